Source: an optimization exercise on an open RTL-to-GDS flow (aim: small area). Production flows keep margins and buffers that such runs may drop.
Where RTL was checked, it was by simulation tests only, not by an equivalence proof against the original.
Runs are listed by start time; runs that overlapped did not see each other's results, and the first one shown may already differ from the original design.
The series may have gaps, and a smaller design here may also do less where the tests do not look.
No functional check of the RTL was part of runs 6 and 7.

==> flow/design.v <==
module clk_div_4 (
  input     wire clk,
  input     wire rst,
  output    wire clk_div_4,    
  output    wire rise_ce,      
  output    wire fall_ce       
);
  reg [1:0] div;
  always @(posedge clk) begin
    if (rst)
      div <= 2'd0;
    else
      div <= div + 2'd1;
  end
  assign clk_div_4 = div[1];
  assign rise_ce   = (div == 2'd1);
  assign fall_ce   = (div == 2'd3);
endmodule
module word_clk #(
  parameter DIVCLK = 256
) (
  input         clk,
  input         rst,
  input         mclk_rise,
  output reg    word_clk,
  output wire   word_rise
);
  localparam bit_width = $clog2(DIVCLK);
  reg [bit_width :0] word_count;
  assign word_rise = mclk_rise && (word_count == DIVCLK/2-1);
  always @(posedge clk) begin
    if (rst) begin
      word_count <= 0;
      word_clk   <= 1'b0;
    end else if (mclk_rise) begin
      word_count <= word_count + 16'b1;
      if (word_count == DIVCLK-1) begin
        word_count <= 16'b0;
        word_clk <= 1'b0;
      end else if (word_count == DIVCLK/2-1) begin
        word_clk <= 1'b1;
      end
    end
  end
endmodule
module data_adc (
  input     wire     clk,
  input     wire     mclk_rise,
  input     wire     data_in_i,
  input     wire     data_in_u,
  output    reg      mdat_i,
  output    reg      mdat_u
);
  always @(posedge clk) begin
    if (mclk_rise) begin
      mdat_i <= data_in_i;
      mdat_u <= data_in_u;
    end
  end
endmodule
module filter_sinc3 #(
  parameter WIDTH = 16,
  parameter REG_BIT_WIDTH = 37      
) (
  input                       clk,
  input                       rst,
  input                       mclk_fall,              
  input                       mdata1,                 
  input                       word_rise,              
  output reg [WIDTH - 1: 0]   DATA                    
);
   reg [REG_BIT_WIDTH - 1:0] ip_data1;
   reg [REG_BIT_WIDTH - 1:0] acc1;
   reg [REG_BIT_WIDTH - 1:0] acc2;
   reg [REG_BIT_WIDTH - 1:0] acc3;
   reg [REG_BIT_WIDTH - 1:0] acc3_d2;
   reg [REG_BIT_WIDTH - 1:0] diff1;
   reg [REG_BIT_WIDTH - 1:0] diff2;
   reg [REG_BIT_WIDTH - 1:0] diff3;
   reg [REG_BIT_WIDTH - 1:0] diff1_d;
   reg [REG_BIT_WIDTH - 1:0] diff2_d;
  always @(*) begin
    if (mdata1 == 0) begin
      ip_data1 = 37'd0;
    end else begin
      ip_data1 = 37'd1;
    end
  end
  always @(posedge clk) begin
    if (rst) begin
      acc1 <= 0;
      acc2 <= 0;
      acc3 <= 0;
    end else if (mclk_fall) begin
      acc1 <= acc1 + ip_data1;
      acc2 <= acc2 + acc1;
      acc3 <= acc3 + acc2;
    end
  end
  always @(posedge clk) begin
    if (rst) begin
      diff1   <= 0;
      diff2   <= 0;
      diff3   <= 0;
      acc3_d2 <= 0;
      diff1_d <= 0;
      diff2_d <= 0;
    end else if (word_rise) begin
      diff1   <= acc3 - acc3_d2;
      diff2   <= diff1 - diff1_d;
      diff3   <= diff2 - diff2_d;
      acc3_d2 <= acc3;
      diff1_d <= diff1;
      diff2_d <= diff2;
    end
  end
  always @(posedge clk) begin
    if (rst)
      DATA <= 0;
    else if (word_rise)
      DATA <= (diff3[24:8] == 17'h10000) ? 16'hFFFF : diff3[23:8];   
  end
endmodule
module uart_tx #(
  parameter DATA_BITS = 8,
  parameter STOP_BITS = 1,
  parameter FIRST_BIT = "lsb",
  parameter PARITY_TYPE = "none",
  parameter BAUDRATE = 115200,
  parameter CLK_FREQ = 75_000_000
) (
  input wire clk,
  input wire rst,
  output reg tx,
  output reg busy,
  input wire tx_valid,
  input wire [DATA_BITS - 1 : 0] tx_data
);
parameter IDLE_S       = 2'b01;
parameter TRANSMIT_S   = 2'b10;
localparam FULLBAUD = CLK_FREQ / BAUDRATE;
localparam SR_LEN = DATA_BITS +
                   ((PARITY_TYPE != "none") ? 1 : 0) +
                   STOP_BITS;
reg [2:0] state;
reg [SR_LEN-1:0] tx_shiftreg;
reg [31:0] clk_counter;
reg [31:0] baud_counter;
function [DATA_BITS - 1 : 0] reverse_slv;
  input [DATA_BITS - 1: 0] data;
  integer i;
  begin
    reverse_slv = 0;
    for (i = 0; i < DATA_BITS; i = i + 1)
      reverse_slv[i] = data[DATA_BITS - 1 - i];
  end
endfunction
always @(posedge clk) begin
  if (rst) begin
    state <= IDLE_S;
    tx <= 1'b1;
    busy <= 1'b0;
    clk_counter <= 0;
    baud_counter <= 0;
  end else begin
    case (state)
        IDLE_S: begin
          busy <= 1'b0;
          if (tx_valid == 1'b1) begin
            state <= TRANSMIT_S;
            tx <= 1'b0;
          if (FIRST_BIT == "msb") begin
            tx_shiftreg[SR_LEN-1 -: DATA_BITS] <= tx_data;
          end else begin  
            tx_shiftreg[SR_LEN-1 -: DATA_BITS] <= reverse_slv(tx_data);
          end
            tx_shiftreg[STOP_BITS-1:0] <= {STOP_BITS{1'b1}};
          end
          end
        TRANSMIT_S: begin
          clk_counter <= clk_counter + 1;
          busy <= 1'b1;
              if (clk_counter == FULLBAUD-1) begin
                tx <= tx_shiftreg[SR_LEN-1];
                tx_shiftreg <= {tx_shiftreg[SR_LEN-2:0], 1'b1};
                baud_counter <= baud_counter + 1;
                clk_counter <= 0;
              end
              if (baud_counter == SR_LEN && clk_counter == FULLBAUD-1) begin
                state <= IDLE_S;
                tx <= 1'b1;
                clk_counter <= 0;
                baud_counter <= 0;
              end
            end
            default: begin
                state <= IDLE_S;
                tx <= 1'b1;
                tx_shiftreg <= {SR_LEN{1'b1}};
                clk_counter <= 0;
                baud_counter <= 0;
            end
        endcase
    end
end
endmodule
module top #(
  parameter WIDTH = 16
  ) (
    input                 clk,               
    input                 rst,               
    input                 data_in_i,         
    input                 data_in_u,         
    output                mclkin,            
    output                word_clk,          
    output [WIDTH - 1 :0] data_i,            
    output [WIDTH - 1 :0] data_u,            
    output                data_tx            
);
  wire      mdat_i;
  wire      mdat_u;
  wire      mclk_rise;
  wire      mclk_fall;
  wire      word_rise;
  wire  [WIDTH - 1 :0]  FILTERED_DATA_I;
  wire  [WIDTH - 1 :0]  FILTERED_DATA_U;
  clk_div_4 gen_mclkin (
    .clk(clk),
    .rst(rst),
    .clk_div_4(mclkin),
    .rise_ce(mclk_rise),
    .fall_ce(mclk_fall)
  );
  word_clk gen_word_clk (
    .clk(clk),
    .rst(rst),
    .mclk_rise(mclk_rise),
    .word_clk(word_clk),
    .word_rise(word_rise)
  );
  data_adc SIGMA_DELTA_DATA (
    .clk(clk),
    .mclk_rise(mclk_rise),
    .data_in_i(data_in_i),
    .data_in_u(data_in_u),
    .mdat_i(mdat_i),
    .mdat_u(mdat_u)
  );
  filter_sinc3 data_filter_I (
    .clk(clk),
    .rst(rst),
    .mclk_fall(mclk_fall),
    .mdata1(mdat_i),
    .word_rise(word_rise),
    .DATA(FILTERED_DATA_I)
  );
  filter_sinc3 data_filter_U (
    .clk(clk),
    .rst(rst),
    .mclk_fall(mclk_fall),
    .mdata1(mdat_u),
    .word_rise(word_rise),
    .DATA(FILTERED_DATA_U)
  );
  assign data_i = FILTERED_DATA_I;
  assign data_u = FILTERED_DATA_U;
  uart_tx #(
    .DATA_BITS(8),
    .STOP_BITS(1),
    .FIRST_BIT("msb"),
    .BAUDRATE(115200),
    .CLK_FREQ(18_750_000)
  ) send_data (
    .clk(clk),
    .rst(rst),
    .tx(data_tx),
    .busy(),
    .tx_valid(word_clk),
    .tx_data(FILTERED_DATA_I[7:0])
  );
endmodule
==> flow/run.sh <==
#!/bin/bash
# synth_recipe.tcl (not shown) runs the flow's synth.tcl, then flattens the netlist and writes it again
# the make line also repeats each setting of config.mk as NAME=value (left out here)
make -C /OpenROAD-flow-scripts/flow DESIGN_CONFIG=/design/flow/config.mk WORK_HOME=/design/flow/orfs CLKGATE_MAP_FILE= SYNTH_SCRIPT=/design/flow/synth_recipe.tcl finish
==> flow/config.mk <==
export PLATFORM = sky130hd
export DESIGN_NAME = top
export DESIGN_NICKNAME = top
export VERILOG_FILES = /design/flow/design.v
export SDC_FILE = /design/flow/constraint.sdc
export NUM_CORES = 4
export LEC_CHECK = 0
export CAP_MARGIN = 20
export CORE_MARGIN = 2
export CORE_UTILIZATION = 40
export SLEW_MARGIN = 20
==> flow/constraint.sdc <==
create_clock -name core_clock -period 10.0 [get_ports {clk}]
set_input_delay 2.0000 -clock core_clock [delete_from_list [all_inputs] [get_ports {clk}]]
set_output_delay 2.0000 -clock core_clock [all_outputs]
set_load 0.01 [all_outputs]
==> results of run 1 <==
-- worst min-delay path, cell delays in order (launching register included) --
cell and delay, ns:
dfxtp_1 0.30, nand2_1 0.05, a21oi_1 0.05
-- cell usage in the layout (no fill, tap or decap), drive strengths merged, types with 33 or more instances in the layout --
cell	n
xor2	149
a21oi	438
a211oi	40
nand4	43
o21ai	157
xnor2	137
a21o	121
clkdlybuf4s50	37
mux2i	74
clkbuf	85
nand3	78
inv	202
nand2	627
nor2	323
and3	43
nand2b	33
ha	251
dfxtp	545
nor2b	34
-- logic make-up after synthesis --
family	Yosys count	share of synthesized area
and+or+nand+nor	1309	0.1882
AOI/OAI and AO/OA	957	0.1916
DFF	555	0.3636
muxes	76	0.02475
xor gates and xnor gates	286	0.08124
buffers and inverters	355	0.04358
adders and majority gates	259	0.1071
-- per-stage QoR --
step / utilization / cell area (um2) / std cells
6_report: 0.4490 / 34160 / 4837
5_1_grt: 0.4490 / 34160 / 4837
4_1_cts: 0.4488 / 34140 / 4836
3_5_place_dp: 0.4219 / 32100 / 4726
3_3_place_gp: 0.4219 / 32100 / 4726
2_1_floorplan: - / 30830 / 3797
-- cells in the mapped netlist (32+ instances only) --
master	instances
clkbuf_1	145
ha_1	251
and3_1	43
nand2_1	626
a211oi_1	40
mux2i_1	74
nand3_1	77
nor2_1	323
o221a_2	32
xnor2_1	137
nand4_1	43
a21oi_1	438
xor2_1	149
dfxtp_1	545
o21ai_0	153
nor2b_1	34
nand2b_1	33
inv_1	198
a21o_1	121
-- layer usage --
| metal | up-vias | global-route usage | wire length (um) |
|---|---|---|---|
| met2 | 218 | 0.2516 | 26790 |
| met5 | - | 0 | 11 |
| met3 | 72 | 0.02627 | 2083 |
| met1 | 10880 | 0.2200 | 32960 |
| li1 | 13110 | - | - |
| met4 | 2 | 0.03028 | 859 |
-- area by class of cell --
class / instances / area, um2
multi-input cells: 2887 / 18330
clock buffers: 85 / 1727
well taps: 1030 / 1289
inverters: 199 / 747.0
repair buffers: 56 / 540.5
flip-flops and latches: 555 / 11210
fillers: 7540 / 41920
clock inverters: 25 / 314.1
-- worst paths after layout --
check | end | slack (ns) | cells after the start
setup reg to reg | data_filter_U.diff2[18] | 5.85 | 9
setup / recovery | data_filter_U.diff2[18] | 5.85 | 9
hold / removal | data_filter_I.diff2_d[4] | 0.45 | 2
hold reg to reg | data_filter_I.diff2_d[4] | 0.45 | 2
==> metrics.md, run 1 <==
| Metric | Value |
|---|---|
| RSZ-0062 raised after global routing | no |
| Post-CTS Resized | 0 |
| Worst min path class | register to register |
| Post-Synthesis Cells | 3797 |
| Async S/R FF share, synth | 0 |
| Main synth FF type | dfxtp_1 |
| CTS buffer count | 60 |
| CP required | between 10 and 15 ns |
| WS Path Type | register to register |
| Slew margin rel. | 0.3084 |
| Crit path max fanout | around 90 |
| RePlAce Congestion | 0.8476 |
| Crit end category | register |
| DRT Wirelength | 62.70 mm |
| R2R Path Start | gen_mclkin.div[1] |
| # rows | 101 |
| MaxCap Viol Count | 0 |
| Total number of vias | 24280 |
| Hold Buf Count CTS | 0 |
| # nets final | a little over 4000 |
| Clk slew on worst S/H paths | 0.06 ns |
| Actual slew at the worst max-slew pin | 1.037 ns |
| Final WS setup | 5.849 ns |
| Cell taking the most area after synthesis | dfxtp_1 |
| Fin crit share | 0.4151 |
| Clock Skew | 0.02431 ns |
| Hold Violations, Final | 0 |
| Number of DRC markers in iteration 0 | 1163 |
| Ys Warns | 5 |
| Yosys reg bits | 555 |
| Io pins | 39 |
| Largest net degree at the start of global routing | between 200 and 250 |
| Total congestion overflow | 0 |
| Status | finished clean |
| Post-synth EDFFs | 10 |
| DPL Wire Length | 42.38 mm |
| Synth-to-Final Area Change | 10.79% |
| CTS Sinks | 555 |
| Mapped cell area | 0.03083 mm2 |
| First-pass DRT Iterations | 5 |
| I/O Buffers | 38 |
| Setup tns final | 0 ns |
| WP buf/inv | 3 |
| Vias in the first global route | 22270 |
| F_max | between 200 and 250 MHz |
| First-pass GRT wire length | 107.1 mm |
| Diodes inserted | 0 |
| H-tree depth | 2 |
| Post-synthesis sequential area ratio | 0.3636 |
| Setup Viol. Count Final | 0 |
| Avg Cell Area, Syn | between 8 and 9 um2 |
| Post-CTS Setup Inserts | 0 |
| Routed Antenna Nets | 0 |
| Slowest stage delay, CP | 0.86 ns |
| Post-synth top area share | 0.3539 |
| Hold_ws | 0.4480 ns |
| CTS tree | yes |
| Max-slew violation count | 0 |
| Total Routing Usage GR | 0.1562 |
| Root Driver | clkbuf_16 |
| Pre-CTS setup slack | 5.455 ns |
| Crit path launch | gen_mclkin.div[1] |
| Initial Util | 0.4053 |
| Startpoint types | register |
| Share of layout cells above drive strength 1 | 0.04807 |
| Hold path start | data_filter_I.diff2_d[4] |
| Vias per cell | roughly 5 |
| Top delay family on crit path | buffers and inverters |
| Synth top area cells | dfxtp_1, ha_1, nand2_1, a21oi_1, xor2_1 |
| Critical path, cell by cell | inv_1, ha_1, nand4_1, or4_4, buf_4, buf_4, nor2_1, a21oi_1, nor2_1 |
| Core Area | 0.07608 mm2 |
| DRC | 0 |
| Crit path DAT | 4.63 ns |
| Yosys cell types | 80 |
| Largest regs | send_data.baud_counter: 32 flops, send_data.clk_counter: 32 flops |
| Crit-path slowest cell | buf_4 |
| Tmin final | ~4.2 ns |
| Die X | 281.6 um |
| Worst-case clock buffer depth | 3 |
| Die height | between 200 and 300 um |
| Full die area | 0.07932 mm2 |
| Clock latency (worst-skew pair) | about 0.63 ns |
| Avg WL per Cell | 12.96 um |
| Antenna violations before repair | 1 |
Power of run 1 is not shown: the default activity estimate is doubtful for this run.
==> run 2: changes to the inputs <==
==> flow/design.v (replaced) <==
module clk_div_4 (
  input  wire       clk,
  input  wire       rst,
  output reg  [9:0] c
);
  always @(posedge clk) begin
    if (rst)
      c <= 10'd2;
    else
      c <= c + 10'd1;
  end
endmodule
module word_clk (
  input  wire        clk,
  input  wire        rst,
  input  wire        step,      
  input  wire [7:0]  p,         
  output reg  [15:0] w0,
  output wire [15:0] w1,
  output wire [15:0] w2
);
  always @(posedge clk) begin
    if (rst)
      w0 <= 16'd8515;                        
    else if (step)
      w0 <= (p == 8'd255) ? 16'd1 : w0 + {8'd0, p} + 16'd2;
  end
  assign w2 = w0 + 16'd32384 - {p, 8'd0};
  assign w1 = 16'd33152 + {p, 8'd0} - {w0[14:0], 1'b0};
endmodule
module data_adc (
  input     wire     clk,
  input     wire     mclk_rise,
  input     wire     data_in_i,
  input     wire     data_in_u,
  output    reg      mdat_i,
  output    reg      mdat_u
);
  always @(posedge clk) begin
    if (mclk_rise) begin
      mdat_i <= data_in_i;
      mdat_u <= data_in_u;
    end
  end
endmodule
module filter_sinc3 (
  input             clk,
  input             rst,
  input             acc_en,                 
  input             mdata1,                 
  input             word_rise,              
  input      [15:0] w0,
  input      [15:0] w1,
  input      [15:0] w2,
  output reg [15:0] DATA                    
);
  reg [21:0] a_new;
  reg [23:0] a_mid;
  reg [24:0] a_old;
  reg [15:0] q0, q1, q2;
  wire add = acc_en & mdata1;
  always @(posedge clk) begin
    if (rst) begin
      a_new <= 0;
      a_mid <= 0;
      a_old <= 0;
    end else if (word_rise) begin
      a_new <= 0;
      a_mid <= {2'b0, a_new};
      a_old <= {1'b0, a_mid};
    end else if (add) begin
      a_new <= a_new + w0;
      a_mid <= a_mid + w1;
      a_old <= a_old + w2;
    end
  end
  always @(posedge clk) begin
    if (rst) begin
      q0   <= 0;
      q1   <= 0;
      q2   <= 0;
      DATA <= 0;
    end else if (word_rise) begin
      DATA <= q0;
      q0   <= q1;
      q1   <= q2;
      q2   <= a_old[24] ? 16'hFFFF : a_old[23:8];
    end
  end
endmodule
module uart_tx (
  input  wire       clk,
  input  wire       rst,
  output wire       tx,
  input  wire       tx_valid,
  input  wire [7:0] tx_data
);
  reg [9:0] sr;
  reg [7:0] cnt;
  wire idle    = (sr == 10'd0);
  wire bit_end = (cnt == 8'd161);
  always @(posedge clk) begin
    if (rst) begin
      sr  <= 10'd0;
      cnt <= 8'd0;
    end else if (idle) begin
      if (tx_valid)
        sr <= {1'b0, tx_data, 1'b1};
    end else if (bit_end) begin
      sr  <= {sr[8:0], 1'b0};
      cnt <= 8'd0;
    end else begin
      cnt <= cnt + 8'd1;
    end
  end
  assign tx = idle | sr[9];
endmodule
module top #(
  parameter WIDTH = 16
  ) (
    input                 clk,               
    input                 rst,               
    input                 data_in_i,         
    input                 data_in_u,         
    output                mclkin,            
    output                word_clk,          
    output [WIDTH - 1 :0] data_i,            
    output [WIDTH - 1 :0] data_u,            
    output                data_tx            
);
  wire [9:0]  c;
  wire        mdat_i, mdat_u;
  wire [15:0] w0, w1, w2;
  clk_div_4 gen_timing (.clk(clk), .rst(rst), .c(c));
  assign mclkin   = ~c[1];
  assign word_clk = c[9];
  wire mclk_rise = (c[1:0] == 2'd3);           
  wire acc_en    = (c[1:0] == 2'd0);           
  wire w_step    = (c[1:0] == 2'd1);           
  wire word_rise = (c == 10'd511);             
  wire [7:0] p   = {~c[9], c[8:2]};            
  word_clk gen_weights (
    .clk(clk), .rst(rst), .step(w_step), .p(p), .w0(w0), .w1(w1), .w2(w2)
  );
  data_adc SIGMA_DELTA_DATA (
    .clk(clk),
    .mclk_rise(mclk_rise),
    .data_in_i(data_in_i),
    .data_in_u(data_in_u),
    .mdat_i(mdat_i),
    .mdat_u(mdat_u)
  );
  filter_sinc3 data_filter_I (
    .clk(clk), .rst(rst), .acc_en(acc_en), .mdata1(mdat_i), .word_rise(word_rise),
    .w0(w0), .w1(w1), .w2(w2), .DATA(data_i)
  );
  filter_sinc3 data_filter_U (
    .clk(clk), .rst(rst), .acc_en(acc_en), .mdata1(mdat_u), .word_rise(word_rise),
    .w0(w0), .w1(w1), .w2(w2), .DATA(data_u)
  );
  uart_tx send_data (
    .clk(clk),
    .rst(rst),
    .tx(data_tx),
    .tx_valid(word_clk),
    .tx_data(data_i[7:0])
  );
endmodule
==> run 2 against run 1 <==
Still clean on timing, DRC and antenna. Final area is 41% lower. Flip-flop and latch count is 239 lower. Clock skew is 0.0059 ns lower. Synthesized area is 41% lower. Worst hold slack worse by 0.00085 ns. Critical path depth is 9 higher. Synthesized cell count is 39% lower. Routed wire length is 24% lower. Critical endpoint is now data_filter_U.a_old[18]. Largest cell class unchanged.
==> metrics.md, run 2 <==
| Metric | Value |
|---|---|
| Status | finished clean |
| Worst Hold Path Cells | 2 (unchanged) |
| Share of layout cells above drive strength 1 | 0.04502 (-0.003048) |
| Largest regs | data_filter_I.a_old: 25 flops, data_filter_U.a_old: 25 flops |
| Crit path to | data_filter_U.a_old[18] |
| Hold Violations, Final | 0 (unchanged) |
| Clock latency (worst-skew pair) | 0.56 ns (-0.07 ns) |
| Async S/R FF share, synth | 0 (unchanged) |
| Die X | 217.3 um (-23%) |
| Synth-to-Final Area Change | 11.64% |
| Die height | 217.3 um (-23%) |
| Ys Warns | 5 (unchanged) |
| Largest net degree at the start of global routing | 235 (+13%) |
| FF-to-FF End | data_filter_U.a_old[18] |
| Yosys cell types | 77 (-3.8%) |
| Vias per cell | 5.488 (+9.3%) |
| Main synth FF type | dfxtp_1 |
| Post-CTS Setup Inserts | 0 (unchanged) |
| DPL Wire Length | 32.25 mm (-24%) |
| Synth top area cells | dfxtp_1, ha_1, nand2_1, a21oi_1, nor2_1 |
| Post-Synthesis Cells | 2309 (-39%) |
| Worst min path class | register to register |
| Initial Util | 0.4027 (-0.002558) |
| Count leader, synth | nand2_1 |
| Cell taking the most area after synthesis | dfxtp_1 |
| Post-synth EDFFs | 2 (-8) |
| Mapped cell area | 0.01820 mm2 (-41%) |
| Full die area | 0.04721 mm2 (-40%) |
| DRC | 0 (unchanged) |
| Most common cell after layout, fill and taps aside | nand2_1 |
| MaxCap Viol Count | 0 (unchanged) |
| Avg WL per Cell | 16.44 um (+27%) |
| Vias in the first global route | 15090 (-32%) |
| CTS tree | yes |
| Routed Antenna Nets | 0 (unchanged) |
| Core Area | 0.04519 mm2 (-41%) |
| Post-synth top area share | 0.3454 (-0.008433) |
| Avg Cell Area, Syn | 7.881 um2 (-2.9%) |
| CP required | 10.47 ns (about the same) |
| Hold Buf Count CTS | 0 (unchanged) |
| Setup Viol. Count Final | 0 (unchanged) |
| Io pins | 39 (unchanged) |
| Root Driver | clkbuf_16 |
| Post-synthesis sequential area ratio | 0.3487 (-0.01487) |
| First-pass GRT wire length | 78.18 mm (-27%) |
| RSZ-0062 raised after global routing | no |
| R2R Path Start | gen_weights.w0[1] |
| Crit path launch | gen_weights.w0[1] |
| Total number of vias | 15970 (-34%) |
| # rows | 78 (-23%) |
| Yosys reg bits | 316 (-43%) |
| Worst R2R Path Depth | 18 (+9) |
| Flop-to-flop setup slack | 4.96 ns (-0.89 ns) |
| WS Path Type | register to register |
| Worst-case clock buffer depth | 3 (unchanged) |
| Max-slew violation count | 0 (unchanged) |
| CTS buffer count | 38 (-37%) |
| First-pass DRT Iterations | 5 (unchanged) |
| Startpoint types | register |
| # nets final | 2450 (-39%) |
| Slew margin rel. | 0.1615 (-0.1469) |
| Fin crit share | 0.5043 (+0.08925) |
| Total congestion overflow | 0 (unchanged) |
| Diodes inserted | 0 (unchanged) |
| Most frequent cells in the layout | nand2_1, dfxtp_1, nor2_1, a21oi_1, ha_1 |
| Clock Skew | 0.01843 ns (-0.005887 ns) |
| Crit path DAT | 5.51 ns (+0.88 ns) |
| F_max | 198.3 MHz (-18%) |
| Tmin final | 5.043 ns (+0.8925 ns) |
| DRT Wirelength | 47.85 mm (-24%) |
| Crit path max fanout | 9 (-90%) |
| H-tree depth | 2 (unchanged) |
| I/O Buffers | 38 (unchanged) |
| Clk slew on worst S/H paths | 0.06 ns (about the same) |
| Crit end category | register |
| RePlAce Congestion | 0.9023 (+6.5%) |
| Setup tns final | 0 ns (unchanged) |
| CTS Sinks | 316 (-43%) |
| Total Routing Usage GR | 0.2019 (+0.04570) |
| Actual slew at the worst max-slew pin | 1.258 ns (+0.2204 ns) |
| Most frequent cells after synthesis | nand2_1, dfxtp_1, nor2_1, a21oi_1, ha_1 |
| Post-CTS Resized | 0 (unchanged) |
| Antenna violations before repair | 0 (-1) |
| Number of DRC markers in iteration 0 | 1183 (+1.7%) |
==> run 2: cell count changes after synthesis, moves of 77 or more <==
cell and delta:
nor3_1 +77, a21oi_1 -195, inv_1 -122, o21ai_0 -81, nand2_1 -253, ha_1 -93, dfxtp_1 -231, xor2_1 -109
a21o_1 -78
==> run 2: final cells by class <==
| class | instances | area [um2] |
|---|---|---|
| sequential | 316 | 6346 |
| multi-input combinational | 1800 | 11120 |
| tap | 600 | 750.7 |
| clock buffer | 55 | 1147 |
| fill | 4531 | 24870 |
| clock inverter | 14 | 173.9 |
| inverter | 77 | 289.0 |
| timing repair buffer | 48 | 484.2 |
==> run 2: critical path, stage by stage (launching register included) <==
cell	delay, ns
dfxtp_1	0.53
inv_1	0.30
ha_1	0.40
o21bai_1	0.07
a21oi_1	0.23
o21bai_1	0.09
a21o_1	0.22
a21oi_1	0.31
o21ai_0	0.21
a21oi_1	0.21
xnor2_1	0.21
ha_1	0.35
a21oi_1	0.15
o21ai_0	0.12
a221o_1	0.37
o31ai_1	0.63
nor3_1	0.15
xnor2_1	0.17
a211oi_1	0.22
==> run 2: worst min path at each step <==
stage	slack [ns]	start	to
floorplan	0.43	data_filter_I.q1[0]	data_filter_I.q0[0]
global placement	0.44	data_filter_U.q2[1]	data_filter_U.q1[1]
detailed placement	0.44	data_filter_I.q0[6]	data_filter_I.DATA[6]
CTS	0.45	data_filter_I.q1[14]	data_filter_I.q0[14]
global route	0.47	data_filter_I.q1[10]	data_filter_I.q0[10]
finish	0.45	data_filter_I.q1[14]	data_filter_I.q0[14]
==> run 2: metal layers <==
layer / track usage / share of wire / up-vias
met1: 0.2691 / 0.48 / 7492
met2: 0.3319 / 0.45 / 327
met4: 0.07671 / 0.031 / 0
met5: 0 / 0 / -
li1: - / - / 8069
met3: 0.02683 / 0.039 / 83
==> run 2: cell families (layout without fill, tap and decap cells) <==
group | count (synthesis) | after routing | share of synthesized area
flops | 316 | 316 | 0.3487
buf+inv | 193 | 194 | 0.04118
xor+xnor | 131 | 131 | 0.06305
fa+ha+maj | 165 | 165 | 0.1163
mux | 9 | 9 | 0.004951
compound gates | 580 | 580 | 0.2043
simple gates | 915 | 915 | 0.2215
==> run 2: through the flow <==
stage	hold WS, ns	util	setup WS [ns]	cells	area (um2)
after global routing	0.4657	0.4496	4.570	2910	20320
after global placement	0.4375	0.4204	5.108	2841	18990
after CTS	0.4494	0.4496	5.022	2910	20320
after detailed placement	0.4428	0.4204	5.112	2841	18990
after floorplan	0.4321	-	5.937	2309	18200
final	0.4471	0.4496	4.957	2910	20320
Power of run 2 is not shown: the default activity estimate is doubtful for this run.
==> run 3: changes to the inputs <==
--- a/flow/design.v
+++ b/flow/design.v
@@ -15,18 +15,32 @@
   input  wire        rst,
   input  wire        step,      
   input  wire [7:0]  p,         
-  output reg  [15:0] w0,
-  output wire [15:0] w1,
-  output wire [15:0] w2
+  input  wire [1:0]  ph,        
+  output wire [6:0]  d0,
+  output wire [6:0]  d1,
+  output wire [6:0]  d2
 );
+  reg  [15:0] w0;
+  wire [15:0] w1, w2;
   always @(posedge clk) begin
     if (rst)
-      w0 <= 16'd8515;                        
+      w0 <= 16'd8385;                        
     else if (step)
       w0 <= (p == 8'd255) ? 16'd1 : w0 + {8'd0, p} + 16'd2;
   end
   assign w2 = w0 + 16'd32384 - {p, 8'd0};
   assign w1 = 16'd33152 + {p, 8'd0} - {w0[14:0], 1'b0};
+  function [6:0] digit(input [15:0] w, input [1:0] k);
+    case (k)
+      2'd0:    digit = w[6:0];
+      2'd1:    digit = w[13:7];
+      2'd2:    digit = {5'd0, w[15:14]};
+      default: digit = 7'd0;
+    endcase
+  endfunction
+  assign d0 = digit(w0, ph);
+  assign d1 = digit(w1, ph);
+  assign d2 = digit(w2, ph);
 endmodule
 module data_adc (
   input     wire     clk,
@@ -46,46 +60,43 @@
 module filter_sinc3 (
   input             clk,
   input             rst,
-  input             acc_en,                 
+  input             fresh,                  
+  input             pass,                   
+  input             first,                  
   input             mdata1,                 
   input             word_rise,              
-  input      [15:0] w0,
-  input      [15:0] w1,
-  input      [15:0] w2,
+  input             valid,                  
+  input      [6:0]  d0,
+  input      [6:0]  d1,
+  input      [6:0]  d2,
   output reg [15:0] DATA                    
 );
-  reg [21:0] a_new;
-  reg [23:0] a_mid;
-  reg [24:0] a_old;
-  reg [15:0] q0, q1, q2;
-  wire add = acc_en & mdata1;
+  reg [6:0] n0, n1, n2, n3;                 
+  reg [6:0] m0, m1, m2, m3;                 
+  reg [6:0] o0, o1, o2, o3;                 
+  reg       cn, cm, co;                     
+  reg [47:0] q;
+  wire [6:0] n_in = (fresh | pass) ? 7'd0 : n0;
+  wire [6:0] m_in = fresh ? 7'd0 : pass ? n0 : m0;
+  wire [6:0] o_in = fresh ? 7'd0 : pass ? m0 : o0;
+  wire [7:0] n_sum = n_in + (mdata1 ? d0 : 7'd0) + (cn & ~first);
+  wire [7:0] m_sum = m_in + (mdata1 ? d1 : 7'd0) + (cm & ~first);
+  wire [7:0] o_sum = o_in + (mdata1 ? d2 : 7'd0) + (co & ~first);
   always @(posedge clk) begin
-    if (rst) begin
-      a_new <= 0;
-      a_mid <= 0;
-      a_old <= 0;
-    end else if (word_rise) begin
-      a_new <= 0;
-      a_mid <= {2'b0, a_new};
-      a_old <= {1'b0, a_mid};
-    end else if (add) begin
-      a_new <= a_new + w0;
-      a_mid <= a_mid + w1;
-      a_old <= a_old + w2;
-    end
+    n0 <= n1; n1 <= n2; n2 <= n3; n3 <= n_sum[6:0]; cn <= n_sum[7];
+    m0 <= m1; m1 <= m2; m2 <= m3; m3 <= m_sum[6:0]; cm <= m_sum[7];
+    o0 <= o1; o1 <= o2; o2 <= o3; o3 <= o_sum[6:0]; co <= o_sum[7];
+  end
+  wire [15:0] word = o0[3] ? 16'hFFFF : {o0[2:0], o3, o2[6:1]};
+  always @(posedge clk) begin
+    q[47:16] <= {q[0], q[47:17]};
+    q[15:0]  <= word_rise ? word : q[16:1];
   end
   always @(posedge clk) begin
-    if (rst) begin
-      q0   <= 0;
-      q1   <= 0;
-      q2   <= 0;
+    if (rst)
       DATA <= 0;
-    end else if (word_rise) begin
-      DATA <= q0;
-      q0   <= q1;
-      q1   <= q2;
-      q2   <= a_old[24] ? 16'hFFFF : a_old[23:8];
-    end
+    else if (word_rise)
+      DATA <= valid ? q[16:1] : 16'd0;
   end
 endmodule
 module uart_tx (
@@ -130,17 +141,33 @@
 );
   wire [9:0]  c;
   wire        mdat_i, mdat_u;
-  wire [15:0] w0, w1, w2;
+  wire [6:0]  d0, d1, d2;
+  reg         fresh;
+  reg  [1:0]  words;
   clk_div_4 gen_timing (.clk(clk), .rst(rst), .c(c));
   assign mclkin   = ~c[1];
   assign word_clk = c[9];
   wire mclk_rise = (c[1:0] == 2'd3);           
-  wire acc_en    = (c[1:0] == 2'd0);           
-  wire w_step    = (c[1:0] == 2'd1);           
+  wire first     = (c[1:0] == 2'd0);           
   wire word_rise = (c == 10'd511);             
+  wire pass      = (c[9:2] == 8'd128);         
   wire [7:0] p   = {~c[9], c[8:2]};            
+  wire valid     = (words == 2'd3);
+  always @(posedge clk) begin
+    if (rst)
+      fresh <= 1'b1;
+    else if (c[2:0] == 3'd7)
+      fresh <= 1'b0;
+  end
+  always @(posedge clk) begin
+    if (rst)
+      words <= 2'd0;
+    else if (word_rise && !valid)
+      words <= words + 2'd1;
+  end
   word_clk gen_weights (
-    .clk(clk), .rst(rst), .step(w_step), .p(p), .w0(w0), .w1(w1), .w2(w2)
+    .clk(clk), .rst(rst), .step(mclk_rise), .p(p), .ph(c[1:0]),
+    .d0(d0), .d1(d1), .d2(d2)
   );
   data_adc SIGMA_DELTA_DATA (
     .clk(clk),
@@ -151,12 +178,12 @@
     .mdat_u(mdat_u)
   );
   filter_sinc3 data_filter_I (
-    .clk(clk), .rst(rst), .acc_en(acc_en), .mdata1(mdat_i), .word_rise(word_rise),
-    .w0(w0), .w1(w1), .w2(w2), .DATA(data_i)
+    .clk(clk), .rst(rst), .fresh(fresh), .pass(pass), .first(first), .mdata1(mdat_i),
+    .word_rise(word_rise), .valid(valid), .d0(d0), .d1(d1), .d2(d2), .DATA(data_i)
   );
   filter_sinc3 data_filter_U (
-    .clk(clk), .rst(rst), .acc_en(acc_en), .mdata1(mdat_u), .word_rise(word_rise),
-    .w0(w0), .w1(w1), .w2(w2), .DATA(data_u)
+    .clk(clk), .rst(rst), .fresh(fresh), .pass(pass), .first(first), .mdata1(mdat_u),
+    .word_rise(word_rise), .valid(valid), .d0(d0), .d1(d1), .d2(d2), .DATA(data_u)
   );
   uart_tx send_data (
     .clk(clk),
==> run 3 against run 2 <==
Worst setup slack improved by 0.80 ns. Final area decreased by 23%. Sequential share of layout area grew 14 points. Clock skew about the same. Flip-flop and latch count grew 35. Non-clock buffer count down 1. Synthesized area down 26%. Cell count decreased by 36%. Die area is 26% lower. Worst hold slack lost 0.14 ns. Maximum frequency up 19%. Core utilization rose by 1.9 points. Largest cell class is now flip-flops and latches.
==> metrics.md, run 3 <==
| Metric | Value |
|---|---|
| Status | finished clean |
| Synth-to-Final Area Change | 16.08% |
| Most frequent cells after synthesis | dfxtp_1, nor2_1, ha_1, a21oi_1, nand2_1 |
| Startpoint types | register |
| Hold Buf Count CTS | 0 (unchanged) |
| Total Routing Usage GR | 0.1670 (-0.03490) |
| Avg Cell Area, Syn | 10.05 um2 (+28%) |
| Setup Viol. Count Final | 0 (unchanged) |
| Post-CTS Setup Inserts | 0 (unchanged) |
| WS Path Type | register to primary output |
| Full die area | 0.03505 mm2 (-26%) |
| Largest net degree at the start of global routing | 36 (-85%) |
| Antenna violations before repair | 0 (unchanged) |
| Cell taking the most area after synthesis | dfxtp_1 |
| Total congestion overflow | 0 (unchanged) |
| # rows | 67 (-14%) |
| Crit path DAT | 2.24 ns (-3.27 ns) |
| CP required | 8.00 ns (-2.47 ns) |
| Slew margin rel. | 0.3603 (+0.1988) |
| Most common cell after layout, fill and taps aside | dfxtp_1 |
| DRC | 0 (unchanged) |
| Count leader, synth | dfxtp_1 |
| Clk slew on worst S/H paths | 0.06 ns (about the same) |
| Diodes inserted | 0 (unchanged) |
| Routed Antenna Nets | 0 (unchanged) |
| Main synth FF type | dfxtp_1 |
| Share of layout cells above drive strength 1 | 0.06914 (+0.02412) |
| Clock latency (worst-skew pair) | 0.53 ns (-0.03 ns) |
| Setup tns final | 0 ns (unchanged) |
| CTS Sinks | 351 (+11%) |
| Post-CTS Resized | 0 (unchanged) |
| Largest regs | data_filter_I.q: 48 flops, data_filter_U.q: 48 flops |
| Clock Skew | 0.01857 ns (+0.0001413 ns) |
| DPL Wire Length | 20.21 mm (-37%) |
| Post-synth EDFFs | 2 (unchanged) |
| RePlAce Congestion | 0.8593 (-4.8%) |
| Core Area | 0.03328 mm2 (-26%) |
| Vias per cell | 4.949 (-9.8%) |
| Number of DRC markers in iteration 0 | 429 (-64%) |
| Hold Violations, Final | 0 (unchanged) |
| Mapped cell area | 0.01343 mm2 (-26%) |
| RSZ-0062 raised after global routing | no |
| Die height | 187.2 um (-14%) |
| Total number of vias | 9160 (-43%) |
| Synth top area cells | dfxtp_1, ha_1, nor2_1, xnor2_1, a21oi_1 |
| Fin crit share | 0.4241 (-0.08021) |
| Async S/R FF share, synth | 0 (unchanged) |
| Tmin final | 4.241 ns (-0.8021 ns) |
| Vias in the first global route | 9077 (-40%) |
| Root Driver | clkbuf_16 |
| DRT Wirelength | 28.70 mm (-40%) |
| Worst min path class | register to register |
| Max-slew violation count | 0 (unchanged) |
| Filler instances | 3149 (-31%) |
| First-pass DRT Iterations | 4 (-1) |
| CTS tree | yes |
| I/O Buffers | 38 (unchanged) |
| GRT Max-Usage Layer | met2 |
| Yosys reg bits | 351 (+11%) |
| CTS buffer count | 38 (unchanged) |
| Actual slew at the worst max-slew pin | 0.9596 ns (-0.2982 ns) |
| Ys Warns | 6 (+1) |
| Die X | 187.2 um (-14%) |
| First-pass GRT wire length | 47.33 mm (-39%) |
| Avg WL per Cell | 15.51 um (-5.7%) |
| Post-synth top area share | 0.5204 (+0.1749) |
| Met2 usage | 0.2642 (-0.06772) |
| Hold_ws | 0.3083 ns (-0.1388 ns) |
| Initial Util | 0.4034 (+0.0007115) |
| Io pins | 39 (unchanged) |
| Yosys cell types | 70 (-9.1%) |
| Worst-case clock buffer depth | 3 (unchanged) |
| MaxCap Viol Count | 0 (unchanged) |
| F_max | 235.8 MHz (+19%) |
| # nets final | 1492 (-39%) |
| Post-synthesis sequential area ratio | 0.5248 (+0.1761) |
| Most frequent cells in the layout | dfxtp_1, nor2_1, ha_1, a21oi_1, nand2_1 |
| Crit end category | primary output |
| Met3 GRT Util | 0.02833 (+0.001496) |
| H-tree depth | 2 (unchanged) |
| Met1 GRT Util | 0.2280 (-0.04114) |
| Post-Synthesis Cells | 1336 (-42%) |
| Crit path max fanout | 9 (unchanged) |
==> run 3: cell count changes after synthesis, moves of 41 or more <==
cell	delta
a21oi_1	-154
nor3_1	-64
nand2_1	-287
a211oi_1	-51
nor2_1	-83
clkbuf_1	-64
o21ai_0	-41
ha_1	-57
==> run 3: worst max-delay path: stages (launching register included) <==
cell	delay (ns)
dfxtp_1	0.33
nor4_2	0.41
nand4_4	0.24
or2b_2	0.22
clkdlybuf4s50_1	0.53
==> run 3: routing by layer <==
layer,vias up,wire (um)
met5,-,0
met4,0,912
met3,67,1267
met2,186,12480
met1,4294,14040
li1,4613,-
==> run 3: cell type report <==
| type | count | area, um2 | area share |
|---|---|---|---|
| sequential | 351 | 7047 | 0.4521 |
| clock buffer | 48 | 1039 | 0.06663 |
| timing repair buffer | 47 | 447.9 | 0.02874 |
| clock inverter | 21 | 332.8 | 0.02135 |
| tap | 448 | 560.5 | 0.03596 |
| inverter | 73 | 274.0 | 0.01758 |
| multi-input combinational | 863 | 5886 | 0.3776 |
==> run 3: logic make-up (layout without fill, tap and decap cells) <==
group | after synthesis | in the layout | share of synthesized area
XOR/XNOR | 72 | 72 | 0.04697
buffers and inverters | 122 | 189 | 0.03709
AO/OA/AOI/OAI | 240 | 240 | 0.1190
flip-flops | 351 | 351 | 0.5248
AND/OR/NAND/NOR | 426 | 426 | 0.1495
multiplexers | 11 | 11 | 0.009133
adder cells (fa/ha/maj) | 114 | 114 | 0.1135
==> run 3: per-stage QoR <==
| step | setup slack, ns | utilization | area (um2) | std cells |
|---|---|---|---|---|
| after detailed placement | 5.954 | 0.4271 | 14210 | 1782 |
| after global placement | 5.974 | 0.4271 | 14210 | 1782 |
| after global routing | 5.544 | 0.4683 | 15590 | 1851 |
| after floorplan | 6.468 | - | 13430 | 1336 |
| final | 5.759 | 0.4683 | 15590 | 1851 |
| after CTS | 5.713 | 0.4683 | 15580 | 1851 |
==> run 3: final timing paths <==
kind,startpoint,end,slack [ns],depth (start not counted)
worst max-delay path,send_data.sr[9],data_tx,5.76,4
worst min-delay path,data_filter_I.q[39],data_filter_I.q[38],0.31,0
worst max register to register,gen_weights.w0[11],data_filter_U.o3[6],5.93,19
worst min register to register,data_filter_I.q[39],data_filter_I.q[38],0.31,0
Power of run 3 is not shown: the default activity estimate is doubtful for this run.
==> run 4: changes to the inputs <==
==> flow/design.v (replaced) <==
module clk_div_4 (
  input  wire       clk,
  input  wire       rst,
  output reg  [9:0] c
);
  wire [9:0] c_inc;
  inc #(.W(10)) c_step (.a(c), .ci(1'b1), .s(c_inc), .co());
  always @(posedge clk) begin
    if (rst)
      c <= 10'd2;
    else
      c <= c_inc;
  end
endmodule
module inc #(
  parameter W = 8
) (
  input  wire [W-1:0] a,
  input  wire         ci,
  output wire [W-1:0] s,
  output wire         co
);
  wire [W:0] cy;
  assign cy[0] = ci;
  genvar i;
  generate
    for (i = 0; i < W; i = i + 1) begin : bit_
      assign s[i]    = a[i] ^ cy[i];
      assign cy[i+1] = a[i] & cy[i];
    end
  endgenerate
  assign co = cy[W];
endmodule
module rca #(
  parameter W = 4
) (
  input  wire [W-1:0] a,
  input  wire [W-1:0] b,
  input  wire         ci,
  output wire [W-1:0] s,
  output wire         co
);
  wire [W:0] cy;
  assign cy[0] = ci;
  genvar i;
  generate
    for (i = 0; i < W; i = i + 1) begin : bit_
      assign s[i]    = a[i] ^ b[i] ^ cy[i];
      assign cy[i+1] = (a[i] & b[i]) | (cy[i] & (a[i] ^ b[i]));
    end
  endgenerate
  assign co = cy[W];
endmodule
module word_clk (
  input  wire        clk,
  input  wire        fresh,     
  input  wire        wrap,      
  input  wire [1:0]  ph,
  input  wire [7:0]  p,         
  output wire [3:0]  w0d,       
  output wire [3:0]  w1d,
  output wire [3:0]  w2d
);
  reg  [3:0] r0, r1, r2, r3;    
  reg  [3:0] s0, s1, s2, s3;    
  reg        ca, cb, cc;
  wire       ph0 = (ph == 2'd0);
  wire [8:0] dl;
  assign dl[0] = p[0];
  inc #(.W(7)) dl_inc (.a(p[7:1]), .ci(1'b1), .s(dl[7:1]), .co(dl[8]));
  reg [3:0] da, db, ka, kb, kw;
  always @(*) begin
    case (ph)
      2'd0: begin da = dl[3:0];        db = dl[3:0];    ka = 4'h2; kb = 4'h3; kw = 4'h1; end
      2'd1: begin da = dl[7:4];        db = dl[7:4];    ka = 4'h4; kb = 4'hC; kw = 4'h8; end
      2'd2: begin da = {3'd0, dl[8]};  db = {4{~dl[8]}}; ka = 4'h1; kb = 4'hE; kw = 4'hE; end
      default: begin da = 4'd0;        db = {4{~dl[8]}}; ka = 4'h2; kb = 4'h1; kw = 4'h7; end
    endcase
  end
  wire [3:0] a_h = fresh ? ka : r0;
  wire [3:0] b_h = fresh ? kb : s0;
  wire [3:0] a_s, b_s;
  wire       a_c, b_c, c_c;
  rca #(.W(4)) a_add (.a(a_h), .b(da), .ci(ca & ~ph0), .s(a_s), .co(a_c));
  rca #(.W(4)) b_add (.a(b_h), .b(db), .ci(cb & ~ph0), .s(b_s), .co(b_c));
  rca #(.W(4)) c_add (.a(~a_h), .b(~b_h), .ci(cc | ph0), .s(w1d), .co(c_c));
  always @(posedge clk) begin
    r0 <= r1; r1 <= r2; r2 <= r3; r3 <= wrap ? 4'd0 : a_s; ca <= a_c;
    s0 <= s1; s1 <= s2; s2 <= s3; s3 <= wrap ? kw : b_s;   cb <= b_c;
    cc <= c_c;
  end
  assign w0d = a_h;
  assign w2d = b_h;
endmodule
module data_adc (
  input     wire     clk,
  input     wire     mclk_rise,
  input     wire     data_in_i,
  input     wire     data_in_u,
  output    reg      mdat_i,
  output    reg      mdat_u
);
  always @(posedge clk) begin
    if (mclk_rise) begin
      mdat_i <= data_in_i;
      mdat_u <= data_in_u;
    end
  end
endmodule
module acc_ring (
  input  wire       clk,
  input  wire       ph0,
  input  wire [3:0] lo_in,      
  input  wire [1:0] hi_in,      
  input  wire       hi_c0,      
  input  wire [3:0] wd,         
  input  wire       ci0,        
  output reg  [3:0] l0, l1, l2, l3,
  output reg  [1:0] h0, h1, h2, h3,
  output reg        cl
);
  reg        ch;
  wire [3:0] ls;
  wire [1:0] hs;
  wire       lc, hc;
  rca #(.W(4)) lo_add (.a(lo_in), .b(wd), .ci(ph0 ? ci0 : cl), .s(ls), .co(lc));
  inc #(.W(2)) hi_add (.a(hi_in), .ci(ph0 ? hi_c0 : ch), .s(hs), .co(hc));
  always @(posedge clk) begin
    l0 <= l1; l1 <= l2; l2 <= l3; l3 <= ls; cl <= lc;
    h0 <= h1; h1 <= h2; h2 <= h3; h3 <= hs; ch <= hc;
  end
endmodule
module filter_sinc3 (
  input             clk,
  input             rst,
  input             fresh,
  input             pass,
  input             ph0,                    
  input             mdata1,                 
  input             word_rise,              
  input             valid,                  
  input      [3:0]  w0d,                    
  input      [3:0]  w1d,
  input      [3:0]  w2d,
  output reg [15:0] DATA                    
);
  wire [3:0] nl0, nl1, nl2, nl3, ml0, ml1, ml2, ml3, ol0, ol1, ol2, ol3;
  wire [1:0] nh0, nh1, nh2, nh3, mh0, mh1, mh2, mh3, oh0, oh1, oh2, oh3;
  wire       ncl, mcl, ocl;
  reg [47:0] q;
  wire x  = mdata1;
  wire zn = fresh | pass;
  acc_ring a_new (
    .clk(clk), .ph0(ph0),
    .lo_in(zn ? 4'd0 : nl0), .hi_in(zn ? 2'd0 : nh0), .hi_c0(~zn & ncl),
    .wd(x ? w0d : 4'd0), .ci0(x),
    .l0(nl0), .l1(nl1), .l2(nl2), .l3(nl3), .h0(nh0), .h1(nh1), .h2(nh2), .h3(nh3), .cl(ncl)
  );
  acc_ring a_mid (
    .clk(clk), .ph0(ph0),
    .lo_in(fresh ? 4'd0 : pass ? nl0 : ml0), .hi_in(fresh ? 2'd0 : pass ? nh0 : mh0),
    .hi_c0(~fresh & (pass ? ncl : mcl)),
    .wd(x ? w1d : 4'd0), .ci0(1'b0),
    .l0(ml0), .l1(ml1), .l2(ml2), .l3(ml3), .h0(mh0), .h1(mh1), .h2(mh2), .h3(mh3), .cl(mcl)
  );
  acc_ring a_old (
    .clk(clk), .ph0(ph0),
    .lo_in(fresh ? 4'd0 : pass ? ml0 : ol0), .hi_in(fresh ? 2'd0 : pass ? mh0 : oh0),
    .hi_c0(~fresh & (pass ? mcl : ocl)),
    .wd(x ? w2d : 4'd0), .ci0(1'b0),
    .l0(ol0), .l1(ol1), .l2(ol2), .l3(ol3), .h0(oh0), .h1(oh1), .h2(oh2), .h3(oh3), .cl(ocl)
  );
  wire [23:8] d3   = {oh0, oh3, oh2, oh1, ol0, ol3};
  wire        zero = ~|{ol0, ol1, ol2, ol3, oh0, oh1, oh2, oh3};
  wire        full = zero & mh0[1];           
  wire [15:0] word = d3 | {16{full}};
  always @(posedge clk) begin
    q[47:16] <= {q[0], q[47:17]};
    q[15:0]  <= word_rise ? word : q[16:1];
  end
  always @(posedge clk) begin
    if (rst)
      DATA <= 0;
    else if (word_rise)
      DATA <= valid ? q[16:1] : 16'd0;
  end
endmodule
module uart_tx (
  input  wire       clk,
  input  wire       rst,
  output wire       tx,
  input  wire       tx_valid,
  input  wire [7:0] tx_data
);
  reg  [9:0] sr;
  reg  [7:0] cnt;
  wire [7:0] cnt_inc;
  wire idle    = (sr == 10'd0);
  wire bit_end = (cnt == 8'd161);
  inc #(.W(8)) cnt_step (.a(cnt), .ci(1'b1), .s(cnt_inc), .co());
  always @(posedge clk) begin
    if (rst) begin
      sr  <= 10'd0;
      cnt <= 8'd0;
    end else if (idle) begin
      if (tx_valid)
        sr <= {1'b0, tx_data, 1'b1};
    end else if (bit_end) begin
      sr  <= {sr[8:0], 1'b0};
      cnt <= 8'd0;
    end else begin
      cnt <= cnt_inc;
    end
  end
  assign tx = idle | sr[9];
endmodule
module top #(
  parameter WIDTH = 16
  ) (
    input                 clk,               
    input                 rst,               
    input                 data_in_i,         
    input                 data_in_u,         
    output                mclkin,            
    output                word_clk,          
    output [WIDTH - 1 :0] data_i,            
    output [WIDTH - 1 :0] data_u,            
    output                data_tx            
);
  wire [9:0]  c;
  wire        mdat_i, mdat_u;
  wire [3:0]  w0d, w1d, w2d;
  reg         fresh;
  reg  [1:0]  words;
  clk_div_4 gen_timing (.clk(clk), .rst(rst), .c(c));
  assign mclkin   = ~c[1];
  assign word_clk = c[9];
  wire [1:0] ph  = c[1:0];
  wire mclk_rise = (ph == 2'd3);               
  wire ph0       = (ph == 2'd0);
  wire word_rise = (c == 10'd511);             
  wire [7:0] p   = {~c[9], c[8:2]};            
  wire pass      = (p == 8'd0);                
  wire wrap      = (p == 8'd255);              
  wire valid     = (words == 2'd3);
  always @(posedge clk) begin
    if (rst)
      fresh <= 1'b1;
    else if (c[2:0] == 3'd7)
      fresh <= 1'b0;
  end
  always @(posedge clk) begin
    if (rst)
      words <= 2'd0;
    else if (word_rise && !valid)
      words <= words + 2'd1;
  end
  word_clk gen_weights (
    .clk(clk), .fresh(fresh), .wrap(wrap), .ph(ph), .p(p),
    .w0d(w0d), .w1d(w1d), .w2d(w2d)
  );
  data_adc SIGMA_DELTA_DATA (
    .clk(clk),
    .mclk_rise(mclk_rise),
    .data_in_i(data_in_i),
    .data_in_u(data_in_u),
    .mdat_i(mdat_i),
    .mdat_u(mdat_u)
  );
  filter_sinc3 data_filter_I (
    .clk(clk), .rst(rst), .fresh(fresh), .pass(pass), .ph0(ph0), .mdata1(mdat_i),
    .word_rise(word_rise), .valid(valid), .w0d(w0d), .w1d(w1d), .w2d(w2d), .DATA(data_i)
  );
  filter_sinc3 data_filter_U (
    .clk(clk), .rst(rst), .fresh(fresh), .pass(pass), .ph0(ph0), .mdata1(mdat_u),
    .word_rise(word_rise), .valid(valid), .w0d(w0d), .w1d(w1d), .w2d(w2d), .DATA(data_u)
  );
  uart_tx send_data (
    .clk(clk),
    .rst(rst),
    .tx(data_tx),
    .tx_valid(word_clk),
    .tx_data(data_i[7:0])
  );
endmodule
==> run 4 against run 3 <==
Flip-flop and latch count up 1. Worst hold slack better by 0.0059 ns. Clock-buffer cell count down 2. Critical path depth unchanged. Maximum frequency down 13%. Worst setup slack worse by 0.64 ns. Die area down 17%. Routed wire length down 33%. Sequential share of layout area up 8.8 points. Core utilization up 0.52 points.
==> metrics.md, run 4 <==
| Metric | Value |
|---|---|
| Total Routing Usage GR | 0.1380 (-0.02907) |
| DRT Wirelength | 19.24 mm (-33%) |
| Post-synth EDFFs | 2 (unchanged) |
| RSZ-0062 raised after global routing | no |
| Tmin final | 4.879 ns (+0.6378 ns) |
| Slowest stage delay, CP | 0.81 ns (+0.28 ns) |
| Most common cell after layout, fill and taps aside | dfxtp_1 |
| Total congestion overflow | 0 (unchanged) |
| Diodes inserted | 0 (unchanged) |
| Hold Violations, Final | 0 (unchanged) |
| # nets final | 1094 (-27%) |
| Synth top area cells | dfxtp_1, fa_1, ha_1, a21oi_1, nor2_1 |
| RePlAce Congestion | 0.7875 (-8.4%) |
| Share of layout cells above drive strength 1 | 0.09309 (+0.02395) |
| Clock Skew | 0.02071 ns (+0.002147 ns) |
| First-pass GRT wire length | 32.43 mm (-31%) |
| Post-synth top area share | 0.6284 (+0.1080) |
| Largest net degree at the start of global routing | 68 (+89%) |
| F_max | 205.0 MHz (-13%) |
| Crit path launch | send_data.sr[3] |
| Max-slew violation count | 0 (unchanged) |
| Largest regs | data_filter_I.q: 48 flops, data_filter_U.q: 48 flops |
| Setup tns final | 0 ns (unchanged) |
| MaxCap Viol Count | 0 (unchanged) |
| CTS buffer count | 35 (-7.9%) |
| Actual slew at the worst max-slew pin | 0.9255 ns (-0.03408 ns) |
| Status | finished clean |
| Io pins | 39 (unchanged) |
| Full die area | 0.02923 mm2 (-17%) |
| DRC | 0 (unchanged) |
| Post-CTS Setup Inserts | 0 (unchanged) |
| Most frequent cells in the layout | dfxtp_1, nor2_1, nand2_1, a21oi_1, inv_1 |
| Avg Cell Area, Syn | 11.32 um2 (+13%) |
| Die height | 171.0 um (-8.7%) |
| First-pass DRT Iterations | 5 (+1) |
| Cell taking the most area after synthesis | dfxtp_1 |
| Vias in the first global route | 6394 (-30%) |
| Post-CTS Resized | 0 (unchanged) |
| Yosys cell types | 39 (-44%) |
| Post-Synthesis Cells | 985 (-26%) |
| Mapped cell area | 0.01115 mm2 (-17%) |
| Fin crit share | 0.4879 (+0.06378) |
| Initial Util | 0.4036 (about the same) |
| Clk slew on worst S/H paths | 0.06 ns (about the same) |
| Root Driver | clkbuf_16 |
| Count leader, synth | dfxtp_1 |
| Yosys reg bits | 352 (+0.28%) |
| H-tree depth | 2 (unchanged) |
| Main synth FF type | dfxtp_1 |
| Async S/R FF share, synth | 0 (unchanged) |
| Vias per cell | 4.590 (-7.2%) |
| Crit-path slowest cell | nor4_2 |
| Filler instances | 2579 (-18%) |
| Worst min path class | register to register |
| Crit path DAT | 2.88 ns (+0.64 ns) |
| Ys Warns | 7 (+1) |
| Critical path, cell by cell | nor4_2, nand3_2, nand2b_1, clkdlybuf4s50_1 |
| Setup Viol. Count Final | 0 (unchanged) |
| Crit path max fanout | 11 (+2) |
| Avg WL per Cell | 13.55 um (-13%) |
| Worst-case clock buffer depth | 3 (unchanged) |
| Post-synthesis sequential area ratio | 0.6338 (+0.1089) |
| Startpoint types | register |
| Number of DRC markers in iteration 0 | 385 (-10%) |
| Hold path start | data_filter_I.a_mid.l3[1] |
| Crit end category | primary output |
| CTS tree | yes |
| Most frequent cells after synthesis | dfxtp_1, nor2_1, nand2_1, a21oi_1, inv_1 |
| CTS Sinks | 352 (+0.28%) |
| Die X | 171.0 um (-8.7%) |
| # rows | 61 (-9.0%) |
| Slew margin rel. | 0.3779 (+0.01759) |
| R2R Path Start | fresh |
| Routed Antenna Nets | 0 (unchanged) |
| Hold Buf Count CTS | 0 (unchanged) |
| I/O Buffers | 38 (unchanged) |
| Synth-to-Final Area Change | 17.34% |
| Core Area | 0.02763 mm2 (-17%) |
| WS Path Type | register to primary output |
| DPL Wire Length | 12.65 mm (-37%) |
| Total number of vias | 6518 (-29%) |
| CP required | 8.00 ns (about the same) |
| Antenna violations before repair | 0 (unchanged) |
| Clock latency (worst-skew pair) | 0.51 ns (-0.02 ns) |
==> run 4: cell count changes after synthesis, moves of 15 or more <==
| cell | change |
|---|---|
| a22o_1 | -32 |
| a22oi_1 | -15 |
| fa_1 | +23 |
| ha_1 | -64 |
| inv_1 | -29 |
| nor2_1 | -74 |
| nor3_1 | -41 |
| o21ai_0 | -27 |
| xnor2_1 | -51 |
| xor2_1 | -18 |
==> run 4: area by class of cell <==
type / instances / area (um2) / area share
Clock buffer: 46 / 1020 / 0.07794
Clock inverter: 16 / 217.7 / 0.01664
Inverter: 43 / 161.4 / 0.01234
Multi-Input combinational cell: 541 / 3722 / 0.2845
Sequential cell: 352 / 7067 / 0.5401
Tap cell: 378 / 473.0 / 0.03615
Timing Repair Buffer: 44 / 422.9 / 0.03232
==> run 4: kinds of logic after synthesis <==
kind of cell,Yosys count,synth area share
DFF,352,0.6338
and+or+nand+nor,317,0.1354
AOI/OAI and AO/OA,119,0.06059
buffers and inverters,92,0.03321
adders and majority gates,73,0.1061
muxes,29,0.02850
xor gates and xnor gates,3,0.002357
==> run 4: critical path: cells and delay by family (launching register included) <==
kind | cells | cell delay (ns)
and+or+nand+nor | 3 | 1.49
DFF | 1 | 0.33
buffers and inverters | 1 | 0.54
==> run 4: stage by stage <==
stage	setup slack [ns]	hold slack (ns)	cell area, um2	cells	utilization
after floorplan	6.364	0.3096	11150	985	-
after global placement	5.695	0.3098	11840	1358	0.4286
after detailed placement	5.653	0.3121	11840	1358	0.4286
after CTS	5.104	0.3136	13080	1420	0.4734
after global routing	4.859	0.3175	13080	1420	0.4736
final	5.121	0.3143	13080	1420	0.4736
==> run 4: worst paths after layout <==
kind                            cells after the start  slack [ns]                        end
worst min register to register                      0        0.31  data_filter_I.a_mid.l2[1]
worst max-delay path                                4        5.12                    data_tx
worst min-delay path                                0        0.31  data_filter_I.a_mid.l2[1]
worst max register to register                     10        5.81  data_filter_I.a_mid.l3[3]
==> run 4: per-layer routing <==
metal | vias to the layer above | wire length (um) | share of wire | global-route usage
met5 | - | 0 | 0 | 0
met4 | 0 | 332 | 0.017 | 0.03906
met3 | 34 | 1071 | 0.056 | 0.03308
met2 | 127 | 8007 | 0.42 | 0.2041
met1 | 3066 | 9825 | 0.51 | 0.2007
li1 | 3291 | - | - | -
Power of run 4 is not shown: the default activity estimate is doubtful for this run.
==> run 5: changes to the inputs <==
--- a/flow/config.mk
+++ b/flow/config.mk
@@ -8,4 +8,5 @@
 export CAP_MARGIN = 20
 export CORE_MARGIN = 2
 export CORE_UTILIZATION = 40
+export CTS_BUF_LIST = sky130_fd_sc_hd__clkbuf_4
 export SLEW_MARGIN = 20
==> run 5 against run 4 <==
Critical path depth is the same. Routed wire length grew 2.5%. Clock skew grew 0.050 ns. Die area is the same. Synthesized cell count unchanged. Cell count rose by 6.6%. Worst hold slack got worse by 0.032 ns. Sequential share of layout area is 0.57 points higher. Flip-flop and latch count did not move. Maximum frequency is 4.0% lower. Register-to-register slack better by 0.04 ns. Largest cell class unchanged. Highest routed layer unchanged.
==> metrics.md, run 5 <==
| Metric | Value |
|---|---|
| Avg Cell Area, Syn | 11.32 um2 (unchanged) |
| # rows | 61 (unchanged) |
| I/O Buffers | 38 (unchanged) |
| Most common cell after layout, fill and taps aside | dfxtp_1 |
| Actual slew at the worst max-slew pin | 0.9280 ns (+0.002470 ns) |
| Mapped cell area | 0.01115 mm2 (unchanged) |
| RePlAce Congestion | 0.7875 (unchanged) |
| WL met2 | 8.396 mm (+4.9%) |
| Critical path, cell by cell | nor4_2, nand3_2, nand2b_1, clkdlybuf4s50_1 |
| WS Path Type | register to primary output |
| Count leader, synth | dfxtp_1 |
| Most frequent cells in the layout | dfxtp_1, clkbuf_4, nor2_1, nand2_1, a21oi_1 |
| Most frequent cells after synthesis | dfxtp_1, nor2_1, nand2_1, a21oi_1, inv_1 |
| Hold EP | data_filter_I.q[39] |
| Hold Buf Count CTS | 0 (unchanged) |
| DPL Wire Length | 12.65 mm (unchanged) |
| Hold_ws | 0.2823 ns (-0.03201 ns) |
| Die X | 171.0 um (unchanged) |
| RSZ-0062 raised after global routing | no |
| CTS tree | yes |
| Worst Hold Path Cells | 0 (unchanged) |
| Crit path DAT | 3.08 ns (+0.20 ns) |
| Crit end category | primary output |
| Hold Violations, Final | 0 (unchanged) |
| Avg WL per Cell | 13.02 um (-3.9%) |
| Filler instances | 2656 (+3.0%) |
| Largest net degree at the start of global routing | 68 (unchanged) |
| Worst R2R Path Depth | 10 (unchanged) |
| Async S/R FF share, synth | 0 (unchanged) |
| H-tree depth | 3 (+1) |
| Post-Synth Adder-Cell Area | 0.1061 (unchanged) |
| Mux cell area share after synthesis | 0.02850 (unchanged) |
| First-pass DRT Iterations | 5 (unchanged) |
| Synth top area cells | dfxtp_1, fa_1, ha_1, a21oi_1, nor2_1 |
| Total Routing Usage GR | 0.1426 (+0.004598) |
| Clk slew on worst S/H paths | 0.07 ns (about the same) |
| Setup Viol. Count Final | 0 (unchanged) |
| MaxCap Viol Count | 0 (unchanged) |
| Core Area | 0.02763 mm2 (unchanged) |
| Slew margin rel. | 0.3762 (-0.001660) |
| Vias per cell | 4.493 (-2.1%) |
| FF-to-FF End | data_filter_I.a_mid.l3[3] |
| Crit-path slowest cell | nor4_2 |
| Post-synthesis sequential area ratio | 0.6338 (unchanged) |
| Initial Util | 0.4036 (unchanged) |
| Full die area | 0.02923 mm2 (unchanged) |
| Post-CTS Resized | 0 (unchanged) |
| Antenna violations before repair | 1 (+1) |
| Flop-to-flop setup slack | 5.85 ns (+0.04 ns) |
| Ys Warns | 7 (unchanged) |
| Vias in the first global route | 6894 (+7.8%) |
| CP required | 8.00 ns (about the same) |
| Register area | 0.007067 mm2 (unchanged) |
| Post-Synthesis Cells | 985 (unchanged) |
| Hold path start | data_filter_I.q[40] |
| CTS buffer count | 86 (+150%) |
| Share of layout cells above drive strength 1 | 0.1507 (+0.05757) |
| Metal-1 WL | 9.837 mm (+0.12%) |
| Crit path max fanout | 11 (unchanged) |
| Status | finished clean |
| Clock latency (worst-skew pair) | 0.70 ns (+0.19 ns) |
| F_max | 196.8 MHz (-4.0%) |
| Yosys cell types | 39 (unchanged) |
| Io pins | 39 (unchanged) |
| Largest regs | data_filter_I.q: 48 flops, data_filter_U.q: 48 flops |
| Post-synth EDFFs | 2 (unchanged) |
| Post-synth top area share | 0.6284 (unchanged) |
| Met3 wire len | 1.101 mm (+2.8%) |
| Top Metal Used | met4 |
| Post-Synth Simple-Gate Area | 0.1354 (unchanged) |
| R2R Path Start | fresh |
| DRT Wirelength | 19.71 mm (+2.5%) |
| Root Driver | clkbuf_4 |
| Routed Antenna Nets | 0 (unchanged) |
| # nets final | 1145 (+4.7%) |
| Compound-Gate Fraction of Synth Area | 0.06059 (unchanged) |
| Cell taking the most area after synthesis | dfxtp_1 |
| Startpoint types | register |
| Total congestion overflow | 0 (unchanged) |
| Die height | 171.0 um (unchanged) |
| Setup tns final | 0 ns (unchanged) |
| Max-slew violation count | 0 (unchanged) |
| XOR/XNOR Fraction of Synth Area | 0.002356 (unchanged) |
| CTS Sinks | 352 (unchanged) |
| Slowest stage delay, CP | 0.82 ns (about the same) |
| Total number of vias | 6803 (+4.4%) |
| Yosys reg bits | 352 (unchanged) |
| Fin crit share | 0.5082 (+0.02027) |
| Largest family of logic cells by synthesized area | simple AND/OR/NAND/NOR gates |
| Worst min path class | register to register |
| First-pass GRT wire length | 33.34 mm (+2.8%) |
| Clock Skew | 0.07032 ns (+0.04960 ns) |
| Number of DRC markers in iteration 0 | 460 (+19%) |
| Synth-to-Final Area Change | 16.10% |
| Worst-case clock buffer depth | 3 (unchanged) |
| Post-CTS Setup Inserts | 0 (unchanged) |
| Tmin final | 5.082 ns (+0.2027 ns) |
| DRC | 0 (unchanged) |
| Main synth FF type | dfxtp_1 |
| Multi-input logic area | 0.003722 mm2 (unchanged) |
run 5: cell counts after synthesis:
No cell type changed its count.
run 5: worst max path at each step:
stage,startpoint,endpoint,slack [ns],cells after the start
final,send_data.sr[3],data_tx,4.92,4
after global routing,send_data.sr[3],data_tx,4.63,4
after CTS,send_data.sr[3],data_tx,4.86,4
after detailed placement,send_data.sr[3],data_tx,5.65,4
after global placement,send_data.sr[3],data_tx,5.70,4
after floorplan,gen_timing.c[1],data_filter_I.a_mid.l3[3],6.36,12
run 5: cell families (layout without fill, tap and decap cells):
group / after synthesis / in the layout
DFF: 352 / 352
and+or+nand+nor: 317 / 317
AOI/OAI and AO/OA: 119 / 119
buffers and inverters: 92 / 242
adders and majority gates: 73 / 73
muxes: 29 / 29
xor gates and xnor gates: 3 / 3
other: 0 / 1
run 5: metal layers:
metal  vias to the layer above  track usage
li1                       3452            -
met1                      3167       0.1962
met2                       148       0.2074
met3                        36      0.03979
met4                         0      0.06669
met5                         -            0
run 5: critical path, delay by kind of cell, from the launching register on:
kind	cells	cell delay [ns]
and+or+nand+nor	3	1.50
buffers and inverters	1	0.54
DFF	1	0.33
run 5: final cells by class:
type	count	area share
inverter	43	0.01247
multi-input combinational	541	0.2875
clock inverter	31	0.01285
timing repair buffer	44	0.03267
sequential	352	0.5459
tap	378	0.03653
clock buffer	124	0.07190
antenna	1	0.0001933
run 5: stage by stage:
stage | instance area, um2 | setup WS, ns | cells | util
2_1_floorplan | 11150 | 6.364 | 985 | -
3_3_place_gp | 11840 | 5.695 | 1358 | 0.4286
3_5_place_dp | 11840 | 5.653 | 1358 | 0.4286
4_1_cts | 12940 | 4.858 | 1513 | 0.4683
5_1_grt | 12950 | 4.626 | 1514 | 0.4686
6_report | 12950 | 4.918 | 1514 | 0.4686
Power of run 5 is not shown: the default activity estimate is doubtful for this run.
==> run 6: changes to the inputs <==
--- a/flow/design.v
+++ b/flow/design.v
@@ -57,40 +57,38 @@
   input  wire        wrap,      
   input  wire [1:0]  ph,
   input  wire [7:0]  p,         
+  input  wire [7:0]  e,         
   output wire [3:0]  w0d,       
   output wire [3:0]  w1d,
   output wire [3:0]  w2d
 );
   reg  [3:0] r0, r1, r2, r3;    
-  reg  [3:0] s0, s1, s2, s3;    
   reg        ca, cb, cc;
   wire       ph0 = (ph == 2'd0);
   wire [8:0] dl;
   assign dl[0] = p[0];
   inc #(.W(7)) dl_inc (.a(p[7:1]), .ci(1'b1), .s(dl[7:1]), .co(dl[8]));
-  reg [3:0] da, db, ka, kb, kw;
+  reg [3:0] da, ka, ke;
   always @(*) begin
     case (ph)
-      2'd0: begin da = dl[3:0];        db = dl[3:0];    ka = 4'h2; kb = 4'h3; kw = 4'h1; end
-      2'd1: begin da = dl[7:4];        db = dl[7:4];    ka = 4'h4; kb = 4'hC; kw = 4'h8; end
-      2'd2: begin da = {3'd0, dl[8]};  db = {4{~dl[8]}}; ka = 4'h1; kb = 4'hE; kw = 4'hE; end
-      default: begin da = 4'd0;        db = {4{~dl[8]}}; ka = 4'h2; kb = 4'h1; kw = 4'h7; end
+      2'd0:    begin da = dl[3:0];       ka = 4'h2; ke = 4'h1;   end
+      2'd1:    begin da = dl[7:4];       ka = 4'h4; ke = 4'h8;   end
+      2'd2:    begin da = {3'd0, dl[8]}; ka = 4'h1; ke = e[3:0]; end
+      default: begin da = 4'd0;          ka = 4'h2; ke = e[7:4]; end
     endcase
   end
   wire [3:0] a_h = fresh ? ka : r0;
-  wire [3:0] b_h = fresh ? kb : s0;
-  wire [3:0] a_s, b_s;
+  wire [3:0] a_s;
   wire       a_c, b_c, c_c;
   rca #(.W(4)) a_add (.a(a_h), .b(da), .ci(ca & ~ph0), .s(a_s), .co(a_c));
-  rca #(.W(4)) b_add (.a(b_h), .b(db), .ci(cb & ~ph0), .s(b_s), .co(b_c));
-  rca #(.W(4)) c_add (.a(~a_h), .b(~b_h), .ci(cc | ph0), .s(w1d), .co(c_c));
+  rca #(.W(4)) b_add (.a(a_h), .b(ke), .ci(cb & ~ph0), .s(w2d), .co(b_c));
+  rca #(.W(4)) c_add (.a(~a_h), .b(~w2d), .ci(cc | ph0), .s(w1d), .co(c_c));
   always @(posedge clk) begin
     r0 <= r1; r1 <= r2; r2 <= r3; r3 <= wrap ? 4'd0 : a_s; ca <= a_c;
-    s0 <= s1; s1 <= s2; s2 <= s3; s3 <= wrap ? kw : b_s;   cb <= b_c;
+    cb <= b_c;
     cc <= c_c;
   end
   assign w0d = a_h;
-  assign w2d = b_h;
 endmodule
 module data_adc (
   input     wire     clk,
@@ -243,6 +241,10 @@
   wire pass      = (p == 8'd0);                
   wire wrap      = (p == 8'd255);              
   wire valid     = (words == 2'd3);
+  wire [7:0] e;                                
+  wire [7:0] c_hi_inc;
+  inc #(.W(8)) e_inc (.a(c[9:2]), .ci(1'b1), .s(c_hi_inc), .co());
+  assign e = ~c_hi_inc;
   always @(posedge clk) begin
     if (rst)
       fresh <= 1'b1;
@@ -256,7 +258,7 @@
       words <= words + 2'd1;
   end
   word_clk gen_weights (
-    .clk(clk), .fresh(fresh), .wrap(wrap), .ph(ph), .p(p),
+    .clk(clk), .fresh(fresh), .wrap(wrap), .ph(ph), .p(p), .e(e),
     .w0d(w0d), .w1d(w1d), .w2d(w2d)
   );
   data_adc SIGMA_DELTA_DATA (
--- a/flow/config.mk
+++ b/flow/config.mk
@@ -9,4 +9,6 @@
 export CORE_MARGIN = 2
 export CORE_UTILIZATION = 40
 export CTS_BUF_LIST = sky130_fd_sc_hd__clkbuf_4
+export CTS_CLUSTER_DIAMETER = 40
+export CTS_CLUSTER_SIZE = 10
 export SLEW_MARGIN = 20
==> run 6 against run 5 <==
Still clean on timing, DRC and antenna. Register-to-register slack worse by 0.23 ns. Worst hold slack improved by 0.025 ns. Via count is 9.3% lower. Cell count shrank 13%. Clock skew decreased by 0.033 ns. Final area is 8.0% lower. Synthesized area shrank 3.3%. Largest cell class unchanged.
==> metrics.md, run 6 <==
| Metric | Value |
|---|---|
| Synth-to-Final Area Change | 10.44% |
| # rows | 60 (-1.6%) |
| RePlAce Congestion | 0.7974 (+1.3%) |
| Main synth FF type | dfxtp_1 |
| Hold EP | data_filter_U.a_mid.l0[2] |
| Worst Hold Path Cells | 0 (unchanged) |
| I/O Buffers | 38 (unchanged) |
| FF-to-FF End | data_filter_I.a_mid.l3[3] |
| Hold Violations, Final | 0 (unchanged) |
| Post-CTS Resized | 0 (unchanged) |
| Worst R2R Path Depth | 15 (+5) |
| Hold path start | data_filter_U.a_mid.l1[2] |
| Crit end category | primary output |
| Routed Antenna Nets | 0 (unchanged) |
| Largest regs | data_filter_I.q: 48 flops, data_filter_U.q: 48 flops |
| Actual slew at the worst max-slew pin | 0.8937 ns (-0.03432 ns) |
| Status | finished clean |
| Slowest stage delay, CP | 0.80 ns (-0.02 ns) |
| Vias per cell | 4.687 (+4.3%) |
| Ys Warns | 7 (unchanged) |
| Worst-case clock buffer depth | 3 (unchanged) |
| Met3 GRT Util | 0.02985 (-0.009933) |
| Post-CTS Setup Inserts | 0 (unchanged) |
| Async S/R FF share, synth | 0 (unchanged) |
| Yosys reg bits | 336 (-4.5%) |
| Crit path max fanout | 11 (unchanged) |
| Core Area | 0.02673 mm2 (-3.3%) |
| Vias in the first global route | 6098 (-12%) |
| Cell taking the most area after synthesis | dfxtp_1 |
| First-pass DRT Iterations | 6 (+1) |
| Met2 usage | 0.2061 (-0.001279) |
| Avg Cell Area, Syn | 11.83 um2 (+4.5%) |
| First-pass GRT wire length | 30.71 mm (-7.9%) |
| Clock Skew | 0.03781 ns (-0.03251 ns) |
| CTS tree | yes |
| Fin crit share | 0.5260 (+0.01779) |
| Total number of vias | 6168 (-9.3%) |
| WP buf/inv | 1 (unchanged) |
| # nets final | 1042 (-9.0%) |
| Met1 GRT Util | 0.1845 (-0.01164) |
| CP required | 8.00 ns (about the same) |
| Setup tns final | 0 ns (unchanged) |
| Post-Synthesis Cells | 912 (-7.4%) |
| Io pins | 39 (unchanged) |
| GRT Max-Usage Layer | met2 |
| Post-synth top area share | 0.6199 (-0.008485) |
| Number of DRC markers in iteration 0 | 315 (-32%) |
| Top delay family on crit path | simple AND/OR/NAND/NOR gates |
| Hold Buf Count CTS | 0 (unchanged) |
| Synth top area cells | dfxtp_1, fa_1, ha_1, nand2_1, o22a_1 |
| Critical path, cell by cell | nor4_2, nand3_1, nand2b_1, clkdlybuf4s50_1 |
| Post-synth EDFFs | 2 (unchanged) |
| RSZ-0062 raised after global routing | no |
| Flop-to-flop setup slack | 5.62 ns (-0.23 ns) |
| Die height | 168.2 um (-1.6%) |
| Crit-path slowest cell | nor4_2 |
| Most frequent cells in the layout | dfxtp_1, nand2_1, inv_1, a21oi_1, clkbuf_4 |
| Worst min path class | register to register |
| Most common cell after layout, fill and taps aside | dfxtp_1 |
| Share of layout cells above drive strength 1 | 0.08727 (-0.06339) |
| Largest net degree at the start of global routing | 68 (unchanged) |
| Total congestion overflow | 0 (unchanged) |
| F_max | 190.1 MHz (-3.4%) |
| H-tree depth | 2 (-1) |
| Clock latency (worst-skew pair) | 0.67 ns (-0.03 ns) |
| Count leader, synth | dfxtp_1 |
| DPL Wire Length | 12.24 mm (-3.2%) |
| Post-synthesis sequential area ratio | 0.6254 (-0.008303) |
| CTS buffer count | 43 (-50%) |
| Startpoint types | register |
| MaxCap Viol Count | 0 (unchanged) |
| Crit path DAT | 3.26 ns (+0.18 ns) |
| Total Routing Usage GR | 0.1335 (-0.009083) |
| Mapped cell area | 0.01079 mm2 (-3.3%) |
| CTS Sinks | 336 (-4.5%) |
| Root Driver | clkbuf_4 |
| Antenna violations before repair | 1 (unchanged) |
| Yosys cell types | 49 (+26%) |
| Most frequent cells after synthesis | dfxtp_1, nand2_1, inv_1, a21oi_1, ha_1 |
| Initial Util | 0.4036 (about the same) |
| Slew margin rel. | 0.3993 (+0.02307) |
| Setup Viol. Count Final | 0 (unchanged) |
| Clk slew on worst S/H paths | 0.09 ns (+0.02 ns) |
| Tmin final | 5.260 ns (+0.1779 ns) |
| Die X | 168.2 um (-1.6%) |
| Max-slew violation count | 0 (unchanged) |
| DRC | 0 (unchanged) |
| R2R Path Start | gen_timing.c[0] |
| WS Path Type | register to primary output |
| Avg WL per Cell | 13.88 um (+6.6%) |
| DRT Wirelength | 18.27 mm (-7.3%) |
| Full die area | 0.02830 mm2 (-3.2%) |
## run 6: cell count changes after synthesis, sizes merged, moves of 7 or more
cell    change
a21oi      -37
clkbuf      -9
dfxtp      -16
ha          +7
inv        +16
nor2       -71
o22a       +33
## run 6: worst max path at each step
stage / endpoint / cells past startpoint / from / slack, ns
final: data_tx / 4 / send_data.sr[9] / 4.74
after global routing: data_tx / 4 / send_data.sr[3] / 4.47
after CTS: data_tx / 4 / send_data.sr[3] / 4.65
after detailed placement: data_tx / 4 / send_data.sr[3] / 5.44
after global placement: data_tx / 4 / send_data.sr[3] / 5.50
after floorplan: data_filter_I.a_mid.l3[3] / 17 / gen_timing.c[1] / 5.87
## run 6: metal layers
metal | share of wire | wire (um) | up-vias
met5 | 0 | 0 | -
li1 | - | - | 3124
met4 | 0.021 | 392 | 0
met1 | 0.50 | 9079 | 2876
met3 | 0.046 | 849 | 44
met2 | 0.44 | 7948 | 124
## run 6: area by class of cell
type | instances | area [um2]
flip-flops and latches | 336 | 6746
clock inverters | 14 | 126.4
diodes | 1 | 2.502
fillers | 2533 | 14810
multi-input cells | 474 | 3613
repair buffers | 44 | 422.9
well taps | 341 | 426.7
clock buffers | 47 | 352.8
inverters | 59 | 221.5
## run 6: logic make-up after synthesis
logic type | after synthesis | share of synthesized area
buffers and inverters | 102 | 0.03990
flip-flops | 336 | 0.6254
AND/OR/NAND/NOR | 243 | 0.1107
adder cells (fa/ha/maj) | 80 | 0.1179
multiplexers | 23 | 0.02355
XOR/XNOR | 4 | 0.003248
AO/OA/AOI/OAI | 124 | 0.07934
## run 6: metrics by stage
| step | instance area (um2) | hold slack (ns) | cells | utilization | setup slack (ns) |
|---|---|---|---|---|---|
| 3_3_place_gp | 11430 | 0.3100 | 1254 | 0.4275 | 5.503 |
| 6_report | 11910 | 0.3077 | 1316 | 0.4457 | 4.740 |
| 2_1_floorplan | 10790 | 0.3096 | 912 | - | 5.870 |
| 5_1_grt | 11910 | 0.3121 | 1316 | 0.4457 | 4.470 |
| 3_5_place_dp | 11430 | 0.3121 | 1254 | 0.4275 | 5.439 |
| 4_1_cts | 11910 | 0.2996 | 1315 | 0.4455 | 4.649 |
Power of run 6 is not shown: the default activity estimate is doubtful for this run.
==> run 7: changes to the inputs <==
--- a/flow/config.mk
+++ b/flow/config.mk
@@ -8,7 +8,7 @@
 export CAP_MARGIN = 20
 export CORE_MARGIN = 2
 export CORE_UTILIZATION = 40
-export CTS_BUF_LIST = sky130_fd_sc_hd__clkbuf_4
-export CTS_CLUSTER_DIAMETER = 40
-export CTS_CLUSTER_SIZE = 10
+export CTS_BUF_LIST = sky130_fd_sc_hd__clkbuf_8
+export CTS_CLUSTER_DIAMETER = 50
+export CTS_CLUSTER_SIZE = 14
 export SLEW_MARGIN = 20
==> run 7 against run 6 <==
First-iteration DRC count is 5.4% higher. Flip-flop and latch count is the same. Sequential share of layout area shrank 0.47 points. Still clean on timing, DRC and antenna. Critical endpoint unchanged.
==> metrics.md, run 7 <==
| Metric | Value |
|---|---|
| Status | finished clean |
| Max-slew violation count | 0 (unchanged) |
| Count leader, synth | dfxtp_1 |
| Tmin final | 5.268 ns (+0.008510 ns) |
| Diodes inserted | 0 (-1) |
| Slew margin rel. | 0.3856 (-0.01365) |
| # nets final | 1030 (-1.2%) |
| Post-synthesis sequential area ratio | 0.6254 (unchanged) |
| Largest regs | data_filter_I.q: 48 flops, data_filter_U.q: 48 flops |
| First-pass GRT wire length | 30.49 mm (-0.70%) |
| Post-CTS Setup Inserts | 0 (unchanged) |
| Hold Violations, Final | 0 (unchanged) |
| Die X | 168.2 um (unchanged) |
| FF-to-FF End | data_filter_I.a_mid.l3[3] |
| Total congestion overflow | 0 (unchanged) |
| Cell taking the most area after synthesis | dfxtp_1 |
| # rows | 60 (unchanged) |
| Routed Antenna Nets | 0 (unchanged) |
| R2R Path Start | gen_timing.c[0] |
| Avg WL per Cell | 14.03 um (+1.0%) |
| Worst Hold Path Cells | 0 (unchanged) |
| Hold path start | data_filter_U.a_new.l3[2] |
| Clock Skew | 0.01502 ns (-0.02279 ns) |
| Flop-to-flop setup slack | 5.63 ns (about the same) |
| WS Path Type | register to primary output |
| Setup tns final | 0 ns (unchanged) |
| Root Driver | clkbuf_8 |
| Most frequent cells after synthesis | dfxtp_1, nand2_1, inv_1, a21oi_1, ha_1 |
| CTS buffer count | 31 (-28%) |
| Slowest stage delay, CP | 0.81 ns (about the same) |
| Startpoint types | register |
| Async S/R FF share, synth | 0 (unchanged) |
| Crit end category | primary output |
| Worst min path class | register to register |
| RSZ-0062 raised after global routing | no |
| Post-CTS Resized | 0 (unchanged) |
| MaxCap Viol Count | 0 (unchanged) |
| Mapped cell area | 0.01079 mm2 (unchanged) |
| Vias in the first global route | 5990 (-1.8%) |
| RePlAce Congestion | 0.7974 (unchanged) |
| Number of DRC markers in iteration 0 | 332 (+5.4%) |
| Ys Warns | 7 (unchanged) |
| Post-synth EDFFs | 2 (unchanged) |
| Avg Cell Area, Syn | 11.83 um2 (unchanged) |
| Share of layout cells above drive strength 1 | 0.07315 (-0.01412) |
| Worst-case clock buffer depth | 3 (unchanged) |
| Largest net degree at the start of global routing | 68 (unchanged) |
| Io pins | 39 (unchanged) |
| Fin crit share | 0.5268 (+0.0008510) |
| F_max | 189.8 MHz (-0.16%) |
| Post-synth top area share | 0.6199 (unchanged) |
| Antenna violations before repair | 0 (-1) |
| Die height | 168.2 um (unchanged) |
| Core Area | 0.02673 mm2 (unchanged) |
| Filler instances | 2518 (-0.59%) |
| CTS tree | yes |
| Actual slew at the worst max-slew pin | 0.9140 ns (+0.02030 ns) |
| DRC | 0 (unchanged) |
| CTS Sinks | 336 (unchanged) |
| Worst R2R Path Depth | 15 (unchanged) |
| Hold EP | data_filter_U.a_new.l2[2] |
| Post-Synthesis Cells | 912 (unchanged) |
| H-tree depth | 1 (-1) |
| Most frequent cells in the layout | dfxtp_1, nand2_1, inv_1, a21oi_1, ha_1 |
| DPL Wire Length | 12.24 mm (unchanged) |
| Total Routing Usage GR | 0.1313 (-0.002179) |
| DRT Wirelength | 18.21 mm (-0.33%) |
| Hold Buf Count CTS | 0 (unchanged) |
| Synth top area cells | dfxtp_1, fa_1, ha_1, nand2_1, o22a_1 |
| Crit path max fanout | 11 (unchanged) |
| Main synth FF type | dfxtp_1 |
| First-pass DRT Iterations | 5 (-1) |
| Vias per cell | 4.679 (-0.17%) |
| Yosys reg bits | 336 (unchanged) |
| Yosys cell types | 49 (unchanged) |
| Synth-to-Final Area Change | 11.37% |
| Setup Viol. Count Final | 0 (unchanged) |
| Full die area | 0.02830 mm2 (unchanged) |
| CP required | 8.00 ns (about the same) |
| Most common cell after layout, fill and taps aside | dfxtp_1 |
| I/O Buffers | 38 (unchanged) |
| Crit-path slowest cell | nor4_2 |
| Clock latency (worst-skew pair) | 0.60 ns (-0.07 ns) |
| Critical path, cell by cell | nor4_2, nand3_1, nand2b_1, clkdlybuf4s50_1 |
| Crit path DAT | 3.27 ns (about the same) |
| Total number of vias | 6073 (-1.5%) |
| Clk slew on worst S/H paths | 0.09 ns (about the same) |
| Initial Util | 0.4036 (unchanged) |
run 7: kinds of logic (layout without fill, tap and decap cells):
kind of cell,count (synthesis),in the layout,synth area share
XOR/XNOR,4,4,0.003248
AO/OA/AOI/OAI,124,124,0.07934
flip-flops,336,336,0.6254
multiplexers,23,23,0.02355
buffers and inverters,102,147,0.03990
AND/OR/NAND/NOR,243,243,0.1107
adder cells (fa/ha/maj),80,80,0.1179
run 7: per-layer routing:
layer | global-route usage | vias to the layer above | wire length (um)
met2 | 0.2065 | 86 | 7989
li1 | - | 3078 | -
met3 | 0.02562 | 31 | 730
met1 | 0.1842 | 2878 | 9115
met5 | 0 | - | 0
met4 | 0.03861 | 0 | 372
run 7: area by class of cell:
cell class | count | area (um2) | area share
clock buffer | 32 | 440.4 | 0.03666
tap | 341 | 426.7 | 0.03552
clock inverter | 12 | 141.4 | 0.01177
multi-input combinational | 474 | 3613 | 0.3008
timing repair buffer | 44 | 422.9 | 0.03520
inverter | 59 | 221.5 | 0.01844
sequential | 336 | 6746 | 0.5616
run 7: worst max path at each step:
stage / startpoint / endpoint / slack [ns]
finish: send_data.sr[3] / data_tx / 4.73
global route: send_data.sr[3] / data_tx / 4.53
CTS: send_data.sr[3] / data_tx / 4.72
detailed placement: send_data.sr[3] / data_tx / 5.44
global placement: send_data.sr[3] / data_tx / 5.50
floorplan: gen_timing.c[1] / data_filter_I.a_mid.l3[3] / 5.87
run 7: worst max-delay path: cells and delay by family, from the launching register on:
family | cells | cell delay [ns]
flops | 1 | 0.33
simple gates | 3 | 1.79
buf+inv | 1 | 0.56
run 7: through the flow:
step	utilization	setup slack, ns	hold slack [ns]	cells	cell area [um2]
finish	0.4495	4.732	0.3172	1298	12010
global route	0.4495	4.533	0.3202	1298	12010
CTS	0.4493	4.723	0.3090	1298	12010
detailed placement	0.4275	5.439	0.3121	1254	11430
global placement	0.4275	5.503	0.3100	1254	11430
floorplan	-	5.870	0.3096	912	10790
Power of run 7 is not shown: the default activity estimate is doubtful for this run.
==> run 8: changes to the inputs <==
--- a/flow/design.v
+++ b/flow/design.v
@@ -192,10 +192,9 @@
 );
   reg  [9:0] sr;
   reg  [7:0] cnt;
-  wire [7:0] cnt_inc;
+  wire [7:0] cnt_inc = {cnt[6:0], ~(cnt[7] ^ cnt[5] ^ cnt[4] ^ cnt[3])};
   wire idle    = (sr == 10'd0);
-  wire bit_end = (cnt == 8'd161);
-  inc #(.W(8)) cnt_step (.a(cnt), .ci(1'b1), .s(cnt_inc), .co());
+  wire bit_end = (cnt == 8'hB7);
   always @(posedge clk) begin
     if (rst) begin
       sr  <= 10'd0;
--- a/flow/config.mk
+++ b/flow/config.mk
@@ -8,7 +8,7 @@
 export CAP_MARGIN = 20
 export CORE_MARGIN = 2
 export CORE_UTILIZATION = 40
-export CTS_BUF_LIST = sky130_fd_sc_hd__clkbuf_8
-export CTS_CLUSTER_DIAMETER = 50
-export CTS_CLUSTER_SIZE = 14
+export CTS_BUF_LIST = sky130_fd_sc_hd__clkbuf_4
+export CTS_CLUSTER_DIAMETER = 40
+export CTS_CLUSTER_SIZE = 10
 export SLEW_MARGIN = 20
==> run 8 against run 7 <==
Largest cell class unchanged. Register-to-register slack worse by 0.03 ns. Routed wire length is 2.4% higher. Still clean. Sequential share of layout area is 0.50 points higher. Non-clock buffer count is 3 higher. Final area is 0.89% lower.
==> metrics.md, run 8 <==
| Metric | Value |
|---|---|
| Post-Synthesis Cells | 911 (-0.11%) |
| Tmin final | 4.609 ns (-0.6597 ns) |
| Post-CTS Setup Inserts | 0 (unchanged) |
| Yosys cell types | 44 (-10%) |
| Post-synth EDFFs | 2 (unchanged) |
| Hold Buf Count CTS | 0 (unchanged) |
| Fin crit share | 0.4609 (-0.06597) |
| First-pass GRT wire length | 31.73 mm (+4.1%) |
| Startpoint types | register |
| Vias in the first global route | 6293 (+5.1%) |
| Largest net degree at the start of global routing | 72 (+5.9%) |
| Hold path start | data_filter_U.a_mid.l3[3] |
| Clock Skew | 0.06251 ns (+0.04750 ns) |
| Setup tns final | 0 ns (unchanged) |
| DPL Wire Length | 12.50 mm (+2.1%) |
| Top Metal Used | met4 |
| Worst-case clock buffer depth | 3 (unchanged) |
| Crit end category | primary output |
| First-pass DRT Iterations | 4 (-1) |
| # nets final | 1040 (+0.97%) |
| Clock latency (worst-skew pair) | 0.68 ns (+0.08 ns) |
| Io pins | 39 (unchanged) |
| Slowest stage delay, CP | 0.61 ns (-0.20 ns) |
| Avg Cell Area, Syn | 11.75 um2 (-0.67%) |
| Number of DRC markers in iteration 0 | 297 (-11%) |
| Async S/R FF share, synth | 0 (unchanged) |
| I/O Buffers | 38 (unchanged) |
| RSZ-0062 raised after global routing | no |
| Most common cell after layout, fill and taps aside | dfxtp_1 |
| Synth-to-Final Area Change | 11.25% |
| Hold Violations, Final | 0 (unchanged) |
| Root Driver | clkbuf_4 |
| Crit path launch | send_data.sr[9] |
| Crit-path slowest cell | nor4_4 |
| Largest regs | data_filter_I.q: 48 flops, data_filter_U.q: 48 flops |
| Filler instances | 2465 (-2.1%) |
| Critical path, cell by cell | nor4_4, nand3_4, or2b_1, clkdlybuf4s50_1 |
| Status | finished clean |
| CTS buffer count | 43 (+39%) |
| CTS tree | yes |
| Slew margin rel. | 0.4738 (+0.08822) |
| Hold_ws | 0.2712 ns (-0.04595 ns) |
| Full die area | 0.02808 mm2 (-0.76%) |
| CTS Sinks | 336 (unchanged) |
| MaxCap Viol Count | 0 (unchanged) |
| Max-slew violation count | 0 (unchanged) |
| Actual slew at the worst max-slew pin | 0.7863 ns (-0.1276 ns) |
| Die X | 167.6 um (-0.38%) |
| Total congestion overflow | 0 (unchanged) |
| R2R Path Start | gen_timing.c[0] |
| # rows | 59 (-1.7%) |
| CP required | 8.00 ns (about the same) |
| H-tree depth | 2 (+1) |
| Total number of vias | 6209 (+2.2%) |
| Main synth FF type | dfxtp_1 |
| Cell taking the most area after synthesis | dfxtp_1 |
| WP buf/inv | 1 (unchanged) |
| Total Routing Usage GR | 0.1384 (+0.007101) |
| Top delay family on crit path | simple AND/OR/NAND/NOR gates |
| Clk slew on worst S/H paths | 0.10 ns (about the same) |
| Initial Util | 0.4096 (+0.005952) |
| Yosys reg bits | 336 (unchanged) |
| RePlAce Congestion | 0.8005 (+0.39%) |
| Vias per cell | 4.718 (+0.84%) |
| Core Area | 0.02613 mm2 (-2.2%) |
| Crit path max fanout | 10 (-1) |
| Metal-1 WL | 9.515 mm (+4.4%) |
| WL met2 | 7.914 mm (-0.94%) |
| Post-synthesis sequential area ratio | 0.6303 (+0.004899) |
| Setup Viol. Count Final | 0 (unchanged) |
| Ys Warns | 7 (unchanged) |
| Crit path DAT | 2.61 ns (-0.66 ns) |
| DRT Wirelength | 18.64 mm (+2.4%) |
| WS Path Type | register to primary output |
| Antenna violations before repair | 1 (+1) |
| Count leader, synth | dfxtp_1 |
| Post-synth top area share | 0.6247 (+0.004855) |
| DRC | 0 (unchanged) |
| F_max | 217.0 MHz (+14%) |
| Die height | 167.6 um (-0.38%) |
| Mapped cell area | 0.01070 mm2 (-0.78%) |
| Avg WL per Cell | 14.17 um (+0.99%) |
| Share of layout cells above drive strength 1 | 0.09184 (+0.01869) |
| Most frequent cells after synthesis | dfxtp_1, nand2_1, a21oi_1, inv_1, nand3_1 |
| Synth top area cells | dfxtp_1, fa_1, ha_1, nand2_1, a21oi_1 |
| Multi-input logic area | 0.003588 mm2 (-0.69%) |
| Routed Antenna Nets | 0 (unchanged) |
| Worst min path class | register to register |
| Met3 wire len | 827 um (+13%) |
| Post-CTS Resized | 0 (unchanged) |
| Register area | 0.006746 mm2 (unchanged) |
| Most frequent cells in the layout | dfxtp_1, nand2_1, a21oi_1, inv_1, clkbuf_4 |
## run 8: changes by cell type after synthesis, moves of 5 or more
cell      before  now
buf_2         14    1
nand2_1       97  107
clkbuf_1      22   31
a21oi_1       51   59
mux2_4         0    8
ha_1          44   37
buf_1          1    7
nor2_1        27   21
mux2_2         7    2
mux2i_1       13    8
## run 8: area by class of cell
class	instances	share of cell area
clock buffers	49	0.03090
clock inverters	13	0.01019
inverters	57	0.01797
multi-input cells	478	0.3014
repair buffers	47	0.03752
flip-flops and latches	336	0.5666
well taps	335	0.03520
diodes	1	0.0002102
## run 8: worst paths after layout
path	end	slack [ns]	cells after the start
hold / removal	data_filter_U.a_mid.l2[3]	0.27	0
setup / recovery	data_tx	5.39	4
hold reg to reg	data_filter_U.a_mid.l2[3]	0.27	0
setup reg to reg	data_filter_U.a_mid.l3[3]	5.60	14
## run 8: worst register-to-register path, stage by stage, from the launching register on
cell and delay (ns):
dfxtp_1 0.39, inv_1 0.08, ha_1 0.27, mux2i_1 0.53
inv_1 0.14, fa_1 0.45, fa_1 0.56, inv_1 0.08
fa_1 0.38, inv_1 0.07, fa_1 0.17, fa_1 0.44
nand2b_1 0.18, fa_1 0.51, inv_1 0.03
## run 8: through the flow
| step | setup WS (ns) | area, um2 | utilization | std cells |
|---|---|---|---|---|
| floorplan | 5.870 | 10700 | - | 911 |
| global placement | 5.676 | 11400 | 0.4362 | 1252 |
| detailed placement | 5.571 | 11410 | 0.4367 | 1253 |
| CTS | 5.325 | 11900 | 0.4554 | 1315 |
| global route | 5.238 | 11910 | 0.4556 | 1316 |
| finish | 5.391 | 11910 | 0.4556 | 1316 |
## run 8: kinds of logic after synthesis
| kind of cell | count (synthesis) | share of synthesized area |
|---|---|---|
| flip-flops | 336 | 0.6303 |
| AND/OR/NAND/NOR | 253 | 0.1189 |
| AO/OA/AOI/OAI | 129 | 0.08043 |
| buffers and inverters | 97 | 0.03484 |
| adder cells (fa/ha/maj) | 73 | 0.1106 |
| multiplexers | 18 | 0.02081 |
| XOR/XNOR | 5 | 0.004091 |
## run 8: routing by layer
metal,track usage,up-vias
li1,-,3141
met1,0.1959,2931
met2,0.2107,100
met5,0,-
met4,0.04423,0
met3,0.03143,37
Power of run 8 is not shown: the default activity estimate is doubtful for this run.
==> run 9: changes to the inputs <==
--- a/flow/config.mk
+++ b/flow/config.mk
@@ -8,7 +8,7 @@
 export CAP_MARGIN = 20
 export CORE_MARGIN = 2
 export CORE_UTILIZATION = 40
-export CTS_BUF_LIST = sky130_fd_sc_hd__clkbuf_4
-export CTS_CLUSTER_DIAMETER = 40
-export CTS_CLUSTER_SIZE = 10
+export CTS_BUF_LIST = sky130_fd_sc_hd__clkbuf_2
+export CTS_CLUSTER_DIAMETER = 30
+export CTS_CLUSTER_SIZE = 6
 export SLEW_MARGIN = 20
==> run 9 against run 8 <==
Worst setup slack got worse by 0.15 ns. Core utilization increased by 0.067 points. Maximum frequency decreased by 3.1%. Die area unchanged. First-iteration DRC count is 4.7% higher. Final area rose by 0.15%.
==> metrics.md, run 9 <==
| Metric | Value |
|---|---|
| Startpoint types | register |
| MaxCap Viol Count | 0 (unchanged) |
| Post-CTS Setup Inserts | 0 (unchanged) |
| WS Path Type | register to primary output |
| Hold Violations, Final | 0 (unchanged) |
| DRT Wirelength | 18.83 mm (+0.99%) |
| Yosys cell types | 44 (unchanged) |
| CP required | 8.00 ns (about the same) |
| Mux cell area share after synthesis | 0.02081 (unchanged) |
| Main synth FF type | dfxtp_1 |
| DPL Wire Length | 12.50 mm (unchanged) |
| Async S/R FF share, synth | 0 (unchanged) |
| Io pins | 39 (unchanged) |
| Vias per cell | 4.692 (-0.56%) |
| Cell taking the most area after synthesis | dfxtp_1 |
| Status | finished clean |
| Count leader, synth | dfxtp_1 |
| Worst min path class | register to register |
| Tmin final | 4.755 ns (+0.1463 ns) |
| RePlAce Congestion | 0.8005 (unchanged) |
| First-pass DRT Iterations | 4 (unchanged) |
| Initial Util | 0.4096 (unchanged) |
| Worst R2R Path Depth | 14 (unchanged) |
| CTS Sinks | 336 (unchanged) |
| Stages on the worst setup path | 4 (unchanged) |
| I/O Buffers | 38 (unchanged) |
| DRC | 0 (unchanged) |
| Yosys reg bits | 336 (unchanged) |
| Largest net degree at the start of global routing | 72 (unchanged) |
| Slowest stage delay, CP | 0.61 ns (about the same) |
| WP buf/inv | 1 (unchanged) |
| Share of layout cells above drive strength 1 | 0.1188 (+0.02698) |
| Crit path DAT | 2.75 ns (+0.14 ns) |
| Mapped cell area | 0.01070 mm2 (unchanged) |
| Post-Synthesis Cells | 911 (unchanged) |
| Number of DRC markers in iteration 0 | 311 (+4.7%) |
| RSZ-0062 raised after global routing | no |
| Die height | 167.6 um (unchanged) |
| Post-synthesis sequential area ratio | 0.6303 (unchanged) |
| Post-CTS Resized | 0 (unchanged) |
| # nets final | 1066 (+2.5%) |
| Routed Antenna Nets | 0 (unchanged) |
| Ys Warns | 7 (unchanged) |
| Clock latency (worst-skew pair) | 0.82 ns (+0.14 ns) |
| H-tree depth | 3 (+1) |
| # rows | 59 (unchanged) |
| Most frequent cells after synthesis | dfxtp_1, nand2_1, a21oi_1, inv_1, nand3_1 |
| Post-Synth Adder-Cell Area | 0.1106 (unchanged) |
| Worst-case clock buffer depth | 3 (unchanged) |
| Top delay family on crit path | simple AND/OR/NAND/NOR gates |
| Total congestion overflow | 0 (unchanged) |
| Setup tns final | 0 ns (unchanged) |
| Filler instances | 2489 (+0.97%) |
| Root Driver | clkbuf_2 |
| Total number of vias | 6315 (+1.7%) |
| Synth-to-Final Area Change | 11.41% |
| Actual slew at the worst max-slew pin | 0.7962 ns (+0.009879 ns) |
| Full die area | 0.02808 mm2 (unchanged) |
| F_max | 210.3 MHz (-3.1%) |
| Flop-to-flop setup slack | 5.61 ns (about the same) |
| Hold Buf Count CTS | 0 (unchanged) |
| Post-Synth Simple-Gate Area | 0.1189 (unchanged) |
| XOR/XNOR Fraction of Synth Area | 0.004092 (unchanged) |
| Crit path max fanout | 10 (unchanged) |
| Avg WL per Cell | 13.99 um (-1.3%) |
| CTS buffer count | 69 (+60%) |
| Fin crit share | 0.4755 (+0.01463) |
| Crit path launch | send_data.sr[9] |
| Synth top area cells | dfxtp_1, fa_1, ha_1, nand2_1, a21oi_1 |
| Antenna violations before repair | 1 (unchanged) |
| Vias in the first global route | 6517 (+3.6%) |
| Most frequent cells in the layout | dfxtp_1, nand2_1, clkbuf_2, a21oi_1, inv_1 |
| Largest family of logic cells by synthesized area | simple AND/OR/NAND/NOR gates |
| Avg Cell Area, Syn | 11.75 um2 (unchanged) |
| Clock Skew | 0.06802 ns (+0.005502 ns) |
| CTS tree | yes |
| First-pass GRT wire length | 32.15 mm (+1.3%) |
| Crit path to | data_tx |
| Crit-path slowest cell | nor4_4 |
| Compound-Gate Fraction of Synth Area | 0.08043 (unchanged) |
| Die X | 167.6 um (unchanged) |
| Most common cell after layout, fill and taps aside | dfxtp_1 |
| Post-synth top area share | 0.6247 (unchanged) |
| Core Area | 0.02613 mm2 (unchanged) |
| Total Routing Usage GR | 0.1412 (+0.002820) |
| Largest regs | data_filter_I.q: 48 flops, data_filter_U.q: 48 flops |
| Critical path, cell by cell | nor4_4, nand3_4, or2b_1, clkdlybuf4s50_1 |
| FF-to-FF End | data_filter_U.a_mid.l3[3] |
| Clk slew on worst S/H paths | 0.11 ns (about the same) |
| Post-synth EDFFs | 2 (unchanged) |
| Slew margin rel. | 0.4672 (-0.006610) |
| Setup Viol. Count Final | 0 (unchanged) |
| R2R Path Start | gen_timing.c[0] |
| Max-slew violation count | 0 (unchanged) |
| Crit end category | primary output |
==> run 9: cell types whose count changed in the layout (fill, tap and decap cells not counted) <==
cell / change
clkbuf_2: +83
clkbuf_4: -49
clkinv_2: -1
clkinv_4: -1
clkinvlp_4: -1
inv_6: -1
==> run 9: routing by layer <==
layer / global-route usage / vias to the layer above / wire length (um)
met5: 0 / - / 0
met4: 0.05482 / 0 / 327
met3: 0.03947 / 34 / 866
met2: 0.2114 / 121 / 8136
met1: 0.1943 / 2964 / 9498
li1: - / 3196 / -
==> run 9: cell type report <==
type,instances,area [um2],share of cell area
Inverter,57,214.0,0.01794
Antenna cell,1,2.502,0.0002099
Clock buffer,83,415.4,0.03484
Sequential cell,336,6746,0.5658
Timing Repair Buffer,47,446.7,0.03746
Clock inverter,9,91.34,0.007660
Multi-Input combinational cell,478,3588,0.3009
Tap cell,335,419.2,0.03515
==> run 9: kinds of logic after synthesis <==
| logic type | Yosys count |
|---|---|
| multiplexers | 18 |
| adder cells (fa/ha/maj) | 73 |
| XOR/XNOR | 5 |
| AND/OR/NAND/NOR | 253 |
| buffers and inverters | 97 |
| AO/OA/AOI/OAI | 129 |
| flip-flops | 336 |
==> run 9: through the flow <==
| step | cells | setup WS (ns) | hold WS, ns | area [um2] | utilization |
|---|---|---|---|---|---|
| after CTS | 1345 | 5.138 | 0.2920 | 11920 | 0.4560 |
| final | 1346 | 5.245 | 0.3009 | 11920 | 0.4563 |
| after detailed placement | 1253 | 5.571 | 0.3121 | 11410 | 0.4367 |
| after floorplan | 911 | 5.870 | 0.3096 | 10700 | - |
| after global routing | 1346 | 5.031 | 0.2746 | 11920 | 0.4563 |
| after global placement | 1252 | 5.676 | 0.3098 | 11400 | 0.4362 |
==> run 9: worst min path at each step <==
stage | start | to | slack (ns) | cells past startpoint
2_1_floorplan | data_filter_I.a_mid.h1[0] | data_filter_I.a_mid.h0[0] | 0.31 | 0
3_5_place_dp | data_filter_I.a_mid.l2[1] | data_filter_I.a_mid.l1[1] | 0.31 | 0
5_1_grt | data_filter_I.a_new.l1[1] | data_filter_I.a_new.l0[1] | 0.27 | 0
3_3_place_gp | data_filter_I.a_mid.l3[0] | data_filter_I.a_mid.l2[0] | 0.31 | 0
4_1_cts | data_filter_I.a_new.l1[1] | data_filter_I.a_new.l0[1] | 0.29 | 0
6_report | data_filter_I.a_new.l1[1] | data_filter_I.a_new.l0[1] | 0.30 | 0
Power of run 9 is not shown: the default activity estimate is doubtful for this run.
==> run 10: changes to the inputs <==
==> flow/flow/run.sh (new file) <==
#!/bin/bash
# Standard layout (standard.sh: standard synthesis, floorplan, power
# grid, placement, CTS, routing) with three settings changed:
#  - the clock tree is built from clkbuf_4 in clusters of at most 10 sinks,
#    without dummy loads;
#  - ports are buffered with buf_1 instead of the resizer's default choice;
#  - buffers inserted by ABC are removed before placement (repair_design
#    puts back what max slew/cap/fanout need).
# The full make output goes to run.log in the work folder; the ORFS logs
# of each step are under orfs/logs/.
set -euo pipefail
cd "$(dirname "$0")/.."
bash standard.sh \
  "CTS_ARGS=-sink_clustering_enable -repair_clock_nets -sink_clustering_size 10 -sink_clustering_max_diameter 40 -buf_list sky130_fd_sc_hd__clkbuf_4 -dont_use_dummy_load" \
  "BUFFER_PORTS_ARGS=-buffer_cell sky130_fd_sc_hd__buf_1" \
  "REMOVE_ABC_BUFFERS=1" \
  finish > run.log 2>&1
==> flow/standard.sh (new file) <==
#!/bin/bash
# synth_recipe.tcl (not shown) runs the flow's synth.tcl, then flattens the netlist and writes it again
# the make line also repeats each setting of config.mk as NAME=value (left out here)
make -C /OpenROAD-flow-scripts/flow DESIGN_CONFIG=/design/flow/config.mk WORK_HOME=/design/flow/orfs CLKGATE_MAP_FILE= SYNTH_SCRIPT=/design/flow/synth_recipe.tcl "${@:-finish}"
--- a/flow/config.mk
+++ b/flow/config.mk
@@ -8,7 +8,7 @@
 export CAP_MARGIN = 20
 export CORE_MARGIN = 2
 export CORE_UTILIZATION = 40
-export CTS_BUF_LIST = sky130_fd_sc_hd__clkbuf_2
-export CTS_CLUSTER_DIAMETER = 30
-export CTS_CLUSTER_SIZE = 6
+export CTS_BUF_LIST = sky130_fd_sc_hd__clkbuf_4
+export CTS_CLUSTER_DIAMETER = 40
+export CTS_CLUSTER_SIZE = 10
 export SLEW_MARGIN = 20
removed: flow/run.sh
==> run 10 against run 9 <==
Maximum frequency is 10% higher. Non-clock buffer count is 2 lower. Worst hold slack worse by 0.020 ns. Clock skew is 0.0041 ns higher. Critical path depth is 11 higher. Synthesized area stayed put. Routed wire length is 3.9% lower. Die area stayed put. Flip-flop and latch count stayed put. Via count is 3.2% lower. Critical endpoint is now data_filter_I.a_mid.l3[3].
==> metrics.md, run 10 <==
| Metric | Value |
|---|---|
| Number of DRC markers in iteration 0 | 390 (+25%) |
| Setup tns final | 0 ns (unchanged) |
| Total number of vias | 6112 (-3.2%) |
| Mapped cell area | 0.01070 mm2 (unchanged) |
| Worst Hold Path Cells | 0 (unchanged) |
| Post-Synth Adder-Cell Area | 0.1106 (unchanged) |
| Mux cell area share after synthesis | 0.02081 (unchanged) |
| Largest family of logic cells by synthesized area | simple AND/OR/NAND/NOR gates |
| Worst R2R Path Depth | 15 (+1) |
| Largest net degree at the start of global routing | 72 (unchanged) |
| Post-CTS Setup Inserts | 0 (unchanged) |
| R2R Path Start | gen_timing.c[0] |
| Post-CTS Resized | 0 (unchanged) |
| Synth-to-Final Area Change | 7.552% |
| Largest regs | data_filter_I.q: 48 flops, data_filter_U.q: 48 flops |
| Clock latency (worst-skew pair) | 0.65 ns (-0.17 ns) |
| Avg WL per Cell | 13.95 um (-0.31%) |
| Count leader, synth | dfxtp_1 |
| Setup Viol. Count Final | 0 (unchanged) |
| Total Routing Usage GR | 0.1351 (-0.006153) |
| # nets final | 1040 (-2.4%) |
| DRC | 0 (unchanged) |
| First-pass GRT wire length | 31.12 mm (-3.2%) |
| Most common cell after layout, fill and taps aside | dfxtp_1 |
| Max-slew violation count | 0 (unchanged) |
| Ys Warns | 7 (unchanged) |
| Cell taking the most area after synthesis | dfxtp_1 |
| Antenna violations before repair | 2 (+1) |
| RSZ-0062 raised after global routing | no |
| Crit path launch | gen_timing.c[0] |
| Post-Synth Simple-Gate Area | 0.1189 (unchanged) |
| Hold Buf Count CTS | 0 (unchanged) |
| Hold path start | gen_weights.r3[2] |
| CP required | 10.54 ns (+2.54 ns) |
| Compound-Gate Fraction of Synth Area | 0.08043 (unchanged) |
| Most frequent cells after synthesis | dfxtp_1, nand2_1, a21oi_1, inv_1, nand3_1 |
| Fin crit share | 0.4322 (-0.04327) |
| Full die area | 0.02808 mm2 (unchanged) |
| Crit path max fanout | 5 (-5) |
| Clk slew on worst S/H paths | 0.09 ns (-0.02 ns) |
| MaxCap Viol Count | 0 (unchanged) |
| CTS buffer count | 45 (-35%) |
| RePlAce Congestion | 0.7669 (-4.2%) |
| Main synth FF type | dfxtp_1 |
| H-tree depth | 2 (-1) |
| Status | finished clean |
| F_max | 231.4 MHz (+10%) |
| Most frequent cells in the layout | dfxtp_1, nand2_1, a21oi_1, inv_1, clkbuf_4 |
| Vias in the first global route | 6218 (-4.6%) |
| Total congestion overflow | 0 (unchanged) |
| Post-synth EDFFs | 2 (unchanged) |
| Post-synth top area share | 0.6247 (unchanged) |
| # rows | 59 (unchanged) |
| Core Area | 0.02613 mm2 (unchanged) |
| Die X | 167.6 um (unchanged) |
| Worst-case clock buffer depth | 3 (unchanged) |
| Share of layout cells above drive strength 1 | 0.08012 (-0.03869) |
| Filler instances | 2483 (-0.24%) |
| I/O Buffers | 38 (unchanged) |
| Crit path DAT | 4.86 ns (+2.11 ns) |
| Avg Cell Area, Syn | 11.75 um2 (unchanged) |
| Yosys reg bits | 336 (unchanged) |
| Slew margin rel. | 0.4881 (+0.02089) |
| Io pins | 39 (unchanged) |
| CTS Sinks | 336 (unchanged) |
| Yosys cell types | 44 (unchanged) |
| DRT Wirelength | 18.09 mm (-3.9%) |
| Vias per cell | 4.712 (+0.44%) |
| XOR/XNOR Fraction of Synth Area | 0.004092 (unchanged) |
| CTS tree | yes |
| Die height | 167.6 um (unchanged) |
| Initial Util | 0.4096 (unchanged) |
| Startpoint types | register |
| Clock Skew | 0.07208 ns (+0.004063 ns) |
| DPL Wire Length | 11.97 mm (-4.2%) |
| Post-Synthesis Cells | 911 (unchanged) |
| WS Path Type | register to register |
| Async S/R FF share, synth | 0 (unchanged) |
| Actual slew at the worst max-slew pin | 0.7650 ns (-0.03122 ns) |
| Hold Violations, Final | 0 (unchanged) |
| Post-synthesis sequential area ratio | 0.6303 (unchanged) |
| Crit end category | register |
| Routed Antenna Nets | 0 (unchanged) |
| Synth top area cells | dfxtp_1, fa_1, ha_1, nand2_1, a21oi_1 |
| First-pass DRT Iterations | 5 (+1) |
| Tmin final | 4.322 ns (-0.4327 ns) |
| Root Driver | clkbuf_4 |
| Worst min path class | register to register |
==> run 10: cell counts after synthesis <==
Identical to the previous run, type by type.
==> run 10: worst paths after layout <==
check / slack, ns / endpoint
max: 5.68 / data_filter_I.a_mid.l3[3]
min: 0.28 / gen_weights.r2[2]
max reg2reg: 5.68 / data_filter_I.a_mid.l3[3]
min reg2reg: 0.28 / gen_weights.r2[2]
==> run 10: cell families (layout without fill, tap and decap cells) <==
group / count (synthesis) / in the layout
multiplexers: 18 / 18
AND/OR/NAND/NOR: 253 / 253
flip-flops: 336 / 336
AO/OA/AOI/OAI: 129 / 129
buffers and inverters: 97 / 147
XOR/XNOR: 5 / 5
other: 0 / 1
adder cells (fa/ha/maj): 73 / 73
==> run 10: area by class of cell <==
class                   instances  area (um2)  share of cell area
diodes                          1       2.502           0.0002174
repair buffers                 45       196.4             0.01707
multi-input cells             478        3595              0.3123
clock buffers                  45       337.8             0.02935
well taps                     335       419.2             0.03641
flip-flops and latches        336        6746              0.5861
inverters                      57       214.0             0.01859
==> run 10: critical path, cell delays in order (launching register included) <==
cell and delay, ns:
dfxtp_1 0.39, inv_1 0.08, ha_1 0.27, mux2i_1 0.52, inv_1 0.14, fa_1 0.46, fa_1 0.53, inv_1 0.07
fa_1 0.38, inv_1 0.07, fa_1 0.42, nor2b_1 0.17, fa_1 0.18, inv_1 0.05, fa_1 0.47, inv_1 0.04
==> run 10: layer usage <==
layer / share of wire / global-route usage / vias to the layer above
li1: - / - / 3118
met1: 0.50 / 0.1870 / 2852
met2: 0.43 / 0.2087 / 101
met3: 0.046 / 0.03309 / 41
met4: 0.023 / 0.04310 / 0
met5: 0 / 0 / -
==> run 10: per-stage QoR <==
| stage | cells | area (um2) | setup slack [ns] | utilization | hold WS [ns] |
|---|---|---|---|---|---|
| 2_1_floorplan | 871 | 10540 | 5.679 | - | 0.3096 |
| 3_3_place_gp | 1251 | 11160 | 5.678 | 0.4271 | 0.3099 |
| 3_5_place_dp | 1251 | 11160 | 5.645 | 0.4272 | 0.3121 |
| 4_1_cts | 1296 | 11500 | 5.646 | 0.4401 | 0.2756 |
| 5_1_grt | 1297 | 11510 | 5.321 | 0.4405 | 0.2708 |
| 6_report | 1297 | 11510 | 5.678 | 0.4405 | 0.2811 |
Power of run 10 is not shown: the default activity estimate is doubtful for this run.
==> run 11: changes to the inputs <==
--- a/flow/design.v
+++ b/flow/design.v
@@ -136,7 +136,7 @@
   input             ph0,                    
   input             mdata1,                 
   input             word_rise,              
-  input             valid,                  
+  input             clr,                    
   input      [3:0]  w0d,                    
   input      [3:0]  w1d,
   input      [3:0]  w2d,
@@ -173,14 +173,14 @@
   wire        full = zero & mh0[1];           
   wire [15:0] word = d3 | {16{full}};
   always @(posedge clk) begin
-    q[47:16] <= {q[0], q[47:17]};
+    q[47:16] <= {q[0] & ~clr, q[47:17]};
     q[15:0]  <= word_rise ? word : q[16:1];
   end
   always @(posedge clk) begin
     if (rst)
       DATA <= 0;
     else if (word_rise)
-      DATA <= valid ? q[16:1] : 16'd0;
+      DATA <= q[16:1];
   end
 endmodule
 module uart_tx (
@@ -228,7 +228,7 @@
   wire        mdat_i, mdat_u;
   wire [3:0]  w0d, w1d, w2d;
   reg         fresh;
-  reg  [1:0]  words;
+  reg         clr;
   clk_div_4 gen_timing (.clk(clk), .rst(rst), .c(c));
   assign mclkin   = ~c[1];
   assign word_clk = c[9];
@@ -239,7 +239,6 @@
   wire [7:0] p   = {~c[9], c[8:2]};            
   wire pass      = (p == 8'd0);                
   wire wrap      = (p == 8'd255);              
-  wire valid     = (words == 2'd3);
   wire [7:0] e;                                
   wire [7:0] c_hi_inc;
   inc #(.W(8)) e_inc (.a(c[9:2]), .ci(1'b1), .s(c_hi_inc), .co());
@@ -252,9 +251,9 @@
   end
   always @(posedge clk) begin
     if (rst)
-      words <= 2'd0;
-    else if (word_rise && !valid)
-      words <= words + 2'd1;
+      clr <= 1'b1;
+    else if (word_rise)
+      clr <= 1'b0;
   end
   word_clk gen_weights (
     .clk(clk), .fresh(fresh), .wrap(wrap), .ph(ph), .p(p), .e(e),
@@ -270,11 +269,11 @@
   );
   filter_sinc3 data_filter_I (
     .clk(clk), .rst(rst), .fresh(fresh), .pass(pass), .ph0(ph0), .mdata1(mdat_i),
-    .word_rise(word_rise), .valid(valid), .w0d(w0d), .w1d(w1d), .w2d(w2d), .DATA(data_i)
+    .word_rise(word_rise), .clr(clr), .w0d(w0d), .w1d(w1d), .w2d(w2d), .DATA(data_i)
   );
   filter_sinc3 data_filter_U (
     .clk(clk), .rst(rst), .fresh(fresh), .pass(pass), .ph0(ph0), .mdata1(mdat_u),
-    .word_rise(word_rise), .valid(valid), .w0d(w0d), .w1d(w1d), .w2d(w2d), .DATA(data_u)
+    .word_rise(word_rise), .clr(clr), .w0d(w0d), .w1d(w1d), .w2d(w2d), .DATA(data_u)
   );
   uart_tx send_data (
     .clk(clk),
==> run 11 against run 10 <==
Non-clock buffer count is the same. Synthesized cell count shrank 0.88%. Sequential share of layout area grew 0.21 points. Die area shrank 0.81%. Synthesized area shrank 0.83%. Clock-buffer cell count is the same. Register-to-register slack lost 0.02 ns. Via count shrank 1.1%. Still clean. Clock skew grew 0.016 ns. Critical endpoint unchanged. Routed wire length shrank 3.1%.
==> metrics.md, run 11 <==
| Metric | Value |
|---|---|
| Synth top area cells | dfxtp_1, fa_1, nand2_1, ha_1, o22a_1 |
| Yosys reg bits | 335 (-0.30%) |
| Clock Skew | 0.08797 ns (+0.01589 ns) |
| Initial Util | 0.4073 (-0.002249) |
| Cell taking the most area after synthesis | dfxtp_1 |
| Vias per cell | 4.674 (-0.81%) |
| Die height | 166.9 um (-0.41%) |
| RSZ-0062 raised after global routing | no |
| Core Area | 0.02606 mm2 (-0.28%) |
| Post-CTS Setup Inserts | 0 (unchanged) |
| Hold_ws | 0.2912 ns (+0.01007 ns) |
| Share of layout cells above drive strength 1 | 0.07941 (-0.0007100) |
| Pre-CTS setup slack | 5.568 ns (-0.07658 ns) |
| Die X | 166.9 um (-0.41%) |
| Slew margin rel. | 0.4527 (-0.03539) |
| Avg Cell Area, Syn | 11.75 um2 (about the same) |
| Crit path max fanout | 5 (unchanged) |
| I/O Buffers | 38 (unchanged) |
| Post-Synthesis Cells | 903 (-0.88%) |
| Total congestion overflow | 0 (unchanged) |
| Async S/R FF share, synth | 0 (unchanged) |
| Avg WL per Cell | 13.56 um (-2.8%) |
| DRC | 0 (unchanged) |
| Crit path launch | gen_timing.c[0] |
| Status | finished clean |
| RePlAce Congestion | 0.7738 (+0.90%) |
| Max-slew violation count | 0 (unchanged) |
| Actual slew at the worst max-slew pin | 0.8179 ns (+0.05288 ns) |
| Post-CTS Resized | 0 (unchanged) |
| Top delay family on crit path | adder cells |
| F_max | 230.4 MHz (-0.44%) |
| R2R Path Start | gen_timing.c[0] |
| CP required | 10.54 ns (about the same) |
| Worst-case clock buffer depth | 3 (unchanged) |
| Io pins | 39 (unchanged) |
| CTS Sinks | 335 (-0.30%) |
| Ys Warns | 7 (unchanged) |
| Clock latency (worst-skew pair) | 0.65 ns (about the same) |
| DRT Wirelength | 17.54 mm (-3.1%) |
| DPL Wire Length | 11.56 mm (-3.5%) |
| Fin crit share | 0.4341 (+0.001890) |
| Yosys cell types | 42 (-4.5%) |
| CTS tree | yes |
| Full die area | 0.02785 mm2 (-0.81%) |
| Crit-path slowest cell | fa_1 |
| Root Driver | clkbuf_4 |
| First-pass DRT Iterations | 4 (-1) |
| H-tree depth | 2 (unchanged) |
| Antenna violations before repair | 1 (-1) |
| Filler instances | 2482 (-0.040%) |
| Crit path DAT | 4.88 ns (+0.02 ns) |
| Vias in the first global route | 6153 (-1.0%) |
| Multi-input logic area | 0.003540 mm2 (-1.5%) |
| Final WS setup | 5.659 ns (-0.01890 ns) |
| Most common cell after layout, fill and taps aside | dfxtp_1 |
| WS Path Type | register to register |
| Setup Viol. Count Final | 0 (unchanged) |
| Tmin final | 4.341 ns (+0.01890 ns) |
| Register area | 0.006726 mm2 (-0.30%) |
| First-pass GRT wire length | 30.45 mm (-2.2%) |
| WP buf/inv | 6 (unchanged) |
| Worst min path class | register to register |
| Hold Violations, Final | 0 (unchanged) |
| # nets final | 1035 (-0.48%) |
| Routed Antenna Nets | 0 (unchanged) |
| Most frequent cells after synthesis | dfxtp_1, nand2_1, a21oi_1, inv_1 |
| Total Routing Usage GR | 0.1322 (-0.002836) |
| Slowest stage delay, CP | 0.56 ns (+0.03 ns) |
| Hold Buf Count CTS | 0 (unchanged) |
| Largest net degree at the start of global routing | 71 (-1.4%) |
| Post-synthesis sequential area ratio | 0.6337 (+0.003390) |
| Number of DRC markers in iteration 0 | 365 (-6.4%) |
| Startpoint types | register |
| Total number of vias | 6044 (-1.1%) |
| Main synth FF type | dfxtp_1 |
| CTS buffer count | 45 (unchanged) |
| # rows | 59 (unchanged) |
| Mapped cell area | 0.01061 mm2 (-0.83%) |
| MaxCap Viol Count | 0 (unchanged) |
| Post-synth top area share | 0.6281 (+0.003343) |
| Setup tns final | 0 ns (unchanged) |
| Synth-to-Final Area Change | 7.745% |
| Crit end category | register |
| Most frequent cells in the layout | dfxtp_1, nand2_1, inv_1, a21oi_1, clkbuf_4 |
| Hold path start | data_filter_U.q[40] |
| Count leader, synth | dfxtp_1 |
| Clk slew on worst S/H paths | 0.10 ns (about the same) |
| Largest regs | data_filter_I.q: 48 flops, data_filter_U.q: 48 flops |
| Post-synth EDFFs | 2 (unchanged) |
| Critical path, cell by cell | inv_1, ha_1, mux2i_1, inv_1, fa_1, fa_1, inv_1, fa_1, nand2_1, fa_1, inv_1, fa_1, inv_1, fa_1, inv_1 |
run 11: worst paths after layout:
kind                                                   to  slack [ns]  depth (start not counted)
worst max-delay path            data_filter_I.a_mid.l3[3]        5.66                         15
worst min-delay path                  data_filter_U.q[39]        0.29                          0
worst max register to register  data_filter_I.a_mid.l3[3]        5.66                         15
worst min register to register        data_filter_U.q[39]        0.29                          0
run 11: cells by family after synthesis:
logic type	Yosys count	share of synthesized area
xor+xnor	5	0.004126
mux	18	0.02098
fa+ha+maj	72	0.1103
compound gates	126	0.07993
simple gates	254	0.1173
flops	335	0.6337
buf+inv	93	0.03360
run 11: area by class of cell:
type                       instances  area share
clock buffer                      45     0.02954
tap                              335     0.03665
multi-input combinational        475      0.3095
timing repair buffer              45     0.01718
antenna                            1   0.0002188
sequential                       335      0.5882
inverter                          57     0.01871
run 11: metrics by stage:
step / area (um2) / utilization / instances
4_1_cts: 11430 / 0.4385 / 1292
3_5_place_dp: 11090 / 0.4255 / 1247
2_1_floorplan: 10470 / - / 867
3_3_place_gp: 11090 / 0.4255 / 1247
5_1_grt: 11440 / 0.4389 / 1293
6_report: 11440 / 0.4389 / 1293
run 11: routing by layer:
metal  up-vias  share of wire  global-route usage
li1       3063              -                   -
met1      2846           0.50              0.1846
met2        96           0.43              0.2004
met3        39          0.044             0.03398
met5         -              0                   0
met4         0          0.021             0.04423
run 11: worst reg2reg max path, cell delays in order, from the launching register on:
cell,delay (ns)
dfxtp_1,0.37
inv_1,0.08
ha_1,0.26
mux2i_1,0.53
inv_1,0.14
fa_1,0.45
fa_1,0.56
inv_1,0.08
fa_1,0.52
nand2_1,0.08
fa_1,0.42
inv_1,0.08
fa_1,0.16
inv_1,0.05
fa_1,0.48
inv_1,0.04
Power of run 11 is not shown: the default activity estimate is doubtful for this run.
==> run 12: changes to the inputs <==
--- a/flow/design.v
+++ b/flow/design.v
@@ -137,6 +137,8 @@
   input             mdata1,                 
   input             word_rise,              
   input             clr,                    
+  input             ins,                    
+  input      [1:0]  ph,
   input      [3:0]  w0d,                    
   input      [3:0]  w1d,
   input      [3:0]  w2d,
@@ -145,7 +147,8 @@
   wire [3:0] nl0, nl1, nl2, nl3, ml0, ml1, ml2, ml3, ol0, ol1, ol2, ol3;
   wire [1:0] nh0, nh1, nh2, nh3, mh0, mh1, mh2, mh3, oh0, oh1, oh2, oh3;
   wire       ncl, mcl, ocl;
-  reg [47:0] q;
+  reg [3:0]  q0, q1, q2, q3, q4, q5, q6, q7, q8, q9, q10, q11;
+  reg        full_r;
   wire x  = mdata1;
   wire zn = fresh | pass;
   acc_ring a_new (
@@ -168,48 +171,79 @@
     .wd(x ? w2d : 4'd0), .ci0(1'b0),
     .l0(ol0), .l1(ol1), .l2(ol2), .l3(ol3), .h0(oh0), .h1(oh1), .h2(oh2), .h3(oh3), .cl(ocl)
   );
-  wire [23:8] d3   = {oh0, oh3, oh2, oh1, ol0, ol3};
-  wire        zero = ~|{ol0, ol1, ol2, ol3, oh0, oh1, oh2, oh3};
-  wire        full = zero & mh0[1];           
-  wire [15:0] word = d3 | {16{full}};
+  wire       zero = ~|{ol0, ol1, ol2, ol3, oh0, oh1, oh2, oh3};
+  wire       full = (ph == 2'd3) ? zero & mh0[1] : full_r;
   always @(posedge clk) begin
-    q[47:16] <= {q[0] & ~clr, q[47:17]};
-    q[15:0]  <= word_rise ? word : q[16:1];
+    if (word_rise)
+      full_r <= zero & mh0[1];
+  end
+  reg [3:0] wd;
+  always @(*) begin
+    case (ph)
+      2'd3:    wd = {oh2, oh1};
+      2'd0:    wd = {oh3, oh2};
+      default: wd = ol1;
+    endcase
+  end
+  always @(posedge clk) begin
+    q0 <= q1; q1 <= q2; q2 <= q3; q3 <= q4; q4 <= q5; q5 <= q6;
+    q6 <= q7; q7 <= q8; q8 <= q9; q9 <= q10; q10 <= q11;
+    q11 <= ins ? (wd | {4{full}}) : (q0 & {4{~clr}});
   end
   always @(posedge clk) begin
     if (rst)
       DATA <= 0;
     else if (word_rise)
-      DATA <= q[16:1];
+      DATA <= {q1, q0, q3, q2};
   end
 endmodule
 module uart_tx (
   input  wire       clk,
   input  wire       rst,
-  output wire       tx,
+  output reg        tx,
   input  wire       tx_valid,
   input  wire [7:0] tx_data
 );
-  reg  [9:0] sr;
+  reg  [3:0] bits;
+  reg  [2:0] low;
   reg  [7:0] cnt;
   wire [7:0] cnt_inc = {cnt[6:0], ~(cnt[7] ^ cnt[5] ^ cnt[4] ^ cnt[3])};
-  wire idle    = (sr == 10'd0);
+  wire [3:0] bits_inc;
+  wire idle    = (bits == 4'd0);
   wire bit_end = (cnt == 8'hB7);
+  inc #(.W(4)) bits_step (.a(bits), .ci(1'b1), .s(bits_inc), .co());
   always @(posedge clk) begin
     if (rst) begin
-      sr  <= 10'd0;
-      cnt <= 8'd0;
+      bits <= 4'd0;
+      cnt  <= 8'd0;
     end else if (idle) begin
       if (tx_valid)
-        sr <= {1'b0, tx_data, 1'b1};
+        bits <= 4'd1;
     end else if (bit_end) begin
-      sr  <= {sr[8:0], 1'b0};
-      cnt <= 8'd0;
+      bits <= (bits == 4'd10) ? 4'd0 : bits_inc;
+      cnt  <= 8'd0;
     end else begin
-      cnt <= cnt_inc;
+      cnt  <= cnt_inc;
     end
   end
-  assign tx = idle | sr[9];
+  always @(posedge clk) begin
+    if (idle)
+      low <= tx_data[2:0];
+  end
+  always @(*) begin
+    case (bits)
+      4'd1:    tx = 1'b0;
+      4'd2:    tx = tx_data[7];
+      4'd3:    tx = tx_data[6];
+      4'd4:    tx = tx_data[5];
+      4'd5:    tx = tx_data[4];
+      4'd6:    tx = tx_data[3];
+      4'd7:    tx = low[2];
+      4'd8:    tx = low[1];
+      4'd9:    tx = low[0];
+      default: tx = 1'b1;
+    endcase
+  end
 endmodule
 module top #(
   parameter WIDTH = 16
@@ -239,6 +273,7 @@
   wire [7:0] p   = {~c[9], c[8:2]};            
   wire pass      = (p == 8'd0);                
   wire wrap      = (p == 8'd255);              
+  wire ins       = word_rise | (pass & (ph != 2'd3));   
   wire [7:0] e;                                
   wire [7:0] c_hi_inc;
   inc #(.W(8)) e_inc (.a(c[9:2]), .ci(1'b1), .s(c_hi_inc), .co());
@@ -269,11 +304,11 @@
   );
   filter_sinc3 data_filter_I (
     .clk(clk), .rst(rst), .fresh(fresh), .pass(pass), .ph0(ph0), .mdata1(mdat_i),
-    .word_rise(word_rise), .clr(clr), .w0d(w0d), .w1d(w1d), .w2d(w2d), .DATA(data_i)
+    .word_rise(word_rise), .clr(clr), .ins(ins), .ph(ph), .w0d(w0d), .w1d(w1d), .w2d(w2d), .DATA(data_i)
   );
   filter_sinc3 data_filter_U (
     .clk(clk), .rst(rst), .fresh(fresh), .pass(pass), .ph0(ph0), .mdata1(mdat_u),
-    .word_rise(word_rise), .clr(clr), .w0d(w0d), .w1d(w1d), .w2d(w2d), .DATA(data_u)
+    .word_rise(word_rise), .clr(clr), .ins(ins), .ph(ph), .w0d(w0d), .w1d(w1d), .w2d(w2d), .DATA(data_u)
   );
   uart_tx send_data (
     .clk(clk),
==> run 12 against run 11 <==
Core utilization fell by 0.21 points. First-iteration DRC count rose by 4.1%. Non-clock buffer count rose by 1. Global-route usage rose by 0.36 points. Largest cell class unchanged. Flip-flop and latch count fell by 1. Synthesized cell count fell by 0.44%. Routed wire length rose by 4.1%. Cell count fell by 0.31%. Clock skew fell by 0.0015 ns. Clock-buffer cell count fell by 2. Still clean.
==> metrics.md, run 12 <==
| Metric | Value |
|---|---|
| Die height | 166.1 um (-0.46%) |
| Most common cell after layout, fill and taps aside | dfxtp_1 |
| Critical path, cell by cell | buf_4, mux2i_1, inv_1, fa_1, inv_1, fa_1, fa_1, nand2_1, fa_1, inv_1, fa_1, inv_1, fa_1, inv_1 |
| Clk slew on worst S/H paths | 0.10 ns (about the same) |
| Status | finished clean |
| Total congestion overflow | 0 (unchanged) |
| RePlAce Congestion | 0.8063 (+4.2%) |
| Avg WL per Cell | 14.16 um (+4.4%) |
| Post-CTS Setup Inserts | 0 (unchanged) |
| Actual slew at the worst max-slew pin | 0.7613 ns (-0.05661 ns) |
| Filler instances | 2447 (-1.4%) |
| First-pass GRT wire length | 30.51 mm (+0.20%) |
| I/O Buffers | 38 (unchanged) |
| Largest net degree at the start of global routing | 57 (-20%) |
| DRC | 0 (unchanged) |
| Full die area | 0.02760 mm2 (-0.91%) |
| Vias per cell | 4.653 (-0.45%) |
| Root Driver | clkbuf_4 |
| Mapped cell area | 0.01052 mm2 (-0.93%) |
| Most frequent cells after synthesis | dfxtp_1, nand2_1, a21oi_1, inv_1, ha_1 |
| Worst Hold Path Cells | 0 (unchanged) |
| Post-CTS Resized | 0 (unchanged) |
| Crit-path slowest cell | mux2i_1 |
| Post-synth EDFFs | 7 (+5) |
| RSZ-0062 raised after global routing | no |
| Slowest stage delay, CP | 0.68 ns (+0.12 ns) |
| H-tree depth | 2 (unchanged) |
| Top Metal Used | met4 |
| CTS tree | yes |
| Post-synthesis sequential area ratio | 0.6426 (+0.008813) |
| Ys Warns | 7 (unchanged) |
| Routed Antenna Nets | 0 (unchanged) |
| WL met2 | 8.164 mm (+8.0%) |
| First-pass DRT Iterations | 4 (unchanged) |
| Top delay family on crit path | adder cells |
| Synth-to-Final Area Change | 7.616% |
| Most common cell on crit path | fa_1 |
| Yosys reg bits | 334 (-0.30%) |
| DPL Wire Length | 12.29 mm (+6.3%) |
| Worst R2R Path Depth | 14 (-1) |
| Post-Synthesis Cells | 899 (-0.44%) |
| Clock Skew | 0.08645 ns (-0.001523 ns) |
| Die X | 166.1 um (-0.46%) |
| Worst min path class | register to register |
| Stages on the worst setup path | 14 (-1) |
| Total number of vias | 5998 (-0.76%) |
| CTS Sinks | 334 (-0.30%) |
| Yosys cell types | 51 (+21%) |
| Post-synth top area share | 0.6226 (-0.005519) |
| Async S/R FF share, synth | 0 (unchanged) |
| Clock latency (worst-skew pair) | 0.66 ns (about the same) |
| Crit end category | register |
| Startpoint types | register |
| Main synth FF type | dfxtp_1 |
| CP required | 10.54 ns (about the same) |
| CTS buffer count | 43 (-4.4%) |
| Synth top area cells | dfxtp_1, fa_1, nand2_1, ha_1, a21oi_1 |
| Metal-1 WL | 8.770 mm (-0.68%) |
| Most frequent cells in the layout | dfxtp_1, nand2_1, a21oi_1, inv_1, clkbuf_4 |
| WS Path Type | register to register |
| Share of layout cells above drive strength 1 | 0.07240 (-0.007012) |
| Antenna violations before repair | 1 (unchanged) |
| Hold Violations, Final | 0 (unchanged) |
| Fin crit share | 0.4510 (+0.01687) |
| Core Area | 0.02591 mm2 (-0.57%) |
| Slew margin rel. | 0.4906 (+0.03788) |
| Tmin final | 4.510 ns (+0.1687 ns) |
| F_max | 221.7 MHz (-3.7%) |
| # rows | 59 (unchanged) |
| Number of DRC markers in iteration 0 | 380 (+4.1%) |
| Crit path max fanout | 31 (+26) |
| Largest regs | data_filter_I.DATA: 16 flops, data_filter_U.DATA: 16 flops, gen_timing.c: 10 flops |
| WP buf/inv | 6 (unchanged) |
| Cell taking the most area after synthesis | dfxtp_1 |
| Hold Buf Count CTS | 0 (unchanged) |
| Vias in the first global route | 6038 (-1.9%) |
| Count leader, synth | dfxtp_1 |
| Initial Util | 0.4058 (-0.001494) |
| Io pins | 39 (unchanged) |
| Total Routing Usage GR | 0.1358 (+0.003601) |
| DRT Wirelength | 18.25 mm (+4.1%) |
| Setup Viol. Count Final | 0 (unchanged) |
| # nets final | 1032 (-0.29%) |
| Setup tns final | 0 ns (unchanged) |
| MaxCap Viol Count | 0 (unchanged) |
| Crit path DAT | 5.05 ns (+0.17 ns) |
| Worst-case clock buffer depth | 3 (unchanged) |
| Max-slew violation count | 0 (unchanged) |
| Avg Cell Area, Syn | 11.70 um2 (-0.49%) |
| Met3 wire len | 943 um (+22%) |
==> run 12: layout make-up <==
cell class              count  area [um2]  area share
repair buffers             46       203.9     0.01802
flip-flops and latches    334        6756      0.5971
diodes                      1       2.502   0.0002211
clock buffers              43       322.8     0.02853
well taps                 335       419.2     0.03704
multi-input cells         470        3386      0.2992
inverters                  60       225.2     0.01990
==> run 12: cell families after synthesis <==
group                      count (synthesis)  share of synthesized area
DFF                                      334                     0.6426
and+or+nand+nor                          260                     0.1208
AOI/OAI and AO/OA                        118                    0.06902
buffers and inverters                     95                    0.03605
adders and majority gates                 73                     0.1126
muxes                                     14                    0.01487
xor gates and xnor gates                   5                   0.004164
==> run 12: per-layer routing <==
metal  global-route usage  up-vias
li1                     -     3018
met1               0.1831     2812
met2               0.2167      134
met3              0.03265       34
met4              0.04348        0
met5                    0        -
==> run 12: path summary, 6_finish.rpt <==
kind | slack, ns | from | to
worst max register to register | 5.49 | fresh | data_filter_U.a_mid.l3[3]
worst min register to register | 0.28 | data_filter_U.a_mid.l3[0] | data_filter_U.a_mid.l2[0]
worst max-delay path | 5.49 | fresh | data_filter_U.a_mid.l3[3]
worst min-delay path | 0.28 | data_filter_U.a_mid.l3[0] | data_filter_U.a_mid.l2[0]
==> run 12: through the flow <==
step | instances | instance area, um2 | util | hold WS (ns) | worst slack [ns]
after floorplan | 864 | 10360 | - | 0.3096 | 5.679
after global placement | 1245 | 10990 | 0.4242 | 0.3097 | 5.637
after detailed placement | 1245 | 10990 | 0.4242 | 0.3121 | 5.483
after CTS | 1288 | 11310 | 0.4366 | 0.2734 | 5.479
after global routing | 1289 | 11320 | 0.4367 | 0.2700 | 5.181
final | 1289 | 11320 | 0.4367 | 0.2799 | 5.490
Power of run 12 is not shown: the default activity estimate is doubtful for this run.
==> run 13: changes to the inputs <==
--- a/flow/flow/run.sh
+++ b/flow/flow/run.sh
@@ -11,7 +11,7 @@
 set -euo pipefail
 cd "$(dirname "$0")/.."
 bash standard.sh \
-  "CTS_ARGS=-sink_clustering_enable -repair_clock_nets -sink_clustering_size 10 -sink_clustering_max_diameter 40 -buf_list sky130_fd_sc_hd__clkbuf_4 -dont_use_dummy_load" \
+  "CTS_ARGS=-sink_clustering_enable -repair_clock_nets -sink_clustering_size 12 -sink_clustering_max_diameter 30 -buf_list sky130_fd_sc_hd__clkbuf_4 -dont_use_dummy_load" \
   "BUFFER_PORTS_ARGS=-buffer_cell sky130_fd_sc_hd__buf_1" \
   "REMOVE_ABC_BUFFERS=1" \
   finish > run.log 2>&1
==> flow/config.mk (replaced) <==
export PLATFORM = sky130hd
export DESIGN_NAME = top
export DESIGN_NICKNAME = top
export VERILOG_FILES = /design/flow/design.v
export SDC_FILE = /design/flow/constraint.sdc
export NUM_CORES = 4
export LEC_CHECK = 0
export CAP_MARGIN = 20
export CORE_MARGIN = 2
export CORE_UTILIZATION = 60
export SLEW_MARGIN = 20
==> run 13 against run 12 <==
First-iteration DRC count fell by 36%. Maximum frequency up 2.2%. Die area fell by 33%. Via count increased by 2.0%. Worst hold slack is essentially flat. Sequential share of layout area increased by 0.61 points. Routed wire length is 0.88% lower. Synthesized cell count unchanged. Flip-flop and latch count unchanged. Clock skew shrank 0.0047 ns. Core utilization grew 21 points. Clock-buffer cell count rose by 3.
==> metrics.md, run 13 <==
| Metric | Value |
|---|---|
| Status | finished clean |
| Vias in the first global route | 6300 (+4.3%) |
| Filler instances | 1384 (-43%) |
| CP required | 10.55 ns (about the same) |
| Yosys cell types | 51 (unchanged) |
| Slew margin rel. | 0.4840 (-0.006587) |
| Critical path, cell by cell | inv_1, ha_1, mux2i_1, inv_1, fa_1, fa_1, inv_1, fa_1, inv_1, fa_1, nor2b_1, fa_1, inv_1, fa_1, inv_1 |
| Setup Viol. Count Final | 0 (unchanged) |
| Post-CTS Setup Inserts | 0 (unchanged) |
| Number of DRC markers in iteration 0 | 242 (-36%) |
| Cell taking the most area after synthesis | dfxtp_1 |
| Hold Violations, Final | 0 (unchanged) |
| Worst min path class | register to register |
| Largest regs | data_filter_I.DATA: 16 flops, data_filter_U.DATA: 16 flops, gen_timing.c: 10 flops |
| Share of layout cells above drive strength 1 | 0.07531 (+0.002911) |
| Actual slew at the worst max-slew pin | 0.7524 ns (-0.008832 ns) |
| First-pass GRT wire length | 29.86 mm (-2.1%) |
| Post-CTS Resized | 0 (unchanged) |
| Startpoint types | register |
| Mapped cell area | 0.01052 mm2 (unchanged) |
| Full die area | 0.01860 mm2 (-33%) |
| Synth top area cells | dfxtp_1, fa_1, nand2_1, ha_1, a21oi_1 |
| WS Path Type | register to register |
| Root Driver | clkbuf_4 |
| CTS tree | yes |
| Top delay family on crit path | adder cells |
| Antenna violations before repair | 1 (unchanged) |
| Most frequent cells in the layout | dfxtp_1, nand2_1, a21oi_1, inv_1, clkbuf_4 |
| DRT Wirelength | 18.09 mm (-0.88%) |
| Vias per cell | 5.178 (+11%) |
| # nets final | 1035 (+0.29%) |
| Most frequent cells after synthesis | dfxtp_1, nand2_1, a21oi_1, inv_1, ha_1 |
| Avg WL per Cell | 15.30 um (+8.1%) |
| Crit path DAT | 4.96 ns (-0.09 ns) |
| Clk slew on worst S/H paths | 0.11 ns (about the same) |
| MaxCap Viol Count | 0 (unchanged) |
| Crit-path slowest cell | fa_1 |
| I/O Buffers | 38 (unchanged) |
| Crit path max fanout | 5 (-84%) |
| F_max | 226.6 MHz (+2.2%) |
| Async S/R FF share, synth | 0 (unchanged) |
| Post-synthesis sequential area ratio | 0.6426 (unchanged) |
| Fin crit share | 0.4412 (-0.009742) |
| First-pass DRT Iterations | 4 (unchanged) |
| Ys Warns | 7 (unchanged) |
| Main synth FF type | dfxtp_1 |
| Max-slew violation count | 0 (unchanged) |
| CTS buffer count | 46 (+7.0%) |
| Routed Antenna Nets | 0 (unchanged) |
| Crit end category | register |
| Core Area | 0.01724 mm2 (-33%) |
| Avg Cell Area, Syn | 11.70 um2 (unchanged) |
| Clock latency (worst-skew pair) | 0.66 ns (about the same) |
| Synth-to-Final Area Change | 6.520% |
| Worst-case clock buffer depth | 3 (unchanged) |
| Setup tns final | 0 ns (unchanged) |
| RePlAce Congestion | 0.8570 (+6.3%) |
| H-tree depth | 2 (unchanged) |
| Die X | 136.4 um (-18%) |
| Slowest stage delay, CP | 0.54 ns (-0.14 ns) |
| Hold Buf Count CTS | 0 (unchanged) |
| Total number of vias | 6120 (+2.0%) |
| DPL Wire Length | 12.54 mm (+2.0%) |
| Total congestion overflow | 0 (unchanged) |
| Post-synth top area share | 0.6226 (unchanged) |
| DRC | 0 (unchanged) |
| Post-synth EDFFs | 7 (unchanged) |
| Tmin final | 4.412 ns (-0.09742 ns) |
| CTS Sinks | 334 (unchanged) |
| Die height | 136.4 um (-18%) |
| Largest net degree at the start of global routing | 57 (unchanged) |
| Clock Skew | 0.08170 ns (-0.004749 ns) |
| Yosys reg bits | 334 (unchanged) |
| Count leader, synth | dfxtp_1 |
| Io pins | 39 (unchanged) |
| # rows | 48 (-19%) |
| Most common cell after layout, fill and taps aside | dfxtp_1 |
| WP buf/inv | 6 (unchanged) |
| Post-Synthesis Cells | 899 (unchanged) |
| RSZ-0062 raised after global routing | no |
| Hold_ws | 0.2797 ns (-0.0001670 ns) |
| Total Routing Usage GR | 0.2044 (+0.06854) |
| Initial Util | 0.6100 (+0.2042) |
[run 13: cell counts after synthesis]
Identical to the previous run, type by type.
[run 13: worst reg2reg max path, delay by kind of cell (launching register included)]
kind	cells	cell delay [ns]
fa+ha+maj	7	2.75
buf+inv	6	0.48
flops	1	0.40
simple gates	1	0.19
mux	1	0.52
[run 13: metal layers]
metal,track usage,share of wire,up-vias
met4,0.08391,0.025,0
met3,0.04474,0.042,42
met1,0.2542,0.45,2933
met2,0.3456,0.48,114
met5,0,0,-
li1,-,-,3031
[run 13: per-stage QoR]
step                  util  cells  instance area [um2]  setup slack (ns)
floorplan                -    864                10360             5.679
detailed placement  0.6296   1135                10850             5.560
global route        0.6498   1182                11200             5.307
finish              0.6498   1182                11200             5.588
CTS                 0.6497   1181                11200             5.565
global placement    0.6296   1135                10850             5.730
[run 13: worst paths after layout]
check / start / end / slack, ns / cells after the start
setup / recovery: gen_timing.c[0] / data_filter_U.a_mid.l3[3] / 5.59 / 15
hold / removal: data_filter_I.q9[0] / data_filter_I.q8[0] / 0.28 / 0
setup reg to reg: gen_timing.c[0] / data_filter_U.a_mid.l3[3] / 5.59 / 15
hold reg to reg: data_filter_I.q9[0] / data_filter_I.q8[0] / 0.28 / 0
[run 13: cell type report]
| class | instances | area [um2] | share of cell area |
|---|---|---|---|
| inverters | 60 | 225.2 | 0.02011 |
| flip-flops and latches | 334 | 6756 | 0.6032 |
| diodes | 1 | 2.502 | 0.0002234 |
| repair buffers | 46 | 203.9 | 0.01821 |
| multi-input cells | 470 | 3386 | 0.3023 |
| clock buffers | 46 | 345.3 | 0.03083 |
| well taps | 225 | 281.5 | 0.02513 |
[run 13: kinds of logic (layout without fill, tap and decap cells)]
| family | count (synthesis) | in the layout | synth area share |
|---|---|---|---|
| other | 0 | 1 | 0 |
| XOR/XNOR | 5 | 5 | 0.004164 |
| AND/OR/NAND/NOR | 260 | 260 | 0.1208 |
| AO/OA/AOI/OAI | 118 | 118 | 0.06902 |
| flip-flops | 334 | 334 | 0.6426 |
| adder cells (fa/ha/maj) | 73 | 73 | 0.1126 |
| buffers and inverters | 95 | 152 | 0.03605 |
| multiplexers | 14 | 14 | 0.01487 |
Power of run 13 is not shown: the default activity estimate is doubtful for this run.
==> run 14: changes to the inputs <==
--- a/flow/flow/run.sh
+++ b/flow/flow/run.sh
@@ -11,7 +11,8 @@
 set -euo pipefail
 cd "$(dirname "$0")/.."
 bash standard.sh \
-  "CTS_ARGS=-sink_clustering_enable -repair_clock_nets -sink_clustering_size 12 -sink_clustering_max_diameter 30 -buf_list sky130_fd_sc_hd__clkbuf_4 -dont_use_dummy_load" \
+  "CTS_ARGS=-sink_clustering_enable -repair_clock_nets -sink_clustering_size 10 -sink_clustering_max_diameter 40 -buf_list sky130_fd_sc_hd__clkbuf_4 -dont_use_dummy_load" \
   "BUFFER_PORTS_ARGS=-buffer_cell sky130_fd_sc_hd__buf_1" \
   "REMOVE_ABC_BUFFERS=1" \
+  "RECOVER_POWER=100" \
   finish > run.log 2>&1
--- a/flow/config.mk
+++ b/flow/config.mk
@@ -7,5 +7,8 @@
 export LEC_CHECK = 0
 export CAP_MARGIN = 20
 export CORE_MARGIN = 2
-export CORE_UTILIZATION = 60
+export CORE_UTILIZATION = 40
+export CTS_BUF_LIST = sky130_fd_sc_hd__clkbuf_4
+export CTS_CLUSTER_DIAMETER = 40
+export CTS_CLUSTER_SIZE = 10
 export SLEW_MARGIN = 20
==> run 14 against run 13 <==
Now fails the layout checks on capacitance limit, slew limit. Critical path depth is 2 lower. Synthesized area stayed put. Clock skew rose by 0.010 ns. Critical path type unchanged.
==> metrics.md, run 14 <==
| Metric | Value |
|---|---|
| Yosys reg bits | 334 (unchanged) |
| Post-synth top area share | 0.6226 (unchanged) |
| Die X | 166.1 um (+22%) |
| Io pins | 39 (unchanged) |
| WS Path Type | register to register |
| CTS buffer count | 43 (-6.5%) |
| Most frequent cells after synthesis | dfxtp_1, nand2_1, a21oi_1, inv_1, ha_1 |
| F_max | 204.4 MHz (-9.8%) |
| Total congestion overflow | 0 (unchanged) |
| Fin crit share | 0.4892 (+0.04802) |
| Count leader, synth | dfxtp_1 |
| Hold Buf Count CTS | 0 (unchanged) |
| Core Area | 0.02591 mm2 (+50%) |
| CTS Sinks | 334 (unchanged) |
| Setup tns final | 0 ns (unchanged) |
| Clock Skew | 0.09207 ns (+0.01036 ns) |
| Most common cell after layout, fill and taps aside | dfxtp_1 |
| # nets final | 1032 (-0.29%) |
| CTS tree | yes |
| Flop-to-flop setup slack | 5.11 ns (-0.48 ns) |
| Clock latency (worst-skew pair) | 0.67 ns (about the same) |
| Number of DRC markers in iteration 0 | 402 (+66%) |
| Startpoint types | register |
| Post-synthesis sequential area ratio | 0.6426 (unchanged) |
| First-pass GRT wire length | 30.51 mm (+2.2%) |
| Critical path, cell by cell | inv_1, ha_1, or4b_1, nor3_4, clkbuf_1, nor2_1, and2_0, fa_1, fa_1, fa_1, inv_1, fa_1, inv_1 |
| Largest regs | data_filter_I.DATA: 16 flops, data_filter_U.DATA: 16 flops, gen_timing.c: 10 flops |
| FF-to-FF End | data_filter_I.a_new.l3[3] |
| Hold path start | data_filter_U.a_mid.l3[0] |
| Main synth FF type | dfxtp_1 |
| Total Routing Usage GR | 0.1358 (-0.06854) |
| Most common cell on crit path | fa_1 |
| Top delay family on crit path | adder cells |
| Avg Cell Area, Syn | 11.70 um2 (unchanged) |
| Async S/R FF share, synth | 0 (unchanged) |
| Post-synth EDFFs | 7 (unchanged) |
| Slowest stage delay, CP | 0.98 ns (+0.44 ns) |
| Crit-path slowest cell | clkbuf_1 |
| Crit path max fanout | 25 (+20) |
| MaxCap Viol Count | 3 (+3) |
| # rows | 59 (+23%) |
| Vias in the first global route | 6038 (-4.2%) |
| Slew margin rel. | -0.7607 (-1.245) |
| Tmin final | 4.892 ns (+0.4802 ns) |
| Mapped cell area | 0.01052 mm2 (unchanged) |
| Actual slew at the worst max-slew pin | 2.641 ns (+1.889 ns) |
| Filler instances | 2455 (+77%) |
| Largest net degree at the start of global routing | 57 (unchanged) |
| Clk slew on worst S/H paths | 0.10 ns (about the same) |
| Register area | 0.006756 mm2 (unchanged) |
| Hold EP | data_filter_U.a_mid.l2[0] |
| DRC | 0 (unchanged) |
| Total number of vias | 5977 (-2.3%) |
| Hold Violations, Final | 0 (unchanged) |
| Most frequent cells in the layout | dfxtp_1, nand2_1, a21oi_1, inv_1, clkbuf_4 |
| Cell taking the most area after synthesis | dfxtp_1 |
| Worst-case clock buffer depth | 3 (unchanged) |
| Worst Hold Path Cells | 0 (unchanged) |
| Ys Warns | 7 (unchanged) |
| Post-Synthesis Cells | 899 (unchanged) |
| Antenna violations before repair | 1 (unchanged) |
| Stages on the worst setup path | 13 (-2) |
| Status | failed layout checks |
| Yosys cell types | 51 (unchanged) |
| RSZ-0062 raised after global routing | no |
| Crit end category | register |
| First-pass DRT Iterations | 4 (unchanged) |
| WP buf/inv | 4 (-2) |
| DRT Wirelength | 18.29 mm (+1.1%) |
| Synth-to-Final Area Change | 7.258% |
| Die height | 166.1 um (+22%) |
| Worst min path class | register to register |
| RePlAce Congestion | 0.8063 (-5.9%) |
| Root Driver | clkbuf_4 |
| CP required | 10.62 ns (+0.07 ns) |
| R2R Path Start | gen_timing.c[3] |
| Routed Antenna Nets | 0 (unchanged) |
| DPL Wire Length | 12.29 mm (-2.0%) |
| Full die area | 0.02760 mm2 (+48%) |
| Initial Util | 0.4058 (-0.2042) |
| Post-CTS Resized | 0 (unchanged) |
| Worst R2R Path Depth | 13 (-2) |
| Setup Viol. Count Final | 0 (unchanged) |
| Crit path DAT | 5.51 ns (+0.55 ns) |
| Share of layout cells above drive strength 1 | 0.06296 (-0.01235) |
| Multi-input logic area | 0.003371 mm2 (-0.44%) |
| I/O Buffers | 38 (unchanged) |
| Vias per cell | 4.637 (-10%) |
| Avg WL per Cell | 14.19 um (-7.3%) |
| Fail Reasons | capacitance limit, slew limit |
| Max-slew violation count | 93 (+93) |
| Post-CTS Setup Inserts | 0 (unchanged) |
| Synth top area cells | dfxtp_1, fa_1, nand2_1, ha_1, a21oi_1 |
| H-tree depth | 2 (unchanged) |
==> run 14: changes by cell type in the layout (fill, tap and decap cells not counted) <==
cell      change
buf_4         -6
clkbuf_1      +6
and2_0        +4
and2_1        -4
clkbuf_4      -3
nor4_1        +1
nor4_2        -1
or3_1         +1
or3_4         -1
or4b_1        +1
or4b_4        -1
==> run 14: logic make-up (layout without fill, tap and decap cells) <==
logic type,Yosys count,in the layout,share of synthesized area
flops,334,334,0.6426
simple gates,260,260,0.1208
compound gates,118,118,0.06902
buf+inv,95,149,0.03605
fa+ha+maj,73,73,0.1126
mux,14,14,0.01487
xor+xnor,5,5,0.004164
other cells,0,1,0
==> run 14: how the worst max path moves through the flow <==
| stage | to | slack, ns | start |
|---|---|---|---|
| floorplan | data_filter_I.a_mid.l3[3] | 5.68 | fresh |
| global placement | data_filter_I.a_mid.l3[3] | 5.64 | fresh |
| detailed placement | data_filter_U.a_mid.l3[3] | 5.48 | fresh |
| CTS | data_filter_U.a_mid.l3[3] | 5.48 | fresh |
| global route | data_filter_I.a_new.l3[3] | 4.81 | gen_timing.c[3] |
| finish | data_filter_I.a_new.l3[3] | 5.11 | gen_timing.c[3] |
==> run 14: layer usage <==
metal	up-vias	track usage	share of wire
met5	-	0	0
met4	0	0.04348	0.022
met3	37	0.03265	0.049
met2	113	0.2167	0.45
met1	2810	0.1831	0.48
li1	3017	-	-
==> run 14: area by class of cell <==
type / count / share of cell area
Sequential cell: 334 / 0.5991
Multi-Input combinational cell: 470 / 0.2989
Tap cell: 335 / 0.03716
Clock buffer: 43 / 0.02862
Inverter: 60 / 0.01997
Timing Repair Buffer: 46 / 0.01609
Antenna cell: 1 / 0.0002219
==> run 14: through the flow <==
| step | std cells | area, um2 | hold WS (ns) | worst slack [ns] | util |
|---|---|---|---|---|---|
| final | 1289 | 11280 | 0.2800 | 5.108 | 0.4353 |
| after global routing | 1289 | 11280 | 0.2700 | 4.807 | 0.4353 |
| after CTS | 1288 | 11310 | 0.2734 | 5.479 | 0.4366 |
| after detailed placement | 1245 | 10990 | 0.3121 | 5.483 | 0.4242 |
| after global placement | 1245 | 10990 | 0.3097 | 5.637 | 0.4242 |
| after floorplan | 864 | 10360 | 0.3096 | 5.679 | - |
Power of run 14 is not shown: the default activity estimate is doubtful for this run.
==> run 15: changes to the inputs <==
--- a/flow/design.v
+++ b/flow/design.v
@@ -1,9 +1,9 @@
 module clk_div_4 (
   input  wire       clk,
   input  wire       rst,
-  output reg  [9:0] c
+  output reg  [9:0] c,
+  output wire [9:0] c_inc       
 );
-  wire [9:0] c_inc;
   inc #(.W(10)) c_step (.a(c), .ci(1'b1), .s(c_inc), .co());
   always @(posedge clk) begin
     if (rst)
@@ -259,11 +259,11 @@
     output                data_tx            
 );
   wire [9:0]  c;
+  wire [9:0]  c_inc;
   wire        mdat_i, mdat_u;
   wire [3:0]  w0d, w1d, w2d;
-  reg         fresh;
   reg         clr;
-  clk_div_4 gen_timing (.clk(clk), .rst(rst), .c(c));
+  clk_div_4 gen_timing (.clk(clk), .rst(rst), .c(c), .c_inc(c_inc));
   assign mclkin   = ~c[1];
   assign word_clk = c[9];
   wire [1:0] ph  = c[1:0];
@@ -274,22 +274,17 @@
   wire pass      = (p == 8'd0);                
   wire wrap      = (p == 8'd255);              
   wire ins       = word_rise | (pass & (ph != 2'd3));   
-  wire [7:0] e;                                
-  wire [7:0] c_hi_inc;
-  inc #(.W(8)) e_inc (.a(c[9:2]), .ci(1'b1), .s(c_hi_inc), .co());
-  assign e = ~c_hi_inc;
-  always @(posedge clk) begin
-    if (rst)
-      fresh <= 1'b1;
-    else if (c[2:0] == 3'd7)
-      fresh <= 1'b0;
-  end
+  wire [7:0] e;
+  wire [3:0] c_lo_inc;
+  inc #(.W(4)) e_inc (.a(c[5:2]), .ci(1'b1), .s(c_lo_inc), .co());
+  assign e = ~{c_inc[9:6], c_lo_inc};
   always @(posedge clk) begin
     if (rst)
       clr <= 1'b1;
     else if (word_rise)
       clr <= 1'b0;
   end
+  wire fresh = clr & (c[9:3] == 7'd0);
   word_clk gen_weights (
     .clk(clk), .fresh(fresh), .wrap(wrap), .ph(ph), .p(p), .e(e),
     .w0d(w0d), .w1d(w1d), .w2d(w2d)
--- a/flow/flow/run.sh
+++ b/flow/flow/run.sh
@@ -14,5 +14,4 @@
   "CTS_ARGS=-sink_clustering_enable -repair_clock_nets -sink_clustering_size 10 -sink_clustering_max_diameter 40 -buf_list sky130_fd_sc_hd__clkbuf_4 -dont_use_dummy_load" \
   "BUFFER_PORTS_ARGS=-buffer_cell sky130_fd_sc_hd__buf_1" \
   "REMOVE_ABC_BUFFERS=1" \
-  "RECOVER_POWER=100" \
   finish > run.log 2>&1
==> run 15 against run 14 <==
Now clean on timing, DRC and antenna. Non-clock buffer count decreased by 2. Global-route usage grew 0.19 points. Maximum frequency decreased by 2.3%.
==> metrics.md, run 15 <==
| Metric | Value |
|---|---|
| Status | finished clean |
| DRT Wirelength | 18.52 mm (+1.3%) |
| # nets final | 1031 (-0.097%) |
| Setup tns final | 0 ns (unchanged) |
| WP buf/inv | 6 (+2) |
| Hold path start | data_filter_U.a_mid.l2[0] |
| Die X | 166 um (about the same) |
| Number of DRC markers in iteration 0 | 317 (-21%) |
| Max-slew violation count | 0 (-100%) |
| Top delay family on crit path | adder cells |
| Critical path, cell by cell | or4_1, or2_1, mux2i_4, inv_1, fa_1, inv_1, fa_1, inv_1, fa_1, nand2b_1, fa_1, inv_1, fa_1, inv_1, fa_1, inv_1 |
| Most frequent cells in the layout | dfxtp_1, nand2_1, a21oi_1, inv_1, clkbuf_4 |
| Worst-case clock buffer depth | 3 (unchanged) |
| DPL Wire Length | 12.53 mm (+2.0%) |
| Count leader, synth | dfxtp_1 |
| Async S/R FF share, synth | 0 (unchanged) |
| Most frequent cells after synthesis | dfxtp_1, nand2_1, a21oi_1, inv_1, nor2b_1 |
| Crit path max fanout | 15 (-40%) |
| Post-CTS Resized | 0 (unchanged) |
| Initial Util | 0.4051 (-0.0006760) |
| Antenna violations before repair | 1 (unchanged) |
| Setup Viol. Count Final | 0 (unchanged) |
| CP required | 10.59 ns (-0.03 ns) |
| FF-to-FF End | data_filter_I.a_mid.l3[3] |
| Vias in the first global route | 5968 (-1.2%) |
| CTS buffer count | 47 (+9.3%) |
| Yosys reg bits | 333 (-0.30%) |
| Worst min path class | register to register |
| Full die area | 0.02756 mm2 (-0.16%) |
| Synth top area cells | dfxtp_1, fa_1, nand2_1, ha_1, a21oi_1 |
| MaxCap Viol Count | 0 (-3) |
| Share of layout cells above drive strength 1 | 0.08071 (+0.01775) |
| Flop-to-flop setup slack | 4.99 ns (-0.11 ns) |
| Largest net degree at the start of global routing | 56 (-1.8%) |
| Post-synthesis sequential area ratio | 0.6417 (-0.0008348) |
| Slowest stage delay, CP | 0.68 ns (-0.30 ns) |
| Main synth FF type | dfxtp_1 |
| Yosys cell types | 51 (unchanged) |
| Worst Hold Path Cells | 0 (unchanged) |
| First-pass GRT wire length | 30.87 mm (+1.2%) |
| Tmin final | 5.007 ns (+0.1149 ns) |
| Die height | 166 um (about the same) |
| Hold Violations, Final | 0 (unchanged) |
| Routed Antenna Nets | 0 (unchanged) |
| Crit-path slowest cell | or4_1 |
| Actual slew at the worst max-slew pin | 0.8578 ns (-1.783 ns) |
| Post-CTS Setup Inserts | 0 (unchanged) |
| First-pass DRT Iterations | 4 (unchanged) |
| Post-synth EDFFs | 7 (unchanged) |
| Cell taking the most area after synthesis | dfxtp_1 |
| Post-Synthesis Cells | 899 (unchanged) |
| Mapped cell area | 0.01050 mm2 (-0.17%) |
| # rows | 59 (unchanged) |
| Total congestion overflow | 0 (unchanged) |
| Largest regs | data_filter_I.DATA: 16 flops, data_filter_U.DATA: 16 flops, gen_timing.c: 10 flops |
| Vias per cell | 4.626 (-0.24%) |
| Clk slew on worst S/H paths | 0.10 ns (about the same) |
| Post-synth top area share | 0.6217 (-0.0008682) |
| Root Driver | clkbuf_4 |
| Hold_ws | 0.2300 ns (-0.04994 ns) |
| Worst R2R Path Depth | 16 (+3) |
| Fin crit share | 0.5007 (+0.01149) |
| RSZ-0062 raised after global routing | no |
| Avg Cell Area, Syn | 11.68 um2 (-0.17%) |
| Hold Buf Count CTS | 0 (unchanged) |
| Total Routing Usage GR | 0.1377 (+0.001918) |
| Synth-to-Final Area Change | 7.556% |
| Clock Skew | 0.1251 ns (+0.03308 ns) |
| I/O Buffers | 38 (unchanged) |
| Most common cell after layout, fill and taps aside | dfxtp_1 |
| Core Area | 0.02591 mm2 (unchanged) |
| Ys Warns | 7 (unchanged) |
| Total number of vias | 5972 (-0.084%) |
| Clock latency (worst-skew pair) | 0.67 ns (about the same) |
| RePlAce Congestion | 0.8160 (+1.2%) |
| Slew margin rel. | 0.4281 (+1.189) |
| CTS Sinks | 333 (-0.30%) |
| Hold EP | data_filter_U.a_mid.l1[0] |
| H-tree depth | 2 (unchanged) |
| R2R Path Start | gen_timing.c[6] |
| Avg WL per Cell | 14.34 um (+1.1%) |
| Crit path DAT | 5.59 ns (+0.08 ns) |
| Crit end category | register |
| WS Path Type | register to register |
| Startpoint types | register |
| CTS tree | yes |
| DRC | 0 (unchanged) |
| Io pins | 39 (unchanged) |
| F_max | 199.7 MHz (-2.3%) |
[run 15: cells by family (layout without fill, tap and decap cells)]
group,Yosys count,after routing,share of synthesized area
flip-flops,333,333,0.6417
AND/OR/NAND/NOR,258,258,0.1185
AO/OA/AOI/OAI,115,115,0.06413
buffers and inverters,97,152,0.03826
adder cells (fa/ha/maj),71,71,0.1104
multiplexers,20,20,0.02288
XOR/XNOR,5,5,0.004171
other,0,2,0
[run 15: area by class of cell]
class	instances	area, um2
timing repair buffer	44	188.9
clock buffer	47	352.8
tap	335	419.2
antenna	2	5.005
fill	2439	14620
sequential	333	6736
multi-input combinational	469	3359
inverter	61	229.0
[run 15: layer usage]
layer	track usage	part of all wire	wire length [um]	up-vias
met5	0	0	0	-
met1	0.1893	0.48	8975	2792
met2	0.2163	0.45	8331	113
met3	0.03146	0.047	863	35
li1	-	-	-	3032
met4	0.04499	0.019	348	0
[run 15: how the worst max path moves through the flow]
stage / startpoint / to / cells after the start
floorplan: gen_timing.c[5] / data_filter_I.a_mid.l3[3] / 16
global placement: gen_timing.c[5] / data_filter_U.a_mid.l3[3] / 16
detailed placement: gen_timing.c[5] / data_filter_I.a_mid.l3[3] / 16
CTS: gen_timing.c[0] / data_filter_I.a_mid.l3[3] / 18
global route: gen_timing.c[0] / data_filter_I.a_mid.l3[3] / 19
finish: gen_timing.c[6] / data_filter_I.a_mid.l3[3] / 16
[run 15: metrics by stage]
step / setup slack, ns / std cells / instance area (um2) / utilization
after global placement: 4.979 / 1242 / 10930 / 0.4219
after global routing: 4.674 / 1291 / 11290 / 0.4358
after floorplan: 5.281 / 863 / 10320 / -
after CTS: 4.954 / 1289 / 11290 / 0.4356
final: 4.993 / 1291 / 11290 / 0.4358
after detailed placement: 4.851 / 1242 / 10930 / 0.4219
Power of run 15 is not shown: the default activity estimate is doubtful for this run.
==> run 16: changes to the inputs <==
--- a/flow/design.v
+++ b/flow/design.v
@@ -200,49 +200,34 @@
 module uart_tx (
   input  wire       clk,
   input  wire       rst,
+  input  wire [9:0] c,
   output reg        tx,
-  input  wire       tx_valid,
   input  wire [7:0] tx_data
 );
-  reg  [3:0] bits;
+  reg        odd;
   reg  [2:0] low;
-  reg  [7:0] cnt;
-  wire [7:0] cnt_inc = {cnt[6:0], ~(cnt[7] ^ cnt[5] ^ cnt[4] ^ cnt[3])};
-  wire [3:0] bits_inc;
-  wire idle    = (bits == 4'd0);
-  wire bit_end = (cnt == 8'hB7);
-  inc #(.W(4)) bits_step (.a(bits), .ci(1'b1), .s(bits_inc), .co());
+  wire [10:0] t = {odd, c};
   always @(posedge clk) begin
-    if (rst) begin
-      bits <= 4'd0;
-      cnt  <= 8'd0;
-    end else if (idle) begin
-      if (tx_valid)
-        bits <= 4'd1;
-    end else if (bit_end) begin
-      bits <= (bits == 4'd10) ? 4'd0 : bits_inc;
-      cnt  <= 8'd0;
-    end else begin
-      cnt  <= cnt_inc;
-    end
+    if (rst)
+      odd <= 1'b0;
+    else if (c == 10'd1023)
+      odd <= ~odd;
   end
   always @(posedge clk) begin
-    if (idle)
+    if (!odd && c[9])
       low <= tx_data[2:0];
   end
   always @(*) begin
-    case (bits)
-      4'd1:    tx = 1'b0;
-      4'd2:    tx = tx_data[7];
-      4'd3:    tx = tx_data[6];
-      4'd4:    tx = tx_data[5];
-      4'd5:    tx = tx_data[4];
-      4'd6:    tx = tx_data[3];
-      4'd7:    tx = low[2];
-      4'd8:    tx = low[1];
-      4'd9:    tx = low[0];
-      default: tx = 1'b1;
-    endcase
+    if (t < 11'd513 || t >= 11'd1971) tx = 1'b1;
+    else if (t < 11'd675)  tx = 1'b0;
+    else if (t < 11'd837)  tx = tx_data[7];
+    else if (t < 11'd999)  tx = tx_data[6];
+    else if (t < 11'd1161) tx = tx_data[5];
+    else if (t < 11'd1323) tx = tx_data[4];
+    else if (t < 11'd1485) tx = tx_data[3];
+    else if (t < 11'd1647) tx = low[2];
+    else if (t < 11'd1809) tx = low[1];
+    else                   tx = low[0];
   end
 endmodule
 module top #(
@@ -308,8 +293,8 @@
   uart_tx send_data (
     .clk(clk),
     .rst(rst),
+    .c(c),
     .tx(data_tx),
-    .tx_valid(word_clk),
     .tx_data(data_i[7:0])
   );
 endmodule
==> run 16 against run 15 <==
First-iteration DRC count grew 14%. Critical endpoint unchanged. Still clean. Global-route usage grew 0.69 points. Register-to-register slack worse by 0.27 ns. Critical path type unchanged. Critical path depth is 3 higher. Synthesized area is 0.54% lower. Via count is 1.4% higher. Synthesized cell count increased by 0.22%. Cell count decreased by 1.0%. Clock-buffer cell count shrank 8. Worst setup slack lost 0.27 ns.
==> metrics.md, run 16 <==
| Metric | Value |
|---|---|
| Status | finished clean |
| DRC | 0 (unchanged) |
| RSZ-0062 raised after global routing | no |
| Share of layout cells above drive strength 1 | 0.06900 (-0.01171) |
| Yosys reg bits | 322 (-3.3%) |
| I/O Buffers | 38 (unchanged) |
| Clk slew on worst S/H paths | 0.10 ns (about the same) |
| # rows | 59 (unchanged) |
| Main synth FF type | dfxtp_1 |
| Post-route cell area | 0.01112 mm2 (-1.5%) |
| CP required | 10.57 ns (-0.02 ns) |
| First-pass DRT Iterations | 4 (unchanged) |
| Ys Warns | 7 (unchanged) |
| Tmin final | 5.273 ns (+0.2656 ns) |
| Total number of vias | 6053 (+1.4%) |
| Total congestion overflow | 0 (unchanged) |
| Routed Antenna Nets | 0 (unchanged) |
| Synth-to-Final Area Change | 6.495% |
| Post-CTS Setup Inserts | 0 (unchanged) |
| Hold Violations, Final | 0 (unchanged) |
| Post-route core utilization | 0.4304 (-0.005390) |
| Crit path DAT | 5.84 ns (+0.25 ns) |
| Hold Buf Count CTS | 0 (unchanged) |
| Die height | 165.6 um (-0.26%) |
| Yosys cell types | 59 (+16%) |
| Worst min path class | register to register |
| RePlAce Congestion | 0.8249 (+1.1%) |
| Total Routing Usage GR | 0.1446 (+0.006901) |
| Cell taking the most area after synthesis | dfxtp_1 |
| Setup Viol. Count Final | 0 (unchanged) |
| Async S/R FF share, synth | 0 (unchanged) |
| Most common cell after layout, fill and taps aside | dfxtp_1 |
| Fin crit share | 0.5273 (+0.02656) |
| Placed inst area | 0.01082 mm2 (-1.0%) |
| Root Driver | clkbuf_4 |
| CTS Sinks | 322 (-3.3%) |
| Full die area | 0.02741 mm2 (-0.52%) |
| Flop-to-flop setup slack | 4.73 ns (-0.27 ns) |
| Setup tns final | 0 ns (unchanged) |
| DPL Wire Length | 12.65 mm (+0.96%) |
| Die X | 165.6 um (-0.26%) |
| Io pins | 39 (unchanged) |
| Largest regs | data_filter_I.DATA: 16 flops, data_filter_U.DATA: 16 flops, gen_timing.c: 10 flops |
| Initial Util | 0.4041 (-0.001022) |
| Clock Skew | 0.07535 ns (-0.04980 ns) |
| Synth top area cells | dfxtp_1, fa_1, nand2_1, ha_1, a21oi_1 |
| Post-synth EDFFs | 7 (unchanged) |
| Post-Synthesis Cells | 901 (+0.22%) |
| DRT Wirelength | 18.80 mm (+1.5%) |
| Count leader, synth | dfxtp_1 |
| Vias in the first global route | 5972 (+0.067%) |
| Most frequent cells after synthesis | dfxtp_1, nand2_1, inv_1, a21oi_1, ha_1 |
| Antenna violations before repair | 2 (+1) |
| Worst R2R Path Depth | 19 (+3) |
| Worst Hold Path Cells | 0 (unchanged) |
| MaxCap Viol Count | 0 (unchanged) |
| Post-synthesis sequential area ratio | 0.6241 (-0.01763) |
| CTS buffer count | 39 (-17%) |
| Avg Cell Area, Syn | 11.59 um2 (-0.76%) |
| Avg WL per Cell | 14.71 um (+2.5%) |
| Number of DRC markers in iteration 0 | 362 (+14%) |
| Startpoint types | register |
| Crit path max fanout | 15 (unchanged) |
| Max-slew violation count | 0 (unchanged) |
| H-tree depth | 2 (unchanged) |
| Post-CTS Resized | 0 (unchanged) |
| F_max | 189.6 MHz (-5.0%) |
| Crit end category | register |
| Largest net degree at the start of global routing | 45 (-20%) |
| CTS tree | yes |
| First-pass GRT wire length | 31.17 mm (+0.98%) |
| Core Area | 0.02584 mm2 (-0.28%) |
| Mapped cell area | 0.01044 mm2 (-0.54%) |
| Actual slew at the worst max-slew pin | 0.8608 ns (+0.003032 ns) |
| WS Path Type | register to register |
| Most frequent cells in the layout | dfxtp_1, nand2_1, inv_1, a21oi_1, clkbuf_4 |
| Vias per cell | 4.736 (+2.4%) |
| # nets final | 1022 (-0.87%) |
| Worst-case clock buffer depth | 3 (unchanged) |
| Post-synth top area share | 0.6040 (-0.01774) |
| Slew margin rel. | 0.4261 (-0.002021) |
| Clock latency (worst-skew pair) | 0.62 ns (-0.05 ns) |
run 16: cell types whose count changed after synthesis, moves of 8 or more:
cell     delta
mux2i_1     +8
nand2_1    +22
nor2b_1    -14
mux2_2      -9
and3_1     +11
a21oi_1    -18
dfxtp_1    -11
run 16: path summary, 6_finish.rpt:
kind                             startpoint                         to
hold / removal    data_filter_U.a_mid.l2[0]  data_filter_U.a_mid.l1[0]
setup / recovery            gen_timing.c[1]  data_filter_I.a_mid.l3[3]
setup reg to reg            gen_timing.c[1]  data_filter_I.a_mid.l3[3]
hold reg to reg   data_filter_U.a_mid.l2[0]  data_filter_U.a_mid.l1[0]
run 16: cell families (layout without fill, tap and decap cells):
group                      count (synthesis)  after routing  synth area share
DFF                                      322            322            0.6241
muxes                                     17             17           0.01666
buffers and inverters                     99            140           0.04182
xor gates and xnor gates                   3              3          0.002517
other                                      0              1                 0
AOI/OAI and AO/OA                        117            117           0.07633
and+or+nand+nor                          269            269            0.1240
adders and majority gates                 74             74            0.1146
run 16: through the flow:
step | setup WS (ns) | hold WS (ns) | std cells
floorplan | 5.221 | 0.3096 | 860
global placement | 4.746 | 0.3098 | 1238
detailed placement | 4.682 | 0.3121 | 1238
CTS | 4.679 | 0.2777 | 1277
global route | 4.347 | 0.2924 | 1278
finish | 4.727 | 0.2835 | 1278
run 16: final cells by class:
type	instances	area, um2
flip-flops and latches	322	6516
clock buffers	39	292.8
inverters	58	219.0
repair buffers	43	181.4
multi-input cells	480	3488
diodes	1	2.502
well taps	335	419.2
fillers	2507	14720
run 16: critical path, cell delays in order (launching register included):
cell     delay, ns
dfxtp_1       0.58
ha_1          0.81
ha_1          0.28
ha_1          0.14
ha_1          0.14
ha_1          0.14
ha_1          0.24
a21oi_1       0.20
fa_1          0.48
inv_1         0.10
fa_1          0.43
and2_1        0.19
fa_1          0.38
inv_1         0.07
fa_1          0.15
inv_1         0.05
fa_1          0.34
inv_1         0.07
fa_1          0.41
inv_1         0.06
run 16: layer usage:
layer / share of wire / up-vias / wire (um) / track usage
li1: - / 3029 / - / -
met1: 0.52 / 2863 / 9729 / 0.2113
met2: 0.41 / 118 / 7735 / 0.2143
met3: 0.050 / 41 / 937 / 0.03272
met4: 0.020 / 2 / 379 / 0.04154
met5: 0.00080 / - / 15 / 0
Power of run 16 is not shown: the default activity estimate is doubtful for this run.
==> run 17: changes to the inputs <==
--- a/flow/flow/run.sh
+++ b/flow/flow/run.sh
@@ -11,7 +11,7 @@
 set -euo pipefail
 cd "$(dirname "$0")/.."
 bash standard.sh \
-  "CTS_ARGS=-sink_clustering_enable -repair_clock_nets -sink_clustering_size 10 -sink_clustering_max_diameter 40 -buf_list sky130_fd_sc_hd__clkbuf_4 -dont_use_dummy_load" \
+  "CTS_ARGS=-sink_clustering_enable -repair_clock_nets -sink_clustering_size 11 -sink_clustering_max_diameter 40 -buf_list sky130_fd_sc_hd__clkbuf_4 -dont_use_dummy_load" \
   "BUFFER_PORTS_ARGS=-buffer_cell sky130_fd_sc_hd__buf_1" \
   "REMOVE_ABC_BUFFERS=1" \
   finish > run.log 2>&1
==> run 17 against run 16 <==
Still clean. Synthesized area stayed put. Die area stayed put. Flip-flop and latch count did not move. Clock-buffer cell count fell by 2. Non-clock buffer count unchanged. Final area shrank 0.13%. Global-route usage hardly changed. First-iteration DRC count decreased by 14%. Sequential share of layout area grew 0.079 points. Maximum frequency down 0.29%. Register-to-register slack worse by 0.02 ns. Routed wire length decreased by 0.31%.
==> metrics.md, run 17 <==
| Metric | Value |
|---|---|
| Clock latency (worst-skew pair) | 0.63 ns (about the same) |
| # nets final | 1020 (-0.20%) |
| Root Driver | clkbuf_4 |
| Post-Synth Simple-Gate Area | 0.1240 (unchanged) |
| Yosys cell types | 59 (unchanged) |
| Number of DRC markers in iteration 0 | 313 (-14%) |
| Post-Synthesis Cells | 901 (unchanged) |
| Core Area | 0.02584 mm2 (unchanged) |
| Top delay family on crit path | adder cells |
| Avg Cell Area, Syn | 11.59 um2 (unchanged) |
| WP buf/inv | 5 (unchanged) |
| Most frequent cells after synthesis | dfxtp_1, nand2_1, inv_1, a21oi_1, ha_1 |
| Flop-to-flop setup slack | 4.71 ns (-0.02 ns) |
| F_max | 189.1 MHz (-0.29%) |
| Largest regs | data_filter_I.DATA: 16 flops, data_filter_U.DATA: 16 flops, gen_timing.c: 10 flops |
| CTS buffer count | 37 (-5.1%) |
| Compound-Gate Fraction of Synth Area | 0.07633 (unchanged) |
| Post-synth top area share | 0.6040 (unchanged) |
| Post-route cell area | 0.01110 mm2 (-0.13%) |
| CTS Sinks | 322 (unchanged) |
| Total Routing Usage GR | 0.1442 (-0.0004287) |
| Post-CTS Resized | 0 (unchanged) |
| Antenna violations before repair | 2 (unchanged) |
| R2R Path Start | gen_timing.c[1] |
| Stages on the worst setup path | 19 (unchanged) |
| Total number of vias | 6004 (-0.81%) |
| Routed Antenna Nets | 0 (unchanged) |
| CP required | 10.55 ns (-0.02 ns) |
| Crit path DAT | 5.83 ns (about the same) |
| XOR/XNOR Fraction of Synth Area | 0.002516 (unchanged) |
| Avg WL per Cell | 14.68 um (-0.16%) |
| Multi-input logic area | 0.003488 mm2 (unchanged) |
| Slowest stage delay, CP | 0.80 ns (about the same) |
| Post-synthesis sequential area ratio | 0.6241 (unchanged) |
| Crit-path slowest cell | ha_1 |
| Hold Buf Count CTS | 0 (unchanged) |
| Cell taking the most area after synthesis | dfxtp_1 |
| Most frequent cells in the layout | dfxtp_1, nand2_1, inv_1, a21oi_1, ha_1 |
| Clock Skew | 0.1121 ns (+0.03680 ns) |
| WS Path Type | register to register |
| Count leader, synth | dfxtp_1 |
| Die X | 165.6 um (unchanged) |
| Worst min path class | register to register |
| MaxCap Viol Count | 0 (unchanged) |
| Share of layout cells above drive strength 1 | 0.06702 (-0.001981) |
| Async S/R FF share, synth | 0 (unchanged) |
| First-pass DRT Iterations | 4 (unchanged) |
| Crit end category | register |
| DRT Wirelength | 18.74 mm (-0.31%) |
| Total congestion overflow | 0 (unchanged) |
| Max-slew violation count | 0 (unchanged) |
| Yosys reg bits | 322 (unchanged) |
| Most common cell after layout, fill and taps aside | dfxtp_1 |
| Post-synth EDFFs | 7 (unchanged) |
| Filler instances | 2496 (-0.44%) |
| Vias in the first global route | 5995 (+0.39%) |
| First-pass GRT wire length | 31.19 mm (about the same) |
| Slew margin rel. | 0.4328 (+0.006699) |
| Die height | 165.6 um (unchanged) |
| I/O Buffers | 38 (unchanged) |
| Post-CTS Setup Inserts | 0 (unchanged) |
| DRC | 0 (unchanged) |
| Crit path launch | gen_timing.c[1] |
| Fin crit share | 0.5288 (+0.001541) |
| Tmin final | 5.288 ns (+0.01541 ns) |
| Setup tns final | 0 ns (unchanged) |
| CTS tree | yes |
| Mux cell area share after synthesis | 0.01666 (unchanged) |
| Clk slew on worst S/H paths | 0.10 ns (about the same) |
| Initial Util | 0.4041 (unchanged) |
| Crit path to | data_filter_I.a_mid.l3[3] |
| Post-Synth Adder-Cell Area | 0.1146 (unchanged) |
| Vias per cell | 4.705 (-0.65%) |
| Worst-case clock buffer depth | 3 (unchanged) |
| Actual slew at the worst max-slew pin | 0.8508 ns (-0.01005 ns) |
| Hold path start | data_filter_I.a_mid.l1[3] |
| Io pins | 39 (unchanged) |
| Synth-to-Final Area Change | 6.351% |
| Largest net degree at the start of global routing | 45 (unchanged) |
| Critical path, cell by cell | ha_1, ha_1, ha_1, ha_1, ha_1, ha_1, a21oi_1, fa_1, inv_1, fa_1, and2_1, fa_1, inv_1, fa_1, inv_1, fa_1, inv_1, fa_1, inv_1 |
| FF-to-FF End | data_filter_I.a_mid.l3[3] |
| Placed inst area | 0.01082 mm2 (unchanged) |
| Startpoint types | register |
| Status | finished clean |
| H-tree depth | 2 (unchanged) |
| Setup Viol. Count Final | 0 (unchanged) |
| Largest family of logic cells by synthesized area | simple AND/OR/NAND/NOR gates |
| Crit path max fanout | 15 (unchanged) |
| Mapped cell area | 0.01044 mm2 (unchanged) |
| Register area | 0.006516 mm2 (unchanged) |
| Ys Warns | 7 (unchanged) |
| DPL Wire Length | 12.65 mm (unchanged) |
| # rows | 59 (unchanged) |
| Synth top area cells | dfxtp_1, fa_1, nand2_1, ha_1, a21oi_1 |
| Full die area | 0.02741 mm2 (unchanged) |
| RSZ-0062 raised after global routing | no |
| Main synth FF type | dfxtp_1 |
| RePlAce Congestion | 0.8249 (unchanged) |
| Hold Violations, Final | 0 (unchanged) |
| Worst R2R Path Depth | 19 (unchanged) |
run 17: cell counts after synthesis:
No cell type changed its count.
run 17: logic make-up (layout without fill, tap and decap cells):
kind of cell	Yosys count	in the layout
mux	17	17
fa+ha+maj	74	74
compound gates	117	117
buf+inv	99	138
flops	322	322
other cells	0	1
simple gates	269	269
xor+xnor	3	3
run 17: per-stage QoR:
step                  util  instances  hold slack, ns  setup WS (ns)
detailed placement  0.4189       1238          0.3121          4.682
CTS                 0.4297       1275          0.2848          4.658
global placement    0.4189       1238          0.3098          4.746
finish              0.4298       1276          0.2734          4.712
global route        0.4298       1276          0.2770          4.349
floorplan                -        860          0.3096          5.221
run 17: how the worst min path moves through the flow:
stage / endpoint / cells past startpoint
finish: data_filter_I.a_mid.l0[3] / 0
global route: data_filter_I.a_mid.l2[1] / 0
CTS: data_filter_I.a_mid.l2[1] / 0
detailed placement: data_filter_I.a_new.h1[0] / 0
global placement: data_filter_I.a_new.l0[0] / 0
floorplan: data_filter_I.a_mid.h0[0] / 0
run 17: cell type report:
type | count | area share
antenna | 1 | 0.0002254
multi-input combinational | 480 | 0.3141
timing repair buffer | 43 | 0.01634
clock buffer | 37 | 0.02501
sequential | 322 | 0.5868
inverter | 58 | 0.01972
tap | 335 | 0.03775
run 17: per-layer routing:
| layer | vias up | track usage | share of wire |
|---|---|---|---|
| met3 | 35 | 0.03422 | 0.052 |
| li1 | 3014 | - | - |
| met1 | 2845 | 0.2099 | 0.51 |
| met5 | - | 0 | 0.00069 |
| met2 | 108 | 0.2148 | 0.41 |
| met4 | 2 | 0.03840 | 0.018 |
run 17: worst reg2reg max path: cells and delay by family (launching register included):
kind            cells  cell delay [ns]
fa+ha+maj          12             3.93
buf+inv             5             0.35
compound gates      1             0.20
flops               1             0.58
simple gates        1             0.19
Power of run 17 is not shown: the default activity estimate is doubtful for this run.
==> run 18: changes to the inputs <==
--- a/flow/flow/run.sh
+++ b/flow/flow/run.sh
@@ -11,7 +11,7 @@
 set -euo pipefail
 cd "$(dirname "$0")/.."
 bash standard.sh \
-  "CTS_ARGS=-sink_clustering_enable -repair_clock_nets -sink_clustering_size 11 -sink_clustering_max_diameter 40 -buf_list sky130_fd_sc_hd__clkbuf_4 -dont_use_dummy_load" \
+  "CTS_ARGS=-sink_clustering_enable -repair_clock_nets -sink_clustering_size 10 -sink_clustering_max_diameter 40 -buf_list sky130_fd_sc_hd__clkbuf_4 -dont_use_dummy_load" \
   "BUFFER_PORTS_ARGS=-buffer_cell sky130_fd_sc_hd__buf_1" \
   "REMOVE_ABC_BUFFERS=1" \
   finish > run.log 2>&1
==> flow/config.mk (replaced) <==
export PLATFORM = sky130hd
export DESIGN_NAME = top
export DESIGN_NICKNAME = top
export VERILOG_FILES = /design/flow/design.v
export SDC_FILE = /design/flow/constraint.sdc
export NUM_CORES = 4
export LEC_CHECK = 0
export CAP_MARGIN = 20
export CORE_MARGIN = 2
export CORE_UTILIZATION = 55
export SLEW_MARGIN = 20
==> run 18 against run 17 <==
Worst hold slack gained 0.034 ns. Core utilization grew 16 points. Final area shrank 0.91%. Critical path depth shrank 3. Non-clock buffer count shrank 2. Routed wire length grew 4.2%. Register-to-register slack lost 0.31 ns. Highest routed layer is now met4. Clock skew shrank 0.034 ns. Clock-buffer cell count grew 5. Synthesized area is the same. Critical endpoint is now data_filter_U.a_mid.l3[3].
==> metrics.md, run 18 <==
| Metric | Value |
|---|---|
| Status | finished clean |
| CTS tree | yes |
| Post-Synth Adder-Cell Area | 0.1146 (unchanged) |
| Clock latency (worst-skew pair) | 0.65 ns (+0.02 ns) |
| Fin crit share | 0.5598 (+0.03093) |
| I/O Buffers | 38 (unchanged) |
| XOR/XNOR Fraction of Synth Area | 0.002516 (unchanged) |
| Crit path max fanout | 26 (+11) |
| First-pass DRT Iterations | 4 (unchanged) |
| Most frequent cells in the layout | dfxtp_1, nand2_1, inv_1, a21oi_1, clkbuf_4 |
| Vias per cell | 5.184 (+10%) |
| Hold Buf Count CTS | 0 (unchanged) |
| Yosys reg bits | 322 (unchanged) |
| Die X | 141.8 um (-14%) |
| CTS Sinks | 322 (unchanged) |
| Worst-case clock buffer depth | 3 (unchanged) |
| Crit end category | register |
| Full die area | 0.02010 mm2 (-27%) |
| H-tree depth | 2 (unchanged) |
| Avg WL per Cell | 16.55 um (+13%) |
| Hold_ws | 0.3072 ns (+0.03384 ns) |
| Largest net degree at the start of global routing | 45 (unchanged) |
| Post-Synth Simple-Gate Area | 0.1240 (unchanged) |
| Post-CTS Resized | 0 (unchanged) |
| Total Routing Usage GR | 0.2038 (+0.05962) |
| CP required | 10.49 ns (-0.06 ns) |
| Main synth FF type | dfxtp_1 |
| Routed Antenna Nets | 0 (unchanged) |
| Compound-Gate Fraction of Synth Area | 0.07633 (unchanged) |
| Hold Violations, Final | 0 (unchanged) |
| Clk slew on worst S/H paths | 0.10 ns (about the same) |
| Count leader, synth | dfxtp_1 |
| Yosys cell types | 59 (unchanged) |
| Die height | 141.8 um (-14%) |
| Most frequent cells after synthesis | dfxtp_1, nand2_1, inv_1, a21oi_1, ha_1 |
| Post-synth EDFFs | 7 (unchanged) |
| RSZ-0062 raised after global routing | no |
| Synth-to-Final Area Change | 5.381% |
| Number of DRC markers in iteration 0 | 309 (-1.3%) |
| Ys Warns | 7 (unchanged) |
| WS Path Type | register to register |
| Io pins | 39 (unchanged) |
| DRT Wirelength | 19.52 mm (+4.2%) |
| Largest family of logic cells by synthesized area | simple AND/OR/NAND/NOR gates |
| Post-synth top area share | 0.6040 (unchanged) |
| Share of layout cells above drive strength 1 | 0.06999 (+0.002968) |
| F_max | 178.6 MHz (-5.5%) |
| Mux cell area share after synthesis | 0.01666 (unchanged) |
| Total number of vias | 6112 (+1.8%) |
| # rows | 50 (-15%) |
| Initial Util | 0.5601 (+0.1560) |
| Worst min path class | register to register |
| Cell taking the most area after synthesis | dfxtp_1 |
| Core Area | 0.01864 mm2 (-28%) |
| DPL Wire Length | 13.35 mm (+5.5%) |
| Setup tns final | 0 ns (unchanged) |
| Post-Synthesis Cells | 901 (unchanged) |
| Most common cell after layout, fill and taps aside | dfxtp_1 |
| Clock Skew | 0.07855 ns (-0.03359 ns) |
| Avg Cell Area, Syn | 11.59 um2 (unchanged) |
| First-pass GRT wire length | 31.99 mm (+2.5%) |
| Vias in the first global route | 6150 (+2.6%) |
| Async S/R FF share, synth | 0 (unchanged) |
| Tmin final | 5.598 ns (+0.3093 ns) |
| Crit path DAT | 6.09 ns (+0.26 ns) |
| Mapped cell area | 0.01044 mm2 (unchanged) |
| # nets final | 1023 (+0.29%) |
| Largest regs | data_filter_I.DATA: 16 flops, data_filter_U.DATA: 16 flops, gen_timing.c: 10 flops |
| Slew margin rel. | 0.3274 (-0.1054) |
| Max-slew violation count | 0 (unchanged) |
| Synth top area cells | dfxtp_1, fa_1, nand2_1, ha_1, a21oi_1 |
| Startpoint types | register |
| Post-synthesis sequential area ratio | 0.6241 (unchanged) |
| Root Driver | clkbuf_4 |
| RePlAce Congestion | 0.8617 (+4.5%) |
| Setup Viol. Count Final | 0 (unchanged) |
| DRC | 0 (unchanged) |
| Total congestion overflow | 0 (unchanged) |
| Actual slew at the worst max-slew pin | 1.009 ns (+0.1581 ns) |
| Post-CTS Setup Inserts | 0 (unchanged) |
| CTS buffer count | 42 (+14%) |
| MaxCap Viol Count | 0 (unchanged) |
| Antenna violations before repair | 1 (-1) |
-- run 18: metal layers --
| layer | vias to the layer above | wire length (um) | GRT usage |
|---|---|---|---|
| li1 | 3049 | - | - |
| met1 | 2889 | 9189 | 0.2808 |
| met2 | 128 | 8993 | 0.3252 |
| met3 | 46 | 833 | 0.03814 |
| met4 | 0 | 500 | 0.07211 |
| met5 | - | 0 | 0 |
-- run 18: cell families after synthesis --
kind of cell,after synthesis
adders and majority gates,74
AOI/OAI and AO/OA,117
DFF,322
muxes,17
buffers and inverters,99
xor gates and xnor gates,3
and+or+nand+nor,269
-- run 18: path summary, 6_finish.rpt --
kind | depth (start not counted) | endpoint | startpoint | slack [ns]
max reg2reg | 16 | data_filter_U.a_mid.l3[3] | gen_timing.c[8] | 4.40
max | 16 | data_filter_U.a_mid.l3[3] | gen_timing.c[8] | 4.40
min | 0 | data_filter_I.a_new.h0[1] | data_filter_I.a_new.h1[1] | 0.31
min reg2reg | 0 | data_filter_I.a_new.h0[1] | data_filter_I.a_new.h1[1] | 0.31
-- run 18: stage by stage --
step	cell area (um2)	cells	utilization	setup slack, ns
final	11000	1179	0.5902	4.402
after global placement	10680	1135	0.5730	4.592
after detailed placement	10680	1135	0.5730	4.453
after CTS	11000	1177	0.5899	4.432
after floorplan	10220	860	-	5.221
after global routing	11000	1179	0.5902	4.097
-- run 18: layout make-up --
type	instances	area [um2]
fill	1586	7640
sequential	322	6516
multi-input combinational	480	3488
clock buffer	42	315.3
tap	234	292.8
inverter	58	219.0
timing repair buffer	41	166.4
antenna	2	5.005
-- run 18: worst max-delay path, cell delays in order, from the launching register on --
cell and delay, ns:
dfxtp_1 0.53, nor4_4 0.48, nand4_2 0.67, mux2i_1 0.75, inv_1 0.14, fa_1 0.60, inv_1 0.07, fa_1 0.39
inv_1 0.08, fa_1 0.42, nand2b_1 0.17, fa_1 0.40, inv_1 0.07, fa_1 0.16, inv_1 0.05, fa_1 0.48
inv_1 0.04
Power of run 18 is not shown: the default activity estimate is doubtful for this run.
==> run 19: changes to the inputs <==
--- a/flow/flow/run.sh
+++ b/flow/flow/run.sh
@@ -11,7 +11,7 @@
 set -euo pipefail
 cd "$(dirname "$0")/.."
 bash standard.sh \
-  "CTS_ARGS=-sink_clustering_enable -repair_clock_nets -sink_clustering_size 10 -sink_clustering_max_diameter 40 -buf_list sky130_fd_sc_hd__clkbuf_4 -dont_use_dummy_load" \
+  "CTS_ARGS=-sink_clustering_enable -repair_clock_nets -sink_clustering_size 10 -sink_clustering_max_diameter 30 -buf_list sky130_fd_sc_hd__clkbuf_4 -dont_use_dummy_load" \
   "BUFFER_PORTS_ARGS=-buffer_cell sky130_fd_sc_hd__buf_1" \
   "REMOVE_ABC_BUFFERS=1" \
   finish > run.log 2>&1
--- a/flow/config.mk
+++ b/flow/config.mk
@@ -7,5 +7,5 @@
 export LEC_CHECK = 0
 export CAP_MARGIN = 20
 export CORE_MARGIN = 2
-export CORE_UTILIZATION = 55
+export CORE_UTILIZATION = 40
 export SLEW_MARGIN = 20
==> run 19 against run 18 <==
Still clean. Final area increased by 1.5%. Critical path depth increased by 3. Cell count increased by 8.9%. Synthesized cell count unchanged. Core utilization decreased by 16 points. Routed wire length decreased by 3.8%. Clock skew increased by 0.017 ns. Flip-flop and latch count unchanged. First-iteration DRC count increased by 17%. Via count decreased by 0.97%.
==> metrics.md, run 19 <==
| Metric | Value |
|---|---|
| Post-Synth Simple-Gate Area | 0.1240 (unchanged) |
| Most common cell after layout, fill and taps aside | dfxtp_1 |
| H-tree depth | 2 (unchanged) |
| Die height | 165.6 um (+17%) |
| # nets final | 1028 (+0.49%) |
| Post-Synth Adder-Cell Area | 0.1146 (unchanged) |
| Largest family of logic cells by synthesized area | simple AND/OR/NAND/NOR gates |
| Total number of vias | 6053 (-0.97%) |
| Clk slew on worst S/H paths | 0.10 ns (about the same) |
| Crit end category | register |
| Clock latency (worst-skew pair) | 0.64 ns (about the same) |
| First-pass GRT wire length | 31.28 mm (-2.2%) |
| Synth top area cells | dfxtp_1, fa_1, nand2_1, ha_1, a21oi_1 |
| Most frequent cells in the layout | dfxtp_1, nand2_1, inv_1, a21oi_1, clkbuf_4 |
| Pre-CTS setup slack | 4.682 ns (+0.2287 ns) |
| Hold Violations, Final | 0 (unchanged) |
| Largest regs | data_filter_I.DATA: 16 flops, data_filter_U.DATA: 16 flops, gen_timing.c: 10 flops |
| Full die area | 0.02741 mm2 (+36%) |
| Crit path DAT | 5.86 ns (-0.23 ns) |
| Yosys reg bits | 322 (unchanged) |
| XOR/XNOR Fraction of Synth Area | 0.002516 (unchanged) |
| Setup tns final | 0 ns (unchanged) |
| Initial Util | 0.4041 (-0.1560) |
| Hold Buf Count CTS | 0 (unchanged) |
| CTS Sinks | 322 (unchanged) |
| Post-route cell area | 0.01116 mm2 (+1.5%) |
| I/O Buffers | 38 (unchanged) |
| Slew margin rel. | 0.4316 (+0.1042) |
| Most frequent cells after synthesis | dfxtp_1, nand2_1, inv_1, a21oi_1, ha_1 |
| CTS tree | yes |
| Synth-to-Final Area Change | 6.927% |
| Total congestion overflow | 0 (unchanged) |
| Startpoint types | register |
| DRC | 0 (unchanged) |
| Post-synth EDFFs | 7 (unchanged) |
| Largest net degree at the start of global routing | 45 (unchanged) |
| Post-CTS Resized | 0 (unchanged) |
| Clock Skew | 0.09523 ns (+0.01668 ns) |
| MaxCap Viol Count | 0 (unchanged) |
| Post-Synthesis Cells | 901 (unchanged) |
| F_max | 189.5 MHz (+6.1%) |
| Compound-Gate Fraction of Synth Area | 0.07633 (unchanged) |
| Ys Warns | 7 (unchanged) |
| Post-CTS Setup Inserts | 0 (unchanged) |
| Avg Cell Area, Syn | 11.59 um2 (unchanged) |
| Worst-case clock buffer depth | 3 (unchanged) |
| Mapped cell area | 0.01044 mm2 (unchanged) |
| Antenna violations before repair | 2 (+1) |
| CP required | 10.58 ns (+0.09 ns) |
| Worst min path class | register to register |
| Status | finished clean |
| Crit path max fanout | 15 (-42%) |
| Tmin final | 5.278 ns (-0.3196 ns) |
| Avg WL per Cell | 14.62 um (-12%) |
| Max-slew violation count | 0 (unchanged) |
| Cell taking the most area after synthesis | dfxtp_1 |
| Number of DRC markers in iteration 0 | 361 (+17%) |
| Io pins | 39 (unchanged) |
| Placed inst area | 0.01082 mm2 (+1.3%) |
| WS Path Type | register to register |
| Count leader, synth | dfxtp_1 |
| DRT Wirelength | 18.77 mm (-3.8%) |
| RePlAce Congestion | 0.8249 (-4.3%) |
| DPL Wire Length | 12.65 mm (-5.2%) |
| Post-synth top area share | 0.6040 (unchanged) |
| Actual slew at the worst max-slew pin | 0.8525 ns (-0.1563 ns) |
| Vias per cell | 4.714 (-9.1%) |
| RSZ-0062 raised after global routing | no |
| Final WS setup | 4.722 ns (+0.3196 ns) |
| First-pass DRT Iterations | 5 (+1) |
| Vias in the first global route | 6030 (-2.0%) |
| Fin crit share | 0.5278 (-0.03196) |
| Async S/R FF share, synth | 0 (unchanged) |
| Root Driver | clkbuf_4 |
| Filler instances | 2502 (+58%) |
| Total Routing Usage GR | 0.1451 (-0.05876) |
| Setup Viol. Count Final | 0 (unchanged) |
| Share of layout cells above drive strength 1 | 0.07489 (+0.004905) |
| Post-synthesis sequential area ratio | 0.6241 (unchanged) |
| # rows | 59 (+18%) |
| Main synth FF type | dfxtp_1 |
| Yosys cell types | 59 (unchanged) |
| Routed Antenna Nets | 0 (unchanged) |
| Post-route core utilization | 0.4321 (-0.1581) |
| Core Area | 0.02584 mm2 (+39%) |
| CTS buffer count | 45 (+7.1%) |
| Mux cell area share after synthesis | 0.01666 (unchanged) |
| Die X | 165.6 um (+17%) |
[run 19: cell counts after synthesis]
No cell type changed its count.
[run 19: cell families after synthesis]
logic type / after synthesis
adder cells (fa/ha/maj): 74
XOR/XNOR: 3
AO/OA/AOI/OAI: 117
flip-flops: 322
buffers and inverters: 99
AND/OR/NAND/NOR: 269
multiplexers: 17
[run 19: worst paths after layout]
path,startpoint,end,slack [ns],depth (start not counted)
worst max register to register,gen_timing.c[1],data_filter_I.a_mid.l3[3],4.72,19
worst min register to register,data_filter_I.a_new.h2[1],data_filter_I.a_new.h1[1],0.26,0
worst max-delay path,gen_timing.c[1],data_filter_I.a_mid.l3[3],4.72,19
worst min-delay path,data_filter_I.a_new.h2[1],data_filter_I.a_new.h1[1],0.26,0
[run 19: area by class of cell]
cell class / count / area, um2 / share of cell area
Tap cell: 335 / 419.2 / 0.03754
Inverter: 58 / 219.0 / 0.01961
Sequential cell: 322 / 6516 / 0.5837
Antenna cell: 1 / 2.502 / 0.0002241
Timing Repair Buffer: 43 / 181.4 / 0.01625
Multi-Input combinational cell: 480 / 3488 / 0.3125
Clock buffer: 45 / 337.8 / 0.03026
[run 19: metrics by stage]
stage | cells | hold WS [ns]
CTS | 1283 | 0.2600
floorplan | 860 | 0.3096
global route | 1284 | 0.2555
finish | 1284 | 0.2558
global placement | 1238 | 0.3098
detailed placement | 1238 | 0.3121
[run 19: per-layer routing]
layer,up-vias,GRT usage,share of wire
li1,3040,-,-
met1,2833,0.2102,0.51
met2,140,0.2131,0.41
met3,38,0.03621,0.057
met4,2,0.04428,0.019
met5,-,0,0.00064
[run 19: worst max-delay path, cell delays in order, from the launching register on]
cell	delay, ns
dfxtp_1	0.58
ha_1	0.80
ha_1	0.28
ha_1	0.14
ha_1	0.14
ha_1	0.14
ha_1	0.24
a21oi_1	0.20
fa_1	0.48
inv_1	0.10
fa_1	0.43
and2_1	0.19
fa_1	0.38
inv_1	0.07
fa_1	0.15
inv_1	0.05
fa_1	0.35
inv_1	0.07
fa_1	0.41
inv_1	0.06
Power of run 19 is not shown: the default activity estimate is doubtful for this run.
==> run 20: changes to the inputs <==
--- a/flow/design.v
+++ b/flow/design.v
@@ -1,13 +1,13 @@
 module clk_div_4 (
   input  wire       clk,
   input  wire       rst,
-  output reg  [9:0] c,
-  output wire [9:0] c_inc       
-);
-  inc #(.W(10)) c_step (.a(c), .ci(1'b1), .s(c_inc), .co());
+  output reg  [10:0] c,
+  output wire [10:0] c_inc      
+);
+  inc #(.W(11)) c_step (.a(c), .ci(1'b1), .s(c_inc), .co());
   always @(posedge clk) begin
     if (rst)
-      c <= 10'd2;
+      c <= 11'd2;
     else
       c <= c_inc;
   end
@@ -200,21 +200,14 @@
 module uart_tx (
   input  wire       clk,
   input  wire       rst,
-  input  wire [9:0] c,
+  input  wire [10:0] c,
   output reg        tx,
   input  wire [7:0] tx_data
 );
-  reg        odd;
   reg  [2:0] low;
-  wire [10:0] t = {odd, c};
-  always @(posedge clk) begin
-    if (rst)
-      odd <= 1'b0;
-    else if (c == 10'd1023)
-      odd <= ~odd;
-  end
-  always @(posedge clk) begin
-    if (!odd && c[9])
+  wire [10:0] t = c;
+  always @(posedge clk) begin
+    if (!c[10] && c[9])
       low <= tx_data[2:0];
   end
   always @(*) begin
@@ -243,8 +236,8 @@
     output [WIDTH - 1 :0] data_u,            
     output                data_tx            
 );
-  wire [9:0]  c;
-  wire [9:0]  c_inc;
+  wire [10:0] c;
+  wire [10:0] c_inc;
   wire        mdat_i, mdat_u;
   wire [3:0]  w0d, w1d, w2d;
   reg         clr;
@@ -254,7 +247,7 @@
   wire [1:0] ph  = c[1:0];
   wire mclk_rise = (ph == 2'd3);               
   wire ph0       = (ph == 2'd0);
-  wire word_rise = (c == 10'd511);             
+  wire word_rise = (c[9:0] == 10'd511);             
   wire [7:0] p   = {~c[9], c[8:2]};            
   wire pass      = (p == 8'd0);                
   wire wrap      = (p == 8'd255);              
--- a/flow/flow/run.sh
+++ b/flow/flow/run.sh
@@ -11,7 +11,7 @@
 set -euo pipefail
 cd "$(dirname "$0")/.."
 bash standard.sh \
-  "CTS_ARGS=-sink_clustering_enable -repair_clock_nets -sink_clustering_size 10 -sink_clustering_max_diameter 30 -buf_list sky130_fd_sc_hd__clkbuf_4 -dont_use_dummy_load" \
+  "CTS_ARGS=-sink_clustering_enable -repair_clock_nets -sink_clustering_size 10 -sink_clustering_max_diameter 40 -buf_list sky130_fd_sc_hd__clkbuf_4 -dont_use_dummy_load" \
   "BUFFER_PORTS_ARGS=-buffer_cell sky130_fd_sc_hd__buf_1" \
   "REMOVE_ABC_BUFFERS=1" \
   finish > run.log 2>&1
--- a/flow/config.mk
+++ b/flow/config.mk
@@ -8,4 +8,7 @@
 export CAP_MARGIN = 20
 export CORE_MARGIN = 2
 export CORE_UTILIZATION = 40
+export CTS_BUF_LIST = sky130_fd_sc_hd__clkbuf_4
+export CTS_CLUSTER_DIAMETER = 40
+export CTS_CLUSTER_SIZE = 10
 export SLEW_MARGIN = 20
==> run 20 against run 19 <==
Still clean. Flip-flop and latch count did not move. First-iteration DRC count fell by 18%. Sequential share of layout area rose by 0.65 points. Critical endpoint unchanged. Highest routed layer is now met4.
==> metrics.md, run 20 <==
| Metric | Value |
|---|---|
| Number of DRC markers in iteration 0 | 296 (-18%) |
| Crit path DAT | 5.69 ns (-0.17 ns) |
| Post-synth top area share | 0.6106 (+0.006659) |
| Crit path max fanout | 26 (+11) |
| Critical path, cell by cell | clkinv_1, nand4_2, buf_4, mux2i_1, inv_1, fa_1, inv_1, fa_1, inv_1, fa_1, nand2b_1, fa_1, inv_1, fa_1, inv_1, fa_1, inv_1 |
| Post-Synth Adder-Cell Area | 0.1158 (+0.001263) |
| F_max | 194.8 MHz (+2.8%) |
| Clock Skew | 0.07823 ns (-0.01700 ns) |
| Routed Antenna Nets | 0 (unchanged) |
| Crit end category | register |
| Total Routing Usage GR | 0.1445 (-0.0005323) |
| First-pass GRT wire length | 30.97 mm (-0.97%) |
| Tmin final | 5.133 ns (-0.1447 ns) |
| # nets final | 1023 (-0.49%) |
| XOR/XNOR Fraction of Synth Area | 0.001696 (-0.0008203) |
| First-pass DRT Iterations | 4 (-1) |
| Hold Buf Count CTS | 0 (unchanged) |
| Crit-path slowest cell | dfxtp_1 |
| H-tree depth | 2 (unchanged) |
| Yosys cell types | 54 (-8.5%) |
| Main synth FF type | dfxtp_1 |
| Mapped cell area | 0.01033 mm2 (-1.1%) |
| Post-synthesis sequential area ratio | 0.6310 (+0.006881) |
| Core Area | 0.02525 mm2 (-2.3%) |
| Hold_ws | 0.2894 ns (+0.03359 ns) |
| CTS tree | yes |
| Mux cell area share after synthesis | 0.01672 (+0.00006249) |
| Synth top area cells | dfxtp_1, fa_1, nand2_1, ha_1, a21oi_1 |
| Most frequent cells after synthesis | dfxtp_1, nand2_1, inv_1, a21oi_1, ha_1 |
| Max-slew violation count | 0 (unchanged) |
| Total number of vias | 5996 (-0.94%) |
| Most frequent cells in the layout | dfxtp_1, nand2_1, inv_1, a21oi_1, clkbuf_4 |
| Io pins | 39 (unchanged) |
| Antenna violations before repair | 1 (-1) |
| Post-CTS Resized | 0 (unchanged) |
| Die X | 164.7 um (-0.53%) |
| Synth-to-Final Area Change | 6.917% (about the same) |
| Clk slew on worst S/H paths | 0.12 ns (+0.02 ns) |
| Total congestion overflow | 0 (unchanged) |
| # rows | 58 (-1.7%) |
| Largest net degree at the start of global routing | 45 (unchanged) |
| Avg WL per Cell | 14.66 um (+0.32%) |
| Hold Violations, Final | 0 (unchanged) |
| Most common cell after layout, fill and taps aside | dfxtp_1 |
| Avg Cell Area, Syn | 11.49 um2 (-0.87%) |
| DPL Wire Length | 12.64 mm (-0.13%) |
| Post-Synth Simple-Gate Area | 0.1248 (+0.0007616) |
| Post-synth EDFFs | 7 (unchanged) |
| DRC | 0 (unchanged) |
| Vias per cell | 4.706 (-0.16%) |
| MaxCap Viol Count | 0 (unchanged) |
| WP buf/inv | 8 (+3) |
| Yosys reg bits | 322 (unchanged) |
| Post-CTS Setup Inserts | 0 (unchanged) |
| CP required | 10.55 ns (-0.03 ns) |
| Ys Warns | 7 (unchanged) |
| Full die area | 0.02712 mm2 (-1.1%) |
| Root Driver | clkbuf_4 |
| RePlAce Congestion | 0.8668 (+5.1%) |
| Fin crit share | 0.5133 (-0.01447) |
| Top delay family on crit path | adder cells |
| CTS buffer count | 41 (-8.9%) |
| Initial Util | 0.4089 (+0.004822) |
| Actual slew at the worst max-slew pin | 0.7556 ns (-0.09692 ns) |
| Cell taking the most area after synthesis | dfxtp_1 |
| Slowest stage delay, CP | 0.60 ns (-0.20 ns) |
| Share of layout cells above drive strength 1 | 0.06893 (-0.005966) |
| Setup tns final | 0 ns (unchanged) |
| Status | finished clean |
| Post-Synthesis Cells | 899 (-0.22%) |
| Compound-Gate Fraction of Synth Area | 0.06906 (-0.007276) |
| Startpoint types | register |
| RSZ-0062 raised after global routing | no |
| Largest family of logic cells by synthesized area | simple AND/OR/NAND/NOR gates |
| CTS Sinks | 322 (unchanged) |
| WS Path Type | register to register |
| Count leader, synth | dfxtp_1 |
| I/O Buffers | 38 (unchanged) |
| Slew margin rel. | 0.4963 (+0.06461) |
| Die height | 164.7 um (-0.53%) |
| DRT Wirelength | 18.68 mm (-0.46%) |
| Largest regs | data_filter_I.DATA: 16 flops, data_filter_U.DATA: 16 flops, gen_timing.c: 11 flops |
| Worst-case clock buffer depth | 3 (unchanged) |
| Setup Viol. Count Final | 0 (unchanged) |
| Clock latency (worst-skew pair) | 0.64 ns (about the same) |
| Vias in the first global route | 5961 (-1.1%) |
| Async S/R FF share, synth | 0 (unchanged) |
| Worst min path class | register to register |
-- run 20: worst paths after layout --
| check | start | to | slack (ns) | cells past startpoint |
|---|---|---|---|---|
| worst max register to register | gen_timing.c[9] | data_filter_I.a_mid.l3[3] | 4.87 | 17 |
| worst min register to register | gen_weights.r3[3] | gen_weights.r2[3] | 0.29 | 0 |
| worst max-delay path | gen_timing.c[9] | data_filter_I.a_mid.l3[3] | 4.87 | 17 |
| worst min-delay path | gen_weights.r3[3] | gen_weights.r2[3] | 0.29 | 0 |
-- run 20: routing by layer --
| metal | share of wire | track usage | vias to the layer above | wire (um) |
|---|---|---|---|---|
| li1 | - | - | 3020 | - |
| met1 | 0.51 | 0.2110 | 2824 | 9535 |
| met2 | 0.42 | 0.2138 | 114 | 7908 |
| met3 | 0.044 | 0.03139 | 38 | 829 |
| met4 | 0.022 | 0.04506 | 0 | 405 |
| met5 | 0 | 0 | - | 0 |
-- run 20: metrics by stage --
step / std cells / util / setup WS, ns / area (um2)
floorplan: 858 / - / 5.229 / 10130
global placement: 1232 / 0.4249 / 4.977 / 10730
detailed placement: 1232 / 0.4249 / 4.813 / 10730
CTS: 1273 / 0.4371 / 4.891 / 11040
global route: 1274 / 0.4372 / 4.508 / 11040
finish: 1274 / 0.4372 / 4.867 / 11040
-- run 20: layout make-up --
| cell class | instances | area [um2] |
|---|---|---|
| fillers | 2411 | 14210 |
| flip-flops and latches | 322 | 6516 |
| multi-input cells | 476 | 3388 |
| well taps | 330 | 412.9 |
| clock buffers | 41 | 307.8 |
| inverters | 60 | 225.2 |
| repair buffers | 44 | 188.9 |
| diodes | 1 | 2.502 |
-- run 20: cell families (layout without fill, tap and decap cells) --
logic type	Yosys count	count (layout)
adders and majority gates	74	74
muxes	17	17
and+or+nand+nor	272	272
xor gates and xnor gates	2	2
AOI/OAI and AO/OA	111	111
other	0	1
DFF	322	322
buffers and inverters	101	145
Power of run 20 is not shown: the default activity estimate is doubtful for this run.

-- afterwards: timing with drivers on the ports --
In the flow no input, the clock included, has a driving cell. The finished layouts below were timed again as built, in two steps.
Step 1 assumes that a clkbuf_16 drives the clock port and a buf_2 every other input.
Step 2 times the ports against the registers' clock, not the clock port: input delays grow and output delays shrink by t, the midpoint of the rising clock arrivals with the driver on.
Three values: no drivers, after step 1, after step 2; two values: the first two.
| run | t (ns) | setup slack, ns | hold slack, ns | clock arrival spread, ns | worst data-port slew with drivers (ns) |
|---|---|---|---|---|---|
| run 1 | 0.684 | 5.849 / 5.849 / 5.373 | 0.448 / 0.448 / 0.448 | 0.029 / 0.029 | 0.10 |
| run 2 | 0.611 | 4.957 / 4.957 / 4.957 | 0.447 / 0.447 / 0.447 | 0.019 / 0.018 | 0.03 |
| run 3 | 0.574 | 5.759 / 5.710 / 5.932 | 0.308 / 0.308 / 0.308 | 0.020 / 0.020 | 0.03 |
| run 4 | 0.545 | 5.121 / 5.074 / 5.619 | 0.314 / 0.314 / 0.314 | 0.022 / 0.022 | 0.03 |
| run 5 | 0.709 | 4.918 / 4.878 / 5.586 | 0.282 / 0.282 / 0.282 | 0.072 / 0.071 | 0.03 |
| run 6 | 0.689 | 4.740 / 4.699 / 5.387 | 0.308 / 0.308 / 0.308 | 0.039 / 0.039 | 0.03 |
| run 7 | 0.633 | 4.732 / 4.690 / 5.323 | 0.317 / 0.317 / 0.317 | 0.016 / 0.016 | 0.03 |
| run 8 | 0.691 | 5.391 / 5.354 / 5.604 | 0.271 / 0.271 / 0.271 | 0.063 / 0.063 | 0.03 |
| run 9 | 0.822 | 5.245 / 5.208 / 5.615 | 0.301 / 0.301 / 0.301 | 0.072 / 0.072 | 0.03 |
| run 10 | 0.658 | 5.678 / 5.678 / 5.678 | 0.281 / 0.281 / 0.281 | 0.076 / 0.076 | 0.04 |
| run 11 | 0.649 | 5.659 / 5.659 / 5.659 | 0.291 / 0.291 / 0.291 | 0.088 / 0.088 | 0.04 |
| run 12 | 0.659 | 5.490 / 5.490 / 5.490 | 0.280 / 0.280 / 0.280 | 0.091 / 0.090 | 0.03 |
| run 13 | 0.660 | 5.588 / 5.588 / 5.588 | 0.280 / 0.280 / 0.280 | 0.081 / 0.082 | 0.03 |
| run 14 | 0.663 | 5.108 / 5.108 / 5.108 | 0.280 / 0.280 / 0.280 | 0.096 / 0.096 | 0.03 |
| run 15 | 0.648 | 4.993 / 4.993 / 4.993 | 0.230 / 0.230 / 0.230 | 0.125 / 0.125 | 0.04 |
| run 16 | 0.623 | 4.727 / 4.727 / 4.727 | 0.284 / 0.284 / 0.284 | 0.076 / 0.076 | 0.06 |
| run 17 | 0.612 | 4.712 / 4.712 / 4.712 | 0.273 / 0.273 / 0.273 | 0.113 / 0.112 | 0.06 |
| run 18 | 0.647 | 4.402 / 4.402 / 4.402 | 0.307 / 0.307 / 0.307 | 0.079 / 0.079 | 0.03 |
| run 19 | 0.633 | 4.722 / 4.722 / 4.722 | 0.256 / 0.256 / 0.256 | 0.096 / 0.095 | 0.06 |
| run 20 | 0.635 | 4.867 / 4.867 / 4.867 | 0.289 / 0.289 / 0.289 | 0.087 / 0.087 | 0.04 |
The setup slack of run 1, which loses most, moves by 0.000 ns with the drivers and by -0.476 ns with both steps.
